This design comes from an exercise in tuning for small area and a short achievable clock period on the open sky130 flow, not from production work.
RTL that was checked went through simulation tests only; none was proved equivalent to the original.
Order is by start time. A run may have started before the one above it ended, and the first run may already hold edits.
The series may have gaps, and a smaller design here may also do less where the tests do not look.
Only the layout flow was run in runs 4 to 9 and 16; the RTL was not checked for function there.
The clock cells of runs 14 to 25 come from the design's own scripts or RTL, not from TritonCTS.
No driver is modelled on the clock port, so clock power and skew are understated where the tree is cut down; a real chip needs a root buffer or a tree.

==> design.v <==
`timescale 1ns / 1ps
module source_code(
    input clk,                          
    input rst,                          
    input [7:0] pixel_in,               
    input valid_in,                     
    output reg [7:0] pixel_out,         
    output reg valid_out                
);
    reg [7:0] line_buffer_1 [0:2];
    reg [7:0] line_buffer_2 [0:2];
    reg [7:0] line_buffer_3 [0:2];
    always @(posedge clk or posedge rst) begin
        if (rst) begin
            line_buffer_1[0] <= 8'b0;  line_buffer_1[1] <= 8'b0;  line_buffer_1[2] <= 8'b0;
            line_buffer_2[0] <= 8'b0;  line_buffer_2[1] <= 8'b0;  line_buffer_2[2] <= 8'b0;
            line_buffer_3[0] <= 8'b0;  line_buffer_3[1] <= 8'b0;  line_buffer_3[2] <= 8'b0;
        end else if (valid_in) begin
            line_buffer_1[2] <= line_buffer_1[1];
            line_buffer_1[1] <= line_buffer_1[0];
            line_buffer_1[0] <= pixel_in;
            line_buffer_2[2] <= line_buffer_2[1];
            line_buffer_2[1] <= line_buffer_2[0];
            line_buffer_2[0] <= line_buffer_1[2];
            line_buffer_3[2] <= line_buffer_3[1];
            line_buffer_3[1] <= line_buffer_3[0];
            line_buffer_3[0] <= line_buffer_2[2];
        end
    end
    reg [7:0] window [0:8];
    reg [7:0] sorted [0:8];
    integer i, j;
    reg [7:0] temp;
    always @(posedge clk or posedge rst) begin
        if (rst) begin
            pixel_out <= 8'b0;
            valid_out <= 1'b0;
        end else if (valid_in) begin
            window[0] = line_buffer_3[2];  
            window[1] = line_buffer_3[1];  
            window[2] = line_buffer_3[0];  
            window[3] = line_buffer_2[2];  
            window[4] = line_buffer_2[1];  
            window[5] = line_buffer_2[0];  
            window[6] = line_buffer_1[2];  
            window[7] = line_buffer_1[1];  
            window[8] = line_buffer_1[0];  
            for (i = 0; i < 9; i = i + 1) begin
                sorted[i] = window[i];
            end
            for (i = 0; i < 9; i = i + 1) begin
                for (j = 0; j < 8 - i; j = j + 1) begin
                    if (sorted[j] > sorted[j+1]) begin
                        temp = sorted[j];
                        sorted[j] = sorted[j+1];
                        sorted[j+1] = temp;
                    end
                end
            end
            pixel_out <= sorted[4];
            valid_out <= 1'b1;
        end else begin
            valid_out <= 1'b0;
        end
    end
endmodule
`timescale 1ns / 1ps
module sobel_filter(
    input clk,
    input rst,
    input [7:0] pixel_in,
    input valid_in,
    output reg [7:0] pixel_out,
    output reg valid_out
);
    reg [7:0] row1 [0:2];
    reg [7:0] row2 [0:2];
    reg [7:0] row3 [0:2];
    reg [7:0] window [0:8];
    integer i;
    always @(posedge clk or posedge rst) begin
        if (rst) begin
            for (i = 0; i < 3; i = i + 1) begin
                row1[i] <= 8'd0;
                row2[i] <= 8'd0;
                row3[i] <= 8'd0;
            end
        end else if (valid_in) begin
            row1[2] <= row1[1];
            row1[1] <= row1[0];
            row1[0] <= pixel_in;
            row2[2] <= row2[1];
            row2[1] <= row2[0];
            row2[0] <= row1[2];
            row3[2] <= row3[1];
            row3[1] <= row3[0];
            row3[0] <= row2[2];
        end
    end
    reg [10:0] Gx, Gy;
    reg [10:0] abs_Gx, abs_Gy;
    reg [10:0] magnitude;
    always @(posedge clk or posedge rst) begin
        if (rst) begin
            pixel_out <= 8'd0;
            valid_out <= 1'b0;
        end else if (valid_in) begin
            window[0] = row3[2]; window[1] = row3[1]; window[2] = row3[0];
            window[3] = row2[2]; window[4] = row2[1]; window[5] = row2[0];
            window[6] = row1[2]; window[7] = row1[1]; window[8] = row1[0];
            Gx = -window[0] + window[2]
               - (window[3] << 1) + (window[5] << 1)
               - window[6] + window[8];
            Gy =  window[0] + (window[1] << 1) + window[2]
               - window[6] - (window[7] << 1) - window[8];
            abs_Gx = (Gx[10]) ? -Gx : Gx;
            abs_Gy = (Gy[10]) ? -Gy : Gy;
            magnitude = abs_Gx + abs_Gy;
            pixel_out <= (magnitude > 255) ? 8'd255 : magnitude[7:0];
            valid_out <= 1'b1;
        end else begin
            valid_out <= 1'b0;
        end
    end
endmodule
`timescale 1ns / 1ps
module image_filter_top (
    input clk,
    input rst,
    input [7:0] pixel_in,
    input valid_in,
    output [7:0] pixel_out,
    output valid_out
);
    wire [7:0] median_out;
    wire       median_valid;
    source_code median_filter (
        .clk(clk),
        .rst(rst),
        .pixel_in(pixel_in),
        .valid_in(valid_in),
        .pixel_out(median_out),
        .valid_out(median_valid)
    );
    sobel_filter sobel (
        .clk(clk),
        .rst(rst),
        .pixel_in(median_out),
        .valid_in(median_valid),
        .pixel_out(pixel_out),
        .valid_out(valid_out)
    );
endmodule
==> run.sh <==
#!/bin/bash
# synth_recipe.tcl (not shown) runs the flow's synth.tcl, then flattens the netlist and writes it again
# the make line also repeats each setting of config.mk as NAME=value (left out here)
make -C /OpenROAD-flow-scripts/flow DESIGN_CONFIG=/design/flow/config.mk WORK_HOME=/design/flow/orfs CLKGATE_MAP_FILE= SYNTH_SCRIPT=/design/flow/synth_recipe.tcl finish
==> config.mk <==
export PLATFORM = sky130hd
export DESIGN_NAME = image_filter_top
export DESIGN_NICKNAME = image_filter_top
export VERILOG_FILES = /design/flow/design.v
export SDC_FILE = /design/flow/constraint.sdc
export NUM_CORES = 4
export LEC_CHECK = 0
export CAP_MARGIN = 20
export CORE_MARGIN = 2
export CORE_UTILIZATION = 40
export SLEW_MARGIN = 20
==> constraint.sdc <==
create_clock -name core_clock -period 24.0 [get_ports {clk}]
set_input_delay 4.8000 -clock core_clock [delete_from_list [all_inputs] [get_ports {clk}]]
set_output_delay 4.8000 -clock core_clock [all_outputs]
set_load 0.01 [all_outputs]
==> results.py, run 1 <==
metrics = {
    "critical_path": {
        "ff2ff_setup_slack_ps": 1340,
        "required_ps": 24390,
        "r2r_start": "median_filter.line_buffer_3[2][1]",
        "crit_path_top_delay_cell": "a2111oi_4",
        "endpoint_kind": "register",
        "worstPathMaxFanout": 22,
        "worstSetupStartpointType": "register",
        "crit_start": "median_filter.line_buffer_3[2][1]",
        "cp.arrival_ps": 23050,
        "critical_path_class": "reg2reg",
        "cpMostUsedCell": "ha_1",
        "crit_path_max_incr_delay_ps": 560,
        "timing.rr.end": "median_filter.pixel_out[6]",
        "critPathCapture": "median_filter.pixel_out[6]",
        "ff2ff_path_depth": 112,
    },
    "sta": {
        "tightest_slew_ps": 931,
        "clock_skew_ps": 7.52,
        "clock.fmax_mhz": 44.1,
        "finalHoldViolCount": 0,
        "relSlewSlack_pct": 37.9,
        "setup_viol_count_final": 0,
        "drv_slew": 0,
        "period_needed_ps": 22660,
        "min_period_over_period_pct": 94.4,
    },
    "route": {
        "vias_per_cell": 5.56,
        "drt_iter0_markers": 1084,
        "drc_errors": 0,
        "ant_nets": 0,
        "drt_wl_total_um": 55800,
        "vias": 18200,
        "dr.pass1.iters": 6,
        "wire_per_inst_um": 17.0,
    },
    "outcome": {
        "status": "no timing/DRC/antenna violations",
    },
    "die": {
        "rows": 83,
        "core_area_um2": 51300,
        "initial_core_util_pct": 40.5,
        "die_x_um": 232,
        "num_io_pins": 20,
        "die_h_um": 232,
        "die_area_um2": 53800,
    },
    "clock_tree": {
        "htreeDepth": 4,
        "clock_sinks": 162,
        "cts_inserted_buffers": 17,
        "clockBufferDepth": 2,
        "clk-insertion-delay-late_ps": 480,
        "cts_tree": "done",
        "path_clk_slew_ps": 70,
        "clock_tree.root_cell": "clkbuf_16",
    },
    "global_routing": {
        "grt_overflow": 0,
        "grt_pass1_vias": 17500,
        "antenna_found_initial": 1,
        "grt_pass1_wl_um": 89100,
        "grt_max_degree": 99,
        "grtUsageTotal_pct": 20.5,
    },
    "yosys": {
        "synth_edf_count": 0,
        "synthDistinctLibCells": 108,
        "ys_seq_area_share_pct": 19.5,
        "async_reset_ff_share_pct": 100,
        "synth_seq_cells": 162,
        "syn_avg_cell_area_um2": 8.20,
        "syn-num-nets": 2850,
        "yosys.area.top_type_share_pct": 19.5,
        "synth_area_leaders": "dfrtp_1 (20%), ha_1 (15%), mux2i_1 (7.7%)",
        "synthCells": 2533,
        "synth.cell_area_um2": 20800,
        "synth_flop_cell": "dfrtp_1",
        "yosys.area.top_type": "dfrtp_1",
        "yosys_warnings": 11,
    },
    "placed_design": {
        "post_dp_cell_area_um2": 21900,
        "io_buffers": 19,
        "place_congestion": 0.904,
        "dp_hpwl_um": 44300,
    },
    "final_layout": {
        "nets": 2897,
        "final_cell_mix": "inv_1 (316), ha_1 (251), nand2_1 (227)",
        "areaGrowthSynthToFinish_pct": 13.7,
        "layout-drive-gt1-share_pct": 15.0,
        "fin_area_um2": 23600,
        "layout_commonest_cell": "inv_1",
        "antennaDiodeCount": 0,
    },
    "job": {
        "drv_cap": 0,
    },
    "min_path": {
        "holdCritPathClass": "reg2reg",
    },
}
-- per-layer routing --
layer	vias up	global-route usage (%)	part of all wire, %
li1	9091	-	-
met1	8676	27.0	47
met2	354	33.8	47
met3	93	2.70	3.3
met4	0	8.31	3.0
met5	-	0	0
-- flip-flops by register name, summed over array words and instances (netlist names) --
register,count
sobel.row3,24
median_filter.pixel_out,8
sobel.row2,24
median_filter.valid_out,1
median_filter.line_buffer_3,24
median_filter.line_buffer_2,24
sobel.valid_out,1
sobel.pixel_out,8
sobel.row1,24
median_filter.line_buffer_1,24
-- cell usage after synthesis (all sizes together) (23+ instances only) --
library cell	n
mux2	109
nand2	227
a21o	64
xnor2	41
nand3	39
fa	55
o21ai	221
clkbuf	63
nor3	26
dfrtp	162
o31ai	29
a211oi	29
nor2	175
mux2i	160
o21bai	23
ha	251
inv	318
a21oi	202
-- worst max-delay path, delay by kind of cell, from the launching register on --
family                   cells  cell delay, ps
flip-flops                   1             460
AO/OA/AOI/OAI               45            8730
multiplexers                10            3030
adder cells (fa/ha/maj)     14            4140
AND/OR/NAND/NOR             23            3450
buffers and inverters       20            2720
-- worst min-delay path by stage --
stage	depth (start not counted)	from	slack, ps	to
2_1_floorplan	0	median_filter.valid_out	350	sobel.valid_out
3_3_place_gp	2	sobel.row2[1][1]	460	sobel.row2[2][1]
3_5_place_dp	2	sobel.row2[1][7]	470	sobel.row2[2][7]
4_1_cts	2	sobel.row2[1][1]	480	sobel.row2[2][1]
5_1_grt	2	sobel.row2[1][6]	520	sobel.row2[2][6]
6_report	2	sobel.row2[1][7]	480	sobel.row2[2][7]
-- timing repair --
item                                    4_1_cts  5_1_grt
endpoints found under the setup margin        8        8
cloned                                        0        6
hold buffers                                  0        0
gates resized for setup                       5      156
pin swaps                                     2       11
setup buffers                                 6       31
-- per-stage QoR --
step	std cells	TNS (ps)	util, %	setup WS, ps	hold WS [ps]
after floorplan	2533	0	-	68.7	352
after CTS	3236	0	44.1	12.4	484
after global routing	3273	-1230	46.0	-173	518
after global placement	3198	0	42.7	82.8	458
final	3273	0	46.0	1340	479
after detailed placement	3198	-4710	42.7	-624	469
-- cells by family after synthesis --
kind of cell / after synthesis / synth area share, %
AO/OA/AOI/OAI: 713 / 22.1
AND/OR/NAND/NOR: 617 / 14.0
buffers and inverters: 399 / 7.34
adder cells (fa/ha/maj): 311 / 20.7
multiplexers: 269 / 13.7
flip-flops: 162 / 19.5
XOR/XNOR: 62 / 2.61
-- area by class of cell --
type,count,area [um2]
inverters,318,1200
clock buffers,21,460
well taps,680,851
flip-flops and latches,162,4060
clock inverters,11,174
fillers,4989,27700
multi-input cells,1976,16000
repair buffers,105,892
Power of run 1 is left out: the tool's default activity adds up to more than one toggle a clock period on the data nets, which glitch-free logic cannot reach.
==> run 2, diff against run 1 <==
==> design.v (replaced) <==
module median9_window (
    input            clk,
    input            rst,
    input            shift,
    input      [7:0] pixel_in,
    output     [7:0] median        
);
    reg  [7:0] p [0:8];
    reg        t [0:7][0:7];       
    wire [7:0] gt;                 
    wire [7:0] prec [0:8];       
    wire [8:0] sel;
    genvar a, b;
    generate
        for (a = 0; a < 8; a = a + 1) begin : g_cmp
            greater8 u_gt (.x(p[a]), .y_n(~p[8]), .gt(gt[a]));
        end
        for (b = 0; b < 9; b = b + 1) begin : g_rank
            for (a = 0; a < 8; a = a + 1) begin : g_other
                if (a < b) begin : g_older
                    if (b == 8) begin : g_new
                        assign prec[b][a] = ~gt[a];
                    end else begin : g_old
                        assign prec[b][a] = ~t[a][b];
                    end
                end else begin : g_newer
                    if (a + 1 == 8) begin : g_new
                        assign prec[b][a] = gt[b];
                    end else begin : g_old
                        assign prec[b][a] = t[b][a+1];
                    end
                end
            end
            exactly4of8 u_rank (.x(prec[b]), .y(sel[b]));
        end
    endgenerate
    assign median = ({8{sel[0]}} & p[0]) | ({8{sel[1]}} & p[1]) | ({8{sel[2]}} & p[2])
                  | ({8{sel[3]}} & p[3]) | ({8{sel[4]}} & p[4]) | ({8{sel[5]}} & p[5])
                  | ({8{sel[6]}} & p[6]) | ({8{sel[7]}} & p[7]) | ({8{sel[8]}} & p[8]);
    integer i, j;
    always @(posedge clk or posedge rst) begin
        if (rst) begin
            for (i = 0; i < 9; i = i + 1)
                p[i] <= 8'd0;
            for (i = 0; i < 8; i = i + 1)
                for (j = 0; j < 8; j = j + 1)
                    t[i][j] <= 1'b0;
        end else if (shift) begin
            for (i = 0; i < 8; i = i + 1)
                p[i] <= p[i+1];
            p[8] <= pixel_in;
            for (i = 0; i < 7; i = i + 1) begin
                for (j = i + 1; j < 7; j = j + 1)
                    t[i][j] <= t[i+1][j+1];
                t[i][7] <= gt[i+1];
            end
        end
    end
endmodule
module greater8 (
    input  [7:0] x,
    input  [7:0] y_n,
    output       gt
);
    wire [8:0] c;
    assign c[0] = 1'b0;
    genvar k;
    generate
        for (k = 0; k < 8; k = k + 1) begin : g_bit
            assign c[k+1] = (x[k] & y_n[k]) | (c[k] & (x[k] | y_n[k]));
        end
    endgenerate
    assign gt = c[8];
endmodule
module exactly4of8 (
    input  [7:0] x,
    output       y
);
    wire s0 = x[0] ^ x[1] ^ x[2];
    wire c0 = (x[0] & x[1]) | (x[2] & (x[0] ^ x[1]));
    wire s1 = x[3] ^ x[4] ^ x[5];
    wire c1 = (x[3] & x[4]) | (x[5] & (x[3] ^ x[4]));
    wire s2 = x[6] ^ x[7];
    wire c2 = x[6] & x[7];
    wire s3 = s0 ^ s1 ^ s2;
    wire c3 = (s0 & s1) | (s2 & (s0 ^ s1));
    wire two = ((c0 ^ c1) & (c2 ^ c3)) | (c0 & c1 & ~c2 & ~c3) | (~c0 & ~c1 & c2 & c3);
    assign y = ~s3 & two;
endmodule
module sobel_mag (
    input         clk,
    input  [71:0] w,       
    output [7:0]  mag
);
    wire [7:0] w0 = w[0 +: 8], w1 = w[8 +: 8], w2 = w[16 +: 8];
    wire [7:0] w3 = w[24 +: 8], w5 = w[40 +: 8];
    wire [7:0] w6 = w[48 +: 8], w7 = w[56 +: 8], w8 = w[64 +: 8];
    wire [7:0] s17, s26, s53, s80;
    wire       c17, c26, c53, c80;
    rca #(8) u17 (.a(w1), .b(~w7), .cin(1'b1), .s(s17), .cout(c17));
    rca #(8) u26 (.a(w2), .b(~w6), .cin(1'b1), .s(s26), .cout(c26));
    rca #(8) u53 (.a(w5), .b(~w3), .cin(1'b1), .s(s53), .cout(c53));
    rca #(8) u80 (.a(w8), .b(~w0), .cin(1'b1), .s(s80), .cout(c80));
    wire [8:0] d17 = {~c17, s17}, d26 = {~c26, s26};
    wire [8:0] d53 = {~c53, s53}, d80 = {~c80, s80};
    wire [9:0]  e, f;
    wire        ce, cf;
    rca #(10) ue (.a({d53[8], d53}), .b({d26[8], d26}), .cin(1'b0), .s(e), .cout(ce));
    rca #(10) uf (.a({d53[8], d53}), .b({d80[8], d80}), .cin(1'b0), .s(f), .cout(cf));
    wire [10:0] sa, sb;
    wire        ca, cb;
    rca #(11) ua (.a({e[9], e}), .b({{2{d17[8]}}, d17}), .cin(1'b0), .s(sa), .cout(ca));
    rca #(11) ub (.a({f[9], f}), .b(~{{2{d17[8]}}, d17}), .cin(1'b1), .s(sb), .cout(cb));
    reg [10:0] da, db;
    always @(posedge clk) begin
        da <= sa;
        db <= sb;
    end
    wire neg_a = da[10], neg_b = db[10];
    wire big_a = ~((da[10:7] == 4'b0000) | ((da[10:7] == 4'b1111) & (da[6:0] != 7'd0)));
    wire big_b = ~((db[10:7] == 4'b0000) | ((db[10:7] == 4'b1111) & (db[6:0] != 7'd0)));
    wire [6:0] a1 = da[6:0] ^ {7{neg_a}};
    wire [6:0] b1 = db[6:0] ^ {7{neg_b}};
    wire [6:0] cmp_s;
    wire       pick_a;
    rca #(7) uc (.a(a1), .b(~b1), .cin(~(neg_b & ~neg_a)), .s(cmp_s), .cout(pick_a));
    wire [6:0] mx1 = pick_a ? a1 : b1;
    wire       inc = pick_a ? neg_a : neg_b;
    wire [7:0] mx;
    rca #(7) ui (.a(mx1), .b(7'd0), .cin(inc), .s(mx[6:0]), .cout(mx[7]));
    reg [7:0] mag_q;
    always @(posedge clk)
        mag_q <= (big_a | big_b) ? 8'd255 : {mx[6:0], 1'b0};
    assign mag = mag_q;
endmodule
module rca #(parameter N = 8) (
    input  [N-1:0] a,
    input  [N-1:0] b,
    input          cin,
    output [N-1:0] s,
    output         cout
);
    wire [N:0] c;
    assign c[0] = cin;
    genvar k;
    generate
        for (k = 0; k < N; k = k + 1) begin : g_bit
            assign s[k]   = a[k] ^ b[k] ^ c[k];
            assign c[k+1] = (a[k] & b[k]) | (c[k] & (a[k] ^ b[k]));
        end
    endgenerate
    assign cout = c[N];
endmodule
module image_filter_top (
    input        clk,
    input        rst,
    input  [7:0] pixel_in,
    input        valid_in,
    output [7:0] pixel_out,
    output       valid_out
);
    wire [7:0] med;
    reg  [7:0] m [0:8];
    reg        v1, v2;
    median9_window u_median (
        .clk(clk), .rst(rst), .shift(valid_in), .pixel_in(pixel_in), .median(med)
    );
    sobel_mag u_sobel (
        .clk(clk),
        .w({m[8], m[7], m[6], m[5], m[4], m[3], m[2], m[1], m[0]}),
        .mag(pixel_out)
    );
    integer i;
    always @(posedge clk or posedge rst) begin
        if (rst) begin
            for (i = 0; i < 9; i = i + 1)
                m[i] <= 8'd0;
            v1 <= 1'b0;
            v2 <= 1'b0;
        end else begin
            if (valid_in) begin
                for (i = 0; i < 8; i = i + 1)
                    m[i] <= m[i+1];
                m[8] <= med;
            end
            v1 <= valid_in;
            v2 <= v1;
        end
    end
    assign valid_out = v2;
endmodule
==> results.py, run 2 <==
metrics = {
    "yosys": {
        "synthDistinctLibCells": 56,
        "yosysMostFrequentCell": "inv_1",
        "synth.cell_area_um2": 11800,
        "async_reset_ff_share_pct": 85.3,
        "synth.cells.most_frequent": "inv_1 (179), dfrtp_1 (174), nand2_1 (105), o21ai_0 (93), fa_1 (90)",
        "yosys.area.top_type": "dfrtp_1",
        "synth_edf_count": 0,
        "ys_seq_area_share_pct": 42.2,
        "synthCells": 1075,
        "syn-num-nets": 1225,
        "synth_seq_cells": 204,
        "syn_avg_cell_area_um2": 10.9,
        "synth_area_leaders": "dfrtp_1 (37%), fa_1 (15%), mux2_2 (7.2%)",
        "synth_flop_cell": "dfrtp_1",
        "yosys.area.top_type_share_pct": 37.1,
        "yosys_warnings": 8,
    },
    "min_path": {
        "holdCritPathClass": "reg2reg",
        "min_from": "v1",
        "hold_end": "v2",
        "hold-path-cell-count": 0,
    },
    "die": {
        "rows": 62,
        "die_h_um": 175,
        "die_area_um2": 30800,
        "initial_core_util_pct": 40.8,
        "num_io_pins": 20,
        "core_area_um2": 28800,
        "die_x_um": 175,
    },
    "critical_path": {
        "endpoint_kind": "register",
        "timing.rr.end": "u_sobel.db[9]",
        "worstPathMaxFanout": 169,
        "required_ps": 24380,
        "worstSetupStartpointType": "input pin",
        "ff2ff_path_depth": 16,
        "cp.arrival_ps": 6960,
        "crit_path_top_delay_cell": "buf_4",
        "ff2ff_setup_slack_ps": 18350,
        "crit_path_max_incr_delay_ps": 850,
        "path_cells": "clkbuf_8 -> buf_4 -> mux2_2",
        "critical_path_class": "in2reg",
        "r2r_start": "m[8][0]",
    },
    "sta": {
        "period_needed_ps": 6580,
        "rsz0062_at_grt": "no",
        "clock.fmax_mhz": 152,
        "relSlewSlack_pct": 32.1,
        "setup_viol_count_final": 0,
        "finalHoldViolCount": 0,
        "fin_tns_setup_ps": 0,
        "drv_slew": 0,
        "min_period_over_period_pct": 27.4,
        "clock_skew_ps": 11.7,
        "tightest_slew_ps": 1020,
    },
    "route": {
        "drt_wl_total_um": 23700,
        "vias": 7554,
        "wire_per_inst_um": 16.0,
        "drt_iter0_markers": 472,
        "dr.pass1.iters": 5,
        "vias_per_cell": 5.08,
        "ant_nets": 0,
        "drc_errors": 0,
    },
    "global_routing": {
        "antenna_found_initial": 0,
        "grt_pass1_vias": 7767,
        "grtUsageTotal_pct": 16.0,
        "grt_max_degree": 170,
        "grt_overflow": 0,
        "grt_pass1_wl_um": 40000,
    },
    "clock_tree": {
        "htreeDepth": 1,
        "post_cts_resized": 0,
        "path_clk_slew_ps": 60,
        "clockBufferDepth": 3,
        "cts_inserted_buffers": 23,
        "post_cts_buffers": 0,
        "cts_tree": "done",
        "clock_tree.root_cell": "clkbuf_16",
        "clk-insertion-delay-late_ps": 500,
        "cts.hold.buffers_added": 0,
        "clock_sinks": 204,
    },
    "final_layout": {
        "final_cell_mix": "inv_1 (178), dfrtp_1 (174), nand2_1 (105)",
        "nets": 1236,
        "register_area_um2": 4950,
        "fillCellCount": 2654,
        "finalNonFillerCells": 1486,
        "areaGrowthSynthToFinish_pct": 11.0,
        "antennaDiodeCount": 0,
        "layout_commonest_cell": "inv_1",
        "top_regs": "m x72, u_median.p x72, u_median.t x28",
        "multi_input_area_um2": 5940,
        "layout-drive-gt1-share_pct": 13.3,
    },
    "job": {
        "drv_cap": 0,
    },
    "placed_design": {
        "io_buffers": 19,
        "dp_hpwl_um": 17100,
        "place_congestion": 0.805,
        "dp_cells": 1445,
    },
    "outcome": {
        "status": "no timing/DRC/antenna violations",
    },
}
run 2: cell types whose count changed after synthesis, moves of 109 or more:
cell and delta:
inv_1 -139, a21oi_1 -189, nand2_1 -122, o21ai_0 -109, ha_1 -202, mux2i_1 -145, nor2_1 -161
run 2: per-layer routing:
metal	vias to the layer above	share of wire, %	track usage [%]
met1	3795	46	22.0
met3	28	3.5	2.27
met2	131	49	26.9
met5	-	0	0
li1	3600	-	-
met4	0	1.8	3.68
run 2: kinds of logic after synthesis:
| family | synth area share, % |
|---|---|
| AOI/OAI and AO/OA | 12.4 |
| xor gates and xnor gates | 1.19 |
| adders and majority gates | 22.0 |
| buffers and inverters | 7.28 |
| DFF | 42.2 |
| muxes | 8.48 |
| and+or+nand+nor | 6.44 |
run 2: area by class of cell:
type	count	share of cell area, %
multi-input combinational	651	45.5
sequential	204	38.0
clock buffer	36	5.40
inverter	183	5.30
tap	384	3.68
timing repair buffer	23	1.72
clock inverter	5	0.374
run 2: worst max path at each step:
stage,start,endpoint,slack [ps],cells after the start
3_3_place_gp,rst,u_median.t[28],16960,3
4_1_cts,valid_in,m[8][5],17480,4
5_1_grt,valid_in,m[8][5],17240,4
6_report,valid_in,m[2][7],17420,3
2_1_floorplan,rst,m[0][0],14480,1
3_5_place_dp,valid_in,m[8][5],16940,4
run 2: worst max-delay path: cells and delay by family:
| kind | cells | cell delay, ps |
|---|---|---|
| buf+inv | 2 | 1590 |
| mux | 1 | 420 |
run 2: stage by stage:
| step | worst slack (ps) | hold WS [ps] | area, um2 | util [%] |
|---|---|---|---|---|
| finish | 17420 | 361 | 13000 | 45.3 |
| CTS | 17480 | 362 | 13000 | 45.3 |
| floorplan | 14480 | 331 | 11800 | - |
| global route | 17240 | 374 | 13000 | 45.3 |
| global placement | 16960 | 347 | 12300 | 42.7 |
| detailed placement | 16940 | 337 | 12300 | 42.7 |
Power of run 2 is not shown: the default activity estimate is doubtful for this run.
==> run 3, diff against run 2 <==
--- a/config.mk
+++ b/config.mk
@@ -5,7 +5,7 @@
 export SDC_FILE = /design/flow/constraint.sdc
 export NUM_CORES = 4
 export LEC_CHECK = 0
-export CAP_MARGIN = 20
+export CAP_MARGIN = 50
 export CORE_MARGIN = 2
 export CORE_UTILIZATION = 40
-export SLEW_MARGIN = 20
+export SLEW_MARGIN = 70
==> results.py, run 3 <==
metrics = {
    "route": {
        "vias_per_cell": 5.03,
        "ant_nets": 0,
        "drt_iter0_markers": 471,
        "drc_errors": 0,
        "dr.pass1.iters": 5,
        "wire_per_inst_um": 15.8,
        "vias": 7562,
        "drt_wl_total_um": 23700,
    },
    "sta": {
        "fin_tns_setup_ps": 0,
        "min_period_over_period_pct": 25.9,
        "finalHoldViolCount": 0,
        "period_needed_ps": 6220,
        "tightest_slew_ps": 437,
        "drv_slew": 0,
        "clock.fmax_mhz": 161,
        "clock_skew_ps": 17.4,
        "relSlewSlack_pct": 70.7,
        "setup_viol_count_final": 0,
        "rsz0062_at_grt": "no",
    },
    "global_routing": {
        "grt_pass1_wl_um": 40100,
        "grt_overflow": 0,
        "grt_max_degree": 76,
        "grtUsageTotal_pct": 16.0,
        "antenna_found_initial": 0,
        "grt_pass1_vias": 7768,
    },
    "yosys": {
        "yosysMostFrequentCell": "inv_1",
        "ys_seq_area_share_pct": 42.2,
        "synth_area_leaders": "dfrtp_1 (37%), fa_1 (15%), mux2_2 (7.2%)",
        "synth_edf_count": 0,
        "synthCells": 1075,
        "synth_flop_cell": "dfrtp_1",
        "yosys.area.top_type": "dfrtp_1",
        "synth_seq_cells": 204,
        "syn-num-nets": 1225,
        "synth.cells.most_frequent": "inv_1 (179), dfrtp_1 (174), nand2_1 (105), o21ai_0 (93), fa_1 (90)",
        "yosys_warnings": 8,
        "synthDistinctLibCells": 56,
        "syn_avg_cell_area_um2": 10.9,
        "yosys.area.top_type_share_pct": 37.1,
        "synth.cell_area_um2": 11800,
        "async_reset_ff_share_pct": 85.3,
    },
    "critical_path": {
        "endpoint_kind": "register",
        "crit_path_top_delay_cell": "mux2_2",
        "worstSetupStartpointType": "input pin",
        "ff2ff_setup_slack_ps": 18340,
        "path_cells": "clkbuf_16 -> buf_12 -> buf_16 -> buf_8 -> buf_12 -> buf_12 -> mux2_2",
        "timing.rr.end": "u_sobel.db[9]",
        "worstPathMaxFanout": 75,
        "required_ps": 24390,
        "cpMostUsedCell": "buf_12",
        "cp.arrival_ps": 6610,
        "ff2ff_path_depth": 16,
        "crit_path_max_incr_delay_ps": 370,
        "critical_path_class": "in2reg",
        "r2r_start": "m[8][0]",
    },
    "placed_design": {
        "place_congestion": 0.805,
        "dp_hpwl_um": 17800,
        "io_buffers": 19,
    },
    "die": {
        "die_x_um": 175,
        "rows": 62,
        "core_area_um2": 28800,
        "die_area_um2": 30800,
        "num_io_pins": 20,
        "initial_core_util_pct": 40.8,
        "die_h_um": 175,
    },
    "clock_tree": {
        "cts_tree": "done",
        "clock_sinks": 204,
        "clock_tree.root_cell": "clkbuf_16",
        "cts_inserted_buffers": 23,
        "cts.hold.buffers_added": 0,
        "clk-insertion-delay-late_ps": 510,
        "clockBufferDepth": 3,
        "post_cts_resized": 0,
        "post_cts_buffers": 0,
        "path_clk_slew_ps": 60,
        "htreeDepth": 1,
    },
    "job": {
        "drv_cap": 0,
    },
    "final_layout": {
        "layout-drive-gt1-share_pct": 15.3,
        "final_cell_mix": "inv_1 (177), dfrtp_1 (172), nand2_1 (105)",
        "top_regs": "m x72, u_median.p x72, u_median.t x28",
        "layout_commonest_cell": "inv_1",
        "areaGrowthSynthToFinish_pct": 13.6,
        "antennaDiodeCount": 0,
        "nets": 1253,
        "fillCellCount": 2625,
    },
    "outcome": {
        "status": "no timing/DRC/antenna violations",
    },
    "min_path": {
        "min_from": "v1",
        "holdCritPathClass": "reg2reg",
        "hold-path-cell-count": 0,
        "hold_end": "v2",
    },
}
## run 3: cell types whose count changed in the layout (fill, tap and decap cells not counted), sizes merged
| cell | previous run | this run |
|---|---|---|
| buf | 4 | 21 |
| inv | 182 | 183 |
| bufinv | 1 | 0 |
| clkbuf | 37 | 36 |
## run 3: how the worst max path moves through the flow
stage | to | from
3_3_place_gp | u_median.t[28] | rst
5_1_grt | m[1][3] | valid_in
2_1_floorplan | m[0][0] | rst
3_5_place_dp | m[2][7] | valid_in
4_1_cts | m[2][7] | valid_in
6_report | m[2][7] | valid_in
## run 3: final cells by class
type	instances	area [um2]	area share, %
multi-input cells	651	6020	45.1
clock inverters	5	32.5	0.244
repair buffers	40	458	3.43
flip-flops and latches	204	4960	37.2
well taps	384	480	3.60
inverters	183	703	5.27
clock buffers	35	692	5.19
## run 3: routing by layer
metal  track usage [%]  part of all wire [%]  vias to the layer above
met2              26.8                    48                      113
met4              4.24                   2.4                        0
li1                  -                     -                     3642
met1              22.2                    46                     3776
met3              1.97                   3.0                       31
met5                 0                     0                        -
## run 3: critical path, delay by kind of cell
family	cells	cell delay [ps]
buffers and inverters	6	1340
muxes	1	370
## run 3: cell families after synthesis
family	Yosys count	share of synthesized area [%]
xor gates and xnor gates	16	1.19
DFF	204	42.2
and+or+nand+nor	167	6.44
muxes	90	8.48
buffers and inverters	220	7.28
adders and majority gates	155	22.0
AOI/OAI and AO/OA	223	12.4
## run 3: per-stage QoR
step	hold slack (ps)	instances	instance area, um2	setup slack [ps]	util, %
floorplan	331	1075	11800	14480	-
detailed placement	339	1462	12600	17240	43.8
global route	386	1502	13300	17670	46.4
global placement	347	1445	12300	16960	42.7
finish	363	1502	13300	17780	46.4
CTS	366	1502	13300	17790	46.3
Power of run 3 is not shown: the default activity estimate is doubtful for this run.
==> run 4, diff against run 3 <==
--- a/design.v
+++ b/design.v
@@ -31,9 +31,12 @@
                     end
                 end
             end
-            exactly4of8 u_rank (.x(prec[b]), .y(sel[b]));
+            if (b < 8) begin : g_sel
+                exactly4of8 u_rank (.x(prec[b]), .y(sel[b]));
+            end
         end
     endgenerate
+    assign sel[8] = ~|sel[7:0];
     assign median = ({8{sel[0]}} & p[0]) | ({8{sel[1]}} & p[1]) | ({8{sel[2]}} & p[2])
                   | ({8{sel[3]}} & p[3]) | ({8{sel[4]}} & p[4]) | ({8{sel[5]}} & p[5])
                   | ({8{sel[6]}} & p[6]) | ({8{sel[7]}} & p[7]) | ({8{sel[8]}} & p[8]);
@@ -159,11 +162,15 @@
     output [7:0] pixel_out,
     output       valid_out
 );
+    reg  [7:0] pix_q;              
+    reg        take;
     wire [7:0] med;
     reg  [7:0] m [0:8];
     reg        v1, v2;
+    always @(posedge clk)
+        pix_q <= pixel_in;
     median9_window u_median (
-        .clk(clk), .rst(rst), .shift(valid_in), .pixel_in(pixel_in), .median(med)
+        .clk(clk), .rst(rst), .shift(take), .pixel_in(pix_q), .median(med)
     );
     sobel_mag u_sobel (
         .clk(clk),
@@ -175,15 +182,17 @@
         if (rst) begin
             for (i = 0; i < 9; i = i + 1)
                 m[i] <= 8'd0;
+            take <= 1'b0;
             v1 <= 1'b0;
             v2 <= 1'b0;
         end else begin
-            if (valid_in) begin
+            if (take) begin
                 for (i = 0; i < 8; i = i + 1)
                     m[i] <= m[i+1];
                 m[8] <= med;
             end
-            v1 <= valid_in;
+            take <= valid_in;
+            v1 <= take;
             v2 <= v1;
         end
     end
--- a/config.mk
+++ b/config.mk
@@ -5,7 +5,7 @@
 export SDC_FILE = /design/flow/constraint.sdc
 export NUM_CORES = 4
 export LEC_CHECK = 0
-export CAP_MARGIN = 50
+export CAP_MARGIN = 20
 export CORE_MARGIN = 2
 export CORE_UTILIZATION = 40
-export SLEW_MARGIN = 70
+export SLEW_MARGIN = 20
==> results.py, run 4 <==
metrics = {
    "route": {
        "drc_errors": 0,
        "vias_per_cell": 5.09,
        "vias": 7592,
        "wire_per_inst_um": 16.5,
        "drt_wl_total_um": 24600,
        "drt_iter0_markers": 426,
        "dr.pass1.iters": 5,
        "ant_nets": 0,
    },
    "final_layout": {
        "top_regs": "m x72, u_median.p x72, u_median.t x28",
        "final_cell_mix": "dfrtp_1 (174), inv_1 (162), nand2_1 (92)",
        "antennaDiodeCount": 0,
        "layout_commonest_cell": "dfrtp_1",
        "layout-drive-gt1-share_pct": 14.3,
        "nets": 1226,
        "areaGrowthSynthToFinish_pct": 11.6,
    },
    "yosys": {
        "yosys_warnings": 8,
        "async_reset_ff_share_pct": 82.2,
        "syn_avg_cell_area_um2": 11.1,
        "synth.cells.most_frequent": "dfrtp_1 (175), inv_1 (163), nand2_1 (92), fa_1 (87), mux2_2 (87)",
        "synth_flop_cell": "dfrtp_1",
        "synthDistinctLibCells": 72,
        "yosysMostFrequentCell": "dfrtp_1",
        "synth_seq_cells": 213,
        "yosys.area.top_type": "dfrtp_1",
        "synth.cell_area_um2": 11900,
        "yosys.area.top_type_share_pct": 36.9,
        "synth_edf_count": 0,
        "syn-num-nets": 1214,
        "synthCells": 1070,
        "synth_area_leaders": "dfrtp_1 (37%), fa_1 (15%), mux2_2 (8.2%)",
        "ys_seq_area_share_pct": 43.3,
    },
    "critical_path": {
        "required_ps": 24500,
        "ff2ff_setup_slack_ps": 18450,
        "ff2ff_path_depth": 16,
        "r2r_start": "m[5][0]",
        "timing.rr.end": "u_sobel.db[9]",
        "endpoint_kind": "async pin",
        "worstSetupStartpointType": "input pin",
        "worstPathMaxFanout": 99,
        "cp.arrival_ps": 6930,
        "critical_path_class": "in2async",
    },
    "clock_tree": {
        "clockBufferDepth": 3,
        "cts_inserted_buffers": 26,
        "clk-insertion-delay-late_ps": 530,
        "cts_tree": "done",
        "clock_tree.root_cell": "clkbuf_16",
        "post_cts_buffers": 0,
        "htreeDepth": 1,
        "post_cts_resized": 0,
        "clock_sinks": 213,
        "cts.hold.buffers_added": 0,
        "path_clk_slew_ps": 60,
    },
    "sta": {
        "period_needed_ps": 6420,
        "tightest_slew_ps": 1030,
        "drv_slew": 0,
        "setup_viol_count_final": 0,
        "fin_hold_ws_ps": 350,
        "fin_tns_setup_ps": 0,
        "clock_skew_ps": 15.0,
        "clock.fmax_mhz": 156,
        "relSlewSlack_pct": 31.3,
        "min_period_over_period_pct": 26.8,
        "finalHoldViolCount": 0,
        "rsz0062_at_grt": "no",
        "fin_ws_ps": 17580,
    },
    "global_routing": {
        "antenna_found_initial": 0,
        "grt_max_degree": 104,
        "grt_pass1_wl_um": 41300,
        "grtUsageTotal_pct": 16.6,
        "grt_pass1_vias": 7895,
        "grt_overflow": 0,
    },
    "min_path": {
        "holdCritPathClass": "reg2reg",
        "hold_end": "v2",
        "min_from": "v1",
        "hold-path-cell-count": 0,
    },
    "placed_design": {
        "dp_hpwl_um": 17600,
        "place_congestion": 0.816,
        "pre_cts_slack_ps": 16960,
        "io_buffers": 19,
    },
    "die": {
        "core_area_um2": 29400,
        "die_area_um2": 31100,
        "initial_core_util_pct": 40.4,
        "die_x_um": 176,
        "die_h_um": 176,
        "num_io_pins": 20,
        "rows": 63,
    },
    "outcome": {
        "status": "no timing/DRC/antenna violations",
    },
    "job": {
        "drv_cap": 0,
    },
}
[run 4: kinds of logic after synthesis]
family	Yosys count	synth area share, %
flops	213	43.3
mux	104	9.73
compound gates	206	11.5
simple gates	184	7.39
buf+inv	206	6.71
xor+xnor	18	1.33
fa+ha+maj	139	20.0
[run 4: critical path: stages]
cell	delay [ps]
clkdlybuf4s50_1	470
inv_6	640
buf_4	900
[run 4: routing by layer]
| layer | routed length, um | track usage, % | vias up |
|---|---|---|---|
| li1 | - | - | 3624 |
| met2 | 11600 | 27.1 | 139 |
| met1 | 11400 | 22.9 | 3782 |
| met5 | 0 | 0 | - |
| met3 | 912 | 2.15 | 47 |
| met4 | 781 | 5.61 | 0 |
[run 4: worst max-delay path by stage]
stage	startpoint	end	slack, ps
floorplan	rst	m[0][0]	14450
CTS	rst	m[7][5]	17490
detailed placement	rst	m[0][7]	16960
global route	rst	m[7][5]	17220
global placement	rst	m[0][7]	16960
finish	rst	m[7][5]	17580
[run 4: layout make-up]
cell class	count	area, um2
fillers	2738	16100
multi-input cells	651	5940
flip-flops and latches	213	5140
clock buffers	34	722
inverters	166	628
well taps	390	488
repair buffers	24	228
clock inverters	14	109
[run 4: per-stage QoR]
step                std cells  util, %  cell area [um2]
floorplan                1070        -            11900
global placement         1444     42.3            12400
detailed placement       1444     42.3            12400
CTS                      1492     45.1            13300
global route             1492     45.1            13300
finish                   1492     45.1            13300
Power of run 4 is left out: the tool's default activity adds up to more than one toggle a clock period on the data nets, which glitch-free logic cannot reach.
==> run 5, diff against run 4 <==
--- a/config.mk
+++ b/config.mk
@@ -8,4 +8,5 @@
 export CAP_MARGIN = 20
 export CORE_MARGIN = 2
 export CORE_UTILIZATION = 40
+export CTS_BUF_LIST = sky130_fd_sc_hd__clkbuf_8
 export SLEW_MARGIN = 20
==> results.py, run 5 <==
metrics = {
    "clock_tree": {
        "cts_tree": "done",
        "clock_sinks": 213,
        "cts.hold.buffers_added": 0,
        "post_cts_resized": 0,
        "htreeDepth": 2,
        "clockBufferDepth": 3,
        "clock_tree.root_cell": "clkbuf_8",
        "cts_inserted_buffers": 38,
        "post_cts_buffers": 0,
        "path_clk_slew_ps": 60,
        "clk-insertion-delay-late_ps": 530,
    },
    "route": {
        "drt_wl_total_um": 24700,
        "drc_errors": 0,
        "vias": 7676,
        "ant_nets": 0,
        "vias_per_cell": 5.08,
        "dr.pass1.iters": 5,
        "wire_per_inst_um": 16.3,
        "drt_iter0_markers": 423,
    },
    "placed_design": {
        "post_dp_cell_area_um2": 12400,
        "io_buffers": 19,
        "dp_hpwl_um": 17600,
        "place_congestion": 0.816,
    },
    "sta": {
        "fin_tns_setup_ps": 0,
        "min_period_over_period_pct": 26.8,
        "relSlewSlack_pct": 32.0,
        "setup_viol_count_final": 0,
        "period_needed_ps": 6440,
        "tightest_slew_ps": 1020,
        "clock.fmax_mhz": 155,
        "drv_slew": 0,
        "clock_skew_ps": 35.2,
        "finalHoldViolCount": 0,
        "rsz0062_at_grt": "no",
    },
    "die": {
        "die_area_um2": 31100,
        "core_area_um2": 29400,
        "num_io_pins": 20,
        "rows": 63,
        "die_x_um": 176,
        "die_h_um": 176,
        "initial_core_util_pct": 40.4,
    },
    "yosys": {
        "synthCells": 1070,
        "synth.cells.most_frequent": "dfrtp_1 (175), inv_1 (163), nand2_1 (92), fa_1 (87), mux2_2 (87)",
        "synth.cell_area_um2": 11900,
        "yosysMostFrequentCell": "dfrtp_1",
        "synth_seq_cells": 213,
        "synth_area_leaders": "dfrtp_1 (37%), fa_1 (15%), mux2_2 (8.2%)",
        "synth_edf_count": 0,
        "yosys.area.top_type": "dfrtp_1",
        "yosys_warnings": 8,
        "synthDistinctLibCells": 72,
        "async_reset_ff_share_pct": 82.2,
        "ys_seq_area_share_pct": 43.3,
        "syn_avg_cell_area_um2": 11.1,
        "synth_flop_cell": "dfrtp_1",
        "yosys.area.top_type_share_pct": 36.9,
        "syn-num-nets": 1214,
    },
    "critical_path": {
        "endpoint_kind": "async pin",
        "worstPathMaxFanout": 99,
        "required_ps": 24490,
        "crit_path_max_incr_delay_ps": 900,
        "critical_path_class": "in2async",
        "worstSetupStartpointType": "input pin",
        "crit_path_top_delay_cell": "buf_4",
        "path_cells": "clkdlybuf4s50_1 -> inv_6 -> buf_4",
        "cp.arrival_ps": 6930,
    },
    "job": {
        "drv_cap": 0,
    },
    "outcome": {
        "status": "no timing/DRC/antenna violations",
    },
    "global_routing": {
        "antenna_found_initial": 0,
        "grt_pass1_wl_um": 41500,
        "grtUsageTotal_pct": 16.7,
        "grt_pass1_vias": 8001,
        "grt_max_degree": 104,
        "grt_overflow": 0,
    },
    "final_layout": {
        "final_cell_mix": "inv_1 (178), dfrtp_1 (174), nand2_1 (92)",
        "nets": 1238,
        "fin_area_um2": 13200,
        "fillCellCount": 2780,
        "layout_commonest_cell": "inv_1",
        "top_regs": "m x72, u_median.p x72, u_median.t x28",
        "antennaDiodeCount": 0,
        "areaGrowthSynthToFinish_pct": 11.0,
        "layout-drive-gt1-share_pct": 15.0,
    },
    "min_path": {
        "holdCritPathClass": "reg2reg",
    },
}
[run 5: cell types whose count changed in the layout (fill, tap and decap cells not counted)]
cell,delta
clkinvlp_4,+3
clkbuf_16,-27
clkbuf_1,-5
inv_1,+16
clkinv_4,-3
clkinv_1,-1
clkbuf_8,+43
clkinv_2,-6
[run 5: metrics by stage]
step	setup slack, ps	utilization, %	std cells	hold WS [ps]
after detailed placement	16960	42.3	1444	338
final	17560	44.8	1512	369
after floorplan	14450	-	1070	331
after global routing	17230	44.8	1512	374
after global placement	16960	42.3	1444	332
after CTS	17490	44.8	1512	366
[run 5: path summary, 6_finish.rpt]
kind	depth (start not counted)	endpoint	slack [ps]	startpoint
min in group asynchronous	2	u_median.t[19]	4850	rst
worst max-delay path	3	m[7][7]	17560	rst
worst min register to register	0	v2	370	v1
worst max register to register	16	u_sobel.db[9]	18440	m[5][0]
max in group core_clock	1	valid_out	17840	v2
worst min-delay path	0	v2	370	v1
[run 5: kinds of logic (layout without fill, tap and decap cells)]
logic type	Yosys count	in the layout	synth area share (%)
and+or+nand+nor	184	184	7.39
AOI/OAI and AO/OA	206	206	11.5
xor gates and xnor gates	18	18	1.33
buffers and inverters	206	258	6.71
DFF	213	213	43.3
adders and majority gates	139	139	20.0
muxes	104	104	9.73
[run 5: worst max-delay path, delay by kind of cell]
family	cells	cell delay (ps)
buffers and inverters	3	2020
[run 5: metal layers]
| layer | GRT usage, % | routed length (um) | up-vias | share of wire [%] |
|---|---|---|---|---|
| li1 | - | - | 3654 | - |
| met1 | 23.0 | 11400 | 3821 | 46 |
| met2 | 27.1 | 11600 | 152 | 47 |
| met3 | 2.76 | 997 | 49 | 4.0 |
| met4 | 5.34 | 704 | 0 | 2.8 |
| met5 | 0 | 0 | - | 0 |
[run 5: cell type report]
| cell class | count | area (um2) | share of cell area, % |
|---|---|---|---|
| timing repair buffer | 24 | 228 | 1.73 |
| multi-input combinational | 651 | 5940 | 45.1 |
| tap | 390 | 488 | 3.70 |
| inverter | 166 | 628 | 4.77 |
| sequential | 213 | 5140 | 39.0 |
| clock inverter | 23 | 131 | 0.997 |
| clock buffer | 45 | 619 | 4.70 |
Power of run 5 is left out for the same reason.
==> run 6, diff against run 5 <==
==> flow/run.sh (new file) <==
#!/bin/bash
# The standard layout, with port buffers of a faster cell than the one
# buffer_ports picks by default (a clock delay buffer).
set -euo pipefail
export BUFFER_PORTS_ARGS="-buffer_cell sky130_fd_sc_hd__buf_2"
bash standard.sh > standard.log 2>&1
==> standard.sh (new file) <==
#!/bin/bash
# synth_recipe.tcl (not shown) runs the flow's synth.tcl, then flattens the netlist and writes it again
# the make line also repeats each setting of config.mk as NAME=value (left out here)
make -C /OpenROAD-flow-scripts/flow DESIGN_CONFIG=/design/flow/config.mk WORK_HOME=/design/flow/orfs CLKGATE_MAP_FILE= SYNTH_SCRIPT=/design/flow/synth_recipe.tcl "${@:-finish}"
--- a/config.mk
+++ b/config.mk
@@ -8,5 +8,4 @@
 export CAP_MARGIN = 20
 export CORE_MARGIN = 2
 export CORE_UTILIZATION = 40
-export CTS_BUF_LIST = sky130_fd_sc_hd__clkbuf_8
 export SLEW_MARGIN = 20
removed: run.sh
==> results.py, run 6 <==
metrics = {
    "sta": {
        "clock.fmax_mhz": 172,
        "relSlewSlack_pct": 33.6,
        "min_period_over_period_pct": 24.3,
        "tightest_slew_ps": 993,
        "rsz0062_at_grt": "no",
        "drv_slew": 0,
        "finalHoldViolCount": 0,
        "period_needed_ps": 5830,
        "clock_skew_ps": 34.6,
        "fin_ws_ps": 18170,
        "setup_viol_count_final": 0,
        "fin_tns_setup_ps": 0,
    },
    "route": {
        "drc_errors": 0,
        "drt_wl_total_um": 24600,
        "wire_per_inst_um": 16.5,
        "vias": 7686,
        "ant_nets": 0,
        "drt_iter0_markers": 410,
        "vias_per_cell": 5.15,
        "dr.pass1.iters": 5,
    },
    "placed_design": {
        "post_dp_cell_area_um2": 12300,
        "pre_cts_slack_ps": 17380,
        "io_buffers": 19,
        "dp_hpwl_um": 17500,
        "place_congestion": 0.773,
    },
    "yosys": {
        "yosys.area.top_type_share_pct": 36.9,
        "syn-num-nets": 1214,
        "async_reset_ff_share_pct": 82.2,
        "synthDistinctLibCells": 72,
        "synth_area_leaders": "dfrtp_1 (37%), fa_1 (15%), mux2_2 (8.2%)",
        "synth.cells.most_frequent": "dfrtp_1 (175), inv_1 (163), nand2_1 (92), fa_1 (87), mux2_2 (87)",
        "syn_avg_cell_area_um2": 11.1,
        "yosys.area.top_type": "dfrtp_1",
        "synthAdderAreaFrac_pct": 20.0,
        "synthCells": 1070,
        "yosys_warnings": 8,
        "synth_compound_gate_area_share_pct": 11.5,
        "synth_simple_gate_area_share_pct": 7.39,
        "synth_seq_cells": 213,
        "synth_top_family_by_area": "adder cells",
        "yosys.area_share.xor_xnor_pct": 1.33,
        "synth_edf_count": 0,
        "synth_flop_cell": "dfrtp_1",
        "synth.cell_area_um2": 11900,
        "yosysMostFrequentCell": "dfrtp_1",
        "ys_seq_area_share_pct": 43.3,
        "synth.area.mux_share_pct": 9.73,
    },
    "final_layout": {
        "final_cell_mix": "dfrtp_1 (174), inv_1 (162), nand2_1 (92)",
        "antennaDiodeCount": 0,
        "register_area_um2": 5140,
        "fillCellCount": 2713,
        "fin_area_um2": 13200,
        "layout-drive-gt1-share_pct": 15.9,
        "multi_input_area_um2": 5940,
        "fin_util_pct": 44.8,
        "areaGrowthSynthToFinish_pct": 10.8,
        "top_regs": "m x72, u_median.p x72, u_median.t x28",
        "nets": 1225,
        "layout_commonest_cell": "dfrtp_1",
    },
    "die": {
        "initial_core_util_pct": 40.4,
        "rows": 63,
        "core_area_um2": 29400,
        "die_x_um": 176,
        "die_area_um2": 31100,
        "die_h_um": 176,
        "num_io_pins": 20,
    },
    "critical_path": {
        "cp_num_buf_inv": 3,
        "worstPathMaxFanout": 111,
        "path_cells": "buf_2 -> inv_8 -> buf_4",
        "cp.arrival_ps": 6350,
        "crit_family": "buffers and inverters",
        "worstSetupStartpointType": "input pin",
        "endpoint_kind": "async pin",
        "critical_path_class": "in2async",
        "crit_path_max_incr_delay_ps": 760,
        "crit_path_top_delay_cell": "buf_4",
        "cp.depth": 3,
        "required_ps": 24520,
        "ff2ff_path_depth": 18,
    },
    "global_routing": {
        "grt_overflow": 0,
        "antenna_found_initial": 0,
        "grt_pass1_vias": 7919,
        "grt_pass1_wl_um": 41100,
        "grtUsageTotal_pct": 16.5,
        "grt_max_degree": 112,
    },
    "clock_tree": {
        "clk-insertion-delay-late_ps": 540,
        "cts_tree": "done",
        "post_cts_buffers": 0,
        "path_clk_slew_ps": 60,
        "cts_inserted_buffers": 26,
        "htreeDepth": 1,
        "post_cts_resized": 0,
        "clockBufferDepth": 3,
        "cts.hold.buffers_added": 0,
        "clock_tree.root_cell": "clkbuf_16",
        "clock_sinks": 213,
    },
    "job": {
        "drv_cap": 0,
    },
    "outcome": {
        "status": "no timing/DRC/antenna violations",
    },
    "min_path": {
        "holdCritPathClass": "reg2reg",
        "hold-path-cell-count": 0,
    },
}
[run 6: worst register-to-register path, cell delays in order (launching register included)]
cell and delay [ps]:
dfrtp_1 370, inv_1 80, ha_1 140, inv_1 50
fa_1 390, fa_1 410, fa_1 490, inv_1 80
fa_1 460, fa_1 420, fa_1 500, inv_1 60
fa_1 450, fa_1 400, fa_1 370, inv_1 80
fa_1 230, fa_1 430, inv_1 60
[run 6: logic make-up (layout without fill, tap and decap cells)]
family / count (synthesis) / in the layout
flip-flops: 213 / 213
XOR/XNOR: 18 / 18
adder cells (fa/ha/maj): 139 / 139
multiplexers: 104 / 104
AND/OR/NAND/NOR: 184 / 184
buffers and inverters: 206 / 237
AO/OA/AOI/OAI: 206 / 206
[run 6: final cells by class]
cell class | count | share of cell area (%)
clock buffer | 37 | 5.63
clock inverter | 11 | 0.732
inverter | 166 | 4.79
multi-input combinational | 651 | 45.1
sequential | 213 | 39.1
tap | 390 | 3.71
timing repair buffer | 23 | 0.950
[run 6: path summary, 6_finish.rpt]
path | from | endpoint | slack, ps
setup / recovery | rst | m[8][7] | 18170
hold / removal | v1 | v2 | 350
setup reg to reg | m[5][0] | u_sobel.da[9] | 18460
hold reg to reg | v1 | v2 | 350
max in group core_clock | v2 | valid_out | 18210
min in group asynchronous | rst | v2 | 4430
[run 6: layer usage]
metal | share of wire [%] | track usage [%] | wire (um) | up-vias
met2 | 48 | 27.2 | 11800 | 185
li1 | - | - | - | 3616
met4 | 3.5 | 6.10 | 868 | 0
met5 | 0 | 0 | 0 | -
met1 | 44 | 22.2 | 10900 | 3834
met3 | 4.3 | 2.26 | 1060 | 51
[run 6: per-stage QoR]
stage | hold WS (ps) | instances
floorplan | 331 | 1070
global placement | 335 | 1443
detailed placement | 337 | 1443
CTS | 350 | 1491
global route | 355 | 1491
finish | 347 | 1491
Power of run 6 is left out for the same reason.
==> run 7, diff against run 6 <==
--- a/config.mk
+++ b/config.mk
@@ -8,4 +8,6 @@
 export CAP_MARGIN = 20
 export CORE_MARGIN = 2
 export CORE_UTILIZATION = 40
+export CTS_CLUSTER_DIAMETER = 80
+export CTS_CLUSTER_SIZE = 25
 export SLEW_MARGIN = 20
==> results.py, run 7 <==
metrics = {
    "sta": {
        "fin_tns_setup_ps": 0,
        "min_period_over_period_pct": 24.2,
        "drv_slew": 0,
        "clock_skew_ps": 27.4,
        "setup_viol_count_final": 0,
        "tightest_slew_ps": 1070,
        "relSlewSlack_pct": 28.7,
        "period_needed_ps": 5800,
        "clock.fmax_mhz": 172,
        "finalHoldViolCount": 0,
        "rsz0062_at_grt": "no",
    },
    "final_layout": {
        "areaGrowthSynthToFinish_pct": 7.93,
        "final_cell_mix": "dfrtp_1 (174), inv_1 (162), nand2_1 (92)",
        "layout_commonest_cell": "dfrtp_1",
        "register_area_um2": 5140,
        "multi_input_area_um2": 5940,
        "top_regs": "m x72, u_median.p x72, u_median.t x28",
        "fin_area_um2": 12800,
        "layout-drive-gt1-share_pct": 14.4,
        "fillCellCount": 2747,
        "antennaDiodeCount": 0,
        "nets": 1213,
    },
    "yosys": {
        "synth.cells.most_frequent": "dfrtp_1 (175), inv_1 (163), nand2_1 (92), fa_1 (87), mux2_2 (87)",
        "synthCells": 1070,
        "synth_edf_count": 0,
        "synth.cell_area_um2": 11900,
        "synth.area.mux_share_pct": 9.73,
        "yosys.area.top_type_share_pct": 36.9,
        "synth_simple_gate_area_share_pct": 7.39,
        "syn_avg_cell_area_um2": 11.1,
        "synth_seq_cells": 213,
        "synth_area_leaders": "dfrtp_1 (37%), fa_1 (15%), mux2_2 (8.2%)",
        "yosysMostFrequentCell": "dfrtp_1",
        "synth_compound_gate_area_share_pct": 11.5,
        "yosys_warnings": 8,
        "synth_top_family_by_area": "adder cells",
        "ys_seq_area_share_pct": 43.3,
        "async_reset_ff_share_pct": 82.2,
        "syn-num-nets": 1214,
        "synthAdderAreaFrac_pct": 20.0,
        "yosys.area.top_type": "dfrtp_1",
        "synthDistinctLibCells": 72,
        "synth_flop_cell": "dfrtp_1",
        "yosys.area_share.xor_xnor_pct": 1.33,
    },
    "clock_tree": {
        "clock_tree.root_cell": "clkbuf_16",
        "cts_inserted_buffers": 14,
        "htreeDepth": 1,
        "post_cts_buffers": 0,
        "clk-insertion-delay-late_ps": 490,
        "cts_tree": "done",
        "path_clk_slew_ps": 100,
        "post_cts_resized": 0,
        "cts.hold.buffers_added": 0,
        "clockBufferDepth": 3,
        "clock_sinks": 213,
    },
    "global_routing": {
        "grt_pass1_vias": 7758,
        "antenna_found_initial": 0,
        "grt_max_degree": 112,
        "grtUsageTotal_pct": 16.3,
        "grt_overflow": 0,
        "grt_pass1_wl_um": 40700,
    },
    "die": {
        "die_h_um": 176,
        "num_io_pins": 20,
        "initial_core_util_pct": 40.4,
        "rows": 63,
        "die_area_um2": 31100,
        "core_area_um2": 29400,
        "die_x_um": 176,
    },
    "job": {
        "drv_cap": 0,
    },
    "min_path": {
        "holdCritPathClass": "reg2reg",
    },
    "critical_path": {
        "critical_path_class": "in2async",
        "required_ps": 24540,
        "crit_path_max_incr_delay_ps": 770,
        "path_cells": "buf_2 -> inv_8 -> buf_4",
        "endpoint_kind": "async pin",
        "crit_path_top_delay_cell": "buf_4",
        "worstSetupStartpointType": "input pin",
        "worstPathMaxFanout": 111,
        "cp.arrival_ps": 6340,
    },
    "route": {
        "drc_errors": 0,
        "drt_iter0_markers": 378,
        "vias": 7580,
        "vias_per_cell": 5.17,
        "ant_nets": 0,
        "drt_wl_total_um": 24300,
        "dr.pass1.iters": 5,
        "wire_per_inst_um": 16.6,
    },
    "placed_design": {
        "dp_hpwl_um": 17500,
        "io_buffers": 19,
        "place_congestion": 0.773,
        "post_dp_cell_area_um2": 12300,
    },
    "outcome": {
        "status": "no timing/DRC/antenna violations",
    },
}
run 7: cell counts after synthesis:
No cell type changed its count.
run 7: worst max-delay path: cells and delay by family:
kind                   cells  cell delay [ps]
buffers and inverters      3             1420
run 7: per-stage QoR:
step	cells	worst slack (ps)	utilization, %	hold WS, ps
2_1_floorplan	1070	14450	-	331
3_3_place_gp	1443	17380	41.9	335
3_5_place_dp	1443	17380	41.9	337
4_1_cts	1466	17920	43.6	361
5_1_grt	1466	17910	43.6	368
6_report	1466	18200	43.6	358
run 7: layout make-up:
type	count	share of cell area, %
Clock buffer	19	3.38
Multi-Input combinational cell	651	46.3
Tap cell	390	3.81
Timing Repair Buffer	23	0.976
Sequential cell	213	40.1
Inverter	166	4.92
Clock inverter	4	0.459
run 7: per-layer routing:
metal / track usage, % / share of wire (%) / wire (um) / up-vias
met1: 22.4 / 45 / 11000 / 3807
met3: 1.94 / 3.8 / 932 / 42
met5: 0 / 0 / 0 / -
met4: 5.20 / 3.0 / 729 / 0
met2: 27.2 / 48 / 11700 / 152
li1: - / - / - / 3579
run 7: cells by family (layout without fill, tap and decap cells):
kind of cell    Yosys count  in the layout
mux                     104            104
flops                   213            213
buf+inv                 206            212
simple gates            184            184
xor+xnor                 18             18
fa+ha+maj               139            139
compound gates          206            206
run 7: worst paths after layout:
path	from	end	slack, ps	cells after the start
max	rst	m[7][6]	18200	3
min	v1	v2	360	0
max reg2reg	m[5][0]	u_sobel.da[9]	18460	18
min reg2reg	v1	v2	360	0
max in group core_clock	v2	valid_out	18210	1
min in group asynchronous	rst	v2	4440	2
Power of run 7 is left out for the same reason.
==> run 8, diff against run 7 <==
--- a/design.v
+++ b/design.v
@@ -3,17 +3,23 @@
     input            rst,
     input            shift,
     input      [7:0] pixel_in,
-    output     [7:0] median        
+    output     [7:0] median,       
+    output     [7:0] live          
 );
     reg  [7:0] p [0:8];
     reg        t [0:7][0:7];       
+    reg  [3:0] fill;
     wire [7:0] gt;                 
-    wire [7:0] prec [0:8];       
+    wire [7:0] prec [0:8];         
     wire [8:0] sel;
+    wire [7:0] pick;
     genvar a, b;
     generate
         for (a = 0; a < 8; a = a + 1) begin : g_cmp
-            greater8 u_gt (.x(p[a]), .y_n(~p[8]), .gt(gt[a]));
+            wire gt_raw;
+            assign live[a] = (fill >= 9 - a);
+            greater8 u_gt (.x(p[a]), .y_n(~p[8]), .gt(gt_raw));
+            assign gt[a] = gt_raw & live[a];
         end
         for (b = 0; b < 9; b = b + 1) begin : g_rank
             for (a = 0; a < 8; a = a + 1) begin : g_other
@@ -37,18 +43,19 @@
         end
     endgenerate
     assign sel[8] = ~|sel[7:0];
-    assign median = ({8{sel[0]}} & p[0]) | ({8{sel[1]}} & p[1]) | ({8{sel[2]}} & p[2])
-                  | ({8{sel[3]}} & p[3]) | ({8{sel[4]}} & p[4]) | ({8{sel[5]}} & p[5])
-                  | ({8{sel[6]}} & p[6]) | ({8{sel[7]}} & p[7]) | ({8{sel[8]}} & p[8]);
+    assign pick = ({8{sel[0]}} & p[0]) | ({8{sel[1]}} & p[1]) | ({8{sel[2]}} & p[2])
+                | ({8{sel[3]}} & p[3]) | ({8{sel[4]}} & p[4]) | ({8{sel[5]}} & p[5])
+                | ({8{sel[6]}} & p[6]) | ({8{sel[7]}} & p[7]) | ({8{sel[8]}} & p[8]);
+    assign median = pick & {8{live[4]}};
+    always @(posedge clk or posedge rst) begin
+        if (rst)
+            fill <= 4'd0;
+        else if (shift && fill != 4'd9)
+            fill <= fill + 4'd1;
+    end
     integer i, j;
-    always @(posedge clk or posedge rst) begin
-        if (rst) begin
-            for (i = 0; i < 9; i = i + 1)
-                p[i] <= 8'd0;
-            for (i = 0; i < 8; i = i + 1)
-                for (j = 0; j < 8; j = j + 1)
-                    t[i][j] <= 1'b0;
-        end else if (shift) begin
+    always @(posedge clk) begin
+        if (shift) begin
             for (i = 0; i < 8; i = i + 1)
                 p[i] <= p[i+1];
             p[8] <= pixel_in;
@@ -93,6 +100,7 @@
 module sobel_mag (
     input         clk,
     input  [71:0] w,       
+    input         zero,    
     output [7:0]  mag
 );
     wire [7:0] w0 = w[0 +: 8], w1 = w[8 +: 8], w2 = w[16 +: 8];
@@ -115,9 +123,11 @@
     rca #(11) ua (.a({e[9], e}), .b({{2{d17[8]}}, d17}), .cin(1'b0), .s(sa), .cout(ca));
     rca #(11) ub (.a({f[9], f}), .b(~{{2{d17[8]}}, d17}), .cin(1'b1), .s(sb), .cout(cb));
     reg [10:0] da, db;
+    reg        zero_q;
     always @(posedge clk) begin
         da <= sa;
         db <= sb;
+        zero_q <= zero;
     end
     wire neg_a = da[10], neg_b = db[10];
     wire big_a = ~((da[10:7] == 4'b0000) | ((da[10:7] == 4'b1111) & (da[6:0] != 7'd0)));
@@ -133,7 +143,7 @@
     rca #(7) ui (.a(mx1), .b(7'd0), .cin(inc), .s(mx[6:0]), .cout(mx[7]));
     reg [7:0] mag_q;
     always @(posedge clk)
-        mag_q <= (big_a | big_b) ? 8'd255 : {mx[6:0], 1'b0};
+        mag_q <= zero_q ? 8'd0 : (big_a | big_b) ? 8'd255 : {mx[6:0], 1'b0};
     assign mag = mag_q;
 endmodule
 module rca #(parameter N = 8) (
@@ -165,32 +175,35 @@
     reg  [7:0] pix_q;              
     reg        take;
     wire [7:0] med;
+    wire [7:0] live;
     reg  [7:0] m [0:8];
     reg        v1, v2;
     always @(posedge clk)
         pix_q <= pixel_in;
     median9_window u_median (
-        .clk(clk), .rst(rst), .shift(take), .pixel_in(pix_q), .median(med)
+        .clk(clk), .rst(rst), .shift(take), .pixel_in(pix_q), .median(med), .live(live)
     );
     sobel_mag u_sobel (
         .clk(clk),
-        .w({m[8], m[7], m[6], m[5], m[4], m[3], m[2], m[1], m[0]}),
+        .w({m[8], m[7], m[6], m[5], m[4], m[3],
+            m[2] & {8{live[2]}}, m[1] & {8{live[1]}}, m[0] & {8{live[0]}}}),
+        .zero(~live[3]),
         .mag(pixel_out)
     );
     integer i;
+    always @(posedge clk) begin
+        if (take) begin
+            for (i = 0; i < 8; i = i + 1)
+                m[i] <= m[i+1];
+            m[8] <= med;
+        end
+    end
     always @(posedge clk or posedge rst) begin
         if (rst) begin
-            for (i = 0; i < 9; i = i + 1)
-                m[i] <= 8'd0;
             take <= 1'b0;
             v1 <= 1'b0;
             v2 <= 1'b0;
         end else begin
-            if (take) begin
-                for (i = 0; i < 8; i = i + 1)
-                    m[i] <= m[i+1];
-                m[8] <= med;
-            end
             take <= valid_in;
             v1 <= take;
             v2 <= v1;
--- a/config.mk
+++ b/config.mk
@@ -8,6 +8,6 @@
 export CAP_MARGIN = 20
 export CORE_MARGIN = 2
 export CORE_UTILIZATION = 40
-export CTS_CLUSTER_DIAMETER = 80
-export CTS_CLUSTER_SIZE = 25
+export CTS_CLUSTER_DIAMETER = 70
+export CTS_CLUSTER_SIZE = 28
 export SLEW_MARGIN = 20
==> results.py, run 8 <==
metrics = {
    "route": {
        "vias_per_cell": 5.05,
        "drc_errors": 0,
        "drt_wl_total_um": 20900,
        "drt_iter0_markers": 499,
        "dr.pass1.iters": 5,
        "vias": 6353,
        "ant_nets": 0,
        "wire_per_inst_um": 16.6,
    },
    "die": {
        "initial_core_util_pct": 40.5,
        "rows": 61,
        "num_io_pins": 20,
        "die_h_um": 172,
        "die_x_um": 172,
        "core_area_um2": 27800,
        "die_area_um2": 29500,
    },
    "sta": {
        "setup_viol_count_final": 0,
        "clock.fmax_mhz": 155,
        "fin_ws_ps": 17550,
        "clock_skew_ps": 30.4,
        "finalHoldViolCount": 0,
        "tightest_slew_ps": 1010,
        "drv_slew": 0,
        "min_period_over_period_pct": 26.9,
        "relSlewSlack_pct": 32.8,
        "rsz0062_at_grt": "no",
        "period_needed_ps": 6450,
        "fin_tns_setup_ps": 0,
    },
    "critical_path": {
        "cpMostUsedCell": "fa_1",
        "ff2ff_setup_slack_ps": 17550,
        "path_cells": "ha_1 -> a21oi_1 -> nand2b_1 -> ha_1 -> inv_1 -> fa_1 -> fa_1 -> inv_1 -> fa_1 -> fa_1 -> inv_1 -> fa_1 -> fa_1 -> fa_1 -> fa_1 -> fa_1 -> inv_1 -> fa_1 -> fa_1 -> inv_1",
        "worstSetupStartpointType": "register",
        "crit_family": "adder cells",
        "crit_path_top_delay_cell": "a21oi_1",
        "required_ps": 24440,
        "cp_num_buf_inv": 5,
        "critical_path_class": "reg2reg",
        "worstPathMaxFanout": 9,
        "crit_path_max_incr_delay_ps": 660,
        "cp.arrival_ps": 6880,
        "endpoint_kind": "register",
    },
    "placed_design": {
        "pre_cts_slack_ps": 17500,
        "place_congestion": 0.823,
        "io_buffers": 19,
        "dp_hpwl_um": 15700,
    },
    "final_layout": {
        "final_cell_mix": "edfxtp_1 (172), inv_1 (156), fa_1 (87)",
        "register_area_um2": 6120,
        "layout_commonest_cell": "edfxtp_1",
        "multi_input_area_um2": 4490,
        "layout-drive-gt1-share_pct": 7.38,
        "top_regs": "m x72, u_median.p x72, u_median.t x28",
        "antennaDiodeCount": 0,
        "fillCellCount": 2558,
        "areaGrowthSynthToFinish_pct": 9.77,
        "nets": 1021,
    },
    "yosys": {
        "yosys_warnings": 8,
        "synth.cells.most_frequent": "edfxtp_1 (172), inv_1 (156), fa_1 (87), ha_1 (50), nand2_1 (44)",
        "synth_edf_count": 172,
        "yosys.area.top_type_share_pct": 45.9,
        "synthDistinctLibCells": 51,
        "synth.cell_area_um2": 11300,
        "synthCells": 840,
        "async_reset_ff_share_pct": 3.21,
        "synth_flop_cell": "edfxtp_1",
        "yosys.area.top_type": "edfxtp_1",
        "synth_seq_cells": 218,
        "yosysMostFrequentCell": "edfxtp_1",
        "syn-num-nets": 988,
        "syn_avg_cell_area_um2": 13.4,
        "synth_area_leaders": "edfxtp_1 (46%), fa_1 (15%), dfxtp_1 (6.9%)",
        "ys_seq_area_share_pct": 54.3,
    },
    "clock_tree": {
        "cts.hold.buffers_added": 0,
        "clock_sinks": 218,
        "clock_tree.root_cell": "clkbuf_16",
        "cts_inserted_buffers": 15,
        "htreeDepth": 1,
        "post_cts_buffers": 0,
        "clk-insertion-delay-late_ps": 500,
        "clockBufferDepth": 3,
        "post_cts_resized": 0,
        "path_clk_slew_ps": 100,
        "cts_tree": "done",
    },
    "job": {
        "drv_cap": 0,
    },
    "global_routing": {
        "grt_pass1_wl_um": 33400,
        "antenna_found_initial": 0,
        "grt_pass1_vias": 6433,
        "grtUsageTotal_pct": 14.6,
        "grt_overflow": 0,
        "grt_max_degree": 87,
    },
    "min_path": {
        "holdCritPathClass": "reg2reg",
    },
    "outcome": {
        "status": "no timing/DRC/antenna violations",
    },
}
[run 8: metal layers]
layer  global-route usage (%)  routed length [um]  share of wire, %
met1                     19.1                9290                44
met2                     25.3               10200                49
met3                     2.25                 934               4.5
met4                     4.02                 517               2.5
met5                        0                   0                 0
[run 8: metrics by stage]
step	utilization [%]	instance area [um2]	hold WS, ps	std cells
after detailed placement	42.7	11900	342	1234
after CTS	44.5	12400	363	1259
final	44.5	12400	360	1259
after floorplan	-	11300	331	840
after global routing	44.5	12400	370	1259
after global placement	42.7	11900	334	1234
[run 8: area by class of cell]
cell class,instances,area share [%]
flip-flops and latches,218,49.5
inverters,157,4.81
repair buffers,29,1.41
multi-input cells,452,36.3
clock buffers,15,3.04
clock inverters,10,1.06
well taps,378,3.83
[run 8: path summary, 6_finish.rpt]
path,endpoint,from,cells past startpoint
min in group asynchronous,u_median.fill[3],rst,2
hold reg to reg,v2,v1,0
setup reg to reg,u_sobel.da[9],u_median.fill[0],20
hold / removal,v2,v1,0
setup / recovery,u_sobel.da[9],u_median.fill[0],20
max in group asynchronous,take,rst,2
[run 8: cell families (layout without fill, tap and decap cells)]
| family | Yosys count | in the layout | synth area share (%) |
|---|---|---|---|
| adders and majority gates | 148 | 148 | 22.0 |
| AOI/OAI and AO/OA | 135 | 135 | 8.94 |
| xor gates and xnor gates | 19 | 19 | 1.48 |
| buffers and inverters | 170 | 211 | 5.83 |
| DFF | 218 | 218 | 54.3 |
| and+or+nand+nor | 136 | 136 | 6.10 |
| muxes | 14 | 14 | 1.27 |
[run 8: worst reg2reg max path, cell delays in order, from the launching register on]
cell      delay, ps
dfrtp_1         460
ha_1            270
a21oi_1         660
nand2b_1        200
ha_1            140
inv_1            50
fa_1            370
fa_1            500
inv_1            60
fa_1            410
fa_1            490
inv_1            50
fa_1            430
fa_1            390
fa_1            390
fa_1            380
fa_1            370
inv_1            80
fa_1            220
fa_1            420
inv_1            50
Power of run 8 is not shown: the default activity estimate is doubtful for this run.
==> run 9, diff against run 8 <==
--- a/config.mk
+++ b/config.mk
@@ -8,6 +8,6 @@
 export CAP_MARGIN = 20
 export CORE_MARGIN = 2
 export CORE_UTILIZATION = 40
-export CTS_CLUSTER_DIAMETER = 70
-export CTS_CLUSTER_SIZE = 28
+export CTS_CLUSTER_DIAMETER = 80
+export CTS_CLUSTER_SIZE = 25
 export SLEW_MARGIN = 20
==> results.py, run 9 <==
metrics = {
    "critical_path": {
        "worstPathMaxFanout": 9,
        "critical_path_class": "reg2reg",
        "required_ps": 24430,
        "endpoint_kind": "register",
        "worstSetupStartpointType": "register",
        "cp.arrival_ps": 6870,
    },
    "clock_tree": {
        "htreeDepth": 1,
        "cts_tree": "done",
        "clk-insertion-delay-late_ps": 500,
        "path_clk_slew_ps": 90,
        "cts.hold.buffers_added": 0,
        "clockBufferDepth": 3,
        "clock_tree.root_cell": "clkbuf_16",
        "clock_sinks": 218,
        "cts_inserted_buffers": 14,
        "post_cts_resized": 0,
        "post_cts_buffers": 0,
    },
    "yosys": {
        "synth.cells.most_frequent": "edfxtp_1 (172), inv_1 (156), fa_1 (87), ha_1 (50), nand2_1 (44)",
        "yosysMostFrequentCell": "edfxtp_1",
        "syn-num-nets": 988,
        "synth_top_family_by_area": "adder cells",
        "synth_area_leaders": "edfxtp_1 (46%), fa_1 (15%), dfxtp_1 (6.9%)",
        "synth.area.mux_share_pct": 1.27,
        "ys_seq_area_share_pct": 54.3,
        "yosys.area.top_type": "edfxtp_1",
        "synth_seq_cells": 218,
        "async_reset_ff_share_pct": 3.21,
        "synth_edf_count": 172,
        "synthAdderAreaFrac_pct": 22.0,
        "synth_simple_gate_area_share_pct": 6.10,
        "yosys.area_share.xor_xnor_pct": 1.48,
        "yosys.area.top_type_share_pct": 45.9,
        "synth_compound_gate_area_share_pct": 8.94,
        "synthCells": 840,
        "yosys_warnings": 8,
        "synth.cell_area_um2": 11300,
        "synthDistinctLibCells": 51,
        "syn_avg_cell_area_um2": 13.4,
        "synth_flop_cell": "edfxtp_1",
    },
    "final_layout": {
        "nets": 1020,
        "register_area_um2": 6120,
        "top_regs": "m x72, u_median.p x72, u_median.t x28",
        "fillCellCount": 2565,
        "multi_input_area_um2": 4490,
        "areaGrowthSynthToFinish_pct": 9.58,
        "antennaDiodeCount": 0,
        "final_cell_mix": "edfxtp_1 (172), inv_1 (156), fa_1 (87)",
        "fin_util_pct": 44.4,
        "layout_commonest_cell": "edfxtp_1",
        "layout-drive-gt1-share_pct": 7.05,
        "finalNonFillerCells": 1258,
    },
    "global_routing": {
        "grt_pass1_wl_um": 33400,
        "grt_overflow": 0,
        "grt_pass1_vias": 6460,
        "antenna_found_initial": 0,
        "grtUsageTotal_pct": 14.6,
        "grt_max_degree": 87,
    },
    "placed_design": {
        "io_buffers": 19,
        "dp_cells": 1234,
        "place_congestion": 0.823,
        "dp_hpwl_um": 15700,
    },
    "die": {
        "num_io_pins": 20,
        "initial_core_util_pct": 40.5,
        "core_area_um2": 27800,
        "die_h_um": 172,
        "rows": 61,
        "die_area_um2": 29500,
        "die_x_um": 172,
    },
    "sta": {
        "finalHoldViolCount": 0,
        "drv_slew": 0,
        "rsz0062_at_grt": "no",
        "min_period_over_period_pct": 26.8,
        "tightest_slew_ps": 1000,
        "setup_viol_count_final": 0,
        "clock_skew_ps": 30.6,
        "fin_hold_ws_ps": 361,
        "relSlewSlack_pct": 33.1,
        "fin_tns_setup_ps": 0,
        "period_needed_ps": 6440,
        "clock.fmax_mhz": 155,
    },
    "route": {
        "drt_wl_total_um": 21000,
        "dr.pass1.iters": 6,
        "ant_nets": 0,
        "drc_errors": 0,
        "drt_iter0_markers": 410,
        "wire_per_inst_um": 16.7,
        "vias": 6344,
        "vias_per_cell": 5.04,
    },
    "job": {
        "drv_cap": 0,
    },
    "outcome": {
        "status": "no timing/DRC/antenna violations",
    },
    "min_path": {
        "holdCritPathClass": "reg2reg",
    },
}
==> run 9: cell types whose count changed in the layout (fill, tap and decap cells not counted), sizes merged <==
cell / before / now
bufinv: 0 / 1
inv: 161 / 158
clkinv: 4 / 2
clkbuf: 15 / 18
==> run 9: cell families (layout without fill, tap and decap cells) <==
kind of cell / after synthesis / in the layout
buf+inv: 170 / 210
simple gates: 136 / 136
compound gates: 135 / 135
mux: 14 / 14
fa+ha+maj: 148 / 148
flops: 218 / 218
xor+xnor: 19 / 19
==> run 9: final timing paths <==
| check | startpoint | to | slack (ps) | cells past startpoint |
|---|---|---|---|---|
| setup / recovery | u_median.fill[0] | u_sobel.da[9] | 17560 | 20 |
| hold / removal | v1 | v2 | 360 | 0 |
| setup reg to reg | u_median.fill[0] | u_sobel.da[9] | 17560 | 20 |
| hold reg to reg | v1 | v2 | 360 | 0 |
| max in group asynchronous | rst | take | 19490 | 2 |
| min in group asynchronous | rst | v1 | 4250 | 2 |
==> run 9: cell type report <==
cell class	count	area share, %
flip-flops and latches	218	49.6
clock inverters	6	0.720
inverters	157	4.82
multi-input cells	452	36.4
repair buffers	29	1.41
well taps	378	3.83
clock buffers	18	3.21
==> run 9: through the flow <==
step	setup slack [ps]	instance area, um2
2_1_floorplan	18050	11300
3_3_place_gp	17680	11900
3_5_place_dp	17500	11900
4_1_cts	17480	12300
5_1_grt	17250	12300
6_report	17560	12300
==> run 9: critical path: stages (launching register included) <==
cell,delay (ps)
dfrtp_1,450
ha_1,270
a21oi_1,650
nand2b_1,200
ha_1,140
inv_1,40
fa_1,380
fa_1,490
inv_1,50
fa_1,410
fa_1,490
inv_1,50
fa_1,430
fa_1,390
fa_1,390
fa_1,380
fa_1,370
inv_1,80
fa_1,230
fa_1,420
inv_1,50
==> run 9: layer usage <==
metal  up-vias  track usage [%]  wire [um]
li1       2992                -          -
met3        34             2.30        977
met4         0             4.02        494
met1      3163             19.1       9240
met5         -                0          0
met2       155             25.4      10200
Power of run 9 is not shown: the default activity estimate is doubtful for this run.
==> run 10, diff against run 9 <==
--- a/design.v
+++ b/design.v
@@ -185,15 +185,16 @@
     );
     sobel_mag u_sobel (
         .clk(clk),
-        .w({m[8], m[7], m[6], m[5], m[4], m[3],
-            m[2] & {8{live[2]}}, m[1] & {8{live[1]}}, m[0] & {8{live[0]}}}),
+        .w({m[8], m[7], m[6], m[5], m[4], m[3], m[2], m[1], m[0]}),
         .zero(~live[3]),
         .mag(pixel_out)
     );
     integer i;
     always @(posedge clk) begin
         if (take) begin
-            for (i = 0; i < 8; i = i + 1)
+            for (i = 0; i < 3; i = i + 1)
+                m[i] <= m[i+1] & {8{live[i+1]}};
+            for (i = 3; i < 8; i = i + 1)
                 m[i] <= m[i+1];
             m[8] <= med;
         end
==> results.py, run 10 <==
metrics = {
    "yosys": {
        "synth_edf_count": 172,
        "yosys.area_share.xor_xnor_pct": 1.44,
        "synth_simple_gate_area_share_pct": 8.28,
        "synth_flop_cell": "edfxtp_1",
        "yosys_warnings": 8,
        "synth.cells.most_frequent": "edfxtp_1 (172), inv_1 (166), fa_1 (87), ha_1 (50), dfxtp_1 (39)",
        "syn_avg_cell_area_um2": 13.2,
        "yosys.area.top_type_share_pct": 44.7,
        "synthCells": 874,
        "synth.cell_area_um2": 11600,
        "synth.area.mux_share_pct": 1.23,
        "ys_seq_area_share_pct": 52.9,
        "synth_top_family_by_area": "adder cells",
        "synth_compound_gate_area_share_pct": 8.32,
        "synthAdderAreaFrac_pct": 21.6,
        "synthDistinctLibCells": 59,
        "synth_area_leaders": "edfxtp_1 (45%), fa_1 (15%), dfxtp_1 (6.8%)",
        "yosys.area.top_type": "edfxtp_1",
        "yosysMostFrequentCell": "edfxtp_1",
        "synth_seq_cells": 218,
        "syn-num-nets": 1022,
        "async_reset_ff_share_pct": 3.21,
    },
    "final_layout": {
        "final_cell_mix": "edfxtp_1 (172), inv_1 (166), fa_1 (87)",
        "antennaDiodeCount": 0,
        "fin_area_um2": 12700,
        "layout_commonest_cell": "edfxtp_1",
        "fin_util_pct": 44.4,
        "nets": 1050,
        "layout-drive-gt1-share_pct": 8.56,
        "top_regs": "m x72, u_median.p x72, u_median.t x28",
        "areaGrowthSynthToFinish_pct": 9.51,
    },
    "sta": {
        "clock.fmax_mhz": 173,
        "fin_tns_setup_ps": 0,
        "clock_skew_ps": 29.2,
        "setup_viol_count_final": 0,
        "relSlewSlack_pct": 29.5,
        "min_period_over_period_pct": 24.0,
        "finalHoldViolCount": 0,
        "tightest_slew_ps": 1060,
        "period_needed_ps": 5770,
        "fin_hold_ws_ps": 352,
        "drv_slew": 0,
        "rsz0062_at_grt": "no",
    },
    "die": {
        "rows": 62,
        "num_io_pins": 20,
        "die_h_um": 174,
        "core_area_um2": 28500,
        "die_x_um": 174,
        "initial_core_util_pct": 40.5,
        "die_area_um2": 30300,
    },
    "outcome": {
        "status": "no timing/DRC/antenna violations",
    },
    "route": {
        "vias": 6476,
        "drt_iter0_markers": 499,
        "drt_wl_total_um": 21100,
        "dr.pass1.iters": 5,
        "vias_per_cell": 5.00,
        "drc_errors": 0,
        "ant_nets": 0,
        "wire_per_inst_um": 16.3,
    },
    "critical_path": {
        "critical_path_class": "reg2out",
        "cp.arrival_ps": 970,
        "ff2ff_path_depth": 16,
        "worstPathMaxFanout": 1,
        "required_ps": 19200,
        "path_cells": "buf_2",
        "worstSetupStartpointType": "register",
        "crit_path_top_delay_cell": "dfrtp_1",
        "cp_num_buf_inv": 1,
        "r2r_start": "m[5][0]",
        "crit_path_max_incr_delay_ps": 360,
        "endpoint_kind": "primary output",
        "ff2ff_setup_slack_ps": 18520,
        "crit_family": "flip-flops",
        "timing.rr.end": "u_sobel.db[9]",
    },
    "min_path": {
        "min_from": "v1",
        "hold-path-cell-count": 0,
        "holdCritPathClass": "reg2reg",
        "hold_end": "v2",
    },
    "clock_tree": {
        "clock_tree.root_cell": "clkbuf_16",
        "clock_sinks": 218,
        "cts_inserted_buffers": 15,
        "post_cts_resized": 0,
        "cts.hold.buffers_added": 0,
        "post_cts_buffers": 0,
        "clockBufferDepth": 3,
        "htreeDepth": 1,
        "cts_tree": "done",
        "path_clk_slew_ps": 70,
        "clk-insertion-delay-late_ps": 500,
    },
    "job": {
        "drv_cap": 0,
    },
    "placed_design": {
        "post_dp_cell_area_um2": 12100,
        "io_buffers": 19,
        "place_congestion": 0.803,
        "dp_hpwl_um": 15800,
    },
    "global_routing": {
        "grt_pass1_wl_um": 35100,
        "antenna_found_initial": 0,
        "grtUsageTotal_pct": 14.4,
        "grt_max_degree": 67,
        "grt_pass1_vias": 6637,
        "grt_overflow": 0,
    },
}
run 10: worst max path at each step:
stage                 start               end  slack [ps]  depth (start not counted)
global placement    m[5][0]     u_sobel.db[9]       18570                         16
CTS                      v2         valid_out       18200                          1
global route             v2         valid_out       18170                          1
floorplan              take  u_median.fill[1]       18720                          2
detailed placement  m[5][0]     u_sobel.db[9]       18490                         16
finish                   v2         valid_out       18230                          1
run 10: through the flow:
step / setup slack [ps] / cells
floorplan: 18720 / 874
global placement: 18570 / 1269
detailed placement: 18490 / 1269
CTS: 18200 / 1295
global route: 18170 / 1295
finish: 18230 / 1295
run 10: kinds of logic after synthesis:
group           Yosys count
flops                   218
buf+inv                 185
simple gates            169
fa+ha+maj               150
compound gates          119
xor+xnor                 19
mux                      14
run 10: area by class of cell:
class | count | area, um2
Clock buffer | 16 | 379
Fill cell | 2652 | 15900
Inverter | 168 | 631
Timing Repair Buffer | 28 | 163
Tap cell | 384 | 480
Multi-Input combinational cell | 471 | 4730
Sequential cell | 218 | 6120
Clock inverter | 10 | 155
run 10: per-layer routing:
layer / vias to the layer above / wire length [um] / GRT usage [%]
met5: - / 0 / 0
met4: 0 / 337 / 3.08
met3: 25 / 933 / 2.01
met2: 146 / 10200 / 23.9
met1: 3222 / 9650 / 20.4
li1: 3083 / - / -
Power of run 10 is not shown: the default activity estimate is doubtful for this run.
==> run 11, diff against run 10 <==
==> flow/run.sh (replaced) <==
#!/bin/bash
# The standard layout (standard.sh), with two changes to how it is made:
#  - logic mapping: ABC runs an area-oriented script (flow/abc_area.script,
#    selected by ABC_AREA=1 in config.mk) instead of ORFS's own. It maps only
#    the logic between registers, so the registers and their names are those
#    of the standard synthesis.
#  - port buffers: buffer_ports uses buf_2 instead of the clock delay buffer
#    it picks by default.
# Every tool's output goes to the ORFS logs under orfs/logs and to
# standard.log here.
set -euo pipefail
here=$(pwd)
rm -rf scripts
cp -r "$FLOW_HOME/scripts" scripts
cp flow/abc_area.script scripts/abc_area.script
export SCRIPTS_DIR="$here/scripts"
export BUFFER_PORTS_ARGS="-buffer_cell sky130_fd_sc_hd__buf_2"
bash standard.sh > standard.log 2>&1
==> flow/abc_area.script (new file) <==
&get -n
&st
&dch
&nf -p -R 1000
&put
topo
stime -c
--- a/config.mk
+++ b/config.mk
@@ -5,6 +5,8 @@
 export SDC_FILE = /design/flow/constraint.sdc
 export NUM_CORES = 4
 export LEC_CHECK = 0
+export ABC_AREA = 1
+export ABC_CLOCK_PERIOD_IN_PS = 10000
 export CAP_MARGIN = 20
 export CORE_MARGIN = 2
 export CORE_UTILIZATION = 40
==> results.py, run 11 <==
metrics = {
    "critical_path": {
        "ff2ff_path_depth": 19,
        "crit_family": "adder cells",
        "cpMostUsedCell": "maj3_1",
        "critical_path_class": "reg2reg",
        "crit_path_top_delay_cell": "a21oi_1",
        "cp.depth": 19,
        "required_ps": 24200,
        "crit_path_max_incr_delay_ps": 740,
        "path_cells": "clkinv_1 -> maj3_1 -> maj3_1 -> maj3_1 -> maj3_1 -> maj3_1 -> maj3_1 -> maj3_1 -> o211a_1 -> ha_1 -> fa_1 -> a21oi_1 -> a21oi_1 -> a21oi_1 -> nor3_1 -> nand2_1 -> nor2_1 -> a222oi_1 -> a31oi_1",
        "endpoint_kind": "register",
        "worstPathMaxFanout": 9,
        "worstSetupStartpointType": "register",
        "cp.arrival_ps": 6410,
        "cp_num_buf_inv": 1,
    },
    "route": {
        "vias_per_cell": 4.88,
        "wire_per_inst_um": 16.3,
        "vias": 5687,
        "drt_wl_total_um": 19000,
        "ant_nets": 0,
        "drt_iter0_markers": 390,
        "drc_errors": 0,
        "dr.pass1.iters": 5,
    },
    "sta": {
        "tightest_slew_ps": 933,
        "setup_viol_count_final": 0,
        "fin_tns_setup_ps": 0,
        "min_period_over_period_pct": 25.9,
        "drv_slew": 0,
        "clock_skew_ps": 26.0,
        "finalHoldViolCount": 0,
        "fin_hold_ws_ps": 362,
        "relSlewSlack_pct": 37.8,
        "fin_ws_ps": 17800,
        "period_needed_ps": 6200,
        "rsz0062_at_grt": "no",
        "clock.fmax_mhz": 161,
    },
    "clock_tree": {
        "path_clk_slew_ps": 90,
        "cts_tree": "done",
        "post_cts_resized": 0,
        "clock_sinks": 218,
        "cts.hold.buffers_added": 0,
        "post_cts_buffers": 0,
        "clk-insertion-delay-late_ps": 490,
        "clock_tree.root_cell": "clkbuf_16",
        "htreeDepth": 1,
        "clockBufferDepth": 3,
        "cts_inserted_buffers": 15,
    },
    "global_routing": {
        "grt_pass1_vias": 5900,
        "antenna_found_initial": 0,
        "grt_pass1_wl_um": 31300,
        "grt_overflow": 0,
        "grt_max_degree": 65,
        "grtUsageTotal_pct": 13.9,
    },
    "die": {
        "num_io_pins": 20,
        "rows": 60,
        "core_area_um2": 26800,
        "die_area_um2": 28500,
        "die_x_um": 169,
        "die_h_um": 169,
        "initial_core_util_pct": 40.5,
    },
    "yosys": {
        "yosys_warnings": 8,
        "syn-num-nets": 926,
        "synth_simple_gate_area_share_pct": 4.85,
        "synth_flop_cell": "edfxtp_1",
        "yosysMostFrequentCell": "edfxtp_1",
        "synth_top_family_by_area": "adder cells",
        "synth.cells.most_frequent": "edfxtp_1 (172), clkinv_1 (147), fa_1 (87), maj3_1 (52), ha_1 (50)",
        "synthCells": 778,
        "synth_seq_cells": 218,
        "synth_edf_count": 172,
        "yosys.area.top_type_share_pct": 47.6,
        "ys_seq_area_share_pct": 56.4,
        "synth.area.mux_share_pct": 0.104,
        "synthDistinctLibCells": 29,
        "synthAdderAreaFrac_pct": 26.6,
        "synth_area_leaders": "edfxtp_1 (48%), fa_1 (16%), dfxtp_1 (7.2%)",
        "yosys.area_share.xor_xnor_pct": 1.45,
        "yosys.area.top_type": "edfxtp_1",
        "async_reset_ff_share_pct": 3.21,
        "synth_compound_gate_area_share_pct": 5.56,
        "synth.cell_area_um2": 10900,
        "syn_avg_cell_area_um2": 14.0,
    },
    "final_layout": {
        "nets": 965,
        "areaGrowthSynthToFinish_pct": 9.77,
        "layout_commonest_cell": "edfxtp_1",
        "top_regs": "m x72, u_median.p x72, u_median.t x28",
        "final_cell_mix": "edfxtp_1 (172), clkinv_1 (147), fa_1 (87)",
        "finalNonFillerCells": 1165,
        "layout-drive-gt1-share_pct": 5.70,
        "antennaDiodeCount": 0,
    },
    "outcome": {
        "status": "no timing/DRC/antenna violations",
    },
    "placed_design": {
        "place_congestion": 0.818,
        "dp_hpwl_um": 14200,
        "io_buffers": 19,
        "dp_cells": 1141,
        "pre_cts_slack_ps": 17830,
    },
    "job": {
        "drv_cap": 0,
    },
    "min_path": {
        "hold-path-cell-count": 0,
        "holdCritPathClass": "reg2reg",
    },
}
-- run 11: final timing paths --
path	slack, ps	to	startpoint
max in group asynchronous	19620	take	rst
max reg2reg	17800	m[8][2]	u_median.p[8][1]
max	17800	m[8][2]	u_median.p[8][1]
min	360	v2	v1
min in group asynchronous	4190	v1	rst
min reg2reg	360	v2	v1
-- run 11: layout make-up --
class                           count  area (um2)
Multi-Input combinational cell    413        4190
Clock buffer                       16         379
Timing Repair Buffer               22         118
Inverter                          147         552
Tap cell                          341         427
Fill cell                        2382       14900
Clock inverter                      8         130
Sequential cell                   218        6120
-- run 11: logic make-up after synthesis --
kind of cell,after synthesis
fa+ha+maj,189
xor+xnor,18
mux,1
buf+inv,147
flops,218
compound gates,97
simple gates,108
-- run 11: routing by layer --
layer	share of wire (%)	vias up	global-route usage, %
met5	0	-	0
li1	-	2752	-
met4	1.4	0	3.00
met2	46	124	22.7
met3	4.7	21	2.13
met1	48	2790	20.0
-- run 11: through the flow --
step	utilization, %	cell area (um2)
floorplan	-	10900
global placement	42.6	11400
detailed placement	42.6	11400
CTS	44.5	11900
global route	44.5	11900
finish	44.5	11900
Power of run 11 is not shown: the default activity estimate is doubtful for this run.
==> run 12, diff against run 11 <==
--- a/flow/run.sh
+++ b/flow/run.sh
@@ -6,6 +6,9 @@
 #    of the standard synthesis.
 #  - port buffers: buffer_ports uses buf_2 instead of the clock delay buffer
 #    it picks by default.
+#  - timing repair: repair_timing works on every path slower than 5.9 ns
+#    (a setup slack margin of 18.1 ns at the 24 ns clock), not only on
+#    failing ones; the clock and constraints are unchanged.
 # Every tool's output goes to the ORFS logs under orfs/logs and to
 # standard.log here.
 set -euo pipefail
@@ -15,4 +18,5 @@
 cp flow/abc_area.script scripts/abc_area.script
 export SCRIPTS_DIR="$here/scripts"
 export BUFFER_PORTS_ARGS="-buffer_cell sky130_fd_sc_hd__buf_2"
+export SETUP_SLACK_MARGIN=18.1
 bash standard.sh > standard.log 2>&1
==> results.py, run 12 <==
metrics = {
    "global_routing": {
        "antenna_found_initial": 0,
        "grt_max_degree": 65,
        "grt_overflow": 0,
        "grtUsageTotal_pct": 14.0,
        "grt_pass1_wl_um": 31500,
        "grt_pass1_vias": 5938,
    },
    "route": {
        "drt_wl_total_um": 19200,
        "ant_nets": 0,
        "dr.pass1.iters": 6,
        "drt_iter0_markers": 394,
        "vias": 5728,
        "drc_errors": 0,
        "vias_per_cell": 4.90,
        "wire_per_inst_um": 16.4,
    },
    "yosys": {
        "yosys.area.top_type": "edfxtp_1",
        "synth.cells.most_frequent": "edfxtp_1 (172), clkinv_1 (147), fa_1 (87), maj3_1 (52), ha_1 (50)",
        "ys_seq_area_share_pct": 56.4,
        "yosysMostFrequentCell": "edfxtp_1",
        "yosys_warnings": 8,
        "synth_area_leaders": "edfxtp_1 (48%), fa_1 (16%), dfxtp_1 (7.2%)",
        "syn-num-nets": 926,
        "synthCells": 778,
        "synth.cell_area_um2": 10900,
        "synth_flop_cell": "edfxtp_1",
        "syn_avg_cell_area_um2": 14.0,
        "yosys.area.top_type_share_pct": 47.6,
        "synth_seq_cells": 218,
        "async_reset_ff_share_pct": 3.21,
        "synthDistinctLibCells": 29,
        "synth_edf_count": 172,
    },
    "critical_path": {
        "crit_path_top_delay_cell": "dfrtp_1",
        "critical_path_class": "reg2out",
        "required_ps": 19200,
        "crit_family": "flip-flops",
        "cp_num_buf_inv": 1,
        "crit_path_max_incr_delay_ps": 360,
        "path_cells": "buf_2",
        "worstPathMaxFanout": 1,
        "worstSetupStartpointType": "register",
        "cp.arrival_ps": 970,
        "endpoint_kind": "primary output",
    },
    "sta": {
        "clock_skew_ps": 27.2,
        "rsz0062_at_grt": "no",
        "finalHoldViolCount": 0,
        "fin_ws_ps": 18230,
        "period_needed_ps": 5770,
        "drv_slew": 0,
        "clock.fmax_mhz": 173,
        "fin_tns_setup_ps": 0,
        "setup_viol_count_final": 0,
        "min_period_over_period_pct": 24.1,
        "tightest_slew_ps": 879,
        "relSlewSlack_pct": 41.4,
    },
    "final_layout": {
        "nets": 970,
        "layout-drive-gt1-share_pct": 8.56,
        "layout_commonest_cell": "edfxtp_1",
        "final_cell_mix": "edfxtp_1 (172), clkinv_1 (144), fa_1 (85)",
        "fillCellCount": 2371,
        "finalNonFillerCells": 1170,
        "fin_util_pct": 45.0,
        "antennaDiodeCount": 0,
        "top_regs": "m x72, u_median.p x72, u_median.t x28",
        "areaGrowthSynthToFinish_pct": 11.1,
    },
    "die": {
        "initial_core_util_pct": 40.5,
        "die_x_um": 169,
        "core_area_um2": 26800,
        "die_area_um2": 28500,
        "rows": 60,
        "die_h_um": 169,
        "num_io_pins": 20,
    },
    "placed_design": {
        "place_congestion": 0.818,
        "dp_hpwl_um": 14200,
        "io_buffers": 19,
        "pre_cts_slack_ps": 17830,
        "dp_cells": 1141,
    },
    "clock_tree": {
        "cts_tree": "done",
        "path_clk_slew_ps": 90,
        "clock_sinks": 218,
        "htreeDepth": 1,
        "clock_tree.root_cell": "clkbuf_16",
        "cts_inserted_buffers": 15,
        "clk-insertion-delay-late_ps": 490,
        "clockBufferDepth": 3,
    },
    "min_path": {
        "holdCritPathClass": "reg2reg",
    },
    "outcome": {
        "status": "no timing/DRC/antenna violations",
    },
    "job": {
        "drv_cap": 0,
    },
}
==> run 12: area by class of cell <==
cell class,instances,area (um2),area share [%]
Tap cell,341,427,3.54
Multi-Input combinational cell,413,4290,35.6
Clock inverter,8,130,1.08
Timing Repair Buffer,27,153,1.27
Clock buffer,16,379,3.14
Sequential cell,218,6120,50.8
Inverter,147,556,4.61
==> run 12: routing by layer <==
layer	share of wire, %	GRT usage (%)	up-vias
met5	0	0	-
met4	1.5	3.34	0
met3	4.5	2.20	25
met2	46	22.8	117
met1	48	20.0	2827
li1	-	-	2759
==> run 12: timing repair <==
action	in CTS	in global routing
pin swaps	0	2
endpoints found under the setup margin	8	10
gates resized for setup	6	21
setup buffers	0	5
hold endpoints to repair	0	0
hold buffers	0	0
==> run 12: logic make-up after synthesis <==
family                   share of synthesized area [%]
flip-flops                                        56.4
XOR/XNOR                                          1.45
multiplexers                                     0.104
buffers and inverters                             5.08
AND/OR/NAND/NOR                                   4.85
adder cells (fa/ha/maj)                           26.6
AO/OA/AOI/OAI                                     5.56
==> run 12: worst paths after layout <==
kind                       slack (ps)        end             start  cells past startpoint
setup / recovery                18230  valid_out                v2                      1
hold / removal                    360         v2                v1                      0
setup reg to reg                18290    m[8][4]  u_median.p[8][1]                     20
hold reg to reg                   360         v2                v1                      0
max in group asynchronous       19620       take               rst                      2
min in group asynchronous        4190         v1               rst                      2
==> run 12: per-stage QoR <==
stage	area [um2]	hold WS, ps
5_1_grt	12100	370
3_5_place_dp	11400	345
2_1_floorplan	10900	331
3_3_place_gp	11400	331
6_report	12100	362
4_1_cts	11900	366
Power of run 12 is not shown: the default activity estimate is doubtful for this run.
==> run 13, diff against run 12 <==
--- a/design.v
+++ b/design.v
@@ -172,16 +172,12 @@
     output [7:0] pixel_out,
     output       valid_out
 );
-    reg  [7:0] pix_q;              
-    reg        take;
     wire [7:0] med;
     wire [7:0] live;
     reg  [7:0] m [0:8];
     reg        v1, v2;
-    always @(posedge clk)
-        pix_q <= pixel_in;
     median9_window u_median (
-        .clk(clk), .rst(rst), .shift(take), .pixel_in(pix_q), .median(med), .live(live)
+        .clk(clk), .rst(rst), .shift(valid_in), .pixel_in(pixel_in), .median(med), .live(live)
     );
     sobel_mag u_sobel (
         .clk(clk),
@@ -191,7 +187,7 @@
     );
     integer i;
     always @(posedge clk) begin
-        if (take) begin
+        if (valid_in) begin
             for (i = 0; i < 3; i = i + 1)
                 m[i] <= m[i+1] & {8{live[i+1]}};
             for (i = 3; i < 8; i = i + 1)
@@ -201,12 +197,10 @@
     end
     always @(posedge clk or posedge rst) begin
         if (rst) begin
-            take <= 1'b0;
             v1 <= 1'b0;
             v2 <= 1'b0;
         end else begin
-            take <= valid_in;
-            v1 <= take;
+            v1 <= valid_in;
             v2 <= v1;
         end
     end
==> results.py, run 13 <==
metrics = {
    "outcome": {
        "status": "no timing/DRC/antenna violations",
    },
    "yosys": {
        "synth_flop_cell": "edfxtp_1",
        "syn-num-nets": 924,
        "yosys.area.top_type_share_pct": 48.3,
        "synthDistinctLibCells": 29,
        "synth_edf_count": 172,
        "synth.cells.most_frequent": "edfxtp_1 (172), clkinv_1 (147), fa_1 (87), a21oi_1 (52), ha_1 (50)",
        "ys_seq_area_share_pct": 55.6,
        "yosys.area.top_type": "edfxtp_1",
        "synth_seq_cells": 209,
        "yosysMostFrequentCell": "edfxtp_1",
        "syn_avg_cell_area_um2": 13.8,
        "synth.cell_area_um2": 10700,
        "synth_area_leaders": "edfxtp_1 (48%), fa_1 (16%), ha_1 (5.9%)",
        "synthCells": 776,
        "yosys_warnings": 8,
        "async_reset_ff_share_pct": 2.87,
    },
    "sta": {
        "min_period_over_period_pct": 24.2,
        "setup_viol_count_final": 0,
        "tightest_slew_ps": 863,
        "rsz0062_at_grt": "no",
        "fin_tns_setup_ps": 0,
        "drv_slew": 0,
        "clock.fmax_mhz": 172,
        "relSlewSlack_pct": 42.5,
        "period_needed_ps": 5800,
        "clock_skew_ps": 27.1,
        "finalHoldViolCount": 0,
    },
    "route": {
        "vias_per_cell": 4.88,
        "drt_wl_total_um": 18600,
        "drt_iter0_markers": 539,
        "drc_errors": 0,
        "ant_nets": 0,
        "dr.pass1.iters": 18,
        "vias": 5708,
        "wire_per_inst_um": 15.9,
    },
    "global_routing": {
        "grt_max_degree": 115,
        "grtUsageTotal_pct": 14.0,
        "grt_pass1_wl_um": 31100,
        "antenna_found_initial": 0,
        "grt_overflow": 0,
        "grt_pass1_vias": 5969,
    },
    "die": {
        "die_area_um2": 28000,
        "core_area_um2": 26100,
        "die_h_um": 167,
        "die_x_um": 167,
        "initial_core_util_pct": 40.9,
        "num_io_pins": 20,
        "rows": 59,
    },
    "final_layout": {
        "fin_area_um2": 11800,
        "multi_input_area_um2": 4230,
        "final_cell_mix": "edfxtp_1 (172), clkinv_1 (146), fa_1 (84)",
        "fillCellCount": 2370,
        "register_area_um2": 5940,
        "top_regs": "m x72, u_median.p x72, u_median.t x28",
        "antennaDiodeCount": 0,
        "layout-drive-gt1-share_pct": 7.55,
        "nets": 975,
        "layout_commonest_cell": "edfxtp_1",
        "areaGrowthSynthToFinish_pct": 10.3,
    },
    "critical_path": {
        "ff2ff_path_depth": 22,
        "required_ps": 19200,
        "crit_path_top_delay_cell": "dfrtp_1",
        "cp.arrival_ps": 1000,
        "crit_path_max_incr_delay_ps": 380,
        "cp.depth": 1,
        "critical_path_class": "reg2out",
        "path_cells": "buf_2",
        "worstPathMaxFanout": 1,
        "endpoint_kind": "primary output",
        "worstSetupStartpointType": "register",
        "cp_num_buf_inv": 1,
        "crit_family": "flip-flops",
    },
    "clock_tree": {
        "htreeDepth": 1,
        "cts_inserted_buffers": 13,
        "cts_tree": "done",
        "clock_tree.root_cell": "clkbuf_16",
        "cts.hold.buffers_added": 0,
        "clk-insertion-delay-late_ps": 490,
        "path_clk_slew_ps": 110,
        "clockBufferDepth": 3,
        "clock_sinks": 209,
    },
    "placed_design": {
        "place_congestion": 0.735,
        "dp_hpwl_um": 13600,
        "io_buffers": 19,
        "post_dp_cell_area_um2": 11300,
    },
    "min_path": {
        "holdCritPathClass": "reg2reg",
        "hold-path-cell-count": 0,
    },
    "job": {
        "drv_cap": 0,
    },
}
run 13: changes by cell type after synthesis, moves of 2 or more:
cell      delta
a22oi_1      +4
a222oi_1     -3
a21oi_1      +4
maj3_1       -3
nor2_1       +2
nand2_1      +2
dfxtp_1      -8
run 13: final timing paths:
kind	start	end	slack [ps]
min in group asynchronous	rst	v1	4170
max in group asynchronous	rst	u_median.fill[3]	19670
setup / recovery	v2	valid_out	18200
hold / removal	v1	v2	360
hold reg to reg	v1	v2	360
setup reg to reg	u_median.p[8][1]	m[8][2]	18310
run 13: metal layers:
| layer | vias to the layer above | track usage [%] | routed length (um) |
|---|---|---|---|
| li1 | 2765 | - | - |
| met1 | 2814 | 19.3 | 8560 |
| met2 | 117 | 23.6 | 9000 |
| met3 | 12 | 2.01 | 865 |
| met4 | 0 | 3.02 | 219 |
| met5 | - | 0 | 0 |
run 13: cells by family after synthesis:
| kind of cell | count (synthesis) | share of synthesized area [%] |
|---|---|---|
| AO/OA/AOI/OAI | 102 | 5.82 |
| XOR/XNOR | 18 | 1.48 |
| buffers and inverters | 147 | 5.17 |
| AND/OR/NAND/NOR | 113 | 5.12 |
| adder cells (fa/ha/maj) | 186 | 26.8 |
| flip-flops | 209 | 55.6 |
| multiplexers | 1 | 0.105 |
run 13: cell type report:
class                   count  area share [%]
repair buffers             36            2.05
well taps                 335            3.56
clock inverters             5           0.478
flip-flops and latches    209            50.4
inverters                 147            4.71
clock buffers              17            2.97
multi-input cells         420            35.9
run 13: per-stage QoR:
step	instances	util, %	setup WS (ps)	hold WS, ps
after floorplan	776	-	18600	331
after global placement	1141	43.2	17190	338
after detailed placement	1141	43.2	17170	342
after CTS	1163	44.8	18180	366
after global routing	1169	45.1	18070	379
final	1169	45.1	18200	361
run 13: timing repair:
item,CTS,global route
endpoints found under the setup margin,71,8
resized for setup,6,8
pin swaps,0,2
setup buffers,0,6
Power of run 13 is not shown: the default activity estimate is doubtful for this run.
==> run 14, diff against run 13 <==
--- a/design.v
+++ b/design.v
@@ -6,7 +6,9 @@
     output     [7:0] median,       
     output     [7:0] live          
 );
-    reg  [7:0] p [0:8];
+    reg  [7:0] p [0:7];
+    reg  [7:0] p8_n;               
+    wire [7:0] p8 = ~p8_n;
     reg        t [0:7][0:7];       
     reg  [3:0] fill;
     wire [7:0] gt;                 
@@ -18,7 +20,7 @@
         for (a = 0; a < 8; a = a + 1) begin : g_cmp
             wire gt_raw;
             assign live[a] = (fill >= 9 - a);
-            greater8 u_gt (.x(p[a]), .y_n(~p[8]), .gt(gt_raw));
+            greater8 u_gt (.x(p[a]), .y_n(p8_n), .gt(gt_raw));
             assign gt[a] = gt_raw & live[a];
         end
         for (b = 0; b < 9; b = b + 1) begin : g_rank
@@ -45,7 +47,7 @@
     assign sel[8] = ~|sel[7:0];
     assign pick = ({8{sel[0]}} & p[0]) | ({8{sel[1]}} & p[1]) | ({8{sel[2]}} & p[2])
                 | ({8{sel[3]}} & p[3]) | ({8{sel[4]}} & p[4]) | ({8{sel[5]}} & p[5])
-                | ({8{sel[6]}} & p[6]) | ({8{sel[7]}} & p[7]) | ({8{sel[8]}} & p[8]);
+                | ({8{sel[6]}} & p[6]) | ({8{sel[7]}} & p[7]) | ({8{sel[8]}} & p8);
     assign median = pick & {8{live[4]}};
     always @(posedge clk or posedge rst) begin
         if (rst)
@@ -56,9 +58,10 @@
     integer i, j;
     always @(posedge clk) begin
         if (shift) begin
-            for (i = 0; i < 8; i = i + 1)
+            for (i = 0; i < 7; i = i + 1)
                 p[i] <= p[i+1];
-            p[8] <= pixel_in;
+            p[7] <= p8;
+            p8_n <= ~pixel_in;
             for (i = 0; i < 7; i = i + 1) begin
                 for (j = i + 1; j < 7; j = j + 1)
                     t[i][j] <= t[i+1][j+1];
==> flow/run.sh (replaced) <==
#!/bin/bash
# The standard layout (standard.sh), with these changes to how it is made:
#  - logic mapping: ABC runs an area-oriented script (flow/abc_area.script,
#    selected by ABC_AREA=1 in config.mk) instead of ORFS's own, and half
#    adder cells are not used (they are marked don't-use), which leaves that
#    logic to ABC. Neither touches the registers, so they and their names
#    are those of the standard synthesis.
#  - port buffers: buffer_ports uses buf_2 instead of the clock delay buffer
#    it picks by default.
#  - clock tree: instead of TritonCTS's three-level tree, a two-level one
#    (flow/clocktree.tcl): the clock port drives two clkbuf_16, which drive
#    twelve clkbuf_16, each at the centre of a cluster of flip-flops. Every
#    flip-flop is two buffers away from the port. The rest of the CTS step
#    (legalising, repair) is ORFS's.
#  - timing repair: repair_timing works on every path slower than 5.6 ns
#    (a setup slack margin of 18.4 ns at the 24 ns clock), not only on
#    failing ones; the clock and constraints are unchanged.
# Every tool's output goes to the ORFS logs under orfs/logs and to
# standard.log here.
set -euo pipefail
here=$(pwd)
rm -rf scripts
cp -r "$FLOW_HOME/scripts" scripts
cp flow/abc_area.script scripts/abc_area.script
grep -q '^log_cmd clock_tree_synthesis {\*}\$cts_args$' scripts/cts.tcl
sed -i 's|^log_cmd clock_tree_synthesis {\*}\$cts_args$|source $::env(CLOCK_TREE_TCL)\nbuild_clock_tree2 2 12 sky130_fd_sc_hd__clkbuf_16\nset_propagated_clock [all_clocks]|' scripts/cts.tcl
export CLOCK_TREE_TCL="$here/flow/clocktree.tcl"
export SCRIPTS_DIR="$here/scripts"
export DONT_USE_CELLS="sky130_fd_sc_hd__ha_1 sky130_fd_sc_hd__ha_2 sky130_fd_sc_hd__ha_4"
export BUFFER_PORTS_ARGS="-buffer_cell sky130_fd_sc_hd__buf_2"
export SETUP_SLACK_MARGIN=18.4
bash standard.sh > standard.log 2>&1
==> flow/clocktree.tcl (new file) <==
# A two-level clock tree: the clock port drives NROOT clock buffers, each of
# which drives some of NLEAF clock buffers; each leaf buffer sits at the
# centre of a cluster of flip-flops and drives only them. Every flip-flop is
# two buffers away from the port. Clusters come from k-means on placed
# locations.

proc ct_kmeans {xs ys k} {
  set n [llength $xs]
  set order [lsort -real -indices [lmap x $xs y $ys {expr {$x + 0.7 * $y}}]]
  set cx {}; set cy {}
  for {set j 0} {$j < $k} {incr j} {
    set i [lindex $order [expr {int(($j + 0.5) * $n / $k)}]]
    lappend cx [lindex $xs $i]; lappend cy [lindex $ys $i]
  }
  set asg {}
  for {set iter 0} {$iter < 60} {incr iter} {
    set asg {}
    for {set i 0} {$i < $n} {incr i} {
      set best 0; set bd 1e30
      for {set j 0} {$j < $k} {incr j} {
        set d [expr {abs([lindex $xs $i] - [lindex $cx $j]) + abs([lindex $ys $i] - [lindex $cy $j])}]
        if {$d < $bd} { set bd $d; set best $j }
      }
      lappend asg $best
    }
    set sx [lrepeat $k 0.0]; set sy [lrepeat $k 0.0]; set cnt [lrepeat $k 0]
    for {set i 0} {$i < $n} {incr i} {
      set j [lindex $asg $i]
      lset sx $j [expr {[lindex $sx $j] + [lindex $xs $i]}]
      lset sy $j [expr {[lindex $sy $j] + [lindex $ys $i]}]
      lset cnt $j [expr {[lindex $cnt $j] + 1}]
    }
    for {set j 0} {$j < $k} {incr j} {
      if {[lindex $cnt $j] > 0} {
        lset cx $j [expr {[lindex $sx $j] / [lindex $cnt $j]}]
        lset cy $j [expr {[lindex $sy $j] / [lindex $cnt $j]}]
      }
    }
  }
  return [list $asg $cx $cy]
}

proc ct_buffer {block master name x y in_net} {
  set inst [odb::dbInst_create $block $master $name]
  $inst setLocation [expr {int($x)}] [expr {int($y)}]
  $inst setPlacementStatus PLACED
  set net [odb::dbNet_create $block "${name}_net"]
  $net setSigType CLOCK
  [$inst findITerm X] connect $net
  [$inst findITerm A] connect $in_net
  return $net
}

proc build_clock_tree2 {nroot nleaf master_name} {
  set block [ord::get_db_block]
  set master [[ord::get_db] findMaster $master_name]
  set clk [$block findNet clk]
  set sinks [$clk getITerms]
  set xs {}; set ys {}
  foreach it $sinks {
    set b [[$it getInst] getBBox]
    lappend xs [expr {([$b xMin] + [$b xMax]) / 2.0}]
    lappend ys [expr {([$b yMin] + [$b yMax]) / 2.0}]
  }
  lassign [ct_kmeans $xs $ys $nleaf] asg lx ly
  lassign [ct_kmeans $lx $ly $nroot] rasg rx ry
  set rnets {}
  for {set r 0} {$r < $nroot} {incr r} {
    lappend rnets [ct_buffer $block $master "clkbuf_root_$r" [lindex $rx $r] [lindex $ry $r] $clk]
  }
  set lnets {}
  for {set j 0} {$j < $nleaf} {incr j} {
    set rn [lindex $rnets [lindex $rasg $j]]
    lappend lnets [ct_buffer $block $master "clkbuf_leaf_$j" [lindex $lx $j] [lindex $ly $j] $rn]
  }
  set i 0
  foreach it $sinks {
    $it disconnect
    $it connect [lindex $lnets [lindex $asg $i]]
    incr i
  }
  puts "clock tree: [llength $sinks] sinks, $nleaf leaf buffers, $nroot root buffers"
}
--- a/config.mk
+++ b/config.mk
@@ -10,6 +10,4 @@
 export CAP_MARGIN = 20
 export CORE_MARGIN = 2
 export CORE_UTILIZATION = 40
-export CTS_CLUSTER_DIAMETER = 80
-export CTS_CLUSTER_SIZE = 25
 export SLEW_MARGIN = 20
==> results.py, run 14 <==
metrics = {
    "outcome": {
        "status": "no timing/DRC/antenna violations",
    },
    "yosys": {
        "synth.cell_area_um2": 10700,
        "synth_compound_gate_area_share_pct": 9.88,
        "yosys.area.top_type_share_pct": 48.5,
        "synth.cells.most_frequent": "edfxtp_1 (172), clkinv_1 (156), fa_1 (87)",
        "yosys.area_share.xor_xnor_pct": 1.48,
        "synth_seq_cells": 209,
        "synth_edf_count": 172,
        "synthAdderAreaFrac_pct": 22.4,
        "syn-num-nets": 941,
        "synth_top_family_by_area": "adder cells",
        "synth_area_leaders": "edfxtp_1 (48%), fa_1 (16%), ha_1 (5.9%)",
        "synthCells": 793,
        "yosys_warnings": 8,
        "synthDistinctLibCells": 33,
        "yosys.area.top_type": "edfxtp_1",
        "synth_simple_gate_area_share_pct": 4.91,
        "ys_seq_area_share_pct": 55.7,
        "synth_flop_cell": "edfxtp_1",
        "async_reset_ff_share_pct": 2.87,
        "yosysMostFrequentCell": "edfxtp_1",
        "synth.area.mux_share_pct": 0.106,
        "syn_avg_cell_area_um2": 13.4,
    },
    "global_routing": {
        "antenna_found_initial": 0,
        "grt_overflow": 0,
        "grtUsageTotal_pct": 13.7,
        "grt_max_degree": 48,
        "grt_pass1_vias": 6209,
        "grt_pass1_wl_um": 31500,
    },
    "route": {
        "vias": 6029,
        "drc_errors": 0,
        "drt_wl_total_um": 18900,
        "vias_per_cell": 5.16,
        "dr.pass1.iters": 16,
        "wire_per_inst_um": 16.2,
        "ant_nets": 0,
        "drt_iter0_markers": 561,
    },
    "critical_path": {
        "crit_path_max_incr_delay_ps": 380,
        "crit_path_top_delay_cell": "dfrtp_1",
        "endpoint_kind": "primary output",
        "cp.arrival_ps": 860,
        "ff2ff_path_depth": 16,
        "cp.depth": 1,
        "path_cells": "buf_2",
        "worstPathMaxFanout": 1,
        "required_ps": 19200,
        "cp_num_buf_inv": 1,
        "worstSetupStartpointType": "register",
        "crit_family": "flip-flops",
        "critical_path_class": "reg2out",
    },
    "final_layout": {
        "areaGrowthSynthToFinish_pct": 10.1,
        "nets": 983,
        "multi_input_area_um2": 4200,
        "antennaDiodeCount": 0,
        "register_area_um2": 5940,
        "layout-drive-gt1-share_pct": 8.16,
        "layout_commonest_cell": "edfxtp_1",
        "final_cell_mix": "edfxtp_1 (172), clkinv_1 (152), fa_1 (65)",
        "fillCellCount": 2385,
        "top_regs": "m x72, u_median.p x64, u_median.t x28",
        "largest_reg_flops": 72,
        "largest_register": "m",
    },
    "min_path": {
        "hold-path-cell-count": 0,
        "holdCritPathClass": "reg2reg",
    },
    "placed_design": {
        "io_buffers": 19,
        "dp_hpwl_um": 13600,
        "place_congestion": 0.779,
    },
    "clock_tree": {
        "cts.hold.buffers_added": 0,
        "clk-insertion-delay-late_ps": 360,
        "path_clk_slew_ps": 100,
    },
    "die": {
        "die_x_um": 167,
        "die_area_um2": 28000,
        "die_h_um": 167,
        "core_area_um2": 26100,
        "initial_core_util_pct": 40.8,
        "rows": 59,
        "num_io_pins": 20,
    },
    "sta": {
        "setup_viol_count_final": 0,
        "min_period_over_period_pct": 23.6,
        "relSlewSlack_pct": 29.8,
        "rsz0062_at_grt": "yes",
        "fin_tns_setup_ps": 0,
        "drv_slew": 0,
        "clock.fmax_mhz": 177,
        "finalHoldViolCount": 0,
        "clock_skew_ps": 44.6,
        "period_needed_ps": 5660,
        "tightest_slew_ps": 1050,
    },
    "job": {
        "drv_cap": 0,
    },
}
run 14: cell types whose count changed in the layout (fill, tap and decap cells not counted), moves of 5 or more:
cell	change
fa_1	-19
o221ai_1	+6
maj3_1	-47
nor2_1	+9
a22oi_1	+8
o21ai_0	+9
nand2_1	-5
clkinv_1	+6
nor2b_1	-8
buf_4	-12
fa_2	+19
a221oi_1	+14
o22ai_1	+17
run 14: per-stage QoR:
step / hold slack [ps] / cell area [um2] / util, % / cells / setup WS, ps
2_1_floorplan: 331 / 10700 / - / 793 / 18670
3_3_place_gp: 338 / 11200 / 42.8 / 1149 / 16970
5_1_grt: 379 / 11700 / 44.9 / 1168 / 18280
3_5_place_dp: 339 / 11200 / 42.8 / 1149 / 16970
6_report: 364 / 11700 / 44.9 / 1168 / 18340
4_1_cts: 364 / 11700 / 44.6 / 1165 / 18310
run 14: area by class of cell:
class | count | share of cell area, %
buffer | 14 | 2.99
inverter | 156 | 5.01
multi-input combinational | 428 | 35.8
sequential | 209 | 50.6
tap | 335 | 3.57
timing repair buffer | 26 | 2.05
run 14: repair_timing:
item | 4_1_cts | 5_1_grt
gates cloned | 2 | 0
gates resized for setup | 15 | 19
setup buffers | 0 | 3
pin swaps | 0 | 1
endpoints found under the hold margin | 0 | 0
setup endpoints to repair | 90 | 8
run 14: routing by layer:
metal	track usage [%]	up-vias	share of wire (%)
li1	-	2873	-
met1	18.9	3036	46
met2	24.1	100	49
met4	2.04	0	1.6
met3	1.23	20	3.2
met5	0	-	0
run 14: cells by family after synthesis:
family | after synthesis
DFF | 209
AOI/OAI and AO/OA | 159
buffers and inverters | 156
adders and majority gates | 139
and+or+nand+nor | 111
xor gates and xnor gates | 18
muxes | 1
run 14: worst paths after layout:
check	startpoint	to	slack, ps
setup / recovery	v2	valid_out	18340
setup reg to reg	m[8][0]	u_sobel.db[9]	18590
hold reg to reg	v1	v2	360
hold / removal	v1	v2	360
max in group asynchronous	rst	u_median.fill[3]	19500
min in group asynchronous	rst	u_median.fill[0]	4310
run 14: worst reg2reg max path, delay by kind of cell, from the launching register on:
family / cells / cell delay, ps
buffers and inverters: 4 / 300
flip-flops: 1 / 400
adder cells (fa/ha/maj): 12 / 4590
Power of run 14 is not shown: the default activity estimate is doubtful for this run.
==> run 15, diff against run 14 <==
--- a/flow/run.sh
+++ b/flow/run.sh
@@ -12,8 +12,8 @@
 #    twelve clkbuf_16, each at the centre of a cluster of flip-flops. Every
 #    flip-flop is two buffers away from the port. The rest of the CTS step
 #    (legalising, repair) is ORFS's.
-#  - timing repair: repair_timing works on every path slower than 5.6 ns
-#    (a setup slack margin of 18.4 ns at the 24 ns clock), not only on
+#  - timing repair: repair_timing works on every path slower than 5.75 ns
+#    (a setup slack margin of 18.25 ns at the 24 ns clock), not only on
 #    failing ones; the clock and constraints are unchanged.
 # Every tool's output goes to the ORFS logs under orfs/logs and to
 # standard.log here.
@@ -28,5 +28,5 @@
 export SCRIPTS_DIR="$here/scripts"
 export DONT_USE_CELLS="sky130_fd_sc_hd__ha_1 sky130_fd_sc_hd__ha_2 sky130_fd_sc_hd__ha_4"
 export BUFFER_PORTS_ARGS="-buffer_cell sky130_fd_sc_hd__buf_2"
-export SETUP_SLACK_MARGIN=18.4
+export SETUP_SLACK_MARGIN=18.25
 bash standard.sh > standard.log 2>&1
==> results.py, run 15 <==
metrics = {
    "route": {
        "dr.pass1.iters": 16,
        "drt_wl_total_um": 18500,
        "drc_errors": 0,
        "ant_nets": 0,
        "vias_per_cell": 5.15,
        "vias": 5996,
        "wire_per_inst_um": 15.9,
        "drt_iter0_markers": 521,
    },
    "critical_path": {
        "critical_path_class": "reg2out",
        "r2r_start": "m[5][0]",
        "worstPathMaxFanout": 1,
        "cp_num_buf_inv": 1,
        "endpoint_kind": "primary output",
        "path_cells": "buf_2",
        "worstSetupStartpointType": "register",
        "crit_path_top_delay_cell": "dfrtp_1",
        "ff2ff_path_depth": 18,
        "cp.arrival_ps": 870,
        "crit_path_max_incr_delay_ps": 380,
        "crit_family": "flip-flops",
        "timing.rr.end": "u_sobel.da[9]",
        "crit_start": "v2",
        "required_ps": 19200,
        "ff2ff_setup_slack_ps": 18480,
    },
    "placed_design": {
        "io_buffers": 19,
        "dp_hpwl_um": 13600,
        "place_congestion": 0.779,
    },
    "sta": {
        "setup_viol_count_final": 0,
        "period_needed_ps": 5670,
        "min_period_over_period_pct": 23.6,
        "finalHoldViolCount": 0,
        "tightest_slew_ps": 1040,
        "clock_skew_ps": 45.9,
        "relSlewSlack_pct": 30.7,
        "rsz0062_at_grt": "no",
        "fin_tns_setup_ps": 0,
        "drv_slew": 0,
        "clock.fmax_mhz": 177,
    },
    "die": {
        "die_area_um2": 28000,
        "initial_core_util_pct": 40.8,
        "rows": 59,
        "die_x_um": 167,
        "num_io_pins": 20,
        "core_area_um2": 26100,
        "die_h_um": 167,
    },
    "yosys": {
        "ys_seq_area_share_pct": 55.7,
        "yosys.area.top_type": "edfxtp_1",
        "syn_avg_cell_area_um2": 13.4,
        "synthCells": 793,
        "async_reset_ff_share_pct": 2.87,
        "yosysMostFrequentCell": "edfxtp_1",
        "synth_area_leaders": "edfxtp_1 (48%), fa_1 (16%), ha_1 (5.9%)",
        "yosys.area.top_type_share_pct": 48.5,
        "yosys_warnings": 8,
        "synth.cells.most_frequent": "edfxtp_1 (172), clkinv_1 (156), fa_1 (87)",
        "syn-num-nets": 941,
        "synth_flop_cell": "edfxtp_1",
        "synthDistinctLibCells": 33,
        "synth.cell_area_um2": 10700,
        "synth_edf_count": 172,
        "synth_seq_cells": 209,
    },
    "global_routing": {
        "grt_overflow": 0,
        "grt_max_degree": 94,
        "antenna_found_initial": 0,
        "grtUsageTotal_pct": 13.5,
        "grt_pass1_vias": 6173,
        "grt_pass1_wl_um": 31100,
    },
    "clock_tree": {
        "cts.hold.buffers_added": 0,
        "path_clk_slew_ps": 100,
        "clk-insertion-delay-late_ps": 360,
    },
    "final_layout": {
        "multi_input_area_um2": 4150,
        "largest_register": "m",
        "layout-drive-gt1-share_pct": 5.78,
        "layout_commonest_cell": "edfxtp_1",
        "nets": 980,
        "fillCellCount": 2395,
        "areaGrowthSynthToFinish_pct": 9.15,
        "antennaDiodeCount": 0,
        "top_regs": "m x72, u_median.p x64, u_median.t x28",
        "register_area_um2": 5940,
        "final_cell_mix": "edfxtp_1 (172), clkinv_1 (151), fa_1 (83)",
        "largest_reg_flops": 72,
    },
    "min_path": {
        "hold_end": "v2",
        "hold-path-cell-count": 0,
        "holdCritPathClass": "reg2reg",
        "min_from": "v1",
    },
    "outcome": {
        "status": "no timing/DRC/antenna violations",
    },
    "job": {
        "drv_cap": 0,
    },
}
## run 15: worst max path at each step
stage / to / slack (ps) / cells after the start
2_1_floorplan: u_sobel.db[9] / 18670 / 16
3_3_place_gp: u_median.fill[1] / 16970 / 5
3_5_place_dp: u_median.fill[1] / 16970 / 5
4_1_cts: u_sobel.da[9] / 18290 / 18
5_1_grt: u_sobel.db[9] / 18260 / 16
6_report: valid_out / 18330 / 1
## run 15: logic make-up (layout without fill, tap and decap cells)
family          after synthesis  in the layout  synth area share (%)
buf+inv                     156            193                  5.50
compound gates              159            159                  9.88
fa+ha+maj                   139            139                  22.4
simple gates                111            111                  4.91
flops                       209            209                  55.7
xor+xnor                     18             18                  1.48
mux                           1              1                 0.106
## run 15: metal layers
layer / track usage (%) / vias to the layer above / wire (um)
met1: 18.8 / 3012 / 8460
met5: 0 / - / 0
met4: 2.00 / 0 / 311
met2: 23.6 / 98 / 9150
li1: - / 2867 / -
met3: 1.23 / 19 / 589
## run 15: cell type report
type	count	share of cell area (%)
multi-input cells	428	35.7
repair buffers	23	1.59
flip-flops and latches	209	51.0
well taps	335	3.60
inverters	156	5.04
plain buffers	14	3.01
## run 15: what timing repair did
action | CTS | global route
gates cloned | 1 | 0
setup buffers | 0 | 1
endpoints found under the setup margin | 86 | 4
gates resized for setup | 6 | 10
## run 15: per-stage QoR
| stage | setup slack (ps) | hold WS, ps | instance area (um2) | util, % | cells |
|---|---|---|---|---|---|
| finish | 18330 | 365 | 11600 | 44.5 | 1165 |
| CTS | 18290 | 364 | 11600 | 44.4 | 1164 |
| global placement | 16970 | 338 | 11200 | 42.8 | 1149 |
| global route | 18260 | 379 | 11600 | 44.5 | 1165 |
| detailed placement | 16970 | 339 | 11200 | 42.8 | 1149 |
| floorplan | 18670 | 331 | 10700 | - | 793 |
Power of run 15 is not shown: the default activity estimate is doubtful for this run.
==> run 16, diff against run 15 <==
--- a/design.v
+++ b/design.v
@@ -89,16 +89,24 @@
     input  [7:0] x,
     output       y
 );
-    wire s0 = x[0] ^ x[1] ^ x[2];
-    wire c0 = (x[0] & x[1]) | (x[2] & (x[0] ^ x[1]));
-    wire s1 = x[3] ^ x[4] ^ x[5];
-    wire c1 = (x[3] & x[4]) | (x[5] & (x[3] ^ x[4]));
+    wire s0, c0, s1, c1, s3, c3;
+    fa_cell u0 (.a(x[0]), .b(x[1]), .ci(x[2]), .s(s0), .co(c0));
+    fa_cell u1 (.a(x[3]), .b(x[4]), .ci(x[5]), .s(s1), .co(c1));
     wire s2 = x[6] ^ x[7];
     wire c2 = x[6] & x[7];
-    wire s3 = s0 ^ s1 ^ s2;
-    wire c3 = (s0 & s1) | (s2 & (s0 ^ s1));
+    fa_cell u3 (.a(s0), .b(s1), .ci(s2), .s(s3), .co(c3));
     wire two = ((c0 ^ c1) & (c2 ^ c3)) | (c0 & c1 & ~c2 & ~c3) | (~c0 & ~c1 & c2 & c3);
     assign y = ~s3 & two;
+endmodule
+module fa_cell (
+    input  a,
+    input  b,
+    input  ci,
+    output s,
+    output co
+);
+    assign s  = a ^ b ^ ci;
+    assign co = (a & b) | (ci & (a ^ b));
 endmodule
 module sobel_mag (
     input         clk,
@@ -106,30 +114,24 @@
     input         zero,    
     output [7:0]  mag
 );
-    wire [7:0] w0 = w[0 +: 8], w1 = w[8 +: 8], w2 = w[16 +: 8];
-    wire [7:0] w3 = w[24 +: 8], w5 = w[40 +: 8];
-    wire [7:0] w6 = w[48 +: 8], w7 = w[56 +: 8], w8 = w[64 +: 8];
-    wire [7:0] s17, s26, s53, s80;
-    wire       c17, c26, c53, c80;
-    rca #(8) u17 (.a(w1), .b(~w7), .cin(1'b1), .s(s17), .cout(c17));
-    rca #(8) u26 (.a(w2), .b(~w6), .cin(1'b1), .s(s26), .cout(c26));
-    rca #(8) u53 (.a(w5), .b(~w3), .cin(1'b1), .s(s53), .cout(c53));
-    rca #(8) u80 (.a(w8), .b(~w0), .cin(1'b1), .s(s80), .cout(c80));
-    wire [8:0] d17 = {~c17, s17}, d26 = {~c26, s26};
-    wire [8:0] d53 = {~c53, s53}, d80 = {~c80, s80};
-    wire [9:0]  e, f;
-    wire        ce, cf;
-    rca #(10) ue (.a({d53[8], d53}), .b({d26[8], d26}), .cin(1'b0), .s(e), .cout(ce));
-    rca #(10) uf (.a({d53[8], d53}), .b({d80[8], d80}), .cin(1'b0), .s(f), .cout(cf));
-    wire [10:0] sa, sb;
-    wire        ca, cb;
-    rca #(11) ua (.a({e[9], e}), .b({{2{d17[8]}}, d17}), .cin(1'b0), .s(sa), .cout(ca));
-    rca #(11) ub (.a({f[9], f}), .b(~{{2{d17[8]}}, d17}), .cin(1'b1), .s(sb), .cout(cb));
+    wire [7:0] w0 = w[0 +: 8], w1 = w[8 +: 8], w2 = w[16 +: 8], w3 = w[24 +: 8];
+    wire [7:0] wn5 = w[40 +: 8], wn6 = w[48 +: 8], wn7 = w[56 +: 8], wn8 = w[64 +: 8];
+    wire [8:0] u17, u26, u35, u08;
+    rca #(8) p17 (.a(w1), .b(wn7), .cin(1'b0), .s(u17[7:0]), .cout(u17[8]));
+    rca #(8) p26 (.a(w2), .b(wn6), .cin(1'b1), .s(u26[7:0]), .cout(u26[8]));
+    rca #(8) p35 (.a(w3), .b(wn5), .cin(1'b0), .s(u35[7:0]), .cout(u35[8]));
+    rca #(8) p08 (.a(w0), .b(wn8), .cin(1'b1), .s(u08[7:0]), .cout(u08[8]));
+    wire [8:0] sa, ca, sb, cb;
+    csa #(9) ra (.a(u17), .b(u26), .c(~u35), .s(sa), .co(ca));
+    csa #(9) rb (.a(u35), .b(u08), .c(u17), .s(sb), .co(cb));
+    wire [10:0] xa, xb;
+    top11 ta (.s(sa), .c(ca), .cin(1'b0), .x(xa));
+    top11 tb (.s(sb), .c(cb), .cin(1'b1), .x(xb));
     reg [10:0] da, db;
     reg        zero_q;
     always @(posedge clk) begin
-        da <= sa;
-        db <= sb;
+        da <= xa;
+        db <= xb;
         zero_q <= zero;
     end
     wire neg_a = da[10], neg_b = db[10];
@@ -137,17 +139,40 @@
     wire big_b = ~((db[10:7] == 4'b0000) | ((db[10:7] == 4'b1111) & (db[6:0] != 7'd0)));
     wire [6:0] a1 = da[6:0] ^ {7{neg_a}};
     wire [6:0] b1 = db[6:0] ^ {7{neg_b}};
-    wire [6:0] cmp_s;
     wire       pick_a;
-    rca #(7) uc (.a(a1), .b(~b1), .cin(~(neg_b & ~neg_a)), .s(cmp_s), .cout(pick_a));
+    carry_chain #(7) uc (.a(a1), .b(~b1), .cin(~(neg_b & ~neg_a)), .cout(pick_a));
     wire [6:0] mx1 = pick_a ? a1 : b1;
     wire       inc = pick_a ? neg_a : neg_b;
-    wire [7:0] mx;
-    rca #(7) ui (.a(mx1), .b(7'd0), .cin(inc), .s(mx[6:0]), .cout(mx[7]));
+    wire [7:0] ic;
+    wire [6:0] mx;
+    assign ic[0] = inc;
+    genvar k;
+    generate
+        for (k = 0; k < 7; k = k + 1) begin : g_inc
+            assign mx[k]   = mx1[k] ^ ic[k];
+            assign ic[k+1] = mx1[k] & ic[k];
+        end
+    endgenerate
     reg [7:0] mag_q;
     always @(posedge clk)
-        mag_q <= zero_q ? 8'd0 : (big_a | big_b) ? 8'd255 : {mx[6:0], 1'b0};
+        mag_q <= zero_q ? 8'd0 : (big_a | big_b) ? 8'd255 : {mx, 1'b0};
     assign mag = mag_q;
+endmodule
+module top11 (
+    input  [8:0]  s,
+    input  [8:0]  c,
+    input         cin,
+    output [10:0] x
+);
+    wire [8:0] lo;
+    wire       c9;
+    rca #(9) u_lo (.a(s), .b({c[7:0], 1'b1}), .cin(cin), .s(lo), .cout(c9));
+    wire       k9 = lo[8];
+    wire       k10 = (c[8] & c9) | (k9 & (c[8] ^ c9));
+    assign x[7:0] = lo[7:0];
+    assign x[8]   = ~lo[8];
+    assign x[9]   = c[8] ^ c9 ^ k9;
+    assign x[10]  = ~k10;
 endmodule
 module rca #(parameter N = 8) (
     input  [N-1:0] a,
@@ -157,12 +182,42 @@
     output         cout
 );
     wire [N:0] c;
+    assign s[0] = a[0] ^ b[0] ^ cin;
+    assign c[1] = (a[0] & b[0]) | (cin & (a[0] ^ b[0]));
+    genvar k;
+    generate
+        for (k = 1; k < N; k = k + 1) begin : g_bit
+            fa_cell u_fa (.a(a[k]), .b(b[k]), .ci(c[k]), .s(s[k]), .co(c[k+1]));
+        end
+    endgenerate
+    assign cout = c[N];
+endmodule
+module csa #(parameter N = 8) (
+    input  [N-1:0] a,
+    input  [N-1:0] b,
+    input  [N-1:0] c,
+    output [N-1:0] s,
+    output [N-1:0] co
+);
+    genvar k;
+    generate
+        for (k = 0; k < N; k = k + 1) begin : g_bit
+            fa_cell u_fa (.a(a[k]), .b(b[k]), .ci(c[k]), .s(s[k]), .co(co[k]));
+        end
+    endgenerate
+endmodule
+module carry_chain #(parameter N = 8) (
+    input  [N-1:0] a,
+    input  [N-1:0] b,
+    input          cin,
+    output         cout
+);
+    wire [N:0] c;
     assign c[0] = cin;
     genvar k;
     generate
         for (k = 0; k < N; k = k + 1) begin : g_bit
-            assign s[k]   = a[k] ^ b[k] ^ c[k];
-            assign c[k+1] = (a[k] & b[k]) | (c[k] & (a[k] ^ b[k]));
+            assign c[k+1] = (a[k] & b[k]) | (c[k] & (a[k] | b[k]));
         end
     endgenerate
     assign cout = c[N];
@@ -193,19 +248,20 @@
         if (valid_in) begin
             for (i = 0; i < 3; i = i + 1)
                 m[i] <= m[i+1] & {8{live[i+1]}};
-            for (i = 3; i < 8; i = i + 1)
+            m[3] <= m[4];
+            m[4] <= ~m[5];
+            for (i = 5; i < 8; i = i + 1)
                 m[i] <= m[i+1];
-            m[8] <= med;
+            m[8] <= ~med;
         end
     end
     always @(posedge clk or posedge rst) begin
-        if (rst) begin
+        if (rst)
             v1 <= 1'b0;
-            v2 <= 1'b0;
-        end else begin
+        else
             v1 <= valid_in;
-            v2 <= v1;
-        end
-    end
+    end
+    always @(posedge clk)
+        v2 <= v1 & ~rst;
     assign valid_out = v2;
 endmodule
==> flow/run.sh (replaced) <==
#!/bin/bash
# The standard layout (standard.sh), with these changes to how it is made:
#  - synthesis: the design's fa_cell modules (one full adder each) are kept
#    whole through synthesis and then mapped to the platform's full adder
#    cell (flow/fa_map.v), so no inverters are left around them; Yosys's own
#    adder extraction finds only full adders (extract_fa -fa); and ABC runs
#    an area-oriented script (flow/abc_area.script, selected by ABC_AREA=1
#    in config.mk). None of this touches the registers, so they and their
#    names are those of the standard synthesis.
#  - port buffers: buffer_ports uses buf_2 instead of the clock delay buffer
#    it picks by default.
#  - clock tree: instead of TritonCTS's three-level tree, a two-level one
#    (flow/clocktree.tcl): the clock port drives two clkbuf_16, which drive
#    twelve clkbuf_16, each at the centre of a cluster of flip-flops. Every
#    flip-flop is two buffers away from the port. The rest of the CTS step
#    (legalising, repair) is ORFS's.
#  - timing repair: repair_timing works on every path slower than 5.55 ns
#    (a setup slack margin of 18.45 ns at the 24 ns clock), not only on
#    failing ones; the clock and constraints are unchanged.
# Every tool's output goes to the ORFS logs under orfs/logs and to
# standard.log here.
set -euo pipefail
here=$(pwd)
rm -rf scripts
cp -r "$FLOW_HOME/scripts" scripts
cp flow/abc_area.script scripts/abc_area.script
python3 - scripts/synth.tcl <<'PY'
import sys
f = sys.argv[1]
s = open(f).read()
def swap(old, new):
    global s
    assert s.count(old) == 1, old
    s = s.replace(old, new)
swap("hierarchy -check -top $::env(DESIGN_NAME)\n",
     "hierarchy -check -top $::env(DESIGN_NAME)\nsetattr -mod -set keep_hierarchy 1 fa_cell\n")
swap("  extract_fa {*}[dont_use_extract_fa_args]\n", "  extract_fa -fa\n")
swap("  log_cmd abc {*}$abc_args\n",
     "  techmap -map $::env(FA_CELL_MAP)\n  hierarchy -top $::env(DESIGN_NAME)\n  log_cmd abc {*}$abc_args\n")
open(f, "w").write(s)
PY
python3 - scripts/cts.tcl <<'PY'
import sys
f = sys.argv[1]
s = open(f).read()
old = "log_cmd clock_tree_synthesis {*}$cts_args\n"
assert s.count(old) == 1
s = s.replace(old, "source $::env(CLOCK_TREE_TCL)\nbuild_clock_tree2 2 12 sky130_fd_sc_hd__clkbuf_16\nset_propagated_clock [all_clocks]\n")
open(f, "w").write(s)
PY
export FA_CELL_MAP="$here/flow/fa_map.v"
export CLOCK_TREE_TCL="$here/flow/clocktree.tcl"
export SCRIPTS_DIR="$here/scripts"
export BUFFER_PORTS_ARGS="-buffer_cell sky130_fd_sc_hd__buf_2"
export SETUP_SLACK_MARGIN=18.45
bash standard.sh > standard.log 2>&1
==> flow/fa_map.v (new file) <==
// Maps each fa_cell instance of the design to the platform's full adder.
module fa_cell (input a, input b, input ci, output s, output co);
    sky130_fd_sc_hd__fa_1 _TECHMAP_REPLACE_ (.A(a), .B(b), .CIN(ci), .SUM(s), .COUT(co));
endmodule
==> results.py, run 16 <==
metrics = {
    "critical_path": {
        "timing.rr.end": "u_sobel.db[9]",
        "critical_path_class": "reg2out",
        "worstPathMaxFanout": 1,
        "required_ps": 19200,
        "crit_family": "flip-flops",
        "crit_path_max_incr_delay_ps": 330,
        "endpoint_kind": "primary output",
        "worstSetupStartpointType": "register",
        "crit_path_top_delay_cell": "dfxtp_2",
        "cp_num_buf_inv": 1,
        "r2r_start": "m[8][0]",
        "path_cells": "buf_6",
        "ff2ff_path_depth": 14,
        "cp.arrival_ps": 780,
        "ff2ff_setup_slack_ps": 18440,
    },
    "yosys": {
        "synth.cell_area_um2": 10000,
        "synth.area.mux_share_pct": 0.0998,
        "yosys_warnings": 8,
        "syn_avg_cell_area_um2": 14.5,
        "synthCells": 692,
        "synth_top_family_by_area": "adder cells",
        "synth_flop_cell": "edfxtp_1",
        "synthAdderAreaFrac_pct": 18.3,
        "yosys.area_share.xor_xnor_pct": 2.18,
        "yosys.area.top_type_share_pct": 51.5,
        "synth.cells.most_frequent": "edfxtp_1 (172), fa_1 (88), clkinv_1 (75), a22oi_1 (37)",
        "ys_seq_area_share_pct": 59.1,
        "yosys.area.top_type": "edfxtp_1",
        "synth_area_leaders": "edfxtp_1 (52%), fa_1 (18%), dfxtp_1 (6.4%)",
        "async_reset_ff_share_pct": 2.39,
        "synth_seq_cells": 209,
        "synth_edf_count": 172,
        "syn-num-nets": 791,
        "synthDistinctLibCells": 38,
        "synth_compound_gate_area_share_pct": 11.8,
        "yosysMostFrequentCell": "edfxtp_1",
        "synth_simple_gate_area_share_pct": 5.67,
    },
    "min_path": {
        "holdCritPathClass": "reg2reg",
        "hold-path-cell-count": 0,
        "min_from": "m[4][0]",
        "hold_end": "m[3][0]",
    },
    "sta": {
        "min_period_over_period_pct": 23.3,
        "tightest_slew_ps": 1070,
        "clock.fmax_mhz": 179,
        "rsz0062_at_grt": "yes",
        "period_needed_ps": 5580,
        "setup_viol_count_final": 0,
        "clock_skew_ps": 40.2,
        "drv_slew": 0,
        "relSlewSlack_pct": 28.8,
        "finalHoldViolCount": 0,
        "fin_tns_setup_ps": 0,
    },
    "route": {
        "ant_nets": 0,
        "drc_errors": 0,
        "maxUsedRoutingLayer": "met4",
        "vias_per_cell": 5.44,
        "route.met3.wl_um": 1020,
        "wire_per_inst_um": 17.7,
        "wl_met2_um": 9280,
        "drt_wl_total_um": 18800,
        "met1_length_um": 8120,
        "dr.pass1.iters": 6,
        "vias": 5801,
        "drt_iter0_markers": 554,
    },
    "final_layout": {
        "nets": 843,
        "fin_area_um2": 11200,
        "top_regs": "m x72, u_median.p x64, u_median.t x28",
        "areaGrowthSynthToFinish_pct": 11.4,
        "fillCellCount": 2141,
        "layout-drive-gt1-share_pct": 12.3,
        "largest_reg_flops": 72,
        "finalNonFillerCells": 1066,
        "final_cell_mix": "edfxtp_1 (172), clkinv_1 (72), fa_1 (54)",
        "largest_register": "m",
        "layout_commonest_cell": "edfxtp_1",
        "antennaDiodeCount": 0,
    },
    "global_routing": {
        "grt_pass1_vias": 6041,
        "grt_max_degree": 73,
        "grt_overflow": 0,
        "grtUsageTotal_pct": 14.5,
        "grt_pass1_wl_um": 31200,
        "antenna_found_initial": 0,
    },
    "clock_tree": {
        "clk-insertion-delay-late_ps": 350,
        "path_clk_slew_ps": 90,
    },
    "die": {
        "die_x_um": 162,
        "core_area_um2": 24500,
        "die_h_um": 162,
        "rows": 57,
        "die_area_um2": 26400,
        "num_io_pins": 20,
        "initial_core_util_pct": 41.0,
    },
    "placed_design": {
        "dp_hpwl_um": 13300,
        "io_buffers": 19,
        "place_congestion": 0.806,
        "post_dp_cell_area_um2": 10600,
        "dp_cells": 1038,
    },
    "outcome": {
        "status": "no timing/DRC/antenna violations",
    },
    "job": {
        "drv_cap": 0,
    },
}
-- run 16: timing repair --
item	4_1_cts	5_1_grt
setup buffers	8	5
pin swaps	14	1
hold buffers	0	0
endpoints found under the setup margin	185	14
gates cloned	1	0
gates resized for setup	26	4
-- run 16: metrics by stage --
step / hold WS, ps / util (%) / worst slack [ps]
finish: 422 / 45.7 / 18420
global route: 425 / 45.7 / 18280
CTS: 425 / 45.5 / 18390
detailed placement: 407 / 43.4 / 17180
global placement: 401 / 43.4 / 17260
floorplan: 400 / - / 18450
-- run 16: worst reg2reg max path, stage by stage, from the launching register on --
cell and delay (ps):
edfxtp_1 410, or2_1 250, fa_1 400, fa_2 350, fa_2 350, fa_2 350, fa_2 360, fa_2 380
fa_1 490, fa_1 530, fa_2 410, fa_1 490, clkinv_1 90, fa_1 540, clkinv_1 50
-- run 16: kinds of logic after synthesis --
kind of cell               after synthesis
AOI/OAI and AO/OA                      172
adders and majority gates               95
other                                    1
DFF                                    209
and+or+nand+nor                        114
xor gates and xnor gates                25
buffers and inverters                   75
muxes                                    1
-- run 16: layout make-up --
type	count	area (um2)	share of cell area, %
buffer	14	350	3.14
inverter	75	285	2.55
multi-input combinational	408	3900	34.9
sequential	209	5930	53.1
tap	324	405	3.63
timing repair buffer	36	297	2.65
-- run 16: how the worst max path moves through the flow --
stage          cells after the start        startpoint             to  slack (ps)
6_report                           1  u_sobel.mag_q[4]   pixel_out[4]       18420
5_1_grt                           14           m[8][0]  u_sobel.db[9]       18280
4_1_cts                            1  u_sobel.mag_q[4]   pixel_out[4]       18390
3_5_place_dp                       2          valid_in        m[8][6]       17180
3_3_place_gp                       2          valid_in        m[0][7]       17260
2_1_floorplan                     14           m[2][0]  u_sobel.da[9]       18450
-- run 16: metal layers --
| layer | GRT usage (%) | up-vias |
|---|---|---|
| met5 | 0 | - |
| met4 | 3.70 | 0 |
| met3 | 1.15 | 27 |
| met2 | 25.1 | 176 |
| met1 | 20.0 | 2950 |
| li1 | - | 2648 |
Power of run 16 is not shown: the default activity estimate is doubtful for this run.
==> run 17, diff against run 16 <==
--- a/design.v
+++ b/design.v
@@ -89,24 +89,16 @@
     input  [7:0] x,
     output       y
 );
-    wire s0, c0, s1, c1, s3, c3;
-    fa_cell u0 (.a(x[0]), .b(x[1]), .ci(x[2]), .s(s0), .co(c0));
-    fa_cell u1 (.a(x[3]), .b(x[4]), .ci(x[5]), .s(s1), .co(c1));
+    wire s0 = x[0] ^ x[1] ^ x[2];
+    wire c0 = (x[0] & x[1]) | (x[2] & (x[0] ^ x[1]));
+    wire s1 = x[3] ^ x[4] ^ x[5];
+    wire c1 = (x[3] & x[4]) | (x[5] & (x[3] ^ x[4]));
     wire s2 = x[6] ^ x[7];
     wire c2 = x[6] & x[7];
-    fa_cell u3 (.a(s0), .b(s1), .ci(s2), .s(s3), .co(c3));
+    wire s3 = s0 ^ s1 ^ s2;
+    wire c3 = (s0 & s1) | (s2 & (s0 ^ s1));
     wire two = ((c0 ^ c1) & (c2 ^ c3)) | (c0 & c1 & ~c2 & ~c3) | (~c0 & ~c1 & c2 & c3);
     assign y = ~s3 & two;
-endmodule
-module fa_cell (
-    input  a,
-    input  b,
-    input  ci,
-    output s,
-    output co
-);
-    assign s  = a ^ b ^ ci;
-    assign co = (a & b) | (ci & (a ^ b));
 endmodule
 module sobel_mag (
     input         clk,
@@ -114,24 +106,30 @@
     input         zero,    
     output [7:0]  mag
 );
-    wire [7:0] w0 = w[0 +: 8], w1 = w[8 +: 8], w2 = w[16 +: 8], w3 = w[24 +: 8];
-    wire [7:0] wn5 = w[40 +: 8], wn6 = w[48 +: 8], wn7 = w[56 +: 8], wn8 = w[64 +: 8];
-    wire [8:0] u17, u26, u35, u08;
-    rca #(8) p17 (.a(w1), .b(wn7), .cin(1'b0), .s(u17[7:0]), .cout(u17[8]));
-    rca #(8) p26 (.a(w2), .b(wn6), .cin(1'b1), .s(u26[7:0]), .cout(u26[8]));
-    rca #(8) p35 (.a(w3), .b(wn5), .cin(1'b0), .s(u35[7:0]), .cout(u35[8]));
-    rca #(8) p08 (.a(w0), .b(wn8), .cin(1'b1), .s(u08[7:0]), .cout(u08[8]));
-    wire [8:0] sa, ca, sb, cb;
-    csa #(9) ra (.a(u17), .b(u26), .c(~u35), .s(sa), .co(ca));
-    csa #(9) rb (.a(u35), .b(u08), .c(u17), .s(sb), .co(cb));
-    wire [10:0] xa, xb;
-    top11 ta (.s(sa), .c(ca), .cin(1'b0), .x(xa));
-    top11 tb (.s(sb), .c(cb), .cin(1'b1), .x(xb));
+    wire [7:0] w0 = w[0 +: 8], w1 = w[8 +: 8], w2 = w[16 +: 8];
+    wire [7:0] w3 = w[24 +: 8], w5 = w[40 +: 8];
+    wire [7:0] w6 = w[48 +: 8], w7 = w[56 +: 8], w8 = w[64 +: 8];
+    wire [7:0] s17, s26, s53, s80;
+    wire       c17, c26, c53, c80;
+    rca #(8) u17 (.a(w1), .b(~w7), .cin(1'b1), .s(s17), .cout(c17));
+    rca #(8) u26 (.a(w2), .b(~w6), .cin(1'b1), .s(s26), .cout(c26));
+    rca #(8) u53 (.a(w5), .b(~w3), .cin(1'b1), .s(s53), .cout(c53));
+    rca #(8) u80 (.a(w8), .b(~w0), .cin(1'b1), .s(s80), .cout(c80));
+    wire [8:0] d17 = {~c17, s17}, d26 = {~c26, s26};
+    wire [8:0] d53 = {~c53, s53}, d80 = {~c80, s80};
+    wire [9:0]  e, f;
+    wire        ce, cf;
+    rca #(10) ue (.a({d53[8], d53}), .b({d26[8], d26}), .cin(1'b0), .s(e), .cout(ce));
+    rca #(10) uf (.a({d53[8], d53}), .b({d80[8], d80}), .cin(1'b0), .s(f), .cout(cf));
+    wire [10:0] sa, sb;
+    wire        ca, cb;
+    rca #(11) ua (.a({e[9], e}), .b({{2{d17[8]}}, d17}), .cin(1'b0), .s(sa), .cout(ca));
+    rca #(11) ub (.a({f[9], f}), .b(~{{2{d17[8]}}, d17}), .cin(1'b1), .s(sb), .cout(cb));
     reg [10:0] da, db;
     reg        zero_q;
     always @(posedge clk) begin
-        da <= xa;
-        db <= xb;
+        da <= sa;
+        db <= sb;
         zero_q <= zero;
     end
     wire neg_a = da[10], neg_b = db[10];
@@ -139,40 +137,17 @@
     wire big_b = ~((db[10:7] == 4'b0000) | ((db[10:7] == 4'b1111) & (db[6:0] != 7'd0)));
     wire [6:0] a1 = da[6:0] ^ {7{neg_a}};
     wire [6:0] b1 = db[6:0] ^ {7{neg_b}};
+    wire [6:0] cmp_s;
     wire       pick_a;
-    carry_chain #(7) uc (.a(a1), .b(~b1), .cin(~(neg_b & ~neg_a)), .cout(pick_a));
+    rca #(7) uc (.a(a1), .b(~b1), .cin(~(neg_b & ~neg_a)), .s(cmp_s), .cout(pick_a));
     wire [6:0] mx1 = pick_a ? a1 : b1;
     wire       inc = pick_a ? neg_a : neg_b;
-    wire [7:0] ic;
-    wire [6:0] mx;
-    assign ic[0] = inc;
-    genvar k;
-    generate
-        for (k = 0; k < 7; k = k + 1) begin : g_inc
-            assign mx[k]   = mx1[k] ^ ic[k];
-            assign ic[k+1] = mx1[k] & ic[k];
-        end
-    endgenerate
+    wire [7:0] mx;
+    rca #(7) ui (.a(mx1), .b(7'd0), .cin(inc), .s(mx[6:0]), .cout(mx[7]));
     reg [7:0] mag_q;
     always @(posedge clk)
-        mag_q <= zero_q ? 8'd0 : (big_a | big_b) ? 8'd255 : {mx, 1'b0};
+        mag_q <= zero_q ? 8'd0 : (big_a | big_b) ? 8'd255 : {mx[6:0], 1'b0};
     assign mag = mag_q;
-endmodule
-module top11 (
-    input  [8:0]  s,
-    input  [8:0]  c,
-    input         cin,
-    output [10:0] x
-);
-    wire [8:0] lo;
-    wire       c9;
-    rca #(9) u_lo (.a(s), .b({c[7:0], 1'b1}), .cin(cin), .s(lo), .cout(c9));
-    wire       k9 = lo[8];
-    wire       k10 = (c[8] & c9) | (k9 & (c[8] ^ c9));
-    assign x[7:0] = lo[7:0];
-    assign x[8]   = ~lo[8];
-    assign x[9]   = c[8] ^ c9 ^ k9;
-    assign x[10]  = ~k10;
 endmodule
 module rca #(parameter N = 8) (
     input  [N-1:0] a,
@@ -182,42 +157,12 @@
     output         cout
 );
     wire [N:0] c;
-    assign s[0] = a[0] ^ b[0] ^ cin;
-    assign c[1] = (a[0] & b[0]) | (cin & (a[0] ^ b[0]));
-    genvar k;
-    generate
-        for (k = 1; k < N; k = k + 1) begin : g_bit
-            fa_cell u_fa (.a(a[k]), .b(b[k]), .ci(c[k]), .s(s[k]), .co(c[k+1]));
-        end
-    endgenerate
-    assign cout = c[N];
-endmodule
-module csa #(parameter N = 8) (
-    input  [N-1:0] a,
-    input  [N-1:0] b,
-    input  [N-1:0] c,
-    output [N-1:0] s,
-    output [N-1:0] co
-);
-    genvar k;
-    generate
-        for (k = 0; k < N; k = k + 1) begin : g_bit
-            fa_cell u_fa (.a(a[k]), .b(b[k]), .ci(c[k]), .s(s[k]), .co(co[k]));
-        end
-    endgenerate
-endmodule
-module carry_chain #(parameter N = 8) (
-    input  [N-1:0] a,
-    input  [N-1:0] b,
-    input          cin,
-    output         cout
-);
-    wire [N:0] c;
     assign c[0] = cin;
     genvar k;
     generate
         for (k = 0; k < N; k = k + 1) begin : g_bit
-            assign c[k+1] = (a[k] & b[k]) | (c[k] & (a[k] | b[k]));
+            assign s[k]   = a[k] ^ b[k] ^ c[k];
+            assign c[k+1] = (a[k] & b[k]) | (c[k] & (a[k] ^ b[k]));
         end
     endgenerate
     assign cout = c[N];
@@ -248,11 +193,9 @@
         if (valid_in) begin
             for (i = 0; i < 3; i = i + 1)
                 m[i] <= m[i+1] & {8{live[i+1]}};
-            m[3] <= m[4];
-            m[4] <= ~m[5];
-            for (i = 5; i < 8; i = i + 1)
+            for (i = 3; i < 8; i = i + 1)
                 m[i] <= m[i+1];
-            m[8] <= ~med;
+            m[8] <= med;
         end
     end
     always @(posedge clk or posedge rst) begin
==> flow/run.sh (replaced) <==
#!/bin/bash
# The standard layout (standard.sh), with these changes to how it is made:
#  - logic mapping: ABC runs an area-oriented script (flow/abc_area.script,
#    selected by ABC_AREA=1 in config.mk) instead of ORFS's own, and Yosys
#    extracts only full adders (extract_fa -fa), which leaves half-adder
#    logic to ABC. Neither touches the registers, so they and their names
#    are those of the standard synthesis.
#  - port buffers: buffer_ports uses buf_2 instead of the clock delay buffer
#    it picks by default.
#  - clock tree: instead of TritonCTS's three-level tree, a two-level one
#    (flow/clocktree.tcl): the clock port drives two clkbuf_16, which drive
#    twelve clkbuf_16, each at the centre of a cluster of flip-flops. Every
#    flip-flop is two buffers away from the port. The rest of the CTS step
#    (legalising, repair) is ORFS's.
#  - timing repair: repair_timing works on every path slower than 5.55 ns
#    (a setup slack margin of 18.45 ns at the 24 ns clock), not only on
#    failing ones; the clock and constraints are unchanged.
# Every tool's output goes to the ORFS logs under orfs/logs and to
# standard.log here.
set -euo pipefail
here=$(pwd)
rm -rf scripts
cp -r "$FLOW_HOME/scripts" scripts
cp flow/abc_area.script scripts/abc_area.script
grep -q '^  extract_fa {\*}\[dont_use_extract_fa_args\]$' scripts/synth.tcl
sed -i 's|^  extract_fa {\*}\[dont_use_extract_fa_args\]$|  extract_fa -fa|' scripts/synth.tcl
grep -q '^log_cmd clock_tree_synthesis {\*}\$cts_args$' scripts/cts.tcl
sed -i 's|^log_cmd clock_tree_synthesis {\*}\$cts_args$|source $::env(CLOCK_TREE_TCL)\nbuild_clock_tree2 2 12 sky130_fd_sc_hd__clkbuf_16\nset_propagated_clock [all_clocks]|' scripts/cts.tcl
export CLOCK_TREE_TCL="$here/flow/clocktree.tcl"
export SCRIPTS_DIR="$here/scripts"
export BUFFER_PORTS_ARGS="-buffer_cell sky130_fd_sc_hd__buf_2"
export SETUP_SLACK_MARGIN=18.45
bash standard.sh > standard.log 2>&1
removed: flow/fa_map.v
==> results.py, run 17 <==
metrics = {
    "outcome": {
        "status": "no timing/DRC/antenna violations",
    },
    "critical_path": {
        "crit_family": "flip-flops",
        "critical_path_class": "reg2out",
        "worstSetupStartpointType": "register",
        "required_ps": 19200,
        "crit_path_max_incr_delay_ps": 320,
        "cp.arrival_ps": 770,
        "path_cells": "buf_6",
        "crit_path_top_delay_cell": "dfxtp_2",
        "worstPathMaxFanout": 1,
        "cp_num_buf_inv": 1,
        "endpoint_kind": "primary output",
    },
    "yosys": {
        "synth_simple_gate_area_share_pct": 5.34,
        "synth.cells.most_frequent": "edfxtp_1 (172), clkinv_1 (131), fa_1 (87), a21oi_1 (36)",
        "synth_seq_cells": 209,
        "synth_top_family_by_area": "adder cells",
        "yosysMostFrequentCell": "edfxtp_1",
        "yosys.area.top_type_share_pct": 50.3,
        "synthCells": 749,
        "syn-num-nets": 847,
        "synth.cell_area_um2": 10300,
        "synth_edf_count": 172,
        "synthDistinctLibCells": 37,
        "synth_flop_cell": "edfxtp_1",
        "synth.area.mux_share_pct": 0.293,
        "synth_area_leaders": "edfxtp_1 (50%), fa_1 (17%), dfxtp_1 (6.2%)",
        "async_reset_ff_share_pct": 2.39,
        "synth_compound_gate_area_share_pct": 11.2,
        "synthAdderAreaFrac_pct": 17.7,
        "syn_avg_cell_area_um2": 13.7,
        "yosys_warnings": 8,
        "ys_seq_area_share_pct": 57.8,
        "yosys.area_share.xor_xnor_pct": 2.90,
        "yosys.area.top_type": "edfxtp_1",
    },
    "sta": {
        "period_needed_ps": 5570,
        "finalHoldViolCount": 0,
        "clock.fmax_mhz": 180,
        "drv_slew": 0,
        "tightest_slew_ps": 862,
        "min_period_over_period_pct": 23.2,
        "fin_tns_setup_ps": 0,
        "setup_viol_count_final": 0,
        "rsz0062_at_grt": "yes",
        "clock_skew_ps": 44.0,
        "relSlewSlack_pct": 42.5,
    },
    "final_layout": {
        "fin_util_pct": 45.0,
        "register_area_um2": 5940,
        "multi_input_area_um2": 3900,
        "fillCellCount": 2275,
        "largest_register": "m",
        "largest_reg_flops": 72,
        "layout-drive-gt1-share_pct": 9.13,
        "top_regs": "m x72, u_median.p x64, u_median.t x28",
        "final_cell_mix": "edfxtp_1 (172), clkinv_1 (126), fa_1 (70)",
        "layout_commonest_cell": "edfxtp_1",
        "antennaDiodeCount": 0,
        "areaGrowthSynthToFinish_pct": 10.4,
        "finalNonFillerCells": 1119,
        "nets": 889,
    },
    "die": {
        "num_io_pins": 20,
        "initial_core_util_pct": 40.8,
        "die_area_um2": 27000,
        "die_x_um": 164,
        "die_h_um": 164,
        "core_area_um2": 25200,
        "rows": 58,
    },
    "clock_tree": {
        "path_clk_slew_ps": 80,
        "clk-insertion-delay-late_ps": 360,
    },
    "global_routing": {
        "antenna_found_initial": 0,
        "grt_pass1_wl_um": 30900,
        "grt_overflow": 0,
        "grtUsageTotal_pct": 14.4,
        "grt_pass1_vias": 5892,
        "grt_max_degree": 69,
    },
    "placed_design": {
        "place_congestion": 0.816,
        "io_buffers": 19,
        "dp_hpwl_um": 13400,
        "dp_cells": 1101,
    },
    "route": {
        "dr.pass1.iters": 6,
        "drc_errors": 0,
        "vias": 5798,
        "wire_per_inst_um": 17.0,
        "drt_wl_total_um": 19000,
        "vias_per_cell": 5.18,
        "ant_nets": 0,
        "drt_iter0_markers": 579,
    },
    "min_path": {
        "holdCritPathClass": "reg2reg",
    },
    "job": {
        "drv_cap": 0,
    },
}
run 17: routing by layer:
| layer | vias up | routed length [um] | global-route usage, % |
|---|---|---|---|
| met1 | 2896 | 8410 | 20.2 |
| met3 | 24 | 820 | 1.52 |
| met2 | 123 | 9380 | 24.6 |
| met5 | - | 0 | 0 |
| met4 | 0 | 355 | 2.43 |
| li1 | 2755 | - | - |
run 17: path summary, 6_finish.rpt:
path / startpoint / to / slack, ps / cells after the start
worst max register to register: m[8][0] / u_sobel.db[9] / 18640 / 14
worst min register to register: m[4][5] / m[3][5] / 420 / 0
min in group asynchronous: rst / u_median.fill[0] / 4300 / 2
worst max-delay path: u_sobel.mag_q[0] / pixel_out[0] / 18430 / 1
worst min-delay path: m[4][5] / m[3][5] / 420 / 0
max in group asynchronous: rst / u_median.fill[1] / 19510 / 2
run 17: layout make-up:
type | count | area share, %
buffer | 14 | 3.09
inverter | 131 | 4.35
multi-input combinational | 409 | 34.4
sequential | 209 | 52.4
tap | 330 | 3.64
timing repair buffer | 26 | 2.11
run 17: worst reg2reg max path: stages, from the launching register on:
cell,delay (ps)
edfxtp_1,390
nand2b_1,180
fa_1,390
fa_1,390
fa_1,400
fa_2,360
fa_2,530
clkinv_1,110
fa_2,380
fa_2,350
fa_1,370
clkinv_1,60
fa_1,420
fa_1,420
fa_1,440
run 17: kinds of logic (layout without fill, tap and decap cells):
| logic type | after synthesis | count (layout) |
|---|---|---|
| AO/OA/AOI/OAI | 164 | 164 |
| AND/OR/NAND/NOR | 114 | 114 |
| flip-flops | 209 | 209 |
| multiplexers | 3 | 3 |
| XOR/XNOR | 34 | 34 |
| adder cells (fa/ha/maj) | 94 | 94 |
| buffers and inverters | 131 | 171 |
run 17: per-stage QoR:
step                hold slack, ps  instance area (um2)  setup slack, ps
floorplan                      400                10300            18530
global placement               403                10800            17200
detailed placement             405                10800            17210
CTS                            420                11300            18410
global route                   440                11300            18390
finish                         420                11300            18430
run 17: what timing repair did:
item | in CTS | in global routing
setup buffers | 3 | 0
pin swaps | 0 | 0
cloned | 1 | 0
setup endpoints to repair | 188 | 16
gates resized for setup | 10 | 31
hold buffers | 0 | 0
Power of run 17 is not shown: the default activity estimate is doubtful for this run.
==> run 18, diff against run 17 <==
==> design.v (replaced) <==
module median9_window (
    input            clk,
    input            rst,
    input            shift,
    input      [7:0] pixel_in,
    output     [7:0] median,       
    output     [7:0] live          
);
    reg  [7:0] p [0:7];
    reg  [7:0] p8_n;               
    wire [7:0] p8 = ~p8_n;
    reg        t [0:7][0:7];       
    reg  [3:0] fill;
    wire [7:0] gt;                 
    wire [7:0] prec [0:7];         
    wire [8:0] sel;
    wire [7:0] pick;
    genvar a, b;
    generate
        for (a = 0; a < 8; a = a + 1) begin : g_cmp
            wire gt_raw;
            assign live[a] = (fill >= 9 - a);
            greater8 u_gt (.x(p[a]), .y_n(p8_n), .gt(gt_raw));
            assign gt[a] = gt_raw & live[a];
        end
        for (b = 0; b < 8; b = b + 1) begin : g_rank
            for (a = 0; a < 8; a = a + 1) begin : g_other
                if (b < 4) begin : g_before
                    if (a < b) begin : g_older
                        assign prec[b][7 - a] = ~t[a][b];
                    end else if (a + 1 == 8) begin : g_new
                        assign prec[b][7 - a] = gt[b];
                    end else begin : g_newer
                        assign prec[b][7 - a] = t[b][a+1];
                    end
                end else begin : g_after
                    if (a < b) begin : g_older
                        assign prec[b][a] = t[a][b];
                    end else if (a + 1 == 8) begin : g_new
                        assign prec[b][a] = ~gt[b];
                    end else begin : g_newer
                        assign prec[b][a] = ~t[b][a+1];
                    end
                end
            end
            exactly4of8 u_rank (.x(prec[b]), .y(sel[b]));
        end
    endgenerate
    assign sel[8] = ~|sel[7:0];
    assign pick = ({8{sel[0]}} & p[0]) | ({8{sel[1]}} & p[1]) | ({8{sel[2]}} & p[2])
                | ({8{sel[3]}} & p[3]) | ({8{sel[4]}} & p[4]) | ({8{sel[5]}} & p[5])
                | ({8{sel[6]}} & p[6]) | ({8{sel[7]}} & p[7]) | ({8{sel[8]}} & p8);
    assign median = pick & {8{live[4]}};
    always @(posedge clk or posedge rst) begin
        if (rst)
            fill <= 4'd0;
        else if (shift && fill != 4'd9)
            fill <= fill + 4'd1;
    end
    integer i, j;
    always @(posedge clk) begin
        if (shift) begin
            for (i = 0; i < 7; i = i + 1)
                p[i] <= p[i+1];
            p[7] <= p8;
            p8_n <= ~pixel_in;
            for (i = 0; i < 7; i = i + 1) begin
                for (j = i + 1; j < 7; j = j + 1)
                    t[i][j] <= t[i+1][j+1];
                t[i][7] <= gt[i+1];
            end
        end
    end
endmodule
module greater8 (
    input  [7:0] x,
    input  [7:0] y_n,
    output       gt
);
    wire [8:0] c;
    assign c[0] = 1'b0;
    genvar k;
    generate
        for (k = 0; k < 8; k = k + 1) begin : g_bit
            assign c[k+1] = (x[k] & y_n[k]) | (c[k] & (x[k] | y_n[k]));
        end
    endgenerate
    assign gt = c[8];
endmodule
module exactly4of8 (
    input  [7:0] x,
    output       y
);
    wire s0, c0, s1, c1, s3, c3;
    fa_cell u0 (.a(x[0]), .b(x[1]), .ci(x[2]), .s(s0), .co(c0));
    fa_cell u1 (.a(x[3]), .b(x[4]), .ci(x[5]), .s(s1), .co(c1));
    wire s2 = x[6] ^ x[7];
    wire c2 = x[6] & x[7];
    fa_cell u3 (.a(s0), .b(s1), .ci(s2), .s(s3), .co(c3));
    wire two = ((c0 ^ c1) & (c2 ^ c3)) | (c0 & c1 & ~c2 & ~c3) | (~c0 & ~c1 & c2 & c3);
    assign y = ~s3 & two;
endmodule
module fa_cell (
    input  a,
    input  b,
    input  ci,
    output s,
    output co
);
    assign s  = a ^ b ^ ci;
    assign co = (a & b) | (ci & (a ^ b));
endmodule
module sobel_mag (
    input         clk,
    input  [71:0] w,       
    input         zero,    
    output [7:0]  mag
);
    wire [7:0] w0 = w[0 +: 8], w1 = w[8 +: 8], w2 = w[16 +: 8], w3 = w[24 +: 8];
    wire [7:0] wn5 = w[40 +: 8], wn6 = w[48 +: 8], wn7 = w[56 +: 8], wn8 = w[64 +: 8];
    wire [8:0] u17, u26, u35, u08;
    rca #(8) p17 (.a(w1), .b(wn7), .cin(1'b0), .s(u17[7:0]), .cout(u17[8]));
    rca #(8) p26 (.a(w2), .b(wn6), .cin(1'b1), .s(u26[7:0]), .cout(u26[8]));
    rca #(8) p35 (.a(w3), .b(wn5), .cin(1'b0), .s(u35[7:0]), .cout(u35[8]));
    rca #(8) p08 (.a(w0), .b(wn8), .cin(1'b1), .s(u08[7:0]), .cout(u08[8]));
    wire [8:0] sa, ca, sb, cb;
    csa #(9) ra (.a(u17), .b(u26), .c(~u35), .s(sa), .co(ca));
    csa #(9) rb (.a(u35), .b(u08), .c(u17), .s(sb), .co(cb));
    wire [10:0] xa, xb;
    top11 ta (.s(sa), .c(ca), .cin(1'b0), .x(xa));
    top11 tb (.s(sb), .c(cb), .cin(1'b1), .x(xb));
    reg [10:0] da, db;
    reg        zero_q;
    always @(posedge clk) begin
        da <= xa;
        db <= xb;
        zero_q <= zero;
    end
    wire neg_a = da[10], neg_b = db[10];
    wire big_a = ~((da[10:7] == 4'b0000) | ((da[10:7] == 4'b1111) & (da[6:0] != 7'd0)));
    wire big_b = ~((db[10:7] == 4'b0000) | ((db[10:7] == 4'b1111) & (db[6:0] != 7'd0)));
    wire [6:0] a1 = da[6:0] ^ {7{neg_a}};
    wire [6:0] b1 = db[6:0] ^ {7{neg_b}};
    wire       pick_a;
    carry_chain #(7) uc (.a(a1), .b(~b1), .cin(~(neg_b & ~neg_a)), .cout(pick_a));
    wire [6:0] mx1 = pick_a ? a1 : b1;
    wire       inc = pick_a ? neg_a : neg_b;
    wire [7:0] ic;
    wire [6:0] mx;
    assign ic[0] = inc;
    genvar k;
    generate
        for (k = 0; k < 7; k = k + 1) begin : g_inc
            assign mx[k]   = mx1[k] ^ ic[k];
            assign ic[k+1] = mx1[k] & ic[k];
        end
    endgenerate
    reg [7:0] mag_q;
    always @(posedge clk)
        mag_q <= zero_q ? 8'd0 : (big_a | big_b) ? 8'd255 : {mx, 1'b0};
    assign mag = mag_q;
endmodule
module top11 (
    input  [8:0]  s,
    input  [8:0]  c,
    input         cin,
    output [10:0] x
);
    wire [8:0] lo;
    wire       c9;
    rca #(9) u_lo (.a(s), .b({c[7:0], 1'b1}), .cin(cin), .s(lo), .cout(c9));
    wire       k9 = lo[8];
    wire       k10 = (c[8] & c9) | (k9 & (c[8] ^ c9));
    assign x[7:0] = lo[7:0];
    assign x[8]   = ~lo[8];
    assign x[9]   = c[8] ^ c9 ^ k9;
    assign x[10]  = ~k10;
endmodule
module rca #(parameter N = 8) (
    input  [N-1:0] a,
    input  [N-1:0] b,
    input          cin,
    output [N-1:0] s,
    output         cout
);
    wire [N:0] c;
    assign s[0] = a[0] ^ b[0] ^ cin;
    assign c[1] = (a[0] & b[0]) | (cin & (a[0] ^ b[0]));
    genvar k;
    generate
        for (k = 1; k < N; k = k + 1) begin : g_bit
            fa_cell u_fa (.a(a[k]), .b(b[k]), .ci(c[k]), .s(s[k]), .co(c[k+1]));
        end
    endgenerate
    assign cout = c[N];
endmodule
module csa #(parameter N = 8) (
    input  [N-1:0] a,
    input  [N-1:0] b,
    input  [N-1:0] c,
    output [N-1:0] s,
    output [N-1:0] co
);
    genvar k;
    generate
        for (k = 0; k < N; k = k + 1) begin : g_bit
            fa_cell u_fa (.a(a[k]), .b(b[k]), .ci(c[k]), .s(s[k]), .co(co[k]));
        end
    endgenerate
endmodule
module carry_chain #(parameter N = 8) (
    input  [N-1:0] a,
    input  [N-1:0] b,
    input          cin,
    output         cout
);
    wire [N:0] c;
    assign c[0] = cin;
    genvar k;
    generate
        for (k = 0; k < N; k = k + 1) begin : g_bit
            assign c[k+1] = (a[k] & b[k]) | (c[k] & (a[k] | b[k]));
        end
    endgenerate
    assign cout = c[N];
endmodule
module image_filter_top (
    input        clk,
    input        rst,
    input  [7:0] pixel_in,
    input        valid_in,
    output [7:0] pixel_out,
    output       valid_out
);
    wire [7:0] med;
    wire [7:0] live;
    reg  [7:0] m [0:8];
    reg        v1, v2;
    median9_window u_median (
        .clk(clk), .rst(rst), .shift(valid_in), .pixel_in(pixel_in), .median(med), .live(live)
    );
    sobel_mag u_sobel (
        .clk(clk),
        .w({m[8], m[7], m[6], m[5], m[4], m[3], m[2], m[1], m[0]}),
        .zero(~live[3]),
        .mag(pixel_out)
    );
    integer i;
    always @(posedge clk) begin
        if (valid_in) begin
            for (i = 0; i < 3; i = i + 1)
                m[i] <= m[i+1] & {8{live[i+1]}};
            m[3] <= m[4];
            m[4] <= ~m[5];
            for (i = 5; i < 8; i = i + 1)
                m[i] <= m[i+1];
            m[8] <= ~med;
        end
    end
    always @(posedge clk or posedge rst) begin
        if (rst)
            v1 <= 1'b0;
        else
            v1 <= valid_in;
    end
    always @(posedge clk)
        v2 <= v1 & ~rst;
    assign valid_out = v2;
endmodule
==> flow/run.sh: back to that of run 16 <==
==> flow/fa_map.v (new file) <==
// Maps each fa_cell instance of the design to the platform's full adder.
module fa_cell (input a, input b, input ci, output s, output co);
    sky130_fd_sc_hd__fa_1 _TECHMAP_REPLACE_ (.A(a), .B(b), .CIN(ci), .SUM(s), .COUT(co));
endmodule
--- a/config.mk
+++ b/config.mk
@@ -9,5 +9,5 @@
 export ABC_CLOCK_PERIOD_IN_PS = 10000
 export CAP_MARGIN = 20
 export CORE_MARGIN = 2
-export CORE_UTILIZATION = 40
+export CORE_UTILIZATION = 60
 export SLEW_MARGIN = 20
==> results.py, run 18 <==
metrics = {
    "min_path": {
        "hold-path-cell-count": 0,
        "min_from": "m[4][4]",
        "holdCritPathClass": "reg2reg",
        "hold_end": "m[3][4]",
    },
    "global_routing": {
        "grt-busiest-layer": "met2",
        "grtUsageTotal_pct": 21.2,
        "met3_usage_pct": 1.57,
        "met2_usage_pct": 37.8,
        "grt_max_degree": 63,
        "antenna_found_initial": 0,
        "grt_pass1_vias": 5879,
        "grt_pass1_wl_um": 29900,
        "grt_overflow": 0,
        "grt_util_met1_pct": 29.2,
    },
    "clock_tree": {
        "clk-insertion-delay-late_ps": 350,
        "cts.hold.buffers_added": 0,
        "path_clk_slew_ps": 80,
    },
    "die": {
        "core_area_um2": 16400,
        "die_area_um2": 17600,
        "rows": 47,
        "num_io_pins": 20,
        "die_x_um": 133,
        "die_h_um": 133,
        "initial_core_util_pct": 60.6,
    },
    "critical_path": {
        "critical_path_class": "reg2reg",
        "cp.arrival_ps": 5810,
        "crit_path_top_delay_cell": "fa_2",
        "cpMostUsedCell": "fa_2",
        "worstSetupStartpointType": "register",
        "cp_num_buf_inv": 2,
        "ff2ff_path_depth": 14,
        "crit_path_max_incr_delay_ps": 540,
        "path_cells": "or2_1 -> fa_2 -> fa_2 -> fa_1 -> fa_2 -> fa_2 -> fa_1 -> fa_2 -> fa_2 -> fa_2 -> fa_1 -> clkinv_2 -> fa_1 -> clkinv_1",
        "r2r_start": "m[2][0]",
        "worstPathMaxFanout": 2,
        "endpoint_kind": "register",
        "required_ps": 24240,
        "timing.rr.end": "u_sobel.da[9]",
        "ff2ff_setup_slack_ps": 18430,
        "crit_family": "adder cells",
    },
    "route": {
        "drc_errors": 0,
        "drt_wl_total_um": 18000,
        "vias": 5609,
        "dr.pass1.iters": 5,
        "ant_nets": 0,
        "drt_iter0_markers": 409,
        "wire_per_inst_um": 19.1,
        "vias_per_cell": 5.97,
    },
    "sta": {
        "clock.fmax_mhz": 179,
        "finalHoldViolCount": 0,
        "min_period_over_period_pct": 23.2,
        "period_needed_ps": 5570,
        "fin_hold_ws_ps": 424,
        "setup_viol_count_final": 0,
        "relSlewSlack_pct": 26.8,
        "drv_slew": 0,
        "fin_tns_setup_ps": 0,
        "rsz0062_at_grt": "yes",
        "tightest_slew_ps": 1090,
        "clock_skew_ps": 38.3,
    },
    "final_layout": {
        "largest_reg_flops": 72,
        "antennaDiodeCount": 0,
        "largest_register": "m",
        "top_regs": "m x72, u_median.p x64, u_median.t x28",
        "fin_area_um2": 10900,
        "nets": 821,
        "layout-drive-gt1-share_pct": 12.9,
        "areaGrowthSynthToFinish_pct": 10.0,
        "final_cell_mix": "edfxtp_1 (172), fa_1 (50), clkinv_1 (47)",
        "fin_util_pct": 66.6,
        "fillCellCount": 1200,
        "layout_commonest_cell": "edfxtp_1",
    },
    "yosys": {
        "synth.cell_area_um2": 9940,
        "yosys_warnings": 8,
        "synth_seq_cells": 209,
        "synth_area_leaders": "edfxtp_1 (52%), fa_1 (18%), dfxtp_1 (6.4%)",
        "synth.cells.most_frequent": "edfxtp_1 (172), fa_1 (88), clkinv_1 (50), nand2_1 (45), dfxtp_1 (32)",
        "async_reset_ff_share_pct": 2.39,
        "synthDistinctLibCells": 35,
        "syn_avg_cell_area_um2": 14.7,
        "yosys.area.top_type_share_pct": 52.0,
        "syn-num-nets": 774,
        "yosys.area.top_type": "edfxtp_1",
        "ys_seq_area_share_pct": 59.7,
        "yosysMostFrequentCell": "edfxtp_1",
        "synth_edf_count": 172,
        "synthCells": 675,
        "synth_flop_cell": "edfxtp_1",
    },
    "job": {
        "drv_cap": 0,
    },
    "placed_design": {
        "dp_hpwl_um": 12900,
        "post_dp_cell_area_um2": 10400,
        "io_buffers": 19,
        "place_congestion": 0.821,
    },
    "outcome": {
        "status": "no timing/DRC/antenna violations",
    },
}
run 18: cell count changes after synthesis, moves of 5 or more:
| cell | before | now |
|---|---|---|
| a21oi_1 | 36 | 31 |
| a22oi_1 | 21 | 28 |
| clkinv_1 | 131 | 50 |
| nand2_1 | 28 | 45 |
| nand2b_1 | 6 | 1 |
| nand3_1 | 9 | 1 |
| nor2_1 | 32 | 26 |
| nor2b_1 | 12 | 21 |
| o21ai_0 | 17 | 31 |
| xnor2_1 | 24 | 13 |
run 18: cell families (layout without fill, tap and decap cells):
| kind of cell | count (synthesis) | in the layout | share of synthesized area [%] |
|---|---|---|---|
| xor gates and xnor gates | 27 | 27 | 2.38 |
| other | 1 | 1 | 0.0377 |
| DFF | 209 | 209 | 59.7 |
| buffers and inverters | 50 | 95 | 1.89 |
| and+or+nand+nor | 124 | 124 | 5.97 |
| AOI/OAI and AO/OA | 168 | 168 | 11.5 |
| adders and majority gates | 95 | 95 | 18.4 |
| muxes | 1 | 1 | 0.101 |
run 18: area by class of cell:
type / instances / area [um2] / area share (%)
repair buffers: 31 / 258 / 2.36
inverters: 50 / 191 / 1.75
well taps: 220 / 275 / 2.52
plain buffers: 14 / 350 / 3.20
multi-input cells: 416 / 3920 / 35.9
flip-flops and latches: 209 / 5940 / 54.3
run 18: worst reg2reg max path, cell delays in order, from the launching register on:
cell and delay, ps:
edfxtp_1 420, or2_1 290, fa_2 360, fa_2 350, fa_1 390, fa_2 360, fa_2 540, fa_1 450
fa_2 420, fa_2 400, fa_2 350, fa_1 500, clkinv_2 70, fa_1 530, clkinv_1 50
run 18: worst max path at each step:
stage / start / depth (start not counted) / end / slack [ps]
after floorplan: m[2][0] / 14 / u_sobel.da[9] / 18450
after global placement: valid_in / 2 / m[2][4] / 17280
after detailed placement: valid_in / 2 / u_median.p[1][7] / 17230
after CTS: u_sobel.mag_q[0] / 1 / pixel_out[0] / 18400
after global routing: m[3][0] / 15 / u_sobel.da[9] / 18290
final: m[2][0] / 14 / u_sobel.da[9] / 18430
run 18: routing by layer:
layer	part of all wire [%]	routed length (um)	vias up
met2	53	9470	105
met4	2.1	381	0
met5	0	0	-
met1	42	7510	2870
met3	3.4	608	30
li1	-	-	2604
run 18: what timing repair did:
item	4_1_cts	5_1_grt
buffers inserted	10	0
cloned	1	0
resized for setup	30	6
hold endpoints to repair	0	0
setup endpoints to repair	189	12
pin swaps	18	0
run 18: metrics by stage:
stage               cells  setup slack, ps
floorplan             675            18450
global placement      915            17280
detailed placement    915            17230
CTS                   940            18400
global route          940            18290
finish                940            18430
Power of run 18 is not shown: the default activity estimate is doubtful for this run.
==> run 19, diff against run 18 <==
--- a/flow/run.sh
+++ b/flow/run.sh
@@ -11,7 +11,7 @@
 #    it picks by default.
 #  - clock tree: instead of TritonCTS's three-level tree, a two-level one
 #    (flow/clocktree.tcl): the clock port drives two clkbuf_16, which drive
-#    twelve clkbuf_16, each at the centre of a cluster of flip-flops. Every
+#    fourteen clkbuf_8, each at the centre of a cluster of flip-flops. Every
 #    flip-flop is two buffers away from the port. The rest of the CTS step
 #    (legalising, repair) is ORFS's.
 #  - timing repair: repair_timing works on every path slower than 5.55 ns
@@ -45,7 +45,7 @@
 s = open(f).read()
 old = "log_cmd clock_tree_synthesis {*}$cts_args\n"
 assert s.count(old) == 1
-s = s.replace(old, "source $::env(CLOCK_TREE_TCL)\nbuild_clock_tree2 2 12 sky130_fd_sc_hd__clkbuf_16\nset_propagated_clock [all_clocks]\n")
+s = s.replace(old, "source $::env(CLOCK_TREE_TCL)\nbuild_clock_tree2 2 14 sky130_fd_sc_hd__clkbuf_16 sky130_fd_sc_hd__clkbuf_8\nset_propagated_clock [all_clocks]\n")
 open(f, "w").write(s)
 PY
 export FA_CELL_MAP="$here/flow/fa_map.v"
--- a/flow/clocktree.tcl
+++ b/flow/clocktree.tcl
@@ -51,9 +51,11 @@
   return $net
 }
 
-proc build_clock_tree2 {nroot nleaf master_name} {
+proc build_clock_tree2 {nroot nleaf master_name {leaf_master_name ""}} {
   set block [ord::get_db_block]
   set master [[ord::get_db] findMaster $master_name]
+  if {$leaf_master_name == ""} { set leaf_master_name $master_name }
+  set lmaster [[ord::get_db] findMaster $leaf_master_name]
   set clk [$block findNet clk]
   set sinks [$clk getITerms]
   set xs {}; set ys {}
@@ -71,7 +73,7 @@
   set lnets {}
   for {set j 0} {$j < $nleaf} {incr j} {
     set rn [lindex $rnets [lindex $rasg $j]]
-    lappend lnets [ct_buffer $block $master "clkbuf_leaf_$j" [lindex $lx $j] [lindex $ly $j] $rn]
+    lappend lnets [ct_buffer $block $lmaster "clkbuf_leaf_$j" [lindex $lx $j] [lindex $ly $j] $rn]
   }
   set i 0
   foreach it $sinks {
--- a/config.mk
+++ b/config.mk
@@ -9,5 +9,5 @@
 export ABC_CLOCK_PERIOD_IN_PS = 10000
 export CAP_MARGIN = 20
 export CORE_MARGIN = 2
-export CORE_UTILIZATION = 60
+export CORE_UTILIZATION = 70
 export SLEW_MARGIN = 20
==> results.py, run 19 <==
metrics = {
    "route": {
        "vias_per_cell": 6.34,
        "dr.pass1.iters": 5,
        "vias": 5749,
        "ant_nets": 0,
        "drt_iter0_markers": 624,
        "drt_wl_total_um": 18100,
        "drc_errors": 0,
        "wire_per_inst_um": 20.0,
    },
    "clock_tree": {
        "clk-insertion-delay-late_ps": 340,
        "path_clk_slew_ps": 90,
    },
    "sta": {
        "tightest_slew_ps": 660,
        "rsz0062_at_grt": "yes",
        "clock_skew_ps": 35.0,
        "drv_slew": 0,
        "fin_tns_setup_ps": 0,
        "setup_viol_count_final": 0,
        "min_period_over_period_pct": 23.2,
        "clock.fmax_mhz": 180,
        "period_needed_ps": 5570,
        "finalHoldViolCount": 0,
        "relSlewSlack_pct": 56.0,
    },
    "yosys": {
        "yosys_warnings": 8,
        "synth_area_leaders": "edfxtp_1 (52%), fa_1 (18%), dfxtp_1 (6.4%)",
        "syn-num-nets": 774,
        "synthCells": 675,
        "synth_seq_cells": 209,
        "synth.cells.most_frequent": "edfxtp_1 (172), fa_1 (88), clkinv_1 (50), nand2_1 (45), dfxtp_1 (32)",
        "synth_flop_cell": "edfxtp_1",
        "synth_edf_count": 172,
        "ys_seq_area_share_pct": 59.7,
        "yosys.area.top_type": "edfxtp_1",
        "yosys.area.top_type_share_pct": 52.0,
        "async_reset_ff_share_pct": 2.39,
        "syn_avg_cell_area_um2": 14.7,
        "synthDistinctLibCells": 35,
        "synth.cell_area_um2": 9940,
        "yosysMostFrequentCell": "edfxtp_1",
    },
    "critical_path": {
        "ff2ff_setup_slack_ps": 18430,
        "crit_family": "flip-flops",
        "worstSetupStartpointType": "register",
        "endpoint_kind": "primary output",
        "worstPathMaxFanout": 1,
        "ff2ff_path_depth": 14,
        "required_ps": 19200,
        "crit_path_top_delay_cell": "dfxtp_2",
        "critical_path_class": "reg2out",
        "crit_path_max_incr_delay_ps": 330,
        "cp_num_buf_inv": 1,
        "timing.rr.end": "u_sobel.db[9]",
        "path_cells": "buf_6",
        "r2r_start": "m[0][0]",
        "cp.arrival_ps": 770,
    },
    "final_layout": {
        "final_cell_mix": "edfxtp_1 (172), fa_1 (50), clkinv_1 (48)",
        "fillCellCount": 832,
        "layout_commonest_cell": "edfxtp_1",
        "largest_reg_flops": 72,
        "top_regs": "m x72, u_median.p x64, u_median.t x28",
        "nets": 828,
        "antennaDiodeCount": 0,
        "multi_input_area_um2": 3920,
        "areaGrowthSynthToFinish_pct": 9.17,
        "register_area_um2": 5940,
        "layout-drive-gt1-share_pct": 13.6,
        "largest_register": "m",
    },
    "die": {
        "num_io_pins": 20,
        "rows": 43,
        "core_area_um2": 13900,
        "die_area_um2": 15200,
        "die_h_um": 123,
        "initial_core_util_pct": 71.6,
        "die_x_um": 123,
    },
    "outcome": {
        "status": "no timing/DRC/antenna violations",
    },
    "placed_design": {
        "place_congestion": 0.840,
        "io_buffers": 19,
        "dp_hpwl_um": 12700,
    },
    "min_path": {
        "hold_end": "m[3][4]",
        "hold-path-cell-count": 0,
        "holdCritPathClass": "reg2reg",
        "min_from": "m[4][4]",
    },
    "global_routing": {
        "grt_pass1_vias": 5805,
        "grt_overflow": 0,
        "grtUsageTotal_pct": 25.0,
        "antenna_found_initial": 0,
        "grt_max_degree": 55,
        "grt_pass1_wl_um": 29600,
    },
    "job": {
        "drv_cap": 0,
    },
}
[run 19: layout make-up]
cell class	instances	share of cell area, %
timing repair buffer	36	3.08
multi-input combinational	416	36.1
tap	180	2.08
sequential	209	54.7
inverter	50	1.75
buffer	16	2.24
[run 19: stage by stage]
| step | area [um2] | utilization, % | hold slack [ps] | std cells | setup WS (ps) |
|---|---|---|---|---|---|
| 2_1_floorplan | 9990 | - | 400 | 675 | 18450 |
| 3_3_place_gp | 10300 | 74.4 | 406 | 876 | 17090 |
| 3_5_place_dp | 10300 | 74.4 | 406 | 876 | 17020 |
| 4_1_cts | 10800 | 77.7 | 432 | 903 | 18330 |
| 5_1_grt | 10800 | 78.2 | 442 | 907 | 18270 |
| 6_report | 10800 | 78.2 | 431 | 907 | 18430 |
[run 19: worst reg2reg max path: cells and delay by family (launching register included)]
kind	cells	cell delay, ps
adders and majority gates	11	4690
and+or+nand+nor	1	270
DFF	1	400
buffers and inverters	2	130
[run 19: repair_timing]
item | CTS | global route
hold buffers | 0 | 0
endpoints found under the setup margin | 101 | 15
buffers inserted | 9 | 3
resized for setup | 28 | 10
pin swaps | 15 | 13
gates cloned | 2 | 0
[run 19: cells by family after synthesis]
logic type | synth area share, %
simple gates | 5.97
fa+ha+maj | 18.4
mux | 0.101
xor+xnor | 2.38
buf+inv | 1.89
flops | 59.7
compound gates | 11.5
other cells | 0.0377
[run 19: metal layers]
layer	track usage (%)	vias to the layer above	wire length (um)
li1	-	2605	-
met1	38.2	2925	8030
met5	0	-	0
met2	41.0	190	8810
met4	3.20	0	265
met3	3.04	29	1010
[run 19: worst max path at each step]
stage | endpoint | slack (ps) | cells past startpoint | from
final | pixel_out[0] | 18430 | 1 | u_sobel.mag_q[0]
after global routing | u_sobel.db[9] | 18270 | 14 | m[8][0]
after CTS | u_sobel.da[9] | 18330 | 14 | m[1][0]
after detailed placement | u_median.fill[1] | 17020 | 5 | valid_in
after global placement | u_median.fill[1] | 17090 | 5 | valid_in
after floorplan | u_sobel.da[9] | 18450 | 14 | m[2][0]
Power of run 19 is not shown: the default activity estimate is doubtful for this run.
==> run 20, diff against run 19 <==
--- a/flow/run.sh
+++ b/flow/run.sh
@@ -11,7 +11,7 @@
 #    it picks by default.
 #  - clock tree: instead of TritonCTS's three-level tree, a two-level one
 #    (flow/clocktree.tcl): the clock port drives two clkbuf_16, which drive
-#    fourteen clkbuf_8, each at the centre of a cluster of flip-flops. Every
+#    twelve clkbuf_16, each at the centre of a cluster of flip-flops. Every
 #    flip-flop is two buffers away from the port. The rest of the CTS step
 #    (legalising, repair) is ORFS's.
 #  - timing repair: repair_timing works on every path slower than 5.55 ns
@@ -45,7 +45,7 @@
 s = open(f).read()
 old = "log_cmd clock_tree_synthesis {*}$cts_args\n"
 assert s.count(old) == 1
-s = s.replace(old, "source $::env(CLOCK_TREE_TCL)\nbuild_clock_tree2 2 14 sky130_fd_sc_hd__clkbuf_16 sky130_fd_sc_hd__clkbuf_8\nset_propagated_clock [all_clocks]\n")
+s = s.replace(old, "source $::env(CLOCK_TREE_TCL)\nbuild_clock_tree2 2 12 sky130_fd_sc_hd__clkbuf_16\nset_propagated_clock [all_clocks]\n")
 open(f, "w").write(s)
 PY
 export FA_CELL_MAP="$here/flow/fa_map.v"
--- a/flow/clocktree.tcl
+++ b/flow/clocktree.tcl
@@ -51,11 +51,9 @@
   return $net
 }
 
-proc build_clock_tree2 {nroot nleaf master_name {leaf_master_name ""}} {
+proc build_clock_tree2 {nroot nleaf master_name} {
   set block [ord::get_db_block]
   set master [[ord::get_db] findMaster $master_name]
-  if {$leaf_master_name == ""} { set leaf_master_name $master_name }
-  set lmaster [[ord::get_db] findMaster $leaf_master_name]
   set clk [$block findNet clk]
   set sinks [$clk getITerms]
   set xs {}; set ys {}
@@ -73,7 +71,7 @@
   set lnets {}
   for {set j 0} {$j < $nleaf} {incr j} {
     set rn [lindex $rnets [lindex $rasg $j]]
-    lappend lnets [ct_buffer $block $lmaster "clkbuf_leaf_$j" [lindex $lx $j] [lindex $ly $j] $rn]
+    lappend lnets [ct_buffer $block $master "clkbuf_leaf_$j" [lindex $lx $j] [lindex $ly $j] $rn]
   }
   set i 0
   foreach it $sinks {
==> results.py, run 20 <==
metrics = {
    "route": {
        "drc_errors": 0,
        "wire_per_inst_um": 20.5,
        "dr.pass1.iters": 6,
        "vias_per_cell": 6.41,
        "drt_wl_total_um": 18600,
        "drt_iter0_markers": 640,
        "ant_nets": 0,
        "vias": 5831,
    },
    "sta": {
        "relSlewSlack_pct": 55.4,
        "clock.fmax_mhz": 179,
        "setup_viol_count_final": 0,
        "min_period_over_period_pct": 23.2,
        "drv_slew": 0,
        "rsz0062_at_grt": "yes",
        "tightest_slew_ps": 668,
        "finalHoldViolCount": 0,
        "fin_tns_setup_ps": 0,
        "clock_skew_ps": 33.0,
        "period_needed_ps": 5580,
    },
    "final_layout": {
        "antennaDiodeCount": 0,
        "fin_util_pct": 79.3,
        "areaGrowthSynthToFinish_pct": 10.7,
        "layout_commonest_cell": "edfxtp_1",
        "nets": 831,
        "top_regs": "m x72, u_median.p x64, u_median.t x28",
        "finalNonFillerCells": 910,
        "largest_register": "m",
        "largest_reg_flops": 72,
        "final_cell_mix": "edfxtp_1 (172), fa_1 (47), nand2_1 (45)",
        "layout-drive-gt1-share_pct": 14.9,
    },
    "die": {
        "rows": 43,
        "die_area_um2": 15200,
        "initial_core_util_pct": 71.6,
        "die_x_um": 123,
        "num_io_pins": 20,
        "die_h_um": 123,
        "core_area_um2": 13900,
    },
    "min_path": {
        "min_from": "m[4][5]",
        "hold_end": "m[3][5]",
        "hold-path-cell-count": 0,
        "holdCritPathClass": "reg2reg",
    },
    "placed_design": {
        "dp_cells": 876,
        "place_congestion": 0.840,
        "io_buffers": 19,
        "dp_hpwl_um": 12700,
    },
    "clock_tree": {
        "clk-insertion-delay-late_ps": 340,
        "path_clk_slew_ps": 80,
        "cts.hold.buffers_added": 0,
    },
    "yosys": {
        "yosys.area.top_type_share_pct": 52.0,
        "syn-num-nets": 774,
        "synth_seq_cells": 209,
        "synth_area_leaders": "edfxtp_1 (52%), fa_1 (18%), dfxtp_1 (6.4%)",
        "yosys_warnings": 8,
        "syn_avg_cell_area_um2": 14.7,
        "synth_edf_count": 172,
        "synthCells": 675,
        "async_reset_ff_share_pct": 2.39,
        "synth.cells.most_frequent": "edfxtp_1 (172), fa_1 (88), clkinv_1 (50), nand2_1 (45), dfxtp_1 (32)",
        "synth.cell_area_um2": 9940,
        "yosys.area.top_type": "edfxtp_1",
        "synth_flop_cell": "edfxtp_1",
        "yosysMostFrequentCell": "edfxtp_1",
        "synthDistinctLibCells": 35,
        "ys_seq_area_share_pct": 59.7,
    },
    "outcome": {
        "status": "no timing/DRC/antenna violations",
    },
    "global_routing": {
        "grt_max_degree": 55,
        "grt_pass1_vias": 5884,
        "antenna_found_initial": 0,
        "grt_pass1_wl_um": 30100,
        "grt_overflow": 0,
        "grtUsageTotal_pct": 25.6,
    },
    "critical_path": {
        "ff2ff_setup_slack_ps": 18420,
        "required_ps": 24220,
        "worstPathMaxFanout": 2,
        "worstSetupStartpointType": "register",
        "endpoint_kind": "register",
        "timing.rr.end": "u_sobel.db[9]",
        "critical_path_class": "reg2reg",
        "r2r_start": "m[0][0]",
        "ff2ff_path_depth": 14,
        "cp.arrival_ps": 5800,
    },
    "job": {
        "drv_cap": 0,
    },
}
run 20: cell counts after synthesis:
No cell type changed its count.
run 20: what timing repair did:
| item | CTS | global route |
|---|---|---|
| pin swaps | 16 | 15 |
| setup endpoints to repair | 94 | 14 |
| resized for setup | 29 | 14 |
| buffers inserted | 12 | 6 |
| gates cloned | 2 | 0 |
run 20: critical path: stages (launching register included):
cell,delay (ps)
edfxtp_1,420
or2_1,280
fa_2,350
fa_2,560
fa_1,450
fa_2,410
fa_2,350
fa_2,350
fa_2,350
fa_2,350
fa_2,390
fa_1,510
clkinv_2,70
fa_1,550
clkinv_1,60
run 20: cell type report:
| type | count | area, um2 |
|---|---|---|
| Timing Repair Buffer | 41 | 365 |
| Tap cell | 180 | 225 |
| Multi-Input combinational cell | 416 | 3930 |
| Sequential cell | 209 | 5940 |
| Fill cell | 817 | 2880 |
| Inverter | 50 | 190 |
| Buffer | 14 | 350 |
run 20: metal layers:
layer  global-route usage [%]  routed length, um
met2                     41.1               9170
met4                     4.62                384
met5                        0                  0
met3                     2.91               1070
met1                     39.2               8020
run 20: worst max path at each step:
stage                  start                to  slack [ps]  cells after the start
global placement    valid_in  u_median.fill[1]       17090                      5
floorplan            m[2][0]     u_sobel.da[9]       18450                     14
finish               m[0][0]     u_sobel.db[9]       18420                     14
CTS                  m[7][0]     u_sobel.db[9]       18320                     14
detailed placement  valid_in  u_median.fill[1]       17020                      5
global route         m[0][0]     u_sobel.db[9]       18270                     14
run 20: per-stage QoR:
| step | hold slack [ps] | instance area [um2] | worst slack (ps) |
|---|---|---|---|
| 2_1_floorplan | 400 | 9990 | 18450 |
| 3_3_place_gp | 406 | 10300 | 17090 |
| 3_5_place_dp | 406 | 10300 | 17020 |
| 4_1_cts | 436 | 10900 | 18320 |
| 5_1_grt | 442 | 11000 | 18270 |
| 6_report | 432 | 11000 | 18420 |
run 20: logic make-up (layout without fill, tap and decap cells):
kind of cell / Yosys count / after routing / share of synthesized area, %
other: 1 / 1 / 0.0377
DFF: 209 / 209 / 59.7
xor gates and xnor gates: 27 / 27 / 2.38
AOI/OAI and AO/OA: 168 / 168 / 11.5
and+or+nand+nor: 124 / 124 / 5.97
muxes: 1 / 1 / 0.101
adders and majority gates: 95 / 95 / 18.4
buffers and inverters: 50 / 105 / 1.89
Power of run 20 is not shown: the default activity estimate is doubtful for this run.
==> run 21, diff against run 20 <==
--- a/flow/run.sh
+++ b/flow/run.sh
@@ -14,8 +14,8 @@
 #    twelve clkbuf_16, each at the centre of a cluster of flip-flops. Every
 #    flip-flop is two buffers away from the port. The rest of the CTS step
 #    (legalising, repair) is ORFS's.
-#  - timing repair: repair_timing works on every path slower than 5.55 ns
-#    (a setup slack margin of 18.45 ns at the 24 ns clock), not only on
+#  - timing repair: repair_timing works on every path slower than 5.6 ns
+#    (a setup slack margin of 18.4 ns at the 24 ns clock), not only on
 #    failing ones; the clock and constraints are unchanged.
 # Every tool's output goes to the ORFS logs under orfs/logs and to
 # standard.log here.
@@ -52,5 +52,5 @@
 export CLOCK_TREE_TCL="$here/flow/clocktree.tcl"
 export SCRIPTS_DIR="$here/scripts"
 export BUFFER_PORTS_ARGS="-buffer_cell sky130_fd_sc_hd__buf_2"
-export SETUP_SLACK_MARGIN=18.45
+export SETUP_SLACK_MARGIN=18.4
 bash standard.sh > standard.log 2>&1
--- a/config.mk
+++ b/config.mk
@@ -9,5 +9,5 @@
 export ABC_CLOCK_PERIOD_IN_PS = 10000
 export CAP_MARGIN = 20
 export CORE_MARGIN = 2
-export CORE_UTILIZATION = 70
+export CORE_UTILIZATION = 60
 export SLEW_MARGIN = 20
==> results.py, run 21 <==
metrics = {
    "outcome": {
        "status": "no timing/DRC/antenna violations",
    },
    "sta": {
        "finalHoldViolCount": 0,
        "rsz0062_at_grt": "yes",
        "tightest_slew_ps": 698,
        "drv_slew": 0,
        "relSlewSlack_pct": 53.4,
        "clock_skew_ps": 30.7,
        "clock.fmax_mhz": 176,
        "fin_tns_setup_ps": 0,
        "period_needed_ps": 5670,
        "setup_viol_count_final": 0,
        "min_period_over_period_pct": 23.6,
    },
    "clock_tree": {
        "path_clk_slew_ps": 80,
        "clk-insertion-delay-late_ps": 350,
    },
    "yosys": {
        "synth_top_family_by_area": "adder cells",
        "synthDistinctLibCells": 35,
        "synthCells": 675,
        "synth_compound_gate_area_share_pct": 11.5,
        "synth_seq_cells": 209,
        "yosysMostFrequentCell": "edfxtp_1",
        "ys_seq_area_share_pct": 59.7,
        "synth.cells.most_frequent": "edfxtp_1 (172), fa_1 (88), clkinv_1 (50), nand2_1 (45), dfxtp_1 (32)",
        "yosys_warnings": 8,
        "synth_flop_cell": "edfxtp_1",
        "yosys.area_share.xor_xnor_pct": 2.38,
        "synth_edf_count": 172,
        "synth_area_leaders": "edfxtp_1 (52%), fa_1 (18%), dfxtp_1 (6.4%)",
        "syn_avg_cell_area_um2": 14.7,
        "yosys.area.top_type_share_pct": 52.0,
        "synth.cell_area_um2": 9940,
        "synth_simple_gate_area_share_pct": 5.97,
        "synthAdderAreaFrac_pct": 18.4,
        "yosys.area.top_type": "edfxtp_1",
        "synth.area.mux_share_pct": 0.101,
        "syn-num-nets": 774,
        "async_reset_ff_share_pct": 2.39,
    },
    "critical_path": {
        "worstPathMaxFanout": 3,
        "path_cells": "and2_4 -> fa_2 -> fa_2 -> fa_2 -> fa_2 -> fa_2 -> fa_2 -> fa_2 -> clkinv_2 -> fa_1 -> fa_2 -> fa_1 -> clkinv_2 -> fa_1 -> clkinv_1",
        "cp.depth": 15,
        "critical_path_class": "reg2reg",
        "crit_family": "adder cells",
        "ff2ff_path_depth": 15,
        "crit_path_max_incr_delay_ps": 570,
        "required_ps": 24240,
        "cp.arrival_ps": 5910,
        "worstSetupStartpointType": "register",
        "crit_path_top_delay_cell": "fa_2",
        "cp_num_buf_inv": 3,
        "endpoint_kind": "register",
        "cpMostUsedCell": "fa_2",
    },
    "global_routing": {
        "grtUsageTotal_pct": 20.9,
        "antenna_found_initial": 0,
        "grt_max_degree": 67,
        "grt_overflow": 0,
        "grt_pass1_wl_um": 29900,
        "grt_pass1_vias": 5693,
    },
    "route": {
        "met1_length_um": 8700,
        "maxUsedRoutingLayer": "met4",
        "vias_per_cell": 5.93,
        "route.met3.wl_um": 921,
        "dr.pass1.iters": 5,
        "wl_met2_um": 8150,
        "wire_per_inst_um": 19.1,
        "drt_wl_total_um": 18000,
        "vias": 5590,
        "drt_iter0_markers": 388,
        "drc_errors": 0,
        "ant_nets": 0,
    },
    "min_path": {
        "hold-path-cell-count": 0,
        "holdCritPathClass": "reg2reg",
    },
    "placed_design": {
        "place_congestion": 0.803,
        "dp_hpwl_um": 12700,
        "io_buffers": 19,
        "dp_cells": 917,
    },
    "die": {
        "initial_core_util_pct": 60.6,
        "rows": 47,
        "core_area_um2": 16400,
        "die_x_um": 133,
        "num_io_pins": 20,
        "die_h_um": 133,
        "die_area_um2": 17600,
    },
    "final_layout": {
        "nets": 824,
        "largest_register": "m",
        "areaGrowthSynthToFinish_pct": 10.1,
        "antennaDiodeCount": 0,
        "final_cell_mix": "edfxtp_1 (172), fa_1 (56), clkinv_1 (47)",
        "finalNonFillerCells": 943,
        "largest_reg_flops": 72,
        "layout_commonest_cell": "edfxtp_1",
        "layout-drive-gt1-share_pct": 12.4,
        "top_regs": "m x72, u_median.p x64, u_median.t x28",
    },
    "job": {
        "drv_cap": 0,
    },
}
run 21: cell counts after synthesis:
Identical to the previous run, type by type.
run 21: worst paths after layout:
check | start | slack [ps] | end
max in group asynchronous | rst | 19520 | v1
setup reg to reg | m[5][0] | 18330 | u_sobel.da[9]
min in group asynchronous | rst | 4340 | u_median.fill[0]
setup / recovery | m[5][0] | 18330 | u_sobel.da[9]
hold reg to reg | m[4][4] | 430 | m[3][4]
hold / removal | m[4][4] | 430 | m[3][4]
run 21: metrics by stage:
step	worst slack (ps)	hold slack [ps]	utilization [%]	area (um2)
3_3_place_gp	17280	403	63.1	10400
4_1_cts	18270	427	66.3	10900
2_1_floorplan	18400	400	-	9960
6_report	18330	428	66.7	10900
3_5_place_dp	17230	407	63.1	10400
5_1_grt	18170	430	66.7	10900
run 21: area by class of cell:
class                           instances  area, um2
Inverter                               50        191
Fill cell                            1149       5460
Multi-Input combinational cell        416       3910
Sequential cell                       209       5940
Buffer                                 14        350
Timing Repair Buffer                   34        287
Tap cell                              220        275
run 21: metal layers:
layer | up-vias | track usage [%]
met5 | - | 0
met4 | 0 | 2.21
met3 | 24 | 2.34
met2 | 151 | 32.3
met1 | 2812 | 34.0
li1 | 2603 | -
run 21: what timing repair did:
item                       4_1_cts  5_1_grt
pin swaps                       13        5
setup buffers                    7        4
cloned                           1        0
setup endpoints to repair      180       10
hold buffers                     0        0
gates resized for setup         33       12
run 21: cells by family after synthesis:
logic type,Yosys count
compound gates,168
xor+xnor,27
fa+ha+maj,95
buf+inv,50
flops,209
mux,1
other cells,1
simple gates,124
run 21: worst reg2reg max path: stages (launching register included):
cell and delay, ps:
edfxtp_1 420, and2_4 170, fa_2 390, fa_2 380
fa_2 370, fa_2 370, fa_2 400, fa_2 350
fa_2 570, clkinv_2 70, fa_1 490, fa_2 410
fa_1 510, clkinv_2 80, fa_1 540, clkinv_1 60
Power of run 21 is not shown: the default activity estimate is doubtful for this run.
==> run 22, diff against run 21 <==
--- a/design.v
+++ b/design.v
@@ -169,11 +169,10 @@
     wire [8:0] lo;
     wire       c9;
     rca #(9) u_lo (.a(s), .b({c[7:0], 1'b1}), .cin(cin), .s(lo), .cout(c9));
-    wire       k9 = lo[8];
-    wire       k10 = (c[8] & c9) | (k9 & (c[8] ^ c9));
+    wire       k10;
     assign x[7:0] = lo[7:0];
     assign x[8]   = ~lo[8];
-    assign x[9]   = c[8] ^ c9 ^ k9;
+    fa_cell u_hi (.a(c[8]), .b(c9), .ci(lo[8]), .s(x[9]), .co(k10));
     assign x[10]  = ~k10;
 endmodule
 module rca #(parameter N = 8) (
--- a/flow/run.sh
+++ b/flow/run.sh
@@ -14,8 +14,8 @@
 #    twelve clkbuf_16, each at the centre of a cluster of flip-flops. Every
 #    flip-flop is two buffers away from the port. The rest of the CTS step
 #    (legalising, repair) is ORFS's.
-#  - timing repair: repair_timing works on every path slower than 5.6 ns
-#    (a setup slack margin of 18.4 ns at the 24 ns clock), not only on
+#  - timing repair: repair_timing works on every path slower than 5.55 ns
+#    (a setup slack margin of 18.45 ns at the 24 ns clock), not only on
 #    failing ones; the clock and constraints are unchanged.
 # Every tool's output goes to the ORFS logs under orfs/logs and to
 # standard.log here.
@@ -52,5 +52,5 @@
 export CLOCK_TREE_TCL="$here/flow/clocktree.tcl"
 export SCRIPTS_DIR="$here/scripts"
 export BUFFER_PORTS_ARGS="-buffer_cell sky130_fd_sc_hd__buf_2"
-export SETUP_SLACK_MARGIN=18.4
+export SETUP_SLACK_MARGIN=18.45
 bash standard.sh > standard.log 2>&1
==> results.py, run 22 <==
metrics = {
    "outcome": {
        "status": "no timing/DRC/antenna violations",
    },
    "die": {
        "num_io_pins": 20,
        "rows": 46,
        "core_area_um2": 16000,
        "initial_core_util_pct": 61.9,
        "die_area_um2": 17600,
        "die_h_um": 133,
        "die_x_um": 133,
    },
    "route": {
        "drt_iter0_markers": 466,
        "vias": 5601,
        "drc_errors": 0,
        "dr.pass1.iters": 5,
        "vias_per_cell": 6.01,
        "ant_nets": 0,
        "wire_per_inst_um": 18.9,
        "drt_wl_total_um": 17600,
    },
    "global_routing": {
        "grt_pass1_vias": 5648,
        "grt_pass1_wl_um": 29400,
        "grtUsageTotal_pct": 20.6,
        "grt_overflow": 0,
        "antenna_found_initial": 0,
        "grt_max_degree": 49,
    },
    "placed_design": {
        "place_congestion": 0.848,
        "post_dp_cell_area_um2": 10300,
        "io_buffers": 19,
        "dp_hpwl_um": 12600,
    },
    "final_layout": {
        "largest_register": "m",
        "final_cell_mix": "edfxtp_1 (172), fa_1 (62), clkinv_1 (46)",
        "areaGrowthSynthToFinish_pct": 10.7,
        "nets": 817,
        "layout-drive-gt1-share_pct": 11.6,
        "layout_commonest_cell": "edfxtp_1",
        "fin_area_um2": 11000,
        "top_regs": "m x72, u_median.p x64, u_median.t x28",
        "antennaDiodeCount": 0,
        "fin_util_pct": 68.5,
        "largest_reg_flops": 72,
    },
    "sta": {
        "drv_slew": 0,
        "finalHoldViolCount": 0,
        "period_needed_ps": 5570,
        "tightest_slew_ps": 670,
        "min_period_over_period_pct": 23.2,
        "setup_viol_count_final": 0,
        "fin_tns_setup_ps": 0,
        "relSlewSlack_pct": 55.3,
        "rsz0062_at_grt": "yes",
        "clock.fmax_mhz": 180,
        "clock_skew_ps": 33.3,
    },
    "yosys": {
        "yosys.area.top_type_share_pct": 52.1,
        "yosys_warnings": 8,
        "synthDistinctLibCells": 38,
        "synth.cells.most_frequent": "edfxtp_1 (172), fa_1 (88), clkinv_1 (46), nand2_1 (43), a22oi_1 (34)",
        "synth_seq_cells": 209,
        "synthCells": 664,
        "yosysMostFrequentCell": "edfxtp_1",
        "synth_flop_cell": "edfxtp_1",
        "yosys.area.top_type": "edfxtp_1",
        "syn-num-nets": 763,
        "async_reset_ff_share_pct": 2.39,
        "synth_edf_count": 172,
        "synth.cell_area_um2": 9910,
        "synth_area_leaders": "edfxtp_1 (52%), fa_1 (18%), dfxtp_1 (6.5%)",
        "ys_seq_area_share_pct": 59.8,
        "syn_avg_cell_area_um2": 14.9,
    },
    "critical_path": {
        "cp_num_buf_inv": 1,
        "required_ps": 19200,
        "path_cells": "buf_2",
        "crit_path_max_incr_delay_ps": 310,
        "worstSetupStartpointType": "register",
        "endpoint_kind": "primary output",
        "critical_path_class": "reg2out",
        "crit_family": "flip-flops",
        "crit_path_top_delay_cell": "dfxtp_1",
        "cp.arrival_ps": 770,
        "worstPathMaxFanout": 1,
    },
    "clock_tree": {
        "clk-insertion-delay-late_ps": 350,
        "path_clk_slew_ps": 70,
    },
    "job": {
        "drv_cap": 0,
    },
    "min_path": {
        "holdCritPathClass": "reg2reg",
    },
}
## run 22: cell types whose count changed in the layout (fill, tap and decap cells not counted), sizes merged, moves of 2 or more
| cell | before | now |
|---|---|---|
| o21ai | 31 | 22 |
| a221o | 10 | 2 |
| o211ai | 0 | 8 |
| a22oi | 28 | 34 |
| a21oi | 31 | 27 |
| clkinv | 50 | 46 |
| nor2 | 26 | 23 |
| buf | 33 | 35 |
| nand2 | 45 | 43 |
## run 22: area by class of cell
cell class | count | area [um2]
buffer | 14 | 350
fill | 1165 | 5030
inverter | 46 | 173
multi-input combinational | 409 | 3880
sequential | 209 | 5940
tap | 216 | 270
timing repair buffer | 38 | 360
## run 22: timing repair
action | CTS | global route
hold buffers | 0 | 0
buffers inserted | 8 | 6
pin swaps | 12 | 6
endpoints found under the setup margin | 96 | 17
resized for setup | 30 | 13
cloned | 2 | 1
## run 22: worst register-to-register path: stages, from the launching register on
cell and delay, ps:
edfxtp_1 380, and2_1 200, fa_2 370, fa_1 390
fa_2 360, fa_2 360, fa_1 500, buf_4 150
fa_1 490, fa_1 450, fa_1 390, fa_2 350
fa_1 530, fa_1 420
## run 22: kinds of logic after synthesis
group	count (synthesis)	share of synthesized area, %
multiplexers	1	0.101
XOR/XNOR	27	2.39
buffers and inverters	46	1.74
AND/OR/NAND/NOR	117	5.68
AO/OA/AOI/OAI	168	11.7
adder cells (fa/ha/maj)	95	18.5
other	1	0.0378
flip-flops	209	59.8
## run 22: path summary, 6_finish.rpt
kind                       cells past startpoint             start               end  slack, ps
max reg2reg                                   13           m[3][0]     u_sobel.db[9]      18580
max                                            1  u_sobel.mag_q[1]      pixel_out[1]      18430
min                                            0           m[4][5]           m[3][5]        430
max in group asynchronous                      2               rst                v1      19520
min in group asynchronous                      2               rst  u_median.fill[1]       4330
min reg2reg                                    0           m[4][5]           m[3][5]        430
## run 22: layer usage
metal	wire length, um	up-vias	global-route usage, %
met5	0	-	0
met4	202	0	2.33
met3	939	16	2.34
met2	8190	150	32.4
met1	8300	2845	32.7
li1	-	2590	-
## run 22: stage by stage
step | cells | setup slack, ps | hold WS, ps
2_1_floorplan | 664 | 18600 | 400
3_3_place_gp | 901 | 16930 | 405
3_5_place_dp | 901 | 16810 | 410
4_1_cts | 925 | 18400 | 428
5_1_grt | 932 | 18390 | 428
6_report | 932 | 18430 | 426
Power of run 22 is not shown: the default activity estimate is doubtful for this run.
==> run 23, diff against run 22 <==
--- a/config.mk
+++ b/config.mk
@@ -10,4 +10,5 @@
 export CAP_MARGIN = 20
 export CORE_MARGIN = 2
 export CORE_UTILIZATION = 60
+export GPL_TIMING_DRIVEN = 1
 export SLEW_MARGIN = 20
==> results.py, run 23 <==
metrics = {
    "yosys": {
        "syn_avg_cell_area_um2": 14.9,
        "async_reset_ff_share_pct": 2.39,
        "synth_seq_cells": 209,
        "yosysMostFrequentCell": "edfxtp_1",
        "synth_edf_count": 172,
        "yosys.area.top_type_share_pct": 52.1,
        "synth_area_leaders": "edfxtp_1 (52%), fa_1 (18%), dfxtp_1 (6.5%)",
        "ys_seq_area_share_pct": 59.8,
        "synth_flop_cell": "edfxtp_1",
        "synthCells": 664,
        "syn-num-nets": 763,
        "yosys_warnings": 8,
        "yosys.area.top_type": "edfxtp_1",
        "synth.cells.most_frequent": "edfxtp_1 (172), fa_1 (88), clkinv_1 (46), nand2_1 (43), a22oi_1 (34)",
        "synth.cell_area_um2": 9910,
        "synthDistinctLibCells": 38,
    },
    "sta": {
        "setup_viol_count_final": 0,
        "drv_slew": 0,
        "tightest_slew_ps": 670,
        "finalHoldViolCount": 0,
        "fin_tns_setup_ps": 0,
        "clock.fmax_mhz": 180,
        "clock_skew_ps": 33.3,
        "relSlewSlack_pct": 55.3,
        "period_needed_ps": 5570,
        "min_period_over_period_pct": 23.2,
        "fin_hold_ws_ps": 426,
        "rsz0062_at_grt": "yes",
    },
    "route": {
        "drc_errors": 0,
        "drt_wl_total_um": 17600,
        "wire_per_inst_um": 18.9,
        "vias": 5601,
        "drt_iter0_markers": 466,
        "dr.pass1.iters": 5,
        "ant_nets": 0,
        "vias_per_cell": 6.01,
    },
    "final_layout": {
        "antennaDiodeCount": 0,
        "nets": 817,
        "top_regs": "m x72, u_median.p x64, u_median.t x28",
        "largest_reg_flops": 72,
        "largest_register": "m",
        "areaGrowthSynthToFinish_pct": 10.7,
        "final_cell_mix": "edfxtp_1 (172), fa_1 (62), clkinv_1 (46)",
        "layout-drive-gt1-share_pct": 11.6,
        "layout_commonest_cell": "edfxtp_1",
        "fin_util_pct": 68.5,
        "finalNonFillerCells": 932,
        "fillCellCount": 1165,
    },
    "job": {
        "drv_cap": 0,
    },
    "placed_design": {
        "dp_hpwl_um": 12600,
        "io_buffers": 19,
        "dp_cells": 901,
        "place_congestion": 0.848,
    },
    "critical_path": {
        "required_ps": 19200,
        "endpoint_kind": "primary output",
        "crit_path_max_incr_delay_ps": 310,
        "path_cells": "buf_2",
        "crit_family": "flip-flops",
        "worstSetupStartpointType": "register",
        "cp.arrival_ps": 770,
        "cp_num_buf_inv": 1,
        "worstPathMaxFanout": 1,
        "critical_path_class": "reg2out",
        "crit_path_top_delay_cell": "dfxtp_1",
    },
    "min_path": {
        "holdCritPathClass": "reg2reg",
    },
    "clock_tree": {
        "clk-insertion-delay-late_ps": 350,
        "cts.hold.buffers_added": 0,
        "path_clk_slew_ps": 70,
    },
    "die": {
        "core_area_um2": 16000,
        "die_x_um": 133,
        "die_h_um": 133,
        "num_io_pins": 20,
        "die_area_um2": 17600,
        "rows": 46,
        "initial_core_util_pct": 61.9,
    },
    "global_routing": {
        "grt_pass1_vias": 5648,
        "grt_pass1_wl_um": 29400,
        "grtUsageTotal_pct": 20.6,
        "antenna_found_initial": 0,
        "grt_overflow": 0,
        "grt_max_degree": 49,
    },
    "outcome": {
        "status": "no timing/DRC/antenna violations",
    },
}
[run 23: area by class of cell]
| class | count | area [um2] | share of cell area (%) |
|---|---|---|---|
| Sequential cell | 209 | 5940 | 54.1 |
| Buffer | 14 | 350 | 3.19 |
| Inverter | 46 | 173 | 1.57 |
| Multi-Input combinational cell | 409 | 3880 | 35.4 |
| Timing Repair Buffer | 38 | 360 | 3.29 |
| Tap cell | 216 | 270 | 2.46 |
[run 23: logic make-up after synthesis]
kind of cell | share of synthesized area [%]
simple gates | 5.68
other cells | 0.0378
mux | 0.101
buf+inv | 1.74
flops | 59.8
xor+xnor | 2.39
compound gates | 11.7
fa+ha+maj | 18.5
[run 23: repair_timing]
| action | CTS | global route |
|---|---|---|
| gates cloned | 2 | 1 |
| resized for setup | 30 | 13 |
| setup buffers | 8 | 6 |
| setup endpoints to repair | 96 | 17 |
| pin swaps | 12 | 6 |
[run 23: path summary, 6_finish.rpt]
path,to,slack [ps],cells past startpoint,startpoint
min in group asynchronous,u_median.fill[1],4330,2,rst
hold reg to reg,m[3][5],430,0,m[4][5]
setup reg to reg,u_sobel.db[9],18580,13,m[3][0]
hold / removal,m[3][5],430,0,m[4][5]
max in group asynchronous,v1,19520,2,rst
setup / recovery,pixel_out[1],18430,1,u_sobel.mag_q[1]
[run 23: metrics by stage]
step                worst slack [ps]  cell area (um2)
CTS                            18400            10900
floorplan                      18600             9910
global route                   18390            11000
finish                         18430            11000
detailed placement             16810            10300
global placement               16930            10300
[run 23: per-layer routing]
| metal | vias up | wire length, um | GRT usage [%] |
|---|---|---|---|
| met1 | 2845 | 8300 | 32.7 |
| met5 | - | 0 | 0 |
| met2 | 150 | 8190 | 32.4 |
| li1 | 2590 | - | - |
| met3 | 16 | 939 | 2.34 |
| met4 | 0 | 202 | 2.33 |
Power of run 23 is not shown: the default activity estimate is doubtful for this run.
==> run 24, diff against run 23 <==
--- a/flow/run.sh
+++ b/flow/run.sh
@@ -11,7 +11,7 @@
 #    it picks by default.
 #  - clock tree: instead of TritonCTS's three-level tree, a two-level one
 #    (flow/clocktree.tcl): the clock port drives two clkbuf_16, which drive
-#    twelve clkbuf_16, each at the centre of a cluster of flip-flops. Every
+#    ten clkbuf_16, each at the centre of a cluster of flip-flops. Every
 #    flip-flop is two buffers away from the port. The rest of the CTS step
 #    (legalising, repair) is ORFS's.
 #  - timing repair: repair_timing works on every path slower than 5.55 ns
@@ -45,7 +45,7 @@
 s = open(f).read()
 old = "log_cmd clock_tree_synthesis {*}$cts_args\n"
 assert s.count(old) == 1
-s = s.replace(old, "source $::env(CLOCK_TREE_TCL)\nbuild_clock_tree2 2 12 sky130_fd_sc_hd__clkbuf_16\nset_propagated_clock [all_clocks]\n")
+s = s.replace(old, "source $::env(CLOCK_TREE_TCL)\nbuild_clock_tree2 2 10 sky130_fd_sc_hd__clkbuf_16\nset_propagated_clock [all_clocks]\n")
 open(f, "w").write(s)
 PY
 export FA_CELL_MAP="$here/flow/fa_map.v"
--- a/config.mk
+++ b/config.mk
@@ -10,5 +10,4 @@
 export CAP_MARGIN = 20
 export CORE_MARGIN = 2
 export CORE_UTILIZATION = 60
-export GPL_TIMING_DRIVEN = 1
 export SLEW_MARGIN = 20
==> results.py, run 24 <==
metrics = {
    "yosys": {
        "ys_seq_area_share_pct": 59.8,
        "yosys.area.top_type_share_pct": 52.1,
        "synthDistinctLibCells": 38,
        "yosys.area.top_type": "edfxtp_1",
        "yosysMostFrequentCell": "edfxtp_1",
        "syn_avg_cell_area_um2": 14.9,
        "synthCells": 664,
        "syn-num-nets": 763,
        "synth_seq_cells": 209,
        "yosys_warnings": 8,
        "synth.cell_area_um2": 9910,
        "synth_area_leaders": "edfxtp_1 (52%), fa_1 (18%), dfxtp_1 (6.5%)",
        "synth_flop_cell": "edfxtp_1",
        "async_reset_ff_share_pct": 2.39,
        "synth.cells.most_frequent": "edfxtp_1 (172), fa_1 (88), clkinv_1 (46), nand2_1 (43), a22oi_1 (34)",
        "synth_edf_count": 172,
    },
    "critical_path": {
        "crit_path_top_delay_cell": "dfxtp_2",
        "crit_path_max_incr_delay_ps": 320,
        "crit_family": "flip-flops",
        "cp_num_buf_inv": 1,
        "ff2ff_setup_slack_ps": 18560,
        "path_cells": "buf_6",
        "cp.arrival_ps": 770,
        "critical_path_class": "reg2out",
        "endpoint_kind": "primary output",
        "worstPathMaxFanout": 1,
        "worstSetupStartpointType": "register",
        "required_ps": 19200,
    },
    "route": {
        "drc_errors": 0,
        "dr.pass1.iters": 6,
        "vias": 5649,
        "ant_nets": 0,
        "vias_per_cell": 6.09,
        "drt_iter0_markers": 540,
        "drt_wl_total_um": 17800,
        "wire_per_inst_um": 19.2,
    },
    "final_layout": {
        "layout-drive-gt1-share_pct": 11.3,
        "largest_reg_flops": 72,
        "nets": 812,
        "largest_register": "m",
        "areaGrowthSynthToFinish_pct": 9.90,
        "top_regs": "m x72, u_median.p x64, u_median.t x28",
        "final_cell_mix": "edfxtp_1 (172), fa_1 (58), clkinv_1 (46)",
        "antennaDiodeCount": 0,
        "layout_commonest_cell": "edfxtp_1",
    },
    "sta": {
        "drv_slew": 0,
        "min_period_over_period_pct": 23.2,
        "rsz0062_at_grt": "yes",
        "clock_skew_ps": 33.7,
        "clock.fmax_mhz": 180,
        "relSlewSlack_pct": 27.8,
        "tightest_slew_ps": 1080,
        "period_needed_ps": 5570,
        "finalHoldViolCount": 0,
        "setup_viol_count_final": 0,
        "fin_tns_setup_ps": 0,
    },
    "global_routing": {
        "grt_max_degree": 49,
        "grt_pass1_wl_um": 29500,
        "grt_overflow": 0,
        "grtUsageTotal_pct": 20.6,
        "antenna_found_initial": 0,
        "grt_pass1_vias": 5659,
    },
    "die": {
        "rows": 46,
        "die_h_um": 133,
        "initial_core_util_pct": 61.9,
        "core_area_um2": 16000,
        "die_x_um": 133,
        "die_area_um2": 17600,
        "num_io_pins": 20,
    },
    "placed_design": {
        "io_buffers": 19,
        "place_congestion": 0.848,
        "dp_hpwl_um": 12600,
    },
    "clock_tree": {
        "path_clk_slew_ps": 80,
        "clk-insertion-delay-late_ps": 340,
    },
    "min_path": {
        "holdCritPathClass": "reg2reg",
    },
    "outcome": {
        "status": "no timing/DRC/antenna violations",
    },
    "job": {
        "drv_cap": 0,
    },
}
-- run 24: cell counts after synthesis --
No cell type changed its count.
-- run 24: final cells by class --
type,instances,area (um2)
inverter,46,173
fill,1168,5110
timing repair buffer,35,332
multi-input combinational,409,3880
sequential,209,5930
tap,216,270
buffer,12,300
-- run 24: cell families after synthesis --
group / count (synthesis) / synth area share [%]
AO/OA/AOI/OAI: 168 / 11.7
adder cells (fa/ha/maj): 95 / 18.5
buffers and inverters: 46 / 1.74
multiplexers: 1 / 0.101
XOR/XNOR: 27 / 2.39
other: 1 / 0.0378
AND/OR/NAND/NOR: 117 / 5.68
flip-flops: 209 / 59.8
-- run 24: path summary, 6_finish.rpt --
path | from | end | depth (start not counted)
max | u_sobel.mag_q[6] | pixel_out[6] | 1
min | m[4][5] | m[3][5] | 0
max reg2reg | m[5][0] | u_sobel.da[9] | 13
min reg2reg | m[4][5] | m[3][5] | 0
max in group asynchronous | rst | v1 | 2
min in group asynchronous | rst | u_median.fill[2] | 2
-- run 24: layer usage --
metal,track usage [%],vias to the layer above,share of wire (%)
met1,32.3,2867,47
met4,2.99,0,1.6
met3,1.92,21,5.1
li1,-,2583,-
met5,0,-,0
met2,32.8,178,46
-- run 24: through the flow --
stage | hold WS (ps) | util [%] | area, um2 | worst slack [ps] | cells
6_report | 424 | 68.1 | 10900 | 18430 | 927
5_1_grt | 428 | 68.1 | 10900 | 18360 | 927
4_1_cts | 427 | 67.5 | 10800 | 18410 | 922
3_5_place_dp | 410 | 64.3 | 10300 | 16810 | 901
3_3_place_gp | 405 | 64.3 | 10300 | 16930 | 901
2_1_floorplan | 400 | - | 9910 | 18600 | 664
-- run 24: what timing repair did --
| item | 4_1_cts | 5_1_grt |
|---|---|---|
| resized for setup | 33 | 12 |
| gates cloned | 2 | 1 |
| hold buffers | 0 | 0 |
| pin swaps | 11 | 11 |
| endpoints found under the setup margin | 96 | 17 |
| buffers inserted | 7 | 4 |
Power of run 24 is not shown: the default activity estimate is doubtful for this run.
==> run 25, diff against run 24 <==
--- a/flow/run.sh
+++ b/flow/run.sh
@@ -10,7 +10,7 @@
 #  - port buffers: buffer_ports uses buf_2 instead of the clock delay buffer
 #    it picks by default.
 #  - clock tree: instead of TritonCTS's three-level tree, a two-level one
-#    (flow/clocktree.tcl): the clock port drives two clkbuf_16, which drive
+#    (flow/clocktree.tcl): the clock port drives one clkbuf_16, which drives
 #    ten clkbuf_16, each at the centre of a cluster of flip-flops. Every
 #    flip-flop is two buffers away from the port. The rest of the CTS step
 #    (legalising, repair) is ORFS's.
@@ -45,7 +45,7 @@
 s = open(f).read()
 old = "log_cmd clock_tree_synthesis {*}$cts_args\n"
 assert s.count(old) == 1
-s = s.replace(old, "source $::env(CLOCK_TREE_TCL)\nbuild_clock_tree2 2 10 sky130_fd_sc_hd__clkbuf_16\nset_propagated_clock [all_clocks]\n")
+s = s.replace(old, "source $::env(CLOCK_TREE_TCL)\nbuild_clock_tree2 1 10 sky130_fd_sc_hd__clkbuf_16\nset_propagated_clock [all_clocks]\n")
 open(f, "w").write(s)
 PY
 export FA_CELL_MAP="$here/flow/fa_map.v"
==> results.py, run 25 <==
metrics = {
    "yosys": {
        "synth.cell_area_um2": 9910,
        "syn_avg_cell_area_um2": 14.9,
        "synthCells": 664,
        "synth_simple_gate_area_share_pct": 5.68,
        "yosys.area_share.xor_xnor_pct": 2.39,
        "yosys.area.top_type_share_pct": 52.1,
        "yosysMostFrequentCell": "edfxtp_1",
        "synthAdderAreaFrac_pct": 18.5,
        "async_reset_ff_share_pct": 2.39,
        "synth_top_family_by_area": "adder cells",
        "synth_compound_gate_area_share_pct": 11.7,
        "synth.area.mux_share_pct": 0.101,
        "synth_edf_count": 172,
        "ys_seq_area_share_pct": 59.8,
        "synthDistinctLibCells": 38,
        "yosys.area.top_type": "edfxtp_1",
        "yosys_warnings": 8,
        "synth_area_leaders": "edfxtp_1 (52%), fa_1 (18%), dfxtp_1 (6.5%)",
        "syn-num-nets": 763,
        "synth_seq_cells": 209,
        "synth.cells.most_frequent": "edfxtp_1 (172), fa_1 (88), clkinv_1 (46), nand2_1 (43), a22oi_1 (34)",
        "synth_flop_cell": "edfxtp_1",
    },
    "min_path": {
        "hold-path-cell-count": 0,
        "min_from": "m[4][5]",
        "hold_end": "m[3][5]",
        "holdCritPathClass": "reg2reg",
    },
    "final_layout": {
        "top_regs": "m x72, u_median.p x64, u_median.t x28",
        "largest_reg_flops": 72,
        "antennaDiodeCount": 0,
        "layout-drive-gt1-share_pct": 11.6,
        "areaGrowthSynthToFinish_pct": 9.90,
        "nets": 814,
        "layout_commonest_cell": "edfxtp_1",
        "final_cell_mix": "edfxtp_1 (172), fa_1 (57), clkinv_1 (46)",
        "largest_register": "m",
    },
    "sta": {
        "period_needed_ps": 5630,
        "min_period_over_period_pct": 23.5,
        "relSlewSlack_pct": 25.7,
        "clock.fmax_mhz": 178,
        "drv_slew": 0,
        "tightest_slew_ps": 1110,
        "finalHoldViolCount": 0,
        "rsz0062_at_grt": "yes",
        "fin_tns_setup_ps": 0,
        "fin_ws_ps": 18370,
        "setup_viol_count_final": 0,
        "clock_skew_ps": 19.1,
    },
    "clock_tree": {
        "path_clk_slew_ps": 80,
        "clk-insertion-delay-late_ps": 400,
        "cts.hold.buffers_added": 0,
    },
    "die": {
        "die_x_um": 133,
        "initial_core_util_pct": 61.9,
        "core_area_um2": 16000,
        "die_area_um2": 17600,
        "num_io_pins": 20,
        "die_h_um": 133,
        "rows": 46,
    },
    "job": {
        "drv_cap": 0,
    },
    "global_routing": {
        "grt_pass1_vias": 5637,
        "grt_pass1_wl_um": 29400,
        "grtUsageTotal_pct": 20.5,
        "antenna_found_initial": 0,
        "grt_max_degree": 49,
        "grt_overflow": 0,
    },
    "route": {
        "drt_iter0_markers": 560,
        "wire_per_inst_um": 19.0,
        "ant_nets": 0,
        "dr.pass1.iters": 6,
        "drc_errors": 0,
        "drt_wl_total_um": 17700,
        "vias_per_cell": 6.01,
        "vias": 5586,
    },
    "critical_path": {
        "worstSetupStartpointType": "register",
        "critical_path_class": "reg2out",
        "crit_path_top_delay_cell": "dfxtp_2",
        "ff2ff_path_depth": 12,
        "worstPathMaxFanout": 1,
        "required_ps": 19200,
        "ff2ff_setup_slack_ps": 18550,
        "crit_path_max_incr_delay_ps": 320,
        "r2r_start": "m[2][0]",
        "crit_family": "flip-flops",
        "path_cells": "buf_6",
        "endpoint_kind": "primary output",
        "timing.rr.end": "u_sobel.da[9]",
        "cp_num_buf_inv": 1,
        "cp.arrival_ps": 830,
    },
    "placed_design": {
        "dp_hpwl_um": 12600,
        "io_buffers": 19,
        "pre_cts_slack_ps": 16810,
        "place_congestion": 0.848,
    },
    "outcome": {
        "status": "no timing/DRC/antenna violations",
    },
}
==> run 25: cell counts after synthesis <==
No cell type changed its count.
==> run 25: worst max path at each step <==
stage,start,end,slack (ps),depth (start not counted)
5_1_grt,u_sobel.mag_q[7],pixel_out[7],18340,1
4_1_cts,u_sobel.mag_q[6],pixel_out[6],18350,1
3_5_place_dp,valid_in,u_median.fill[1],16810,4
2_1_floorplan,m[3][0],u_sobel.da[9],18600,13
6_report,u_sobel.mag_q[6],pixel_out[6],18370,1
3_3_place_gp,valid_in,u_median.fill[1],16930,4
==> run 25: area by class of cell <==
cell class,instances,area (um2)
Timing Repair Buffer,38,354
Multi-Input combinational cell,409,3880
Sequential cell,209,5930
Fill cell,1173,5110
Inverter,46,173
Buffer,11,275
Tap cell,216,270
==> run 25: logic make-up after synthesis <==
kind of cell               count (synthesis)
muxes                                      1
adders and majority gates                 95
xor gates and xnor gates                  27
buffers and inverters                     46
DFF                                      209
and+or+nand+nor                          117
other                                      1
AOI/OAI and AO/OA                        168
==> run 25: per-stage QoR <==
stage | hold slack [ps] | util (%) | std cells | area, um2
after global routing | 428 | 68.1 | 929 | 10900
after global placement | 405 | 64.3 | 901 | 10300
after floorplan | 400 | - | 664 | 9910
final | 425 | 68.1 | 929 | 10900
after detailed placement | 410 | 64.3 | 901 | 10300
after CTS | 427 | 67.4 | 922 | 10800
==> run 25: what timing repair did <==
item | CTS | global route
cloned | 2 | 1
resized for setup | 32 | 14
pin swaps | 11 | 13
endpoints found under the setup margin | 96 | 16
buffers inserted | 8 | 6
==> run 25: metal layers <==
layer  track usage (%)  vias up  part of all wire [%]
li1                  -     2584                     -
met1              32.3     2832                    46
met2              32.5      148                    46
met3              1.57       22                   5.7
met4              3.29        0                   1.9
met5                 0        -                     0
Power of run 25 is not shown: the default activity estimate is doubtful for this run.

## port drivers added, routing unchanged
No port has a modelled driver above. Below, the same layouts with a new extraction and two added sets of constraints. Step 1 sets driving cells, clkbuf_16 on the clock port and buf_2 on the other inputs (assumed; they add their load-dependent delay and slew). Step 2 moves the port delays by t, midway between the first and last clock arrival at a register: inputs arrive t later, outputs are due t later. That takes back most of the time a late clock gives input paths. Slacks: no drivers / after step 1 / after step 2; pairs: no drivers / after step 1.
| run | t (ns) | slack for setup (ns) | cell pins on the clock port's net |
|---|---|---|---|
| run 1 | 0.530 | 1.340 / 1.340 / 1.340 | 1 |
| run 2 | 0.544 | 17.416 / 17.428 / 16.885 | 1 |
| run 3 | 0.550 | 17.781 / 17.777 / 17.227 | 1 |
| run 4 | 0.566 | 17.577 / 17.603 / 17.038 | 1 |
| run 5 | 0.561 | 17.565 / 17.587 / 17.026 | 1 |
| run 6 | 0.569 | 18.172 / 18.158 / 17.631 | 1 |
| run 7 | 0.528 | 18.197 / 18.162 / 17.697 | 1 |
| run 8 | 0.536 | 17.552 / 17.552 / 17.552 | 1 |
| run 9 | 0.528 | 17.561 / 17.561 / 17.561 | 1 |
| run 10 | 0.533 | 18.234 / 18.185 / 18.517 | 1 |
| run 11 | 0.523 | 17.795 / 17.795 / 17.795 | 1 |
| run 12 | 0.524 | 18.225 / 18.180 / 18.294 | 1 |
| run 13 | 0.526 | 18.202 / 18.154 / 17.737 | 1 |
| run 14 | 0.400 | 18.335 / 18.270 / 18.065 | 2 |
| run 15 | 0.398 | 18.335 / 18.271 / 17.970 | 2 |
| run 16 | 0.393 | 18.419 / 18.358 / 18.041 | 2 |
| run 17 | 0.399 | 18.430 / 18.366 / 18.005 | 2 |
| run 18 | 0.388 | 18.425 / 18.380 / 18.051 | 2 |
| run 19 | 0.377 | 18.429 / 18.374 / 18.047 | 2 |
| run 20 | 0.380 | 18.420 / 18.371 / 18.107 | 2 |
| run 21 | 0.391 | 18.330 / 18.330 / 18.061 | 2 |
| run 22 | 0.388 | 18.431 / 18.377 / 18.049 | 2 |
| run 23 | 0.388 | 18.431 / 18.377 / 18.049 | 2 |
| run 24 | 0.385 | 18.432 / 18.372 / 18.033 | 2 |
| run 25 | 0.436 | 18.372 / 18.330 / 18.094 | 1 |
After both steps setup and hold are still met in every run listed. For run 3, which loses most, drivers alone change the setup slack by -0.004 ns; drivers and shift together by -0.554 ns. The worst setup slack also covers recovery checks on asynchronous resets.
